Source: an optimization exercise on an open RTL-to-GDS flow (aim: small area, a short achievable clock period and few clock cycles). Production flows keep margins and buffers that such runs may drop. At most, simulation tests tie the RTL to the original design; equivalence was not proved. The runs stand in the order in which they began. Some may have run side by side, so a run need not build on the results above it, and the first need not be the original design. Some runs may be left out. An edit can pass the tests and still lose a function that they never use. Function not checked in run 3: the RTL went through the layout flow alone. Power is estimated from default activity; no workload was simulated.

--- flow/design.v ---
`timescale 1ns / 1ps
`timescale 1ns / 1ps
 `timescale 1ns / 1ps
module ALU(
    input wire [31:0] Operand1,
    input wire [31:0] Operand2,
    input wire [3:0] AluContrl,
    output reg [31:0] AluOut
    );
    always@(*)
    begin
      case(AluContrl)
        4'd0 : AluOut = Operand1 << Operand2[4:0];
        4'd1 : AluOut = Operand1 >> Operand2[4:0];
        4'd2 : AluOut = $signed(Operand1) >>> Operand2[4:0];
        4'd3 : AluOut = Operand1 + Operand2;
        4'd4 : AluOut = Operand1 - Operand2;
        4'd5 : AluOut = Operand1 ^ Operand2;
        4'd6  : AluOut = Operand1 | Operand2;
        4'd7 : AluOut = Operand1 & Operand2;
        4'd8 : AluOut = $signed(Operand1) < $signed(Operand2) ? 32'b01 : 32'b0;
        4'd9: AluOut = $unsigned(Operand1) < $unsigned(Operand2) ? 32'b01 : 32'b0;
        4'd10 : AluOut = Operand2;
        default : AluOut = 32'b0; 
      endcase
    end
endmodule
`timescale 1ns / 1ps
 `timescale 1ns / 1ps
module BranchDecisionMaking(
    input wire [2:0] BranchTypeE,
    input wire signed [31:0] Operand1,Operand2,
    output reg BranchE
    );
    always@(*)
    begin
      case(BranchTypeE)
        3'd1 :   BranchE <= Operand1 == Operand2;
        3'd2 :   BranchE <= Operand1 != Operand2;
        3'd3 :   BranchE <= $signed(Operand1) < $signed(Operand2);
        3'd4:   BranchE <= $unsigned(Operand1) < $unsigned(Operand2);
        3'd5 :   BranchE <= $signed(Operand1) >= $signed(Operand2);
        3'd6:   BranchE <= $unsigned(Operand1) >= $unsigned(Operand2);
        default :   BranchE <= 1'b0;
      endcase
    end
endmodule
`timescale 1ns / 1ps
 `timescale 1ns / 1ps
module ControlUnit(
    input wire [6:0] Op,
    input wire [2:0] Fn3,
    input wire [6:0] Fn7,
    output wire JalD,
    output wire JalrD,
    output reg [2:0] RegWriteD,
    output wire MemToRegD,
    output reg [3:0] MemWriteD,
    output wire LoadNpcD,
    output reg [1:0] RegReadD,
    output reg [2:0] BranchTypeD,
    output reg [3:0] AluContrlD,
    output wire [1:0] AluSrc2D,
    output wire AluSrc1D,
    output reg [2:0] ImmType        
    );
    assign JalD     = (Op == 7'b1101111);    
    assign JalrD    = (Op == 7'b1100111);   
    assign MemToRegD= (Op == 7'b0000011);    
    assign LoadNpcD = JalD || JalrD;          
    assign AluSrc1D = (Op == 7'b0010111);    
    assign AluSrc2D = (Op == 7'b0010011) && ((Fn3 == 3'b001) || (Fn3 == 3'b101)) ? 2'b01 : ( (Op == 7'b0110011 || Op == 7'b1100011 ) ? 2'b00 : 2'b10 ) ;
    always@(*)
    begin
        case(Op)
            7'b0000011: 
            begin
                case(Fn3)
                    3'b000: 
                    begin
                        RegWriteD   <=  3'd1;
                        MemWriteD   <=  4'b0000;
                        RegReadD    <=  2'b10;
                        BranchTypeD <=  3'd0;
                        AluContrlD  <=  4'd3;
                        ImmType     <=  3'd1;
                    end
                    3'b001: 
                    begin
                        RegWriteD   <=  3'd2;
                        MemWriteD   <=  4'b0000;
                        RegReadD    <=  2'b10;
                        BranchTypeD <=  3'd0;
                        AluContrlD  <=  4'd3;
                        ImmType     <=  3'd1;
                    end
                    3'b010: 
                    begin
                        RegWriteD   <=  3'd3;
                        MemWriteD   <=  4'b0000;
                        RegReadD    <=  2'b10;
                        BranchTypeD <=  3'd0;
                        AluContrlD  <=  4'd3;
                        ImmType     <=  3'd1;
                    end
                    3'b100: 
                    begin
                        RegWriteD   <=  3'd4;
                        MemWriteD   <=  4'b0000;
                        RegReadD    <=  2'b10;
                        BranchTypeD <=  3'd0;
                        AluContrlD  <=  4'd3;
                        ImmType     <=  3'd1;
                    end
                    3'b101: 
                    begin
                        RegWriteD   <=  3'd5;
                        MemWriteD   <=  4'b0000;
                        RegReadD    <=  2'b10;
                        BranchTypeD <=  3'd0;
                        AluContrlD  <=  4'd3;
                        ImmType     <=  3'd1;
                    end
                    default:
                    begin
                        RegWriteD   <=  3'b0;
                        MemWriteD   <=  4'b0000;
                        RegReadD    <=  2'b00;
                        BranchTypeD <=  3'd0;
                        AluContrlD  <=  4'd3;
                        ImmType     <=  3'd0;
                    end
                endcase
            end
            7'b0100011: 
            begin
                case(Fn3)
                    3'b000: 
                    begin
                        RegWriteD   <=  3'b0;
                        MemWriteD   <=  4'b0001;
                        RegReadD    <=  2'b11;
                        BranchTypeD <=  3'd0;
                        AluContrlD  <=  4'd3;
                        ImmType     <=  3'd2;
                    end
                    3'b001: 
                    begin
                        RegWriteD   <=  3'b0;
                        MemWriteD   <=  4'b0011;
                        RegReadD    <=  2'b11;
                        BranchTypeD <=  3'd0;
                        AluContrlD  <=  4'd3;
                        ImmType     <=  3'd2;
                    end
                    3'b010: 
                    begin
                        RegWriteD   <=  3'b0;
                        MemWriteD   <=  4'b1111;
                        RegReadD    <=  2'b11;
                        BranchTypeD <=  3'd0;
                        AluContrlD  <=  4'd3;
                        ImmType     <=  3'd2;
                    end
                    default:
                    begin
                        RegWriteD   <=  3'b0;
                        MemWriteD   <=  4'b0000;
                        RegReadD    <=  2'b00;
                        BranchTypeD <=  3'd0;
                        AluContrlD  <=  4'd3;
                        ImmType     <=  3'd0;
                    end
                endcase
            end
            7'b0110011: 
            begin
                case(Fn3)
                    3'b000: 
                    begin
                        case(Fn7)
                            7'b0000000: 
                            begin
                                RegWriteD   <=  3'd3;
                                MemWriteD   <=  4'b0000;
                                RegReadD    <=  2'b11;
                                BranchTypeD <=  3'd0;
                                AluContrlD  <=  4'd3;
                                ImmType     <=  3'd0;
                            end
                            7'b0100000: 
                            begin
                                RegWriteD   <=  3'd3;
                                MemWriteD   <=  4'b0000;
                                RegReadD    <=  2'b11;
                                BranchTypeD <=  3'd0;
                                AluContrlD  <=  4'd4;
                                ImmType     <=  3'd0;
                            end
                            default:
                            begin
                                RegWriteD   <=  3'b0;
                                MemWriteD   <=  4'b0000;
                                RegReadD    <=  2'b00;
                                BranchTypeD <=  3'd0;
                                AluContrlD  <=  4'd3;
                                ImmType     <=  3'd0;
                            end
                        endcase
                    end
                    3'b100: 
                    begin
                        RegWriteD   <=  3'd3;
                        MemWriteD   <=  4'b0000;
                        RegReadD    <=  2'b11;
                        BranchTypeD <=  3'd0;
                        AluContrlD  <=  4'd5;
                        ImmType     <=  3'd0;
                    end
                    3'b110: 
                    begin
                        RegWriteD   <=  3'd3;
                        MemWriteD   <=  4'b0000;
                        RegReadD    <=  2'b11;
                        BranchTypeD <=  3'd0;
                        AluContrlD  <=  4'd6;
                        ImmType     <=  3'd0;
                    end
                    3'b111: 
                    begin
                        RegWriteD   <=  3'd3;
                        MemWriteD   <=  4'b0000;
                        RegReadD    <=  2'b11;
                        BranchTypeD <=  3'd0;
                        AluContrlD  <=  4'd7;
                        ImmType     <=  3'd0;
                    end
                    3'b001: 
                    begin
                        RegWriteD   <=  3'd3;
                        MemWriteD   <=  4'b0000;
                        RegReadD    <=  2'b11;
                        BranchTypeD <=  3'd0;
                        AluContrlD  <=  4'd0;
                        ImmType     <=  3'd0;
                    end
                    3'b101: 
                    begin
                        case(Fn7)
                            7'b0000000: 
                            begin
                                RegWriteD   <=  3'd3;
                                MemWriteD   <=  4'b0000;
                                RegReadD    <=  2'b11;
                                BranchTypeD <=  3'd0;
                                AluContrlD  <=  4'd1;
                                ImmType     <=  3'd0;
                            end
                            7'b0100000: 
                            begin
                                RegWriteD   <=  3'd3;
                                MemWriteD   <=  4'b0000;
                                RegReadD    <=  2'b11;
                                BranchTypeD <=  3'd0;
                                AluContrlD  <=  4'd2;
                                ImmType     <=  3'd0;
                            end
                            default:
                            begin
                                RegWriteD   <=  3'b0;
                                MemWriteD   <=  4'b0000;
                                RegReadD    <=  2'b00;
                                BranchTypeD <=  3'd0;
                                AluContrlD  <=  4'd3;
                                ImmType     <=  3'd0;
                            end
                        endcase
                    end
                    3'b010: 
                    begin
                        RegWriteD   <=  3'd3;
                        MemWriteD   <=  4'b0000;
                        RegReadD    <=  2'b11;
                        BranchTypeD <=  3'd0;
                        AluContrlD  <=  4'd8;
                        ImmType     <=  3'd0;
                    end
                    3'b011: 
                    begin
                        RegWriteD   <=  3'd3;
                        MemWriteD   <=  4'b0000;
                        RegReadD    <=  2'b11;
                        BranchTypeD <=  3'd0;
                        AluContrlD  <=  4'd9;
                        ImmType     <=  3'd0;
                    end
                    default:
                    begin
                        RegWriteD   <=  3'b0;
                        MemWriteD   <=  4'b0000;
                        RegReadD    <=  2'b00;
                        BranchTypeD <=  3'd0;
                        AluContrlD  <=  4'd3;
                        ImmType     <=  3'd0;
                    end
                endcase
            end
            7'b0010011: 
            begin
                case(Fn3)
                    3'b000: 
                    begin
                        RegWriteD   <=  3'd3;
                        MemWriteD   <=  4'b0000;
                        RegReadD    <=  2'b10;
                        BranchTypeD <=  3'd0;
                        AluContrlD  <=  4'd3;
                        ImmType     <=  3'd1;
                    end
                    3'b100: 
                    begin
                        RegWriteD   <=  3'd3;
                        MemWriteD   <=  4'b0000;
                        RegReadD    <=  2'b10;
                        BranchTypeD <=  3'd0;
                        AluContrlD  <=  4'd5;
                        ImmType     <=  3'd1;
                    end
                    3'b110: 
                    begin
                        RegWriteD   <=  3'd3;
                        MemWriteD   <=  4'b0000;
                        RegReadD    <=  2'b10;
                        BranchTypeD <=  3'd0;
                        AluContrlD  <=  4'd6;
                        ImmType     <=  3'd1;
                    end
                    3'b111: 
                    begin
                        RegWriteD   <=  3'd3;
                        MemWriteD   <=  4'b0000;
                        RegReadD    <=  2'b10;
                        BranchTypeD <=  3'd0;
                        AluContrlD  <=  4'd7;
                        ImmType     <=  3'd1;
                    end
                    3'b001: 
                    begin
                        RegWriteD   <=  3'd3;
                        MemWriteD   <=  4'b0000;
                        RegReadD    <=  2'b10;
                        BranchTypeD <=  3'd0;
                        AluContrlD  <=  4'd0;
                        ImmType     <=  3'd0;
                    end
                    3'b101: 
                    begin
                        case(Fn7)
                            7'b0000000: 
                            begin
                                RegWriteD   <=  3'd3;
                                MemWriteD   <=  4'b0000;
                                RegReadD    <=  2'b10;
                                BranchTypeD <=  3'd0;
                                AluContrlD  <=  4'd1;
                                ImmType     <=  3'd0;
                            end
                            7'b0100000: 
                            begin
                                RegWriteD   <=  3'd3;
                                MemWriteD   <=  4'b0000;
                                RegReadD    <=  2'b10;
                                BranchTypeD <=  3'd0;
                                AluContrlD  <=  4'd2;
                                ImmType     <=  3'd0;
                            end
                            default:
                            begin
                                RegWriteD   <=  3'b0;
                                MemWriteD   <=  4'b0000;
                                RegReadD    <=  2'b00;
                                BranchTypeD <=  3'd0;
                                AluContrlD  <=  4'd3;
                                ImmType     <=  3'd0;
                            end
                        endcase
                    end
                    3'b010: 
                    begin
                        RegWriteD   <=  3'd3;
                        MemWriteD   <=  4'b0000;
                        RegReadD    <=  2'b10;
                        BranchTypeD <=  3'd0;
                        AluContrlD  <=  4'd8;
                        ImmType     <=  3'd1;
                    end
                    3'b011: 
                    begin
                        RegWriteD   <=  3'd3;
                        MemWriteD   <=  4'b0000;
                        RegReadD    <=  2'b10;
                        BranchTypeD <=  3'd0;
                        AluContrlD  <=  4'd9;
                        ImmType     <=  3'd1;
                    end
                    default:
                    begin
                        RegWriteD   <=  3'b0;
                        MemWriteD   <=  4'b0000;
                        RegReadD    <=  2'b00;
                        BranchTypeD <=  3'd0;
                        AluContrlD  <=  4'd3;
                        ImmType     <=  3'd0;
                    end
                endcase
            end
            7'b0110111: 
            begin
                RegWriteD   <=  3'd3;
                MemWriteD   <=  4'b0000;
                RegReadD    <=  2'b00;
                BranchTypeD <=  3'd0;
                AluContrlD  <=  4'd10;
                ImmType     <=  3'd4;
            end
            7'b0010111: 
            begin
                RegWriteD   <=  3'd3;
                MemWriteD   <=  4'b0000;
                RegReadD    <=  2'b00;
                BranchTypeD <=  3'd0;
                AluContrlD  <=  4'd3;
                ImmType     <=  3'd4;
            end
            7'b1100011: 
            begin
                case(Fn3)
                    3'b000: 
                    begin
                        RegWriteD   <=  3'b0;
                        MemWriteD   <=  4'b0000;
                        RegReadD    <=  2'b11;
                        BranchTypeD <=  3'd1;
                        AluContrlD  <=  4'd3;
                        ImmType     <=  3'd3;
                    end
                    3'b001: 
                    begin
                        RegWriteD   <=  3'b0;
                        MemWriteD   <=  4'b0000;
                        RegReadD    <=  2'b11;
                        BranchTypeD <=  3'd2;
                        AluContrlD  <=  4'd3;
                        ImmType     <=  3'd3;
                    end
                    3'b100: 
                    begin
                        RegWriteD   <=  3'b0;
                        MemWriteD   <=  4'b0000;
                        RegReadD    <=  2'b11;
                        BranchTypeD <=  3'd3;
                        AluContrlD  <=  4'd3;
                        ImmType     <=  3'd3;
                    end
                    3'b101: 
                    begin
                        RegWriteD   <=  3'b0;
                        MemWriteD   <=  4'b0000;
                        RegReadD    <=  2'b11;
                        BranchTypeD <=  3'd5;
                        AluContrlD  <=  4'd3;
                        ImmType     <=  3'd3;
                    end
                    3'b110: 
                    begin
                        RegWriteD   <=  3'b0;
                        MemWriteD   <=  4'b0000;
                        RegReadD    <=  2'b11;
                        BranchTypeD <=  3'd4;
                        AluContrlD  <=  4'd3;
                        ImmType     <=  3'd3;
                    end
                    3'b111: 
                    begin
                        RegWriteD   <=  3'b0;
                        MemWriteD   <=  4'b0000;
                        RegReadD    <=  2'b11;
                        BranchTypeD <=  3'd6;
                        AluContrlD  <=  4'd3;
                        ImmType     <=  3'd3;
                    end
                    default:
                    begin
                        RegWriteD   <=  3'b0;
                        MemWriteD   <=  4'b0000;
                        RegReadD    <=  2'b00;
                        BranchTypeD <=  3'd0;
                        AluContrlD  <=  4'd3;
                        ImmType     <=  3'd0;
                    end
                endcase
            end
            7'b1101111: 
            begin
                RegWriteD   <=  3'd3;
                MemWriteD   <=  4'b0000;
                RegReadD    <=  2'b00;
                BranchTypeD <=  3'd0;
                AluContrlD  <=  4'd3;
                ImmType     <=  3'd5;
            end
            7'b1100111: 
            begin
                RegWriteD   <=  3'd3;
                MemWriteD   <=  4'b0000;
                RegReadD    <=  2'b10;
                BranchTypeD <=  3'd0;
                AluContrlD  <=  4'd3;
                ImmType     <=  3'd1;
            end
            default:
            begin
                RegWriteD   <=  3'b0;
                MemWriteD   <=  4'b0000;
                RegReadD    <=  2'b00;
                BranchTypeD <=  3'd0;
                AluContrlD  <=  4'd3;
                ImmType     <=  3'd0;
            end
        endcase
    end
endmodule
`timescale 1ns / 1ps
 `timescale 1ns / 1ps
module DataExt(
    input wire [31:0] IN,
    input wire [1:0] LoadedBytesSelect,
    input wire [2:0] RegWriteW,
    output reg [31:0] OUT
    );    
    always@(*)
    begin
        case(RegWriteW)
            3'd1 :
            begin
                case(LoadedBytesSelect)
                    2'b00:  OUT <= { {24{IN[7]}}, IN[7:0] };
                    2'b01:  OUT <= { {24{IN[15]}}, IN[15:8] };
                    2'b10:  OUT <= { {24{IN[23]}}, IN[23:16] };
                    2'b11:  OUT <= { {24{IN[31]}}, IN[31:24] };
                    default: OUT <= 32'b0;
                endcase
            end
            3'd2 :
            begin
                case(LoadedBytesSelect)
                    2'b00:  OUT <= { {16{IN[15]}}, IN[15:0] };
                    2'b01:  OUT <= { {16{IN[23]}}, IN[23:8] };
                    2'b10:  OUT <= { {16{IN[31]}}, IN[31:16] };
                    default: OUT <= 32'b0;
                endcase
            end
            3'd3 :
            begin
                OUT = IN;
            end
            3'd4:
            begin
                case(LoadedBytesSelect)
                    2'b00:  OUT <= { 24'b0, IN[7:0] };
                    2'b01:  OUT <= { 24'b0, IN[15:8] };
                    2'b10:  OUT <= { 24'b0, IN[23:16] };
                    2'b11:  OUT <= { 24'b0, IN[31:24] };
                    default: OUT <= 32'b0;
                endcase
            end
            3'd5:
            begin
                case(LoadedBytesSelect)
                    2'b00:  OUT <= { 16'b0, IN[15:0] };
                    2'b01:  OUT <= { 16'b0, IN[23:8] };
                    2'b10:  OUT <= { 16'b0, IN[31:16] };
                    default: OUT <= 32'b0;
                endcase
            end
        default:    OUT = 32'b0;
        endcase
    end
endmodule
`timescale 1ns / 1ps
module EXSegReg(
    input wire clk,
    input wire en,
    input wire clear,
    input wire [31:0] PCD,
    output reg [31:0] PCE, 
    input wire [31:0] JalNPC,
    output reg [31:0] BrNPC, 
    input wire [31:0] ImmD,
    output reg [31:0] ImmE,
    input wire [4:0] RdD,
    output reg [4:0] RdE,
    input wire [4:0] Rs1D,
    output reg [4:0] Rs1E,
    input wire [4:0] Rs2D,
    output reg [4:0] Rs2E,
    input wire [31:0] RegOut1D,
    output reg [31:0] RegOut1E,
    input wire [31:0] RegOut2D,
    output reg [31:0] RegOut2E,
    input wire JalrD,
    output reg JalrE,
    input wire [2:0] RegWriteD,
    output reg [2:0] RegWriteE,
    input wire MemToRegD,
    output reg MemToRegE,
    input wire [3:0] MemWriteD,
    output reg [3:0] MemWriteE,
    input wire LoadNpcD,
    output reg LoadNpcE,
    input wire [1:0] RegReadD,
    output reg [1:0] RegReadE, 
    input wire [2:0] BranchTypeD,
    output reg [2:0] BranchTypeE,
    input wire [3:0] AluContrlD,
    output reg [3:0] AluContrlE,
    input wire AluSrc1D,
    output reg AluSrc1E,
    input wire [1:0] AluSrc2D,
    output reg [1:0] AluSrc2E
    );
    always@(posedge clk) begin
        if(en)
            if(clear)
                begin
                PCE<=32'b0; 
                BrNPC<=32'b0; 
                ImmE<=32'b0;
                RdE<=32'b0;
                Rs1E<=5'b0;
                Rs2E<=5'b0;
                RegOut1E<=32'b0;
                RegOut2E<=32'b0;
                JalrE<=1'b0;
                RegWriteE<=1'b0;
                MemToRegE<=1'b0;
                MemWriteE<=1'b0;
                LoadNpcE<=1'b0;
                RegReadE<=2'b00;
                BranchTypeE<=3'b0;
                AluContrlE<=4'b0;
                AluSrc1E<=1'b0; 
                AluSrc2E<=2'b0;     
            end else begin
                PCE<=PCD; 
                BrNPC<=JalNPC; 
                ImmE<=ImmD;
                RdE<=RdD;
                Rs1E<=Rs1D;
                Rs2E<=Rs2D;
                RegOut1E<=RegOut1D;
                RegOut2E<=RegOut2D;
                JalrE<=JalrD;
                RegWriteE<=RegWriteD;
                MemToRegE<=MemToRegD;
                MemWriteE<=MemWriteD;
                LoadNpcE<=LoadNpcD;
                RegReadE<=RegReadD;
                BranchTypeE<=BranchTypeD;
                AluContrlE<=AluContrlD;
                AluSrc1E<=AluSrc1D;
                AluSrc2E<=AluSrc2D;         
            end
        end
endmodule
`timescale 1ns / 1ps
module HarzardUnit(
    input wire CpuRst, ICacheMiss, DCacheMiss, 
    input wire BranchE, JalrE, JalD, 
    input wire [4:0] Rs1D, Rs2D, Rs1E, Rs2E, RdE, RdM, RdW,
    input wire [1:0] RegReadE,
    input wire [2:0] MemToRegE, RegWriteM, RegWriteW,
    output reg StallF, FlushF, StallD, FlushD, StallE, FlushE, StallM, FlushM, StallW, FlushW,
    output reg [1:0] Forward1E, Forward2E
    );
    wire LoadUseE = (Rs1D == RdE || Rs2D == RdE) && MemToRegE[0] == 1'b1;
    always@(*)
    begin
        if(DCacheMiss)
        begin
            StallF <= 1'b1;
            StallD <= 1'b1;
            StallE <= 1'b1;
            StallM <= 1'b1;
            StallW <= 1'b1;
        end
        else if((Rs1D == RdE || Rs2D == RdE) && MemToRegE[0] == 1'b1)
        begin
            StallF <= 1'b1;
            StallD <= 1'b1;
            StallE <= 1'b0;
            StallM <= 1'b0;
            StallW <= 1'b0;
        end
        else
        begin
            StallF <= 1'b0;
            StallD <= 1'b0;
            StallE <= 1'b0;
            StallM <= 1'b0;
            StallW <= 1'b0;
        end
    end
    always@(*)
    begin
        if(CpuRst)
        begin
            FlushF <= 1'b1;
            FlushD <= 1'b1;
            FlushE <= 1'b1;
            FlushM <= 1'b1;
            FlushW <= 1'b1;
        end
        else if(BranchE || JalrE)
        begin
            FlushF <= 1'b0;
            FlushD <= 1'b1;
            FlushE <= 1'b1;
            FlushM <= 1'b0;
            FlushW <= 1'b0;
        end
        else if(JalD)
        begin
            FlushF <= 1'b0;
            FlushD <= 1'b1;
            FlushE <= LoadUseE;    
            FlushM <= 1'b0;
            FlushW <= 1'b0;
        end
        else
        begin
            FlushF <= 1'b0;
            FlushD <= 1'b0;
            FlushE <= LoadUseE;    
            FlushM <= 1'b0;
            FlushW <= 1'b0;
        end
    end
    always@(*)
    begin
        if(RegReadE[1] == 1'b1)
        begin
            if(RegWriteM != 3'b0 && RdM != 5'b0 && Rs1E == RdM)                      
                Forward1E <= 2'b10;
            else if(RegWriteW != 3'b0 && RdW != 5'b0 && Rs1E == RdW)  
                Forward1E <= 2'b01;
            else
                Forward1E <= 2'b00;
        end
        else    Forward1E <= 2'b00;
    end
    always@(*)
    begin
        if(RegReadE[0] == 1'b1)
        begin
            if(RegWriteM != 3'b0 && RdM != 5'b0 && Rs2E == RdM)                      
                Forward2E <= 2'b10;
            else if(RegWriteW != 3'b0 && RdW != 5'b0 && Rs2E == RdW)  
                Forward2E <= 2'b01;
            else
                Forward2E <= 2'b00;
        end
        else    Forward2E <= 2'b00;
    end
endmodule
`timescale 1ns / 1ps
module IDSegReg(
    input wire clk,
    input wire clear,
    input wire en,
    input wire [31:0] A,
    output wire [31:0] RD,
    output wire [31:0] IM_Addr,
    input wire [31:0] IM_RData,
    input wire [31:0] PCF,
    output reg [31:0] PCD
    );
    always@(posedge clk)
        if(en)
            PCD <= clear ? 0: PCF;
    assign IM_Addr = A;
    wire [31:0] RD_raw = IM_RData;
    reg stall_ff;
    reg clear_ff;
    reg [31:0] RD_old;
    always @ (posedge clk)
    begin
        stall_ff<=~en;
        clear_ff<=clear;
        RD_old<=RD_raw;
    end
    assign RD = stall_ff ? RD_old : (clear_ff ? 32'b0 : RD_raw );
endmodule
`timescale 1ns / 1ps
module IFSegReg(
    input wire clk,
    input wire en, clear,
    input wire [31:0] PC_In,
    output reg [31:0] PCF
    );
    always@(posedge clk)
        if(en) begin
            if(clear)
                PCF <= 0;
            else 
                PCF <= PC_In;
        end
endmodule
`timescale 1ns / 1ps
 `timescale 1ns / 1ps
module ImmOperandUnit(
    input wire [31:7] In,
    input wire [2:0] Type,
    output reg [31:0] Out
    );
    always@(*)
    begin
        case(Type)
            3'd1: Out <= { {21{In[31]}}, In[30:20] };
            3'd0: Out <= 32'b0;
            3'd2: Out <= { {21{In[31]}}, In[30:25], In[11:7] };
            3'd3: Out <= { {20{In[31]}}, In[7], In[30:25], In[11:8], 1'b0 };
            3'd4: Out <= { In[31:12], 12'b0 };
            3'd5: Out <= { {12{In[31]}}, In[19:12], In[20], In[30:21], 1'b0 };
            default:Out <= 32'hxxxxxxxx;
        endcase
    end
endmodule
`timescale 1ns / 1ps
module MEMSegReg(
    input wire clk,
    input wire en,
    input wire clear,
    input wire [31:0] AluOutE,
    output reg [31:0] AluOutM, 
    input wire [31:0] ForwardData2,
    output reg [31:0] StoreDataM, 
    input wire [4:0] RdE,
    output reg [4:0] RdM,
    input wire [31:0] PCE,
    output reg [31:0] PCM,
    input wire [2:0] RegWriteE,
    output reg [2:0] RegWriteM,
    input wire MemToRegE,
    output reg MemToRegM,
    input wire [3:0] MemWriteE,
    output reg [3:0] MemWriteM,
    input wire LoadNpcE,
    output reg LoadNpcM
    );
    always@(posedge clk)
        if(en) begin
            AluOutM    <= clear ?     0 : AluOutE;
            StoreDataM <= clear ?     0 : ForwardData2;
            RdM        <= clear ?  5'h0 : RdE;
            PCM        <= clear ?     0 : PCE;
            RegWriteM  <= clear ?  3'h0 : RegWriteE;
            MemToRegM  <= clear ?  1'b0 : MemToRegE;
            MemWriteM  <= clear ?  4'b0 : MemWriteE;
            LoadNpcM   <= clear ?     0 : LoadNpcE;
        end
endmodule
`timescale 1ns / 1ps
module NPC_Generator(
    input wire [31:0] PCF,JalrTarget, BranchTarget, JalTarget,
    input wire BranchE,JalD,JalrE,
    output reg [31:0] PC_In
    );
    always@(*)
    begin
        case({ BranchE, JalrE, JalD })
            3'b100  :   PC_In <= BranchTarget;
            3'b101  :   PC_In <= BranchTarget;   
            3'b010  :   PC_In <= JalrTarget;
            3'b011  :   PC_In <= JalrTarget;     
            3'b001  :   PC_In <= JalTarget;
            3'b000  :   PC_In <= PCF + 4;
            default :   PC_In <= PCF;
        endcase
    end
endmodule
`timescale 1ns / 1ps
module RegisterFile(
    input wire clk,
    input wire rst,
    input wire WE3,
    input wire [4:0] A1,
    input wire [4:0] A2,
    input wire [4:0] A3,
    input wire [31:0] WD3,
    output wire [31:0] RD1,
    output wire [31:0] RD2
    );
    reg [31:0] RegFile[31:1];
    integer i;
    always@(posedge clk)
    begin
        if(rst)                                 for(i=1;i<32;i=i+1) RegFile[i][31:0]<=32'b0;
        else if( (WE3==1'b1) && (A3!=5'b0) )    RegFile[A3]<=WD3;
    end
    wire Byp1 = (WE3==1'b1) && (A3==A1);
    wire Byp2 = (WE3==1'b1) && (A3==A2);
    assign RD1= (A1==5'b0)?32'b0:(Byp1?WD3:RegFile[A1]);
    assign RD2= (A2==5'b0)?32'b0:(Byp2?WD3:RegFile[A2]);
endmodule
`timescale 1ns / 1ps
module WBSegReg(
    input wire clk,
    input wire en,
    input wire clear,
    input wire [31:0] A,
    input wire [31:0] WD,
    input wire [3:0] WE,
    output wire [31:0] RD,
    output reg [1:0] LoadedBytesSelect,
    output wire [31:0] DM_Addr,
    output reg [3:0] DM_WE,
    output reg [31:0] DM_WData,
    input wire [31:0] DM_RData,
    input wire [31:0] ResultM,
    output reg [31:0] ResultW,
    input wire [4:0] RdM,
    output reg [4:0] RdW,
    input wire [2:0] RegWriteM,
    output reg [2:0] RegWriteW,
    input wire MemToRegM,
    output reg MemToRegW
    );
    always@(posedge clk)
        if(en) begin
            LoadedBytesSelect <= clear ? 2'b00 : A[1:0];
            RegWriteW         <= clear ?  3'b0 : RegWriteM;
            MemToRegW         <= clear ?  1'b0 : MemToRegM;
            ResultW           <= clear ?     0 : ResultM;
            RdW               <= clear ?  5'b0 : RdM;
        end
    always@(*)
    begin
        case(WE)
            4'b0001:    DM_WE = WE << A[1:0];
            4'b0011:    DM_WE = WE << A[1:0];
            4'b1111:    DM_WE = WE;
            default:    DM_WE = 4'b0000;
        endcase
        DM_WData = WD << (A[1:0] * 8);
    end
    assign DM_Addr = A;
    wire [31:0] RD_raw = DM_RData;
    reg stall_ff;
    reg clear_ff;
    reg [31:0] RD_old;
    always @ (posedge clk)
    begin
        stall_ff<=~en;
        clear_ff<=clear;
        RD_old<=RD_raw;
    end
    assign RD = stall_ff ? RD_old : (clear_ff ? 32'b0 : RD_raw );
endmodule
`timescale 1ns / 1ps
module RV32Core(
    input wire CPU_CLK,
    input wire CPU_RST,
    output wire [31:0] IM_Addr,
    input wire [31:0] IM_RData,
    output wire [31:0] DM_Addr,
    output wire [3:0] DM_WE,
    output wire [31:0] DM_WData,
    input wire [31:0] DM_RData
    );
    wire StallF, FlushF, StallD, FlushD, StallE, FlushE, StallM, FlushM, StallW, FlushW;
    wire [31:0] PC_In;
    wire [31:0] PCF;
    wire [31:0] Instr, PCD;
    wire JalD, JalrD, LoadNpcD, MemToRegD, AluSrc1D;
    wire [2:0] RegWriteD;
    wire [3:0] MemWriteD;
    wire [1:0] RegReadD;
    wire [2:0] BranchTypeD;
    wire [3:0] AluContrlD;
    wire [1:0] AluSrc2D;
    wire [2:0] RegWriteW;
    wire [4:0] RdW;
    wire [31:0] RegWriteData;
    wire [31:0] DM_RD_Ext;
    wire [2:0] ImmType;
    wire [31:0] ImmD;
    wire [31:0] JalNPC;
    wire [31:0] BrNPC; 
    wire [31:0] ImmE;
    wire [6:0] OpCodeD, Funct7D;
    wire [2:0] Funct3D;
    wire [4:0] Rs1D, Rs2D, RdD;
    wire [4:0] Rs1E, Rs2E, RdE;
    wire [31:0] RegOut1D;
    wire [31:0] RegOut1E;
    wire [31:0] RegOut2D;
    wire [31:0] RegOut2E;
    wire JalrE;
    wire [2:0] RegWriteE;
    wire MemToRegE;
    wire [3:0] MemWriteE;
    wire LoadNpcE;
    wire [1:0] RegReadE;
    wire [2:0] BranchTypeE;
    wire [3:0] AluContrlE;
    wire AluSrc1E;
    wire [1:0] AluSrc2E;
    wire [31:0] Operand1;
    wire [31:0] Operand2;
    wire BranchE;
    wire [31:0] AluOutE;
    wire [31:0] AluOutM; 
    wire [31:0] ForwardData1;
    wire [31:0] ForwardData2;
    wire [31:0] PCE;
    wire [31:0] StoreDataM; 
    wire [4:0] RdM;
    wire [31:0] PCM;
    wire [2:0] RegWriteM;
    wire MemToRegM;
    wire [3:0] MemWriteM;
    wire LoadNpcM;
    wire [31:0] DM_RD;
    wire [31:0] ResultM;
    wire [31:0] ResultW;
    wire MemToRegW;
    wire [1:0] Forward1E;
    wire [1:0] Forward2E;
    wire [1:0] LoadedBytesSelect;
    assign {Funct7D, Rs2D, Rs1D, Funct3D, RdD, OpCodeD} = Instr;
    assign JalNPC=ImmD+PCD;
    assign ForwardData1 = Forward1E[1]?(AluOutM):( Forward1E[0]?RegWriteData:RegOut1E );
    assign Operand1 = AluSrc1E?PCE:ForwardData1;
    assign ForwardData2 = Forward2E[1]?(AluOutM):( Forward2E[0]?RegWriteData:RegOut2E );
    assign Operand2 = AluSrc2E[1]?(ImmE):( AluSrc2E[0]?Rs2E:ForwardData2 );
    assign ResultM = LoadNpcM ? (PCM+4) : AluOutM;
    assign RegWriteData = ~MemToRegW?ResultW:DM_RD_Ext;
    NPC_Generator NPC_Generator1(
        .PCF(PCF),
        .JalrTarget(AluOutE), 
        .BranchTarget(BrNPC), 
        .JalTarget(JalNPC),
        .BranchE(BranchE),
        .JalD(JalD),
        .JalrE(JalrE),
        .PC_In(PC_In)
    );
    IFSegReg IFSegReg1(
        .clk(CPU_CLK),
        .en(~StallF),
        .clear(FlushF), 
        .PC_In(PC_In),
        .PCF(PCF)
    );
    IDSegReg IDSegReg1(
        .clk(CPU_CLK),
        .clear(FlushD),
        .en(~StallD),
        .A(PCF),
        .RD(Instr),
        .IM_Addr(IM_Addr),
        .IM_RData(IM_RData),
        .PCF(PCF),
        .PCD(PCD) 
    );
    ControlUnit ControlUnit1(
        .Op(OpCodeD),
        .Fn3(Funct3D),
        .Fn7(Funct7D),
        .JalD(JalD),
        .JalrD(JalrD),
        .RegWriteD(RegWriteD),
        .MemToRegD(MemToRegD),
        .MemWriteD(MemWriteD),
        .LoadNpcD(LoadNpcD),
        .RegReadD(RegReadD),
        .BranchTypeD(BranchTypeD),
        .AluContrlD(AluContrlD),
        .AluSrc1D(AluSrc1D),
        .AluSrc2D(AluSrc2D),
        .ImmType(ImmType)
    );
    ImmOperandUnit ImmOperandUnit1(
        .In(Instr[31:7]),
        .Type(ImmType),
        .Out(ImmD)
    );
    RegisterFile RegisterFile1(
        .clk(CPU_CLK),
        .rst(CPU_RST),
        .WE3(|RegWriteW),
        .A1(Rs1D),
        .A2(Rs2D),
        .A3(RdW),
        .WD3(RegWriteData),
        .RD1(RegOut1D),
        .RD2(RegOut2D)
    );
    EXSegReg EXSegReg1(
        .clk(CPU_CLK),
        .en(~StallE),
        .clear(FlushE),
        .PCD(PCD),
        .PCE(PCE), 
        .JalNPC(JalNPC),
        .BrNPC(BrNPC), 
        .ImmD(ImmD),
        .ImmE(ImmE),
        .RdD(RdD),
        .RdE(RdE),
        .Rs1D(Rs1D),
        .Rs1E(Rs1E),
        .Rs2D(Rs2D),
        .Rs2E(Rs2E),
        .RegOut1D(RegOut1D),
        .RegOut1E(RegOut1E),
        .RegOut2D(RegOut2D),
        .RegOut2E(RegOut2E),
        .JalrD(JalrD),
        .JalrE(JalrE),
        .RegWriteD(RegWriteD),
        .RegWriteE(RegWriteE),
        .MemToRegD(MemToRegD),
        .MemToRegE(MemToRegE),
        .MemWriteD(MemWriteD),
        .MemWriteE(MemWriteE),
        .LoadNpcD(LoadNpcD),
        .LoadNpcE(LoadNpcE),
        .RegReadD(RegReadD),
        .RegReadE(RegReadE),
        .BranchTypeD(BranchTypeD),
        .BranchTypeE(BranchTypeE),
        .AluContrlD(AluContrlD),
        .AluContrlE(AluContrlE),
        .AluSrc1D(AluSrc1D),
        .AluSrc1E(AluSrc1E),
        .AluSrc2D(AluSrc2D),
        .AluSrc2E(AluSrc2E)
    	); 
    ALU ALU1(
        .Operand1(Operand1),
        .Operand2(Operand2),
        .AluContrl(AluContrlE),
        .AluOut(AluOutE)
    	);
    BranchDecisionMaking BranchDecisionMaking1(
        .BranchTypeE(BranchTypeE),
        .Operand1(Operand1),
        .Operand2(Operand2),
        .BranchE(BranchE)
        );
    MEMSegReg MEMSegReg1(
        .clk(CPU_CLK),
        .en(~StallM),
        .clear(FlushM),
        .AluOutE(AluOutE),
        .AluOutM(AluOutM), 
        .ForwardData2(ForwardData2),
        .StoreDataM(StoreDataM), 
        .RdE(RdE),
        .RdM(RdM),
        .PCE(PCE),
        .PCM(PCM),
        .RegWriteE(RegWriteE),
        .RegWriteM(RegWriteM),
        .MemToRegE(MemToRegE),
        .MemToRegM(MemToRegM),
        .MemWriteE(MemWriteE),
        .MemWriteM(MemWriteM),
        .LoadNpcE(LoadNpcE),
        .LoadNpcM(LoadNpcM)
    );
    WBSegReg WBSegReg1(
        .clk(CPU_CLK),
        .en(~StallW),
        .clear(FlushW),
        .A(AluOutM),
        .WD(StoreDataM),
        .WE(MemWriteM),
        .RD(DM_RD),
        .LoadedBytesSelect(LoadedBytesSelect),
        .DM_Addr(DM_Addr),
        .DM_WE(DM_WE),
        .DM_WData(DM_WData),
        .DM_RData(DM_RData),
        .ResultM(ResultM),
        .ResultW(ResultW), 
        .RdM(RdM),
        .RdW(RdW),
        .RegWriteM(RegWriteM),
        .RegWriteW(RegWriteW),
        .MemToRegM(MemToRegM),
        .MemToRegW(MemToRegW)
    );
    DataExt DataExt1(
        .IN(DM_RD),
        .LoadedBytesSelect(LoadedBytesSelect),
        .RegWriteW(RegWriteW),
        .OUT(DM_RD_Ext)
    );
    HarzardUnit HarzardUnit1(
        .CpuRst(CPU_RST),
        .BranchE(BranchE),
        .JalrE(JalrE),
        .JalD(JalD),
        .Rs1D(Rs1D),
        .Rs2D(Rs2D),
        .Rs1E(Rs1E),
        .Rs2E(Rs2E),
        .RegReadE(RegReadE),
        .MemToRegE({2'b0, MemToRegE}),
        .RdE(RdE),
        .RdM(RdM),
        .RegWriteM(RegWriteM),
        .RdW(RdW),
        .RegWriteW(RegWriteW),
        .ICacheMiss(1'b0),
        .DCacheMiss(1'b0),
        .StallF(StallF),
        .FlushF(FlushF),
        .StallD(StallD),
        .FlushD(FlushD),
        .StallE(StallE),
        .FlushE(FlushE),
        .StallM(StallM),
        .FlushM(FlushM),
        .StallW(StallW),
        .FlushW(FlushW),
        .Forward1E(Forward1E),
        .Forward2E(Forward2E)
    	);    
endmodule
--- flow/run.sh ---
#!/bin/bash
# synth_recipe.tcl (not shown) runs the flow's synth.tcl, then flattens the netlist and writes it again
# the make line also repeats each setting of config.mk as NAME=value (left out here)
make -C /OpenROAD-flow-scripts/flow DESIGN_CONFIG=/design/flow/config.mk WORK_HOME=/design/flow/orfs CLKGATE_MAP_FILE= SYNTH_SCRIPT=/design/flow/synth_recipe.tcl finish
--- flow/config.mk ---
export PLATFORM = sky130hd
export DESIGN_NAME = RV32Core
export DESIGN_NICKNAME = RV32Core
export VERILOG_FILES = /design/flow/design.v
export SDC_FILE = /design/flow/constraint.sdc
export NUM_CORES = 4
export LEC_CHECK = 0
export CAP_MARGIN = 20
export CORE_MARGIN = 2
export CORE_UTILIZATION = 25
export PLACE_DENSITY = 0.5
export SLEW_MARGIN = 20
--- flow/constraint.sdc ---
create_clock -name core_clock -period 10.0 [get_ports {CPU_CLK}]
set_input_delay 2.0000 -clock core_clock [delete_from_list [all_inputs] [get_ports {CPU_CLK}]]
set_output_delay 2.0000 -clock core_clock [all_outputs]
set_load 0.01 [all_outputs]
==> results of run 1 <==
-- cells by family (layout without fill, tap and decap cells) --
logic type,Yosys count,count (layout),share of synthesized area [%]
simple gates,5656,5656,28.43
compound gates,1639,1639,14.35
flops,1471,1471,47.00
buf+inv,1097,960,5.017
xor+xnor,143,143,1.459
fa+ha+maj,136,136,2.009
mux,124,124,1.738
other cells,1,50,0.004369
-- per-stage QoR --
step	total power [mW]	cell area [µm²]	setup slack, ns	util (%)	hold WS, ns
2_1_floorplan	8.569	85950	1.678	-	0.4138
3_3_place_gp	9.981	92800	0.6750	27.10	0.4401
3_5_place_dp	9.958	92830	0.7179	27.11	0.4423
4_1_cts	16.36	98450	1.570	28.75	0.4419
5_1_grt	16.81	98520	0.9502	28.77	0.4447
6_report	16.44	98560	1.213	28.78	0.4321
-- flip-flops by register name (all words and copies together) (netlist names), 4 cells and up --
name	cells
EXSegReg1.RegOut1E	32
EXSegReg1.RdE	5
MEMSegReg1.PCM	32
EXSegReg1.RegOut2E	32
MEMSegReg1.RdM	5
IFSegReg1.PCF	32
IDSegReg1.PCD	32
MEMSegReg1.StoreDataM	32
EXSegReg1.ImmE	32
RegisterFile1.RegFile	1024
EXSegReg1.Rs1E	5
EXSegReg1.Rs2E	5
IDSegReg1.RD_old	32
EXSegReg1.AluContrlE	4
EXSegReg1.BrNPC	32
WBSegReg1.RdW	5
MEMSegReg1.AluOutM	32
EXSegReg1.PCE	32
WBSegReg1.ResultW	32
-- critical path: cells and delay by family --
| kind | cells | cell delay [ns] |
|---|---|---|
| AOI/OAI and AO/OA | 9 | 2.99 |
| adders and majority gates | 2 | 0.64 |
| buffers and inverters | 4 | 1.35 |
| muxes | 1 | 0.63 |
| and+or+nand+nor | 8 | 1.91 |
-- cell usage in the layout (no fill, tap or decap), types with 88 or more instances in the layout --
cell and instances:
clkdlybuf4s50_1 164, a21oi_1 276, a31oi_1 88, dfxtp_1 376, inv_1 153, nor2_1 1480
nor3_1 101, nand3_1 1101, buf_4 269, clkbuf_16 192, o21ai_0 158, and3_1 228
nand2_1 2324, a211oi_1 174, edfxtp_1 1088, nor2b_1 100, ha_1 133, a311oi_1 337
-- metal layers --
| layer | vias to the layer above | part of all wire (%) | track usage, % |
|---|---|---|---|
| li1 | 35790 | - | - |
| met1 | 40370 | 41 | 33.09 |
| met2 | 5388 | 41 | 34.99 |
| met3 | 1050 | 12 | 7.238 |
| met4 | 40 | 5.8 | 12.50 |
| met5 | - | 0.090 | 0.3284 |
-- power by group --
group | internal (mW) | switching [mW] | leakage, nW
clock | 3.64 | 2.83 | 2.77
combinational | 0.829 | 2.15 | 18.3
sequential | 6.77 | 0.217 | 14.5
-- final timing paths --
check | end | depth (start not counted) | slack (ns)
min reg2reg | MEMSegReg1.RegWriteM[2] | 1 | 0.43
max | EXSegReg1.MemWriteE[2] | 24 | 1.21
min | MEMSegReg1.RegWriteM[2] | 1 | 0.43
max reg2reg | IFSegReg1.PCF[31] | 24 | 1.68
-- area by class of cell --
cell class,count,area (µm²)
Antenna cell,18,45.04
Clock buffer,247,5121
Clock inverter,77,495.5
Fill cell,36230,243900
Inverter,176,660.6
Multi-Input combinational cell,7730,42020
Sequential cell,1471,40350
Tap cell,4557,5702
Timing Repair Buffer,460,4170
==> flow_summary_export.csv, run 1 <==
group,metric,value,unit
logic_synthesis,synth_area,0.08584,mm²
logic_synthesis,syn_inst,10270,
die,io_pins,166,
finish,drive_above_1_share,8.159,%
routing,via_per_inst,5.608,
routing,routed_wl,443900,µm
outcome,status,"timing/DRC/antenna clean",
routing,wl_per_cell,30.12,µm
logic_synthesis,synth_cell_types,114,
logic_synthesis,synth_warnings,13,
global_route,antenna_found_initial,46,
logic_synthesis,synth_seq_cells,1471,
cts,post_cts_buffers,0,
routing,drc,0,
run,maxCapViolations,0,
worst_setup_path,path_class,"input port to flop",
logic_synthesis,async_reset_ff_share,0,%
worst_setup_path,crit_path_max_incr_delay,0.63,ns
global_route,track_usage,24.45,%
routing,ant_nets,0,
sta,max_freq,113.8,MHz
cts,cts_made_buffers,184,
logic_synthesis,synth.most_common_cell,"nand2_1",
hold_path,hold_path.class,"flop to flop",
worst_setup_path,worstPathArrival,9.55,ns
logic_synthesis,synthFlopType,"edfxtp_1",
die,initial_core_util,25.07,%
worst_setup_path,cp.required,10.76,ns
die,die_w,590.0,µm
logic_synthesis,ys_top_cells_by_area,"edfxtp_1 38%, nand2_1 10%, dfxtp_1 8.9%",
die,rows,215,
power_and_ir_drop,leakagePower,35.54,nW
cts,cts_root_buffer,"clkbuf_16",
finish,synthToLayoutAreaGrowth,14.82,%
routing,dr.pass1.iters,7,
die,die_h,590.0,µm
logic_synthesis,synthTopCellsByCount,"2356 x nand2_1, 1487 x nor2_1, 1101 x nand3_1, 1088 x edfxtp_1, 750 x clkbuf_1",
hold_path,hp-start,"EXSegReg1.RegWriteE[2]",
logic_synthesis,synth_top_cell_by_area,"edfxtp_1",
cts,worstSkewPairLatency,0.93,ns
sta,relSlewSlack,8.857,%
sta,finalCritPeriodShare,87.87,%
global_route,grt-ovfl-total,0,
placement,port_buffers,165,
worst_setup_path,crit_path_frequent_cell,"nor2_1",
sta,skew,0.1279,ns
sta,rsz0062_at_grt,"no",
worst_setup_path,cp_max_fo,69,
sta,fin_setup_tns,0,ns
worst_setup_path,end_kind,"flop",
cts,clkTransAtPathRegs,0.06,ns
die,core-area,0.3424,mm²
cts,hold_buffers,0,
global_route,grt_start_max_net_pins,130,
routing,vias,82640,
placement,dp_hpwl,287500,µm
worst_setup_path,crit_chain,"clkdlybuf4s50_1, mux4_2, nand3_2, o21ai_0, a221oi_4, a211oi_1, a22oi_1, inv_1, ha_1, or3_1, nor2_1, a211o_1, o21ai_0, a31oi_1, o311a_1, nor2_1, a21oi_1, inv_1, ha_1, nor2b_4, buf_4, nand2_2, nor2_1, and3_1",
cts,post_cts_resized,0,
routing,drtIter0Drc,12000,
logic_synthesis,synth_edf_count,1088,
cts,clk_path_buf_depth,4,
global_route,grt_pass1_vias,75830,
sta,drv_slew,0,
die,dieArea,0.3480,mm²
finish,nets,10230,
worst_setup_path,crit_path_start_kind,"input port",
logic_synthesis,synth_seq_area_share,47.00,%
placement,place_congestion,1.036,
logic_synthesis,avgSynthCellArea,8.360,µm²
finish,stdcell_count,14740,
sta,fin_crit,8.787,ns
logic_synthesis,synth_top_area_share,38.06,%
cts,clkSinkCount,1471,
cts,h-tree-depth,4,
sta,tightestPinTransition,1.358,ns
worst_setup_path,cp-startpoint,"DM_RData[7]",
sta,setup_viol,0,
global_route,grt_pass1_wl,610700,µm
cts,cts_tree,"done",
power_and_ir_drop,power_density,166.8,mW/mm²
worst_setup_path,crit_slowest_cell,"mux4_2",
worst_setup_path,r2r-start,"MEMSegReg1.RdM[0]",
power_and_ir_drop,peakVddDrop,138.9,µV
placement,numPlacedInstances,14390,
sta,finalHoldViolations,0,
Testbench counts, summed over its fixed seeds: cycles 86,895.
==> run 2: changes to the inputs <==
==> flow/design.v (replaced) <==
`timescale 1ns / 1ps
module RegisterFile(
    input wire clk,
    input wire rst,
    input wire we,
    input wire [4:0] wa,
    input wire [31:0] wd,
    input wire [4:0] ra1,
    input wire [4:0] ra2,
    output wire [31:0] rd1,
    output wire [31:0] rd2
    );
    reg [31:0] rf [1:31];
    wire [31:0] wdm = rst ? 32'b0 : wd;
    genvar i;
    generate
        for (i = 1; i < 32; i = i + 1) begin : g_reg
            always @(posedge clk)
                if (rst || (we && wa == i)) rf[i] <= wdm;
        end
    endgenerate
    assign rd1 = (ra1 == 5'd0) ? 32'b0 : rf[ra1];
    assign rd2 = (ra2 == 5'd0) ? 32'b0 : rf[ra2];
endmodule
`timescale 1ns / 1ps
module RV32Core(
    input wire CPU_CLK,
    input wire CPU_RST,
    output wire [31:0] IM_Addr,
    input wire [31:0] IM_RData,
    output wire [31:0] DM_Addr,
    output wire [3:0] DM_WE,
    output wire [31:0] DM_WData,
    input wire [31:0] DM_RData
    );
    wire clk = CPU_CLK;
    wire rst = CPU_RST;
    reg  [31:2] pc_f;            
    reg  [31:2] pc_d;            
    reg         v_d;             
    reg  [31:0] rs1v_e, rs2v_e;  
    reg  [31:0] imm_e;
    reg  [31:2] pc_e;
    reg  [4:0]  rd_e;
    reg         we_e, ld_e, st_e, br_e, jalr_e;
    reg  [3:0]  fa_e, fb_e;      
    reg         apc_e, azero_e, bimm_e, sub_e, sra_e, addonly_e, link_e;
    reg  [2:0]  f3_e;
    reg  [31:0] res_m, wdat_m;
    reg  [3:0]  dmwe_m;
    reg  [4:0]  rd_m;
    reg         we_m, ld_m;
    reg  [2:0]  f3_m;
    reg  [31:0] res_w;
    reg  [4:0]  rd_w;
    reg         we_w, ld_w;
    reg  [2:0]  f3_w;
    reg  [31:0] res_x;
    assign IM_Addr  = {pc_f, 2'b00};
    assign DM_Addr  = res_m;
    assign DM_WE    = dmwe_m;
    assign DM_WData = wdat_m;
    wire [15:0] ld_half = res_w[1] ? DM_RData[31:16] : DM_RData[15:0];
    wire [7:0]  ld_byte = res_w[0] ? ld_half[15:8] : ld_half[7:0];
    wire        ld_sgn  = ~f3_w[2] & (f3_w[0] ? ld_half[15] : ld_byte[7]);
    wire [31:0] ld_val  = f3_w[1] ? DM_RData :
                          f3_w[0] ? {{16{ld_sgn}}, ld_half} :
                                    {{24{ld_sgn}}, ld_byte};
    wire [31:0] wb_val  = ld_w ? ld_val : res_w;
    wire [31:0] ins = IM_RData;
    wire [4:0]  op  = ins[6:2];
    wire [4:0]  rd  = ins[11:7];
    wire [4:0]  rs1 = ins[19:15];
    wire [4:0]  rs2 = ins[24:20];
    wire [2:0]  f3  = ins[14:12];
    wire is_jal    =  op[4] &  op[1];
    wire is_jalr   =  op[4] & ~op[1] &  op[0];
    wire is_br     =  op[4] & ~op[0];
    wire is_load   = ~op[4] & ~op[3] & ~op[2];
    wire is_store  = ~op[4] &  op[3] & ~op[2];
    wire is_opimm  = ~op[4] & ~op[3] &  op[2] & ~op[0];
    wire is_auipc  = ~op[4] & ~op[3] &  op[2] &  op[0];
    wire is_op     = ~op[4] &  op[3] &  op[2] & ~op[0];
    wire is_lui    = ~op[4] &  op[3] &  op[2] &  op[0];
    wire use1      = ~op[0] | is_jalr;
    wire use2      =  op[3] & ~op[0];
    wire wr        = ~is_br & ~is_store & (rd != 5'd0);
    wire [31:0] imm_i = {{21{ins[31]}}, ins[30:20]};
    wire [31:0] imm_s = {{21{ins[31]}}, ins[30:25], ins[11:7]};
    wire [31:0] imm_b = {{20{ins[31]}}, ins[7], ins[30:25], ins[11:8], 1'b0};
    wire [31:0] imm_u = {ins[31:12], 12'b0};
    wire [31:0] imm_d = is_store ? imm_s :
                        is_br    ? imm_b :
                        (is_lui | is_auipc) ? imm_u : imm_i;
    wire [31:2] jal_off = {{12{ins[31]}}, ins[19:12], ins[20], ins[30:22]};
    wire [31:2] jal_tgt = pc_d + jal_off;
    wire [31:0] rf1, rf2;
    RegisterFile RegisterFile1(
        .clk(clk), .rst(rst),
        .we(we_w), .wa(rd_w), .wd(wb_val),
        .ra1(rs1), .ra2(rs2),
        .rd1(rf1), .rd2(rf2)
    );
    wire a_m = we_e & (rd_e == rs1);
    wire a_w = we_m & (rd_m == rs1);
    wire a_x = we_w & (rd_w == rs1);
    wire b_m = we_e & (rd_e == rs2);
    wire b_w = we_m & (rd_m == rs2);
    wire b_x = we_w & (rd_w == rs2);
    wire lu  = (use1 & ((a_m & ld_e) | (~a_m & a_w & ld_m))) |
               (use2 & ((b_m & ld_e) | (~b_m & b_w & ld_m)));
    wire [31:0] fwd_a = ({32{fa_e[0]}} & rs1v_e) | ({32{fa_e[1]}} & res_m) |
                        ({32{fa_e[2]}} & res_w)  | ({32{fa_e[3]}} & res_x);
    wire [31:0] fwd_b = ({32{fb_e[0]}} & rs2v_e) | ({32{fb_e[1]}} & res_m) |
                        ({32{fb_e[2]}} & res_w)  | ({32{fb_e[3]}} & res_x);
    wire [31:0] alu_a = apc_e ? {pc_e, 2'b00} : (azero_e ? 32'b0 : fwd_a);
    wire [31:0] alu_b = bimm_e ? imm_e : fwd_b;
    wire [32:0] sum   = {1'b0, alu_a} + {1'b0, alu_b ^ {32{sub_e}}} + {32'b0, sub_e};
    wire        eq    = (fwd_a == fwd_b);
    wire        ltu   = ~sum[32];
    wire        lts   = (alu_a[31] ^ alu_b[31]) ? alu_a[31] : sum[31];
    wire        shl   = ~f3_e[2];
    reg  [31:0] sh_in_r, sh_out_r;
    integer k;
    always @(*) begin
        for (k = 0; k < 32; k = k + 1) sh_in_r[k] = shl ? alu_a[31-k] : alu_a[k];
    end
    wire [31:0] sh_r  = $signed({sra_e & alu_a[31], sh_in_r}) >>> alu_b[4:0];
    always @(*) begin
        for (k = 0; k < 32; k = k + 1) sh_out_r[k] = shl ? sh_r[31-k] : sh_r[k];
    end
    reg [31:0] alu_out;
    always @(*) begin
        if (addonly_e) alu_out = sum[31:0];
        else case (f3_e)
            3'b000: alu_out = sum[31:0];
            3'b001: alu_out = sh_out_r;
            3'b010: alu_out = {31'b0, lts};
            3'b011: alu_out = {31'b0, ltu};
            3'b100: alu_out = alu_a ^ alu_b;
            3'b101: alu_out = sh_out_r;
            3'b110: alu_out = alu_a | alu_b;
            default: alu_out = alu_a & alu_b;
        endcase
    end
    wire [31:0] res_e = link_e ? {pc_d, 2'b00} : alu_out;
    reg cond;
    always @(*) begin
        case (f3_e)
            3'b000: cond = eq;
            3'b001: cond = ~eq;
            3'b100: cond = lts;
            3'b101: cond = ~lts;
            3'b110: cond = ltu;
            default: cond = ~ltu;
        endcase
    end
    wire [31:2] br_tgt = pc_e + imm_e[31:2];
    wire        take_br = br_e & cond;
    wire        redir_e = take_br | jalr_e;
    wire [3:0]  st_we = f3_e[1] ? 4'b1111 :
                        f3_e[0] ? (sum[1] ? 4'b1100 : 4'b0011) :
                                  (4'b0001 << sum[1:0]);
    wire [31:0] st_dat = f3_e[1] ? fwd_b :
                         f3_e[0] ? {2{fwd_b[15:0]}} : {4{fwd_b[7:0]}};
    wire dv      = v_d & ~redir_e;           
    wire replay  = dv & lu;
    wire jal_go  = dv & ~lu & is_jal;
    wire issue   = dv & ~lu;
    always @(posedge clk) begin
        if (rst)          pc_f <= 30'b0;
        else if (redir_e) pc_f <= take_br ? br_tgt : sum[31:2];
        else if (replay)  pc_f <= pc_d;
        else if (jal_go)  pc_f <= jal_tgt;
        else              pc_f <= pc_f + 30'd1;
        pc_d <= pc_f;
        v_d  <= ~rst & ~redir_e & ~replay & ~jal_go;
        rs1v_e  <= rf1;
        rs2v_e  <= rf2;
        imm_e   <= imm_d;
        pc_e    <= pc_d;
        rd_e    <= rd;
        we_e    <= ~rst & issue & wr;
        ld_e    <= ~rst & issue & is_load;
        st_e    <= ~rst & issue & is_store;
        br_e    <= ~rst & issue & is_br;
        jalr_e  <= ~rst & issue & is_jalr;
        fa_e    <= {a_x & ~a_w & ~a_m, a_w & ~a_m, a_m, ~a_m & ~a_w & ~a_x};
        fb_e    <= {b_x & ~b_w & ~b_m, b_w & ~b_m, b_m, ~b_m & ~b_w & ~b_x};
        apc_e   <= is_auipc;
        azero_e <= is_lui;
        bimm_e  <= ~is_op & ~is_br;
        sub_e   <= is_br | ((is_op | is_opimm) & (f3 == 3'b010 || f3 == 3'b011)) |
                   (is_op & f3 == 3'b000 & ins[30]);
        sra_e   <= ins[30];
        addonly_e <= ~is_op & ~is_opimm;
        link_e  <= is_jal | is_jalr;
        f3_e    <= f3;
        res_m  <= res_e;
        wdat_m <= st_dat;
        dmwe_m <= (~rst & st_e) ? st_we : 4'b0000;
        rd_m   <= rd_e;
        we_m   <= ~rst & we_e;
        ld_m   <= ~rst & ld_e;
        f3_m   <= f3_e;
        res_w  <= res_m;
        rd_w   <= rd_m;
        we_w   <= ~rst & we_m;
        ld_w   <= ld_m;
        f3_w   <= f3_m;
        res_x  <= wb_val;
    end
endmodule
==> run 2 against run 1 <==
Against the previous run: sequential share of layout area grew 7.5 points; critical endpoint is now pc_f[7]; setup slack gained 2.3 ns; combinational power grew 35%.
==> flow_summary_export.csv, run 2 <==
group,metric,value,unit
routing,drc,0,
routing,routed_wl,350600,µm
logic_synthesis,synthFlopType,"edfxtp_1",
worst_setup_path,crit_chain,"buf_4, a22oi_1, nand3_1, o21ai_0, xnor2_1, ha_1, a21o_1, a21oi_1, o21bai_1, a21oi_1, o21bai_1, a21o_1, a221o_1, a22o_1, a211oi_2, nand3_2, nor2_2, o221ai_1, a221oi_1",
routing,wl_per_cell,37.98,µm
logic_synthesis,ys_top_cells_by_area,"edfxtp_1 46%, dfxtp_1 11%, a22oi_1 6.0%",
logic_synthesis,synth_warnings,35,
placement,port_buffers,161,
worst_setup_path,worstPathArrival,7.16,ns
global_route,grt_pass1_vias,54070,
sta,setup_ws,3.537,ns
routing,ant_nets,0,
worst_setup_path,crit_path_start_kind,"flop",
logic_synthesis,synth.most_common_cell,"edfxtp_1",
finish,fin_util,29.57,%
sta,fin_setup_tns,0,ns
sta,skew,0.04406,ns
routing,drtIter0Drc,11460,
die,io_pins,166,
worst_setup_path,cp.required,10.69,ns
routing,via_per_inst,6.305,
cts,h-tree-depth,4,
cts,clkSinkCount,1359,
placement,dp_worst_setup_slack,3.282,ns
sta,fin_crit,6.463,ns
finish,synthToLayoutAreaGrowth,17.72,%
sta,drv_slew,0,
finish,design_area,0.07674,mm²
power_and_ir_drop,leakagePower,27.10,nW
power_and_ir_drop,peakVddDrop,191.9,µV
logic_synthesis,avgSynthCellArea,11.66,µm²
placement,dp_hpwl,216800,µm
sta,finalHoldViolations,0,
cts,post_cts_resized,0,
global_route,grt_pass1_wl,466000,µm
sta,finalCritPeriodShare,64.63,%
finish,drive_above_1_share,10.94,%
cts,cts_root_buffer,"clkbuf_16",
die,initial_core_util,25.12,%
die,die_h,514.6,µm
die,rows,187,
logic_synthesis,synth_area,0.06519,mm²
global_route,antenna_found_initial,35,
finish,final.fill_count,26250,
logic_synthesis,synth_top_area_share,45.70,%
global_route,grt_start_max_net_pins,65,
die,dieArea,0.2648,mm²
sta,setup_viol,0,
logic_synthesis,synth_seq_cells,1359,
cts,clk_path_buf_depth,3,
placement,place_congestion,0.9769,
finish,largest_reg_flops,992,
outcome,status,"timing/DRC/antenna clean",
sta,fin_worst_hold_slack,0.3338,ns
run,maxCapViolations,0,
cts,worstSkewPairLatency,0.82,ns
logic_synthesis,synth_edf_count,992,
worst_setup_path,end_kind,"flop",
cts,cts_tree,"done",
finish,largest_register,"RegisterFile1.rf",
global_route,track_usage,25.35,%
die,core-area,0.2595,mm²
logic_synthesis,synth_seq_area_share,56.97,%
cts,hold_buffers,0,
routing,vias,58210,
worst_setup_path,crit_slowest_cell,"dfxtp_1",
die,die_w,514.6,µm
logic_synthesis,async_reset_ff_share,0,%
cts,cts_made_buffers,143,
cts,post_cts_buffers,0,
sta,rsz0062_at_grt,"no",
logic_synthesis,synth_top_cell_by_area,"edfxtp_1",
sta,relSlewSlack,15.41,%
finish,mostFrequentLayoutCell,"edfxtp_1",
finish,final_cell_mix,"992 x edfxtp_1, 521 x a22oi_1, 362 x dfxtp_1, 337 x a21oi_1, 324 x nand2_1",
global_route,grt-ovfl-total,0,
worst_setup_path,crit_path_max_incr_delay,0.96,ns
sta,max_freq,154.7,MHz
routing,dr.pass1.iters,13,
logic_synthesis,synthTopCellsByCount,"992 x edfxtp_1, 521 x a22oi_1, 367 x dfxtp_1, 337 x a21oi_1, 333 x nand2_1",
hold_path,hold_path.class,"flop to flop",
logic_synthesis,synth_cell_types,106,
worst_setup_path,cp_max_fo,30,
sta,tightestPinTransition,1.269,ns
power_and_ir_drop,power_density,231.4,mW/mm²
finish,nets,5916,
cts,clkTransAtPathRegs,0.06,ns
worst_setup_path,path_class,"flop to flop",
placement,dpl-instance-area,0.07187,mm²
logic_synthesis,syn_inst,5592,
[run 2: cell count changes in the layout (fill, tap and decap cells not counted), sizes merged, moves of 89 or more]
cell,delta
edfxtp,-96
and3,-203
nor2,-1204
a211oi,-146
buf,-89
a221oi,+220
nand3,-927
a311oi,-338
nand2,-2023
a22o,+226
nand4,+102
a22oi,+461
[run 2: layer usage]
metal	share of wire, %	routed length [µm]	global-route usage [%]
met5	0.073	256	0.1096
met4	7.4	25940	14.99
met3	14	50700	9.143
met2	42	147900	37.82
met1	36	125800	31.28
[run 2: per-stage QoR]
step           total power, mW  instances
2_1_floorplan            9.931       5593
3_3_place_gp             12.05       8961
3_5_place_dp             12.06       8961
4_1_cts                  17.55       9217
5_1_grt                  18.19       9221
6_report                 17.76       9232
[run 2: area by class of cell]
type / instances / area, µm² / share of cell area (%)
antenna: 14 / 35.03 / 0.04565
clock buffer: 174 / 3865 / 5.036
clock inverter: 82 / 950.9 / 1.239
inverter: 130 / 489.2 / 0.6375
multi-input combinational: 3706 / 26760 / 34.88
sequential: 1359 / 37140 / 48.40
tap: 3402 / 4257 / 5.547
timing repair buffer: 365 / 3237 / 4.218
[run 2: final timing paths]
path	start	to	slack, ns	depth (start not counted)
min	f3_m[1]	f3_w[1]	0.33	0
min reg2reg	f3_m[1]	f3_w[1]	0.33	0
max reg2reg	fb_e[2]	pc_f[7]	3.54	19
max	fb_e[2]	pc_f[7]	3.54	19
[run 2: cells by family (layout without fill, tap and decap cells)]
kind of cell	after synthesis	count (layout)	share of synthesized area [%]
AOI/OAI and AO/OA	1975	1975	22.30
xor gates and xnor gates	212	212	2.906
adders and majority gates	149	149	2.881
buffers and inverters	528	751	3.106
DFF	1359	1359	56.97
muxes	117	117	2.582
other	1	16	0.005753
and+or+nand+nor	1251	1251	9.252
[run 2: report_power, final]
group | internal [mW] | switching [mW] | total, mW | leakage (nW)
registers | 7.32 | 0.841 | 8.16 | 13.2
clock network | 3.15 | 2.44 | 5.59 | 2.34
logic | 1.23 | 2.78 | 4.01 | 11.5
[run 2: worst max-delay path, delay by kind of cell, from the launching register on]
family                   cells  cell delay, ns
buffers and inverters        1            0.41
AO/OA/AOI/OAI               13            2.83
XOR/XNOR                     1            0.23
adder cells (fa/ha/maj)      1            0.42
flip-flops                   1            0.96
AND/OR/NAND/NOR              3            1.45
Testbench counts for the RTL of run 2, summed over its fixed seeds: cycles 87,574.
==> run 3: changes to the inputs <==
--- a/flow/design.v
+++ b/flow/design.v
@@ -37,13 +37,15 @@
     wire rst = CPU_RST;
     reg  [31:2] pc_f;            
+    reg  [31:2] pc_i;            
+    reg         v_i;             
+    reg  [31:2] ir;              
     reg  [31:2] pc_d;            
     reg         v_d;             
     reg  [31:0] rs1v_e, rs2v_e;  
-    reg  [31:0] imm_e;
-    reg  [31:2] pc_e;
+    reg  [31:0] imm_e;           
     reg  [4:0]  rd_e;
     reg         we_e, ld_e, st_e, br_e, jalr_e;
     reg  [3:0]  fa_e, fb_e;      
-    reg         apc_e, azero_e, bimm_e, sub_e, sra_e, addonly_e, link_e;
+    reg         azero_e, bimm_e, sub_e, sra_e, addonly_e, link_e;
     reg  [2:0]  f3_e;
     reg  [31:0] res_m, wdat_m;
@@ -57,4 +59,6 @@
     reg  [2:0]  f3_w;
     reg  [31:0] res_x;
+    reg  [4:0]  rd_x;
+    reg         we_x;
     assign IM_Addr  = {pc_f, 2'b00};
     assign DM_Addr  = res_m;
@@ -68,5 +72,5 @@
                                     {{24{ld_sgn}}, ld_byte};
     wire [31:0] wb_val  = ld_w ? ld_val : res_w;
-    wire [31:0] ins = IM_RData;
+    wire [31:0] ins = {ir, 2'b11};
     wire [4:0]  op  = ins[6:2];
     wire [4:0]  rd  = ins[11:7];
@@ -88,18 +92,22 @@
     wire [31:0] imm_i = {{21{ins[31]}}, ins[30:20]};
     wire [31:0] imm_s = {{21{ins[31]}}, ins[30:25], ins[11:7]};
-    wire [31:0] imm_b = {{20{ins[31]}}, ins[7], ins[30:25], ins[11:8], 1'b0};
     wire [31:0] imm_u = {ins[31:12], 12'b0};
+    wire [31:2] off_j = {{12{ins[31]}}, ins[19:12], ins[20], ins[30:22]};
+    wire [31:2] off_b = {{20{ins[31]}}, ins[7], ins[30:25], ins[11:9]};
+    wire [31:2] off_u = {ins[31:12], 10'b0};
+    wire [31:2] off   = op[1] ? off_j : (op[4] ? off_b : off_u);
+    wire [31:2] tgt_d = pc_d + off;
     wire [31:0] imm_d = is_store ? imm_s :
-                        is_br    ? imm_b :
-                        (is_lui | is_auipc) ? imm_u : imm_i;
-    wire [31:2] jal_off = {{12{ins[31]}}, ins[19:12], ins[20], ins[30:22]};
-    wire [31:2] jal_tgt = pc_d + jal_off;
+                        (is_br | is_auipc) ? {tgt_d, 2'b00} :
+                        is_lui ? imm_u : imm_i;
     wire [31:0] rf1, rf2;
     RegisterFile RegisterFile1(
         .clk(clk), .rst(rst),
-        .we(we_w), .wa(rd_w), .wd(wb_val),
+        .we(we_x), .wa(rd_x), .wd(res_x),
         .ra1(rs1), .ra2(rs2),
         .rd1(rf1), .rd2(rf2)
     );
+    wire [31:0] rv1 = (we_x && rd_x == rs1) ? res_x : rf1;
+    wire [31:0] rv2 = (we_x && rd_x == rs2) ? res_x : rf2;
     wire a_m = we_e & (rd_e == rs1);
     wire a_w = we_m & (rd_m == rs1);
@@ -114,5 +122,5 @@
     wire [31:0] fwd_b = ({32{fb_e[0]}} & rs2v_e) | ({32{fb_e[1]}} & res_m) |
                         ({32{fb_e[2]}} & res_w)  | ({32{fb_e[3]}} & res_x);
-    wire [31:0] alu_a = apc_e ? {pc_e, 2'b00} : (azero_e ? 32'b0 : fwd_a);
+    wire [31:0] alu_a = azero_e ? 32'b0 : fwd_a;
     wire [31:0] alu_b = bimm_e ? imm_e : fwd_b;
     wire [32:0] sum   = {1'b0, alu_a} + {1'b0, alu_b ^ {32{sub_e}}} + {32'b0, sub_e};
@@ -156,5 +164,4 @@
         endcase
     end
-    wire [31:2] br_tgt = pc_e + imm_e[31:2];
     wire        take_br = br_e & cond;
     wire        redir_e = take_br | jalr_e;
@@ -168,16 +175,19 @@
     wire jal_go  = dv & ~lu & is_jal;
     wire issue   = dv & ~lu;
+    wire flush   = rst | redir_e | replay | jal_go;
     always @(posedge clk) begin
         if (rst)          pc_f <= 30'b0;
-        else if (redir_e) pc_f <= take_br ? br_tgt : sum[31:2];
+        else if (redir_e) pc_f <= take_br ? imm_e[31:2] : sum[31:2];
         else if (replay)  pc_f <= pc_d;
-        else if (jal_go)  pc_f <= jal_tgt;
+        else if (jal_go)  pc_f <= tgt_d;
         else              pc_f <= pc_f + 30'd1;
-        pc_d <= pc_f;
-        v_d  <= ~rst & ~redir_e & ~replay & ~jal_go;
-        rs1v_e  <= rf1;
-        rs2v_e  <= rf2;
+        pc_i <= pc_f;
+        v_i  <= ~flush;
+        ir   <= IM_RData[31:2];
+        pc_d <= pc_i;
+        v_d  <= ~flush & v_i;
+        rs1v_e  <= rv1;
+        rs2v_e  <= rv2;
         imm_e   <= imm_d;
-        pc_e    <= pc_d;
         rd_e    <= rd;
         we_e    <= ~rst & issue & wr;
@@ -188,6 +198,5 @@
         fa_e    <= {a_x & ~a_w & ~a_m, a_w & ~a_m, a_m, ~a_m & ~a_w & ~a_x};
         fb_e    <= {b_x & ~b_w & ~b_m, b_w & ~b_m, b_m, ~b_m & ~b_w & ~b_x};
-        apc_e   <= is_auipc;
-        azero_e <= is_lui;
+        azero_e <= is_lui | is_auipc;
         bimm_e  <= ~is_op & ~is_br;
         sub_e   <= is_br | ((is_op | is_opimm) & (f3 == 3'b010 || f3 == 3'b011)) |
@@ -210,4 +219,6 @@
         f3_w   <= f3_m;
         res_x  <= wb_val;
+        rd_x   <= rd_w;
+        we_x   <= ~rst & we_w;
     end
 endmodule
==> flow/flow/run.sh (new file) <==
#!/bin/bash
set -euo pipefail
bash standard.sh SETUP_SLACK_MARGIN=${MARGIN:-6.5} finish > standard_flow.log 2>&1
==> flow/standard.sh (new file) <==
#!/bin/bash
# synth_recipe.tcl (not shown) runs the flow's synth.tcl, then flattens the netlist and writes it again
# the make line also repeats each setting of config.mk as NAME=value (left out here)
make -C /OpenROAD-flow-scripts/flow DESIGN_CONFIG=/design/flow/config.mk WORK_HOME=/design/flow/orfs CLKGATE_MAP_FILE= SYNTH_SCRIPT=/design/flow/synth_recipe.tcl "${@:-finish}"
--- a/flow/config.mk
+++ b/flow/config.mk
@@ -10,3 +10,4 @@
 export CORE_UTILIZATION = 25
 export PLACE_DENSITY = 0.5
+export SETUP_SLACK_MARGIN = 5
 export SLEW_MARGIN = 20
removed: flow/run.sh
==> run 3 against run 2 <==
Against the previous run: synthesized area up 0.61%; setup slack better by 1.7 ns; hold slack worse by 0.0090 ns; combinational power up 18%; largest power group unchanged; synthesized cell count down 0.21%; sequential share of layout area down 3.0 points; flip-flop and latch count up 36; routed wire length up 1.6%.
==> flow_summary_export.csv, run 3 <==
group,metric,value,unit
die,rows,188,
die,dieArea,0.2665,mm²
routing,drc,0,
sta,fin_crit,4.771,ns
logic_synthesis,syn_inst,5580,
routing,wl_per_cell,36.88,µm
global_route,track_usage,25.68,%
power_and_ir_drop,leakagePower,29.78,nW
global_route,grt_pass1_vias,56800,
placement,dp_worst_setup_slack,2.631,ns
cts,worstSkewPairLatency,0.86,ns
logic_synthesis,ys_top_cells_by_area,"edfxtp_1 45%, dfxtp_1 12%, a22oi_1 7.2%",
routing,drtIter0Drc,10770,
logic_synthesis,synth_cell_types,93,
run,maxCapViolations,0,
placement,port_buffers,161,
finish,final_cell_mix,"992 x edfxtp_1, 584 x a22oi_1, 376 x buf_4, 325 x dfxtp_1, 301 x a21oi_1",
die,initial_core_util,25.07,%
worst_setup_path,r2r_setup_slack,5.23,ns
finish,nets,6197,
hold_path,hold_path.class,"flop to flop",
finish,largest_reg_flops,992,
routing,routed_wl,356100,µm
sta,relSlewSlack,27.54,%
routing,vias,60230,
placement,place_congestion,0.9591,
worst_setup_path,end_kind,"flop",
die,die_w,516.2,µm
die,die_h,516.2,µm
sta,drv_slew,0,
logic_synthesis,synth_seq_cells,1395,
routing,ant_nets,0,
logic_synthesis,synth_warnings,35,
sta,max_freq,209.6,MHz
placement,dp_hpwl,206300,µm
finish,stdcell_count,9657,
logic_synthesis,synth_top_family_by_area,"compound AO/OA/AOI/OAI gates",
finish,drive_above_1_share,23.99,%
logic_synthesis,async_reset_ff_share,0,%
logic_synthesis,synth_simple_gate_area_share,8.806,%
sta,setup_viol,0,
cts,clkSinkCount,1395,
worst_setup_path,r2r-start,"fb_e[3]",
logic_synthesis,synth_edf_count,992,
worst_setup_path,cp_max_fo,7,
logic_synthesis,synth_area,0.06559,mm²
die,io_pins,166,
worst_setup_path,cp.required,10.72,ns
cts,clk_path_buf_depth,3,
sta,setup_ws,5.229,ns
sta,skew,0.07467,ns
global_route,antenna_found_initial,25,
outcome,status,"timing/DRC/antenna clean",
routing,via_per_inst,6.237,
finish,mostFrequentLayoutCell,"edfxtp_1",
logic_synthesis,synthFlopType,"edfxtp_1",
die,core-area,0.2616,mm²
sta,fin_setup_tns,0,ns
power_and_ir_drop,finalPower,19.36,mW
logic_synthesis,synthTopCellsByCount,"992 x edfxtp_1, 628 x a22oi_1, 403 x dfxtp_1, 342 x a21oi_1, 331 x clkbuf_1",
cts,clkTransAtPathRegs,0.06,ns
global_route,grt_start_max_net_pins,65,
worst_setup_path,worstPathArrival,5.50,ns
worst_setup_path,rr_worst_depth,20,
global_route,grt_pass1_wl,477400,µm
worst_setup_path,path_class,"flop to flop",
logic_synthesis,synth.mux.area_fraction,2.379,%
logic_synthesis,synth_top_cell_by_area,"edfxtp_1",
finish,largest_register,"RegisterFile1.rf",
sta,tightestPinTransition,1.087,ns
logic_synthesis,synth_top_area_share,45.42,%
hold_path,hold_path_depth,0,
power_and_ir_drop,peakVddDrop,190.8,µV
logic_synthesis,synth_fa_ha_area_share,2.446,%
logic_synthesis,synth_seq_area_share,57.72,%
logic_synthesis,synth_compound_area_share,23.35,%
hold_path,hp-start,"pc_i[28]",
sta,finalCritPeriodShare,47.71,%
logic_synthesis,avgSynthCellArea,11.75,µm²
finish,synthToLayoutAreaGrowth,28.04,%
cts,cts_root_buffer,"clkbuf_16",
power_and_ir_drop,power_density,230.5,mW/mm²
logic_synthesis,synth.most_common_cell,"edfxtp_1",
global_route,grt-ovfl-total,0,
cts,h-tree-depth,4,
worst_setup_path,r2r_end,"pc_f[8]",
sta,rsz0062_at_grt,"yes",
cts,cts_tree,"done",
routing,dr.pass1.iters,10,
placement,numPlacedInstances,9052,
sta,finalHoldViolations,0,
logic_synthesis,synth-xor-area-share,2.057,%
cts,cts_made_buffers,160,
worst_setup_path,crit_path_start_kind,"flop",
hold_path,hold-path-endpoint,"pc_d[28]",
## run 3: how the worst max path moves through the flow
stage          endpoint  cells after the start  startpoint  slack [ns]
5_1_grt        pc_f[20]                     19     fb_e[1]        5.15
4_1_cts        pc_f[23]                     19      bimm_e        5.30
3_5_place_dp       we_e                     19      bimm_e        2.63
3_3_place_gp       we_e                     19      bimm_e        2.75
2_1_floorplan  pc_f[21]                     23     fb_e[3]        5.52
6_report        pc_f[8]                     20     fb_e[3]        5.23
## run 3: critical path, cell delays in order, from the launching register on
cell and delay, ns:
dfxtp_4 0.39, buf_12 0.16, a22o_4 0.24, o31a_1 0.32
buf_12 0.16, mux2_4 0.33, inv_2 0.07, fa_2 0.23
nor2b_4 0.05, o31a_1 0.34, o211ai_1 0.19, buf_4 0.18
a211oi_2 0.07, o32a_1 0.36, a22o_1 0.23, or3_4 0.48
o21ai_4 0.10, buf_12 0.16, nor2_4 0.07, buf_12 0.18
a2111oi_4 0.35
## run 3: routing by layer
| metal | routed length [µm] | vias up | global-route usage, % |
|---|---|---|---|
| met3 | 51860 | 1571 | 8.555 |
| met1 | 126500 | 29710 | 31.93 |
| met5 | 106 | - | 0 |
| met2 | 148100 | 5521 | 37.98 |
| li1 | - | 23420 | - |
| met4 | 29570 | 16 | 16.53 |
## run 3: repair_timing
action | CTS | global route
setup buffers | 219 | 66
resized for setup | 858 | 211
gates cloned | 18 | 1
hold buffers | 0 | 0
pin swaps | 129 | 116
setup endpoints to repair | 702 | 359
## run 3: layout make-up
class / instances / area [µm²]
Multi-Input combinational cell: 3650 / 28910
Clock buffer: 201 / 4294
Inverter: 113 / 501.7
Clock inverter: 92 / 1282
Fill cell: 26180 / 177600
Timing Repair Buffer: 680 / 6425
Antenna cell: 7 / 17.52
Timing Repair inverter: 4 / 41.29
Sequential cell: 1395 / 38110
Tap cell: 3515 / 4398
## run 3: cell families after synthesis
| logic type | after synthesis |
|---|---|
| adders and majority gates | 127 |
| and+or+nand+nor | 1169 |
| other | 1 |
| AOI/OAI and AO/OA | 2083 |
| DFF | 1395 |
| xor gates and xnor gates | 154 |
| muxes | 111 |
| buffers and inverters | 540 |
## run 3: stage by stage
step | util (%) | cell area, µm² | hold WS [ns]
CTS | 31.58 | 82600 | 0.3253
detailed placement | 27.73 | 72540 | 0.3121
finish | 32.11 | 83980 | 0.3248
floorplan | - | 66000 | 0.3096
global route | 32.10 | 83960 | 0.3279
global placement | 27.72 | 72510 | 0.3095
## run 3: where the power goes
part,switching (mW),internal [mW]
clock network,2.63,3.63
registers,0.877,7.48
logic,2.97,1.77
total,6.48,12.9
==> run 4: changes to the inputs <==
==> flow/design.v: back to that of run 2 <==
==> flow/run.sh (new file) <==
#!/bin/bash
# synth_recipe.tcl (not shown) runs the flow's synth.tcl, then flattens the netlist and writes it again
# the make line also repeats each setting of config.mk as NAME=value (left out here)
make -C /OpenROAD-flow-scripts/flow DESIGN_CONFIG=/design/flow/config.mk WORK_HOME=/design/flow/orfs CLKGATE_MAP_FILE= SYNTH_SCRIPT=/design/flow/synth_recipe.tcl finish
removed: flow/flow/run.sh
removed: flow/standard.sh
==> run 4 against run 3 <==
Against the previous run: sequential share of layout area increased by 2.3 points; combinational power decreased by 12%; flip-flop and latch count decreased by 36; register-to-register slack got worse by 0.14 ns; count of clock-buffer cells in the layout decreased by 12; critical endpoint is now rs1v_e[18]; largest power group unchanged.
==> flow_summary_export.csv, run 4 <==
group,metric,value,unit
outcome,status,"timing/DRC/antenna clean",
logic_synthesis,ys_top_cells_by_area,"edfxtp_1 46%, dfxtp_1 11%, a22oi_1 6.0%",
finish,nets,5969,
die,die_h,514.6,µm
placement,port_buffers,161,
finish,drive_above_1_share,13.61,%
sta,fin_worst_hold_slack,0.3164,ns
finish,final.fill_count,26120,
finish,mostFrequentLayoutCell,"edfxtp_1",
cts,worstSkewPairLatency,0.83,ns
routing,wl_per_cell,38.63,µm
placement,place_congestion,0.9706,
routing,dr.pass1.iters,10,
placement,dpl-instance-area,0.07200,mm²
power_and_ir_drop,power.switching,6.186,mW
power_and_ir_drop,sw_frac_of_total,34.49,%
worst_setup_path,crit_chain,"clkdlybuf4s50_1, buf_6, nand2b_1, nor2_4, buf_4, a22o_1, a221oi_1, nand4_1, nor3_1, a21oi_1",
sta,tightestPinTransition,1.240,ns
logic_synthesis,synth_seq_cells,1359,
worst_setup_path,crit_slowest_cell,"nor2_4",
logic_synthesis,synth_edf_count,992,
cts,hold_buffers,0,
finish,synthToLayoutAreaGrowth,19.59,%
power_and_ir_drop,power_density,230.1,mW/mm²
finish,largest_register,"RegisterFile1.rf",
logic_synthesis,synth.most_common_cell,"edfxtp_1",
finish,fin_util,30.04,%
cts,clkSinkCount,1359,
placement,dp_worst_setup_slack,3.279,ns
worst_setup_path,crit_path_max_incr_delay,0.83,ns
sta,setup_ws,4.790,ns
cts,clk_path_buf_depth,3,
power_and_ir_drop,p_seq_share,45.5,%
die,core-area,0.2595,mm²
logic_synthesis,synthTopCellsByCount,"992 x edfxtp_1, 521 x a22oi_1, 367 x dfxtp_1, 337 x a21oi_1, 333 x nand2_1",
die,die_w,514.6,µm
sta,finalCritPeriodShare,52.10,%
sta,rsz0062_at_grt,"yes",
global_route,track_usage,25.95,%
logic_synthesis,synthFlopType,"edfxtp_1",
cts,clkTransAtPathRegs,0.07,ns
sta,relSlewSlack,17.31,%
finish,design_area,0.07796,mm²
routing,vias,59110,
worst_setup_path,path_class,"input port to flop",
routing,drc,0,
routing,drtIter0Drc,11040,
global_route,grt_pass1_vias,54610,
global_route,grt-ovfl-total,0,
power_and_ir_drop,power.internal,11.75,mW
die,io_pins,166,
logic_synthesis,synth_simple_gate_area_share,9.252,%
logic_synthesis,async_reset_ff_share,0,%
worst_setup_path,worstPathArrival,5.83,ns
finish,largest_reg_flops,992,
global_route,grt_pass1_wl,475700,µm
finish,final_cell_mix,"992 x edfxtp_1, 503 x a22oi_1, 357 x dfxtp_1, 332 x a21oi_1, 317 x nand2_1",
sta,fin_setup_tns,0,ns
logic_synthesis,synth_cell_types,106,
cts,cts_root_buffer,"clkbuf_16",
routing,via_per_inst,6.356,
sta,skew,0.06003,ns
sta,drv_slew,0,
cts,h-tree-depth,4,
power_and_ir_drop,leakagePower,27.57,nW
sta,max_freq,191.9,MHz
die,rows,187,
worst_setup_path,cp.required,10.61,ns
cts,cts_tree,"done",
sta,finalHoldViolations,0,
global_route,grt_start_max_net_pins,65,
cts,cts_made_buffers,145,
logic_synthesis,synth.mux.area_fraction,2.582,%
power_and_ir_drop,comb_power_share,23.1,%
routing,ant_nets,0,
run,maxCapViolations,0,
die,dieArea,0.2648,mm²
logic_synthesis,synth_top_area_share,45.70,%
logic_synthesis,syn_inst,5592,
sta,fin_crit,5.210,ns
hold_path,hold_path.class,"flop to flop",
logic_synthesis,synth_top_family_by_area,"compound AO/OA/AOI/OAI gates",
global_route,antenna_found_initial,35,
logic_synthesis,synth_area,0.06519,mm²
placement,dp_hpwl,220000,µm
sta,setup_viol,0,
worst_setup_path,cp_max_fo,21,
logic_synthesis,avgSynthCellArea,11.66,µm²
logic_synthesis,synth-xor-area-share,2.906,%
die,initial_core_util,25.12,%
logic_synthesis,synth_seq_area_share,56.97,%
logic_synthesis,synth_warnings,35,
power_and_ir_drop,peakVddDrop,191.1,µV
worst_setup_path,crit_path_start_kind,"input port",
logic_synthesis,synth_fa_ha_area_share,2.881,%
worst_setup_path,end_kind,"flop",
logic_synthesis,synth_compound_area_share,22.30,%
power_and_ir_drop,power_frac_clock,31.4,%
routing,routed_wl,359300,µm
logic_synthesis,synth_top_cell_by_area,"edfxtp_1",
## run 4: metrics by stage
| step | total power [mW] | cells |
|---|---|---|
| floorplan | 9.931 | 5593 |
| global placement | 12.09 | 8972 |
| detailed placement | 12.10 | 8972 |
| CTS | 17.67 | 9259 |
| global route | 18.35 | 9283 |
| finish | 17.93 | 9299 |
## run 4: logic make-up after synthesis
family,Yosys count
simple gates,1251
mux,117
xor+xnor,212
fa+ha+maj,149
compound gates,1975
flops,1359
buf+inv,528
other cells,1
## run 4: path summary, 6_finish.rpt
kind	from	end	slack, ns	cells after the start
max	IM_RData[19]	rs1v_e[18]	4.79	10
min	f3_m[2]	f3_w[2]	0.32	0
max reg2reg	res_m[19]	pc_f[31]	5.09	16
min reg2reg	f3_m[2]	f3_w[2]	0.32	0
## run 4: cell type report
cell class | count | area [µm²] | share of cell area (%)
Clock inverter | 80 | 962.2 | 1.234
Multi-Input combinational cell | 3708 | 27240 | 34.94
Inverter | 130 | 508.0 | 0.6516
Clock buffer | 189 | 3934 | 5.046
Timing Repair Buffer | 413 | 3857 | 4.948
Sequential cell | 1359 | 37150 | 47.65
Tap cell | 3402 | 4257 | 5.460
Timing Repair inverter | 1 | 5.005 | 0.006420
Antenna cell | 17 | 42.54 | 0.05457
## run 4: per-layer routing
metal  up-vias  global-route usage, %  routed length [µm]
met1     29390                  32.32              130100
li1      22680                      -                   -
met4        17                  16.33               29250
met3      1498                  9.075               50950
met5         -                 0.2009                 167
met2      5519                  38.11              148800
## run 4: what timing repair did
item                       CTS  global route
pin swaps                   10            19
hold endpoints to repair     0             0
setup buffers               14            20
gates resized for setup    116           106
gates cloned                 4             2
setup endpoints to repair  320           422
## run 4: worst max-delay path: cells and delay by family
family                 cells  cell delay (ns)
AND/OR/NAND/NOR            4             1.54
AO/OA/AOI/OAI              3             0.86
buffers and inverters      3             1.37
## run 4: power by group through the flow
stage,registers [mW],clock network (mW),logic [mW]
global placement,8.21,0,3.88
finish,8.16,5.62,4.15
floorplan,7.85,0,2.08
CTS,8.11,5.62,3.94
detailed placement,8.21,0,3.89
global route,8.22,5.84,4.29
Testbench counts for the RTL of run 4, summed over its fixed seeds: cycles 87,574.
==> run 5: changes to the inputs <==
==> flow/design.v (replaced) <==
`timescale 1ns / 1ps
module AddKS #(parameter W = 32) (
    input wire [W-1:0] a,
    input wire [W-1:0] b,
    input wire cin,
    output wire [W-1:0] s
    );
    wire [W-1:0] p0 = a ^ b;
    wire [W-1:0] g0 = a & b;
    reg  [W-1:0] g, p;
    integer i, d;
    always @(*) begin
        g = g0;
        p = p0;
        g[0] = g0[0] | (p0[0] & cin);
        for (d = 1; d < W; d = d * 2)
            for (i = W - 1; i >= d; i = i - 1) begin
                g[i] = g[i] | (p[i] & g[i-d]);
                p[i] = p[i] & p[i-d];
            end
    end
    assign s = p0 ^ {g[W-2:0], cin};
endmodule
module LtTree (
    input wire [31:0] a,
    input wire [31:0] b,
    output wire lt
    );
    reg [31:0] l, e;
    integer i, d;
    always @(*) begin
        l = ~a & b;
        e = ~(a ^ b);
        for (d = 1; d < 32; d = d * 2)
            for (i = 0; i < 32; i = i + 2 * d) begin
                l[i] = l[i+d] | (e[i+d] & l[i]);
                e[i] = e[i+d] & e[i];
            end
    end
    assign lt = l[0];
endmodule
`timescale 1ns / 1ps
module RegisterFile(
    input wire clk,
    input wire rst,
    input wire we,
    input wire [4:0] wa,
    input wire [31:0] wd,
    input wire [4:0] ra1,
    input wire [4:0] ra2,
    output reg [31:0] rd1,
    output reg [31:0] rd2
    );
    reg [31:0] rf [1:31];
    wire [31:0] wdm = rst ? 32'b0 : wd;
    genvar i;
    generate
        for (i = 1; i < 32; i = i + 1) begin : g_reg
            always @(posedge clk)
                if (rst || (we && wa == i)) rf[i] <= wdm;
        end
    endgenerate
    integer k;
    always @(*) begin
        rd1 = 32'b0;
        rd2 = 32'b0;
        for (k = 1; k < 32; k = k + 1) begin
            rd1 = rd1 | ({32{ra1 == k}} & rf[k]);
            rd2 = rd2 | ({32{ra2 == k}} & rf[k]);
        end
    end
endmodule
`timescale 1ns / 1ps
module RV32Core(
    input wire CPU_CLK,
    input wire CPU_RST,
    output wire [31:0] IM_Addr,
    input wire [31:0] IM_RData,
    output wire [31:0] DM_Addr,
    output wire [3:0] DM_WE,
    output wire [31:0] DM_WData,
    input wire [31:0] DM_RData
    );
    wire clk = CPU_CLK;
    wire rst = CPU_RST;
    reg  [31:2] pc_f;            
    reg  [31:2] pc_d;            
    reg         v_d;             
    reg  [31:0] rs1v_e, rs2v_e;  
    reg  [31:0] imm_e;           
    reg  [4:0]  rd_e;
    reg  [31:2] pc_e;
    reg         we_e, ld_e, st_e, jalr_e, jal_e;
    reg         kill_e;          
    reg  [3:0]  fa_e;            
    reg  [3:0]  fb_e;            
    reg  [2:0]  fs_e;            
    reg  [5:0]  fh_e;            
    reg  [7:0]  rs_e;            
    reg  [3:0]  bc_e;            
    reg         sub_e, sgn_e, sra_e;
    reg  [2:0]  f3_e;
    reg  [31:0] res_m, wdat_m;
    reg  [3:0]  dmwe_m;
    reg  [4:0]  rd_m;
    reg         we_m, ld_m;
    reg  [2:0]  f3_m;
    reg  [31:0] res_w;
    reg  [4:0]  rd_w;
    reg         we_w, ld_w;
    reg  [2:0]  f3_w;
    assign IM_Addr  = {pc_f, 2'b00};
    assign DM_Addr  = res_m;
    assign DM_WE    = dmwe_m;
    assign DM_WData = wdat_m;
    wire [15:0] ld_half = res_w[1] ? DM_RData[31:16] : DM_RData[15:0];
    wire [7:0]  ld_byte = res_w[0] ? ld_half[15:8] : ld_half[7:0];
    wire        ld_sgn  = ~f3_w[2] & (f3_w[0] ? ld_half[15] : ld_byte[7]);
    wire [31:0] ld_val  = f3_w[1] ? DM_RData :
                          f3_w[0] ? {{16{ld_sgn}}, ld_half} :
                                    {{24{ld_sgn}}, ld_byte};
    wire [31:0] wb_val  = ld_w ? ld_val : res_w;
    wire [31:0] ins = IM_RData;
    wire [4:0]  op  = ins[6:2];
    wire [4:0]  rd  = ins[11:7];
    wire [4:0]  rs1 = ins[19:15];
    wire [4:0]  rs2 = ins[24:20];
    wire [2:0]  f3  = ins[14:12];
    wire is_jal    =  op[4] &  op[1];
    wire is_jalr   =  op[4] & ~op[1] &  op[0];
    wire is_br     =  op[4] & ~op[0];
    wire is_load   = ~op[4] & ~op[3] & ~op[2];
    wire is_store  = ~op[4] &  op[3] & ~op[2];
    wire is_opimm  = ~op[4] & ~op[3] &  op[2] & ~op[0];
    wire is_auipc  = ~op[4] & ~op[3] &  op[2] &  op[0];
    wire is_op     = ~op[4] &  op[3] &  op[2] & ~op[0];
    wire is_lui    = ~op[4] &  op[3] &  op[2] &  op[0];
    wire use1      = ~op[0] | is_jalr;
    wire use2      =  op[3] & ~op[0];
    wire wr        = ~is_br & ~is_store & (rd != 5'd0);
    wire [31:0] imm_i = {{21{ins[31]}}, ins[30:20]};
    wire [31:0] imm_s = {{21{ins[31]}}, ins[30:25], ins[11:7]};
    wire [31:0] imm_u = {ins[31:12], 12'b0};
    wire [31:0] imm_b = {{20{ins[31]}}, ins[7], ins[30:25], ins[11:8], 1'b0};
    wire [31:0] imm_j = {{12{ins[31]}}, ins[19:12], ins[20], ins[30:21], 1'b0};
    wire [31:0] imm_d = is_store ? imm_s :
                        is_br ? imm_b :
                        is_jal ? imm_j :
                        (is_lui | is_auipc) ? imm_u : imm_i;
    wire [31:0] rf1, rf2;
    RegisterFile RegisterFile1(
        .clk(clk), .rst(rst),
        .we(we_w), .wa(rd_w), .wd(wb_val),
        .ra1(rs1), .ra2(rs2),
        .rd1(rf1), .rd2(rf2)
    );
    wire [31:0] rv1 = (we_w && rd_w == rs1) ? wb_val : rf1;
    wire [31:0] rv2 = (we_w && rd_w == rs2) ? wb_val : rf2;
    wire a_m = we_e & (rd_e == rs1);
    wire a_w = we_m & (rd_m == rs1);
    wire b_m = we_e & (rd_e == rs2);
    wire b_w = we_m & (rd_m == rs2);
    wire [2:0] sel_a = {a_w & ~a_m, a_m, ~a_m & ~a_w};
    wire [2:0] sel_b = {b_w & ~b_m, b_m, ~b_m & ~b_w};
    wire alu_op = is_op | is_opimm;
    wire bimm   = ~is_op & ~is_br;
    wire lu  = (use1 & ((a_m & ld_e) | (~a_m & a_w & ld_m))) |
               (use2 & ((b_m & ld_e) | (~b_m & b_w & ld_m)));
    wire [31:0] alu_a = ({32{fa_e[0]}} & rs1v_e) | ({32{fa_e[1]}} & res_m) |
                        ({32{fa_e[2]}} & res_w)  | ({32{fa_e[3]}} & {pc_e, 2'b00});
    wire [31:0] alu_b = ({32{fb_e[0]}} & rs2v_e) | ({32{fb_e[1]}} & res_m) |
                        ({32{fb_e[2]}} & res_w)  | ({32{fb_e[3]}} & imm_e);
    wire [31:0] st_b  = ({32{fs_e[0]}} & rs2v_e) | ({32{fs_e[1]}} & res_m) |
                        ({32{fs_e[2]}} & res_w);
    function [31:0] rev32(input [31:0] x);
        integer j;
        for (j = 0; j < 32; j = j + 1) rev32[j] = x[31-j];
    endfunction
    wire [31:0] sh_in = ({32{fh_e[0]}} & rs1v_e) | ({32{fh_e[1]}} & res_m) |
                        ({32{fh_e[2]}} & res_w)  |
                        ({32{fh_e[3]}} & rev32(rs1v_e)) | ({32{fh_e[4]}} & rev32(res_m)) |
                        ({32{fh_e[5]}} & rev32(res_w));
    wire [31:0] sum;
    AddKS #(32) AddAlu(.a(alu_a), .b(alu_b ^ {32{sub_e}}), .cin(sub_e), .s(sum));
    wire [31:0] cmp_a = {alu_a[31] ^ sgn_e, alu_a[30:0]};
    wire [31:0] cmp_b = {alu_b[31] ^ sgn_e, alu_b[30:0]};
    wire        lt;
    LtTree Cmp(.a(cmp_a), .b(cmp_b), .lt(lt));
    wire        eq    = (alu_a == alu_b);
    wire [31:0] sh_r  = $signed({sra_e & sh_in[31], sh_in}) >>> alu_b[4:0];
    wire [31:0] res_e = ({32{rs_e[0]}} & sum) |
                        ({32{rs_e[1]}} & sh_r) |
                        ({32{rs_e[2]}} & rev32(sh_r)) |
                        {31'b0, rs_e[3] & lt} |
                        ({32{rs_e[4]}} & (alu_a ^ alu_b)) |
                        ({32{rs_e[5]}} & (alu_a | alu_b)) |
                        ({32{rs_e[6]}} & (alu_a & alu_b)) |
                        ({32{rs_e[7]}} & {pc_d, 2'b00});
    wire [3:0]  bcv     = bc_e & {4{~kill_e}};
    wire        jalv    = jal_e & ~kill_e;
    wire        jalrv   = jalr_e & ~kill_e;
    wire        take_br = (bcv[0] & eq) | (bcv[1] & ~eq) | (bcv[2] & lt) | (bcv[3] & ~lt);
    wire [31:2] tgt_e   = pc_e + imm_e[31:2];
    wire        redir_e = take_br | jalrv | jalv;
    wire [3:0]  st_we = f3_e[1] ? 4'b1111 :
                        f3_e[0] ? (sum[1] ? 4'b1100 : 4'b0011) :
                                  (4'b0001 << sum[1:0]);
    wire [31:0] st_dat = f3_e[1] ? st_b :
                         f3_e[0] ? {2{st_b[15:0]}} : {4{st_b[7:0]}};
    wire replay  = v_d & lu;
    wire issue   = v_d & ~lu;
    wire [31:2] pc_seq = rst    ? 30'b0 :
                         jalrv  ? sum[31:2] :
                         jalv   ? tgt_e :
                         replay ? pc_d : pc_f + 30'd1;
    always @(posedge clk) begin
        pc_f <= take_br ? tgt_e : pc_seq;
        pc_d <= pc_f;
        kill_e <= redir_e;
        v_d  <= ~rst & ~redir_e & ~replay;
        rs1v_e  <= rv1;
        rs2v_e  <= rv2;
        imm_e   <= imm_d;
        rd_e    <= rd;
        we_e    <= ~rst & issue & wr;
        ld_e    <= ~rst & issue & is_load;
        st_e    <= ~rst & issue & is_store;
        jalr_e  <= ~rst & issue & is_jalr;
        jal_e   <= ~rst & issue & is_jal;
        pc_e    <= pc_d;
        bc_e    <= (~rst & issue & is_br) ?
                   {f3[2] & f3[0], f3[2] & ~f3[0], ~f3[2] & f3[0], ~f3[2] & ~f3[0]} : 4'b0000;
        fa_e    <= is_lui ? 4'b0000 : is_auipc ? 4'b1000 : {1'b0, sel_a};
        fb_e    <= bimm ? 4'b1000 : {1'b0, sel_b};
        fs_e    <= sel_b;
        fh_e    <= (f3[2] ? {3'b000, sel_a} : {sel_a, 3'b000});
        rs_e    <= {is_jal | is_jalr,
                    alu_op & f3 == 3'b111,
                    alu_op & f3 == 3'b110,
                    alu_op & f3 == 3'b100,
                    alu_op & f3[2:1] == 2'b01,
                    alu_op & f3 == 3'b001,
                    alu_op & f3 == 3'b101,
                    ~alu_op & ~is_jal & ~is_jalr | alu_op & f3 == 3'b000};
        sub_e   <= is_op & ins[30];
        sgn_e   <= is_br ? ~f3[1] : ~f3[0];
        sra_e   <= ins[30];
        f3_e    <= f3;
        res_m  <= res_e;
        wdat_m <= st_dat;
        dmwe_m <= (~rst & st_e & ~kill_e) ? st_we : 4'b0000;
        rd_m   <= rd_e;
        we_m   <= ~rst & we_e & ~kill_e;
        ld_m   <= ~rst & ld_e & ~kill_e;
        f3_m   <= f3_e;
        res_w  <= res_m;
        rd_w   <= rd_m;
        we_w   <= ~rst & we_m;
        ld_w   <= ld_m;
        f3_w   <= f3_m;
    end
endmodule
==> flow/flow/run.sh (new file) <==
#!/bin/bash
# The standard layout (standard.sh: ORFS synthesis to final layout), with
# the port buffers that ORFS inserts made plain buffers (buf_4) instead of the
# delay cell buffer_ports picks by default. Every port still gets a buffer.
set -euo pipefail
bash standard.sh "BUFFER_PORTS_ARGS=-buffer_cell sky130_fd_sc_hd__buf_4" finish > standard_flow.log 2>&1
==> flow/standard.sh (new file) <==
#!/bin/bash
# synth_recipe.tcl (not shown) runs the flow's synth.tcl, then flattens the netlist and writes it again
# the make line also repeats each setting of config.mk as NAME=value (left out here)
make -C /OpenROAD-flow-scripts/flow DESIGN_CONFIG=/design/flow/config.mk WORK_HOME=/design/flow/orfs CLKGATE_MAP_FILE= SYNTH_SCRIPT=/design/flow/synth_recipe.tcl "${@:-finish}"
removed: flow/run.sh
==> run 5 against run 4 <==
Against the previous run: maximum frequency grew 2.1%; register-to-register slack lost 0.07 ns; count of clock-buffer cells in the layout shrank 14; synthesized area shrank 3.4%; sequential power grew 1%; synthesized cell count shrank 7.2%; die area shrank 3.4%.
==> flow_summary_export.csv, run 5 <==
group,metric,value,unit
outcome,status,"timing/DRC/antenna clean",
routing,wl_per_cell,39.56,µm
logic_synthesis,syn_inst,5190,
cts,cts_root_buffer,"clkbuf_16",
placement,port_buffers,161,
finish,drive_above_1_share,14.02,%
sta,setup_ws,4.896,ns
global_route,grtUsageMet1,31.99,%
global_route,track_usage,25.94,%
finish,nets,5552,
hold_path,hp-start,"f3_m[0]",
power_and_ir_drop,leakagePower,26.47,nW
die,die_h,505.8,µm
worst_setup_path,cp.required,10.61,ns
sta,fin_worst_hold_slack,0.3276,ns
logic_synthesis,synth_top_area_share,47.33,%
cts,clkTransAtPathRegs,0.06,ns
worst_setup_path,rr_worst_depth,14,
power_and_ir_drop,peakVddDrop,132.8,µV
placement,dp_hpwl,216800,µm
logic_synthesis,synth_area,0.06294,mm²
routing,drtIter0Drc,10910,
logic_synthesis,synth_seq_cells,1345,
worst_setup_path,cp_top_family,"simple AND/OR/NAND/NOR gates",
logic_synthesis,synthTopCellsByCount,"992 x edfxtp_1, 422 x a221oi_1, 418 x a22o_1, 353 x dfxtp_1, 337 x a22oi_1",
logic_synthesis,ys_top_cells_by_area,"edfxtp_1 47%, dfxtp_1 11%, a221oi_1 5.9%",
die,die_w,505.8,µm
global_route,grt_start_max_net_pins,49,
logic_synthesis,synth_cell_types,85,
cts,cts_tree,"done",
finish,design_area,0.07405,mm²
routing,dr.pass1.iters,10,
worst_setup_path,crit_slowest_cell,"nor3_1",
sta,finalHoldViolations,0,
die,initial_core_util,25.08,%
finish,final.fill_count,25450,
sta,finalCritPeriodShare,51.04,%
finish,largest_reg_flops,992,
sta,relSlewSlack,7.807,%
hold_path,hold-path-endpoint,"f3_w[0]",
global_route,grt_pass1_vias,51590,
worst_setup_path,cp_num_buf_inv,2,
logic_synthesis,synth.most_common_cell,"edfxtp_1",
cts,cts_made_buffers,139,
worst_setup_path,crit_chain,"buf_4, nand2b_1, nor2_4, buf_4, a22o_1, a221oi_1, nand4_1, nor3_1, a21oi_1",
sta,fin_setup_tns,0,ns
cts,worstSkewPairLatency,0.83,ns
global_route,grt-ovfl-total,0,
worst_setup_path,worstPathArrival,5.71,ns
logic_synthesis,synthFlopType,"edfxtp_1",
cts,clk_path_buf_depth,3,
finish,synthToLayoutAreaGrowth,17.65,%
global_route,grt.busiest_layer,"met2",
hold_path,hold_path.class,"flop to flop",
worst_setup_path,end_kind,"flop",
logic_synthesis,avgSynthCellArea,12.13,µm²
routing,via_per_inst,6.387,
worst_setup_path,r2r-start,"fb_e[0]",
sta,setup_viol,0,
routing,ant_nets,0,
logic_synthesis,synth_top_cell_by_area,"edfxtp_1",
global_route,grt_pass1_wl,458400,µm
global_route,globalRouteMet3Util,9.682,%
finish,stdcell_count,8802,
sta,fin_crit,5.104,ns
placement,numPlacedInstances,8531,
worst_setup_path,path_class,"input port to flop",
placement,dp_worst_setup_slack,4.370,ns
placement,place_congestion,0.9888,
finish,mostFrequentLayoutCell,"edfxtp_1",
die,dieArea,0.2558,mm²
sta,skew,0.04042,ns
power_and_ir_drop,power_density,230.6,mW/mm²
worst_setup_path,crit_path_start_kind,"input port",
sta,max_freq,195.9,MHz
sta,tightestPinTransition,1.372,ns
worst_setup_path,r2r_end,"pc_f[25]",
logic_synthesis,synth_seq_area_share,58.56,%
placement,dpl-instance-area,0.06921,mm²
finish,final_cell_mix,"992 x edfxtp_1, 422 x a221oi_1, 418 x a22o_1, 370 x buf_4, 345 x dfxtp_1",
routing,vias,56220,
worst_setup_path,crit_path_max_incr_delay,1.02,ns
worst_setup_path,crit_path_frequent_cell,"buf_4",
logic_synthesis,async_reset_ff_share,0,%
cts,clkSinkCount,1345,
logic_synthesis,synth_edf_count,992,
die,rows,184,
routing,drc,0,
die,io_pins,166,
sta,drv_slew,0,
die,core-area,0.2509,mm²
routing,routed_wl,348200,µm
hold_path,hold_path_depth,0,
worst_setup_path,r2r_setup_slack,5.02,ns
worst_setup_path,cp_max_fo,25,
sta,rsz0062_at_grt,"yes",
finish,largest_register,"RegisterFile1.rf",
global_route,antenna_found_initial,34,
run,maxCapViolations,0,
global_route,use_met2,37.92,%
logic_synthesis,synth_warnings,5,
cts,h-tree-depth,4,
## run 5: cell count changes in the layout (fill, tap and decap cells not counted), moves of 109 or more
cell / before / now
a21oi_1: 332 / 223
a22oi_1: 503 / 337
buf_4: 214 / 370
clkdlybuf4s50_1: 146 / 0
a221oi_1: 253 / 422
a22o_1: 253 / 418
## run 5: logic make-up after synthesis
| family | count (synthesis) | share of synthesized area (%) |
|---|---|---|
| buffers and inverters | 500 | 3.032 |
| XOR/XNOR | 146 | 2.032 |
| flip-flops | 1345 | 58.56 |
| AND/OR/NAND/NOR | 991 | 7.473 |
| other | 1 | 0.005958 |
| multiplexers | 112 | 1.889 |
| AO/OA/AOI/OAI | 1937 | 23.85 |
| adder cells (fa/ha/maj) | 158 | 3.165 |
## run 5: final cells by class
| class | count | area (µm²) | area share (%) |
|---|---|---|---|
| clock inverter | 80 | 887.1 | 1.198 |
| tap | 3348 | 4189 | 5.657 |
| timing repair buffer | 378 | 2854 | 3.854 |
| sequential | 1345 | 36870 | 49.79 |
| inverter | 118 | 446.7 | 0.6032 |
| antenna | 12 | 30.03 | 0.04055 |
| clock buffer | 175 | 3747 | 5.061 |
| multi-input combinational | 3346 | 25030 | 33.80 |
## run 5: worst max path at each step
stage	from	depth (start not counted)	to	slack, ns
global route	fb_e[2]	17	pc_f[31]	4.98
floorplan	rd_w[1]	3	RegisterFile1.rf[19][0]	5.34
CTS	fb_e[3]	17	pc_f[31]	5.01
finish	IM_RData[21]	9	rs2v_e[1]	4.90
detailed placement	fb_e[1]	16	pc_f[25]	4.37
global placement	fb_e[1]	16	pc_f[25]	4.32
## run 5: metal layers
metal / vias to the layer above / wire length (µm) / part of all wire [%]
li1: 21460 / - / -
met1: 27880 / 125500 / 36
met2: 5400 / 144700 / 42
met3: 1455 / 49710 / 14
met4: 22 / 28080 / 8.1
met5: - / 291 / 0.084
## run 5: repair_timing
action,in CTS,in global routing
hold buffers,0,0
endpoints found under the setup margin,51,22
cloned,0,0
hold endpoints to repair,0,0
resized for setup,12,11
pin swaps,0,1
buffers inserted,1,1
## run 5: through the flow
stage | power (mW) | util (%)
final | 17.07 | 29.51
after global routing | 17.44 | 29.50
after CTS | 16.84 | 29.45
after detailed placement | 11.52 | 27.58
after global placement | 11.52 | 27.57
after floorplan | 9.465 | -
## run 5: where the power goes
part	internal [mW]	switching [mW]	leakage, nW	total (mW)
logic	1.01	2.42	11.1	3.43
clock network	2.99	2.42	2.26	5.40
registers	7.19	1.05	13.1	8.25
total	11.2	5.88	26.5	17.1
Testbench counts for the RTL of run 5, summed over its fixed seeds: cycles 89,076.
==> run 6: changes to the inputs <==
--- a/flow/config.mk
+++ b/flow/config.mk
@@ -9,4 +9,7 @@
 export CORE_MARGIN = 2
 export CORE_UTILIZATION = 25
+export CTS_BUF_LIST = sky130_fd_sc_hd__clkbuf_8
+export CTS_CLUSTER_DIAMETER = 60
+export CTS_CLUSTER_SIZE = 12
 export PLACE_DENSITY = 0.5
 export SETUP_SLACK_MARGIN = 5
==> run 6 against run 5 <==
Against the previous run: routed wire length hardly changed; clock power is 36% lower; critical path depth is 5 higher; synthesized area stayed put; register-to-register slack better by 0.03 ns; largest cell class unchanged; largest power group unchanged; highest routed layer unchanged.
==> flow_summary_export.csv, run 6 <==
group,metric,value,unit
finish,fin_util,28.58,%
sta,setup_viol,0,
global_route,track_usage,25.94,%
die,io_pins,166,
outcome,status,"timing/DRC/antenna clean",
logic_synthesis,syn_inst,5190,
sta,rsz0062_at_grt,"yes",
logic_synthesis,synth_warnings,5,
die,core-area,0.2509,mm²
power_and_ir_drop,leakagePower,25.41,nW
logic_synthesis,synth_area,0.06294,mm²
die,die_h,505.8,µm
logic_synthesis,synth_seq_area_share,58.56,%
sta,fin_crit,4.948,ns
sta,tightestPinTransition,1.317,ns
sta,fin_setup_tns,0,ns
logic_synthesis,synthTopCellsByCount,"992 x edfxtp_1, 422 x a221oi_1, 418 x a22o_1, 353 x dfxtp_1, 337 x a22oi_1",
cts,cts_root_buffer,"clkbuf_8",
power_and_ir_drop,peakVddDrop,134.5,µV
die,dieArea,0.2558,mm²
routing,drc,0,
cts,h-tree-depth,4,
routing,via_per_inst,6.419,
placement,numPlacedInstances,8531,
placement,dp_hpwl,216800,µm
finish,drive_above_1_share,13.32,%
hold_path,hold_path.class,"flop to flop",
routing,wl_per_cell,39.87,µm
worst_setup_path,worstPathArrival,5.81,ns
finish,largest_register,"RegisterFile1.rf",
global_route,antenna_found_initial,38,
finish,stdcell_count,8738,
cts,cts_tree,"done",
die,initial_core_util,25.08,%
cts,cts_made_buffers,138,
global_route,grt_pass1_wl,458300,µm
logic_synthesis,ys_top_cells_by_area,"edfxtp_1 47%, dfxtp_1 11%, a221oi_1 5.9%",
finish,final_cell_mix,"992 x edfxtp_1, 422 x a221oi_1, 418 x a22o_1, 370 x buf_4, 346 x dfxtp_1",
logic_synthesis,synth_edf_count,992,
sta,finalCritPeriodShare,49.48,%
global_route,grt_pass1_vias,51780,
sta,relSlewSlack,11.50,%
worst_setup_path,cp_max_fo,32,
finish,final.fill_count,25630,
die,rows,184,
die,die_w,505.8,µm
routing,routed_wl,348400,µm
cts,clkTransAtPathRegs,0.09,ns
finish,synthToLayoutAreaGrowth,13.95,%
worst_setup_path,crit_path_start_kind,"flop",
logic_synthesis,synth_cell_types,85,
logic_synthesis,synth_seq_cells,1345,
cts,clkSinkCount,1345,
run,maxCapViolations,0,
sta,skew,0.07142,ns
finish,largest_reg_flops,992,
routing,drtIter0Drc,10960,
routing,ant_nets,0,
logic_synthesis,avgSynthCellArea,12.13,µm²
logic_synthesis,synth_top_cell_by_area,"edfxtp_1",
worst_setup_path,cp.required,10.86,ns
sta,max_freq,202.1,MHz
global_route,grt-ovfl-total,0,
placement,place_congestion,0.9888,
worst_setup_path,path_class,"flop to flop",
finish,nets,5550,
logic_synthesis,synthFlopType,"edfxtp_1",
cts,clk_path_buf_depth,3,
cts,hold_buffers,0,
finish,mostFrequentLayoutCell,"edfxtp_1",
placement,port_buffers,161,
sta,finalHoldViolations,0,
logic_synthesis,async_reset_ff_share,0,%
logic_synthesis,synth.most_common_cell,"edfxtp_1",
routing,vias,56090,
worst_setup_path,end_kind,"flop",
sta,fin_worst_hold_slack,0.3321,ns
global_route,grt_start_max_net_pins,49,
routing,dr.pass1.iters,13,
sta,drv_slew,0,
logic_synthesis,synth_top_area_share,47.33,%
power_and_ir_drop,power_density,210.7,mW/mm²
cts,worstSkewPairLatency,0.98,ns
-- run 6: cell counts after synthesis --
No cell type changed its count.
-- run 6: worst paths after layout --
| kind | startpoint | end | slack (ns) | depth (start not counted) |
|---|---|---|---|---|
| max | fb_e[0] | pc_f[25] | 5.05 | 14 |
| min | f3_m[0] | f3_w[0] | 0.33 | 0 |
| max reg2reg | fb_e[0] | pc_f[25] | 5.05 | 14 |
| min reg2reg | f3_m[0] | f3_w[0] | 0.33 | 0 |
-- run 6: through the flow --
step	instance area (µm²)	power [mW]	setup WS (ns)
detailed placement	69210	11.52	4.370
global route	71670	15.46	4.991
CTS	71560	14.88	5.024
finish	71720	15.11	5.052
global placement	69190	11.52	4.323
floorplan	62940	9.465	5.343
-- run 6: layout make-up --
cell class,instances,area (µm²),share of cell area [%]
Antenna cell,23,57.56,0.08026
Clock buffer,141,1941,2.706
Clock inverter,40,351.6,0.4903
Inverter,118,446.7,0.6229
Multi-Input combinational cell,3346,25020,34.88
Sequential cell,1345,36870,51.41
Tap cell,3348,4189,5.841
Timing Repair Buffer,377,2844,3.966
-- run 6: kinds of logic (layout without fill, tap and decap cells) --
logic type      Yosys count  after routing  synth area share (%)
simple gates            991            991                 7.473
fa+ha+maj               158            158                 3.165
compound gates         1937           1937                 23.85
xor+xnor                146            146                 2.032
flops                  1345           1345                 58.56
other cells               1             25              0.005958
buf+inv                 500            676                 3.032
mux                     112            112                 1.889
-- run 6: where the power goes --
group	leakage (nW)	internal [mW]	switching (mW)
registers	13.1	7.18	1.05
clock network	1.21	1.35	2.10
logic	11.1	1.01	2.42
-- run 6: routing by layer --
metal,wire (µm),GRT usage [%],vias up
li1,-,-,21370
met1,125200,32.09,27750
met2,143900,37.55,5510
met5,340,1.000,-
met4,28090,17.00,14
met3,50850,9.735,1449
-- run 6: worst max-delay path, stage by stage, from the launching register on --
cell and delay [ns]:
dfxtp_1 0.32, buf_6 0.20, a22oi_1 0.60, nand2_1 0.41, ha_1 0.43, nor2_1 0.07
and4_1 0.26, o21a_1 0.24, a2111o_1 0.48, o311ai_1 0.60, and2_1 0.24, a21o_1 0.52
a32o_1 0.26, a31oi_1 0.04, o2bb2ai_1 0.18
-- run 6: what timing repair did --
item	4_1_cts	5_1_grt
setup buffers	1	1
gates resized for setup	12	11
pin swaps	0	2
endpoints found under the setup margin	51	26
==> run 7: changes to the inputs <==
==> flow/flow/run.sh (replaced) <==
#!/bin/bash
set -euo pipefail
bash standard.sh "BUFFER_PORTS_ARGS=-buffer_cell sky130_fd_sc_hd__buf_4" SETUP_SLACK_MARGIN=5.6 finish > standard_flow.log 2>&1
==> run 7 against run 6 <==
Against the previous run: still clean on timing, DRC and antenna; first-iteration DRC count rose by 4.3%; hold slack barely moved; cell count rose by 0.21%; flip-flop and latch count did not move; clock skew fell by 0.0023 ns; global-route usage rose by 0.24 points; via count rose by 0.51%.
==> flow_summary_export.csv, run 7 <==
group,metric,value,unit
sta,relSlewSlack,12.27,%
placement,port_buffers,161,
hold_path,hp-start,"f3_m[0]",
global_route,track_usage,26.18,%
cts,clkSinkCount,1345,
sta,max_freq,218.9,MHz
placement,dpl-instance-area,0.06923,mm²
die,initial_core_util,25.08,%
worst_setup_path,end_kind,"flop",
finish,mostFrequentLayoutCell,"edfxtp_1",
logic_synthesis,synthTopCellsByCount,"992 x edfxtp_1, 422 x a221oi_1, 418 x a22o_1, 353 x dfxtp_1, 337 x a22oi_1",
worst_setup_path,cp_max_fo,21,
finish,synthToLayoutAreaGrowth,15.08,%
die,rows,184,
logic_synthesis,synth.most_common_cell,"edfxtp_1",
routing,vias,56370,
routing,via_per_inst,6.438,
logic_synthesis,synth_cell_types,85,
outcome,status,"timing/DRC/antenna clean",
sta,tightestPinTransition,1.302,ns
hold_path,hold_path_depth,0,
sta,setup_viol,0,
logic_synthesis,synth_seq_cells,1345,
logic_synthesis,async_reset_ff_share,0,%
cts,cts_root_buffer,"clkbuf_8",
logic_synthesis,synth_top_cell_by_area,"edfxtp_1",
finish,fin_util,28.86,%
worst_setup_path,r2r-start,"fa_e[2]",
global_route,use_met2,38.33,%
worst_setup_path,r2r_end,"pc_f[17]",
global_route,grt_start_max_net_pins,57,
logic_synthesis,synth_seq_area_share,58.56,%
sta,drv_slew,0,
global_route,grt_pass1_wl,463500,µm
logic_synthesis,avgSynthCellArea,12.13,µm²
die,die_h,505.8,µm
worst_setup_path,crit_path_start_kind,"input port",
run,maxCapViolations,0,
die,dieArea,0.2558,mm²
finish,largest_reg_flops,992,
cts,h-tree-depth,4,
sta,rsz0062_at_grt,"yes",
logic_synthesis,synth_area,0.06294,mm²
cts,cts_made_buffers,140,
cts,cts_tree,"done",
hold_path,hold-path-endpoint,"f3_w[0]",
sta,fin_crit,4.569,ns
die,die_w,505.8,µm
global_route,grtUsageMet1,32.21,%
global_route,globalRouteMet3Util,10.15,%
placement,place_congestion,1.019,
power_and_ir_drop,leakagePower,25.72,nW
logic_synthesis,synth_warnings,5,
logic_synthesis,ys_top_cells_by_area,"edfxtp_1 47%, dfxtp_1 11%, a221oi_1 5.9%",
global_route,antenna_found_initial,42,
worst_setup_path,path_class,"input port to flop",
power_and_ir_drop,power_density,213.0,mW/mm²
finish,nets,5570,
finish,largest_register,"RegisterFile1.rf",
finish,design_area,0.07243,mm²
logic_synthesis,syn_inst,5190,
cts,clk_path_buf_depth,3,
cts,clkTransAtPathRegs,0.08,ns
cts,worstSkewPairLatency,0.99,ns
finish,drive_above_1_share,14.82,%
worst_setup_path,rr_worst_depth,16,
routing,routed_wl,351200,µm
die,io_pins,166,
routing,drc,0,
finish,final_cell_mix,"992 x edfxtp_1, 422 x a221oi_1, 418 x a22o_1, 374 x buf_4, 336 x dfxtp_1",
logic_synthesis,synthFlopType,"edfxtp_1",
sta,fin_setup_tns,0,ns
routing,ant_nets,0,
global_route,grt-ovfl-total,0,
hold_path,hold_path.class,"flop to flop",
sta,finalCritPeriodShare,45.69,%
routing,drtIter0Drc,11430,
routing,dr.pass1.iters,10,
global_route,grt.busiest_layer,"met2",
worst_setup_path,cp.required,10.76,ns
power_and_ir_drop,peakVddDrop,121.5,µV
global_route,grt_pass1_vias,52060,
die,core-area,0.2509,mm²
placement,dp_hpwl,213800,µm
routing,wl_per_cell,40.11,µm
sta,finalHoldViolations,0,
logic_synthesis,synth_top_area_share,47.33,%
logic_synthesis,synth_edf_count,992,
sta,skew,0.06915,ns
worst_setup_path,r2r_setup_slack,5.64,ns
worst_setup_path,worstPathArrival,5.33,ns
==> run 7: cell counts after synthesis <==
Identical to the previous run, type by type.
==> run 7: critical path, stage by stage <==
cell and delay (ns):
buf_4 0.14, inv_1 0.10, nand2_1 0.60, nor2_4 0.06, buf_4 0.27, buf_4 0.38, a22o_1 0.31, a221oi_1 0.26
nand4_1 0.12, nor3_1 0.97, a21oi_1 0.07
==> run 7: where the power goes <==
part	internal, mW	leakage, nW	switching [mW]
Sequential	7.19	13.1	1.05
Clock	1.41	1.29	2.15
Combinational	1.09	11.3	2.55
==> run 7: through the flow <==
step | hold WS [ns] | setup WS, ns | instances | power [mW]
after floorplan | 0.3096 | 5.711 | 5191 | 9.465
after global placement | 0.3135 | 4.521 | 8526 | 11.60
after detailed placement | 0.3188 | 4.489 | 8528 | 11.59
after CTS | 0.3321 | 5.600 | 8728 | 15.10
after global routing | 0.3436 | 5.505 | 8747 | 15.76
final | 0.3326 | 5.431 | 8756 | 15.43
==> run 7: area by class of cell <==
type                    count  area, µm²
fillers                 25640     178500
repair buffers            394       3100
well taps                3348       4189
clock buffers             143       1968
repair inverters            1      5.005
flip-flops and latches   1345      36880
inverters                 118      455.4
clock inverters            50      449.2
multi-input cells        3346      25360
diodes                     11      27.53
==> run 7: worst max-delay path by stage <==
| stage | start | to | slack, ns | cells after the start |
|---|---|---|---|---|
| after floorplan | CPU_RST | RegisterFile1.rf[21][0] | 5.71 | 4 |
| after global placement | IM_RData[20] | rs2v_e[16] | 4.52 | 10 |
| after detailed placement | IM_RData[20] | rs2v_e[16] | 4.49 | 10 |
| after CTS | IM_RData[15] | rs1v_e[2] | 5.60 | 9 |
| after global routing | fa_e[2] | pc_f[17] | 5.51 | 15 |
| final | IM_RData[16] | rs1v_e[24] | 5.43 | 11 |
==> run 7: logic make-up after synthesis <==
logic type / share of synthesized area (%)
AO/OA/AOI/OAI: 23.85
flip-flops: 58.56
AND/OR/NAND/NOR: 7.473
buffers and inverters: 3.032
adder cells (fa/ha/maj): 3.165
XOR/XNOR: 2.032
multiplexers: 1.889
other: 0.005958
==> run 7: per-layer routing <==
metal | routed length [µm] | up-vias
met4 | 28550 | 26
met2 | 145300 | 5538
met5 | 347 | -
met1 | 125300 | 27850
met3 | 51640 | 1532
li1 | - | 21430
==> run 7: timing repair <==
action	4_1_cts	5_1_grt
pin swaps	5	14
endpoints found under the setup margin	59	39
resized for setup	63	52
hold buffers	0	0
buffers inserted	6	11
cloned	1	1
==> run 8: changes to the inputs <==
==> flow/flow/run.sh (replaced) <==
#!/bin/bash
# The standard layout (standard.sh: ORFS synthesis to final layout), with
# the port buffers that ORFS inserts made plain buffers (buf_4) instead of the
# delay cell buffer_ports picks by default. Every port still gets a buffer.
set -euo pipefail
bash standard.sh "BUFFER_PORTS_ARGS=-buffer_cell sky130_fd_sc_hd__buf_4" finish > standard_flow.log 2>&1
--- a/flow/config.mk
+++ b/flow/config.mk
@@ -8,9 +8,9 @@
 export CAP_MARGIN = 20
 export CORE_MARGIN = 2
-export CORE_UTILIZATION = 25
+export CORE_UTILIZATION = 45
 export CTS_BUF_LIST = sky130_fd_sc_hd__clkbuf_8
 export CTS_CLUSTER_DIAMETER = 60
 export CTS_CLUSTER_SIZE = 12
-export PLACE_DENSITY = 0.5
+export PLACE_DENSITY = 0.6
 export SETUP_SLACK_MARGIN = 5
 export SLEW_MARGIN = 20
==> run 8 against run 7 <==
Against the previous run: critical path depth grew 5; final area decreased by 3.4%; via count increased by 1.5%; synthesized area is the same; still clean; critical endpoint is now pc_f[31]; largest power group unchanged; count of clock-buffer cells in the layout grew 1.
==> flow_summary_export.csv, run 8 <==
group,metric,value,unit
global_route,antenna_found_initial,20,
worst_setup_path,path_class,"flop to flop",
placement,port_buffers,161,
logic_synthesis,synth_seq_cells,1345,
global_route,grt-ovfl-total,0,
power_and_ir_drop,finalPower,15.17,mW
logic_synthesis,synth_warnings,5,
logic_synthesis,synthFlopType,"edfxtp_1",
sta,max_freq,203.0,MHz
sta,setup_ws,5.073,ns
cts,cts_root_buffer,"clkbuf_8",
finish,nets,5517,
sta,tightestPinTransition,1.471,ns
logic_synthesis,ys_top_cells_by_area,"edfxtp_1 47%, dfxtp_1 11%, a221oi_1 5.9%",
finish,final.fill_count,12280,
finish,final_cell_mix,"992 x edfxtp_1, 422 x a221oi_1, 418 x a22o_1, 350 x dfxtp_1, 336 x a22oi_1",
die,die_w,378.0,µm
cts,hold_buffers,0,
routing,vias,57200,
worst_setup_path,end_kind,"flop",
logic_synthesis,synth_edf_count,992,
logic_synthesis,synth_top_cell_by_area,"edfxtp_1",
finish,largest_reg_flops,992,
sta,finalHoldViolations,0,
die,rows,137,
logic_synthesis,synth.mux.area_fraction,1.889,%
sta,setup_viol,0,
placement,place_congestion,1.040,
logic_synthesis,synth_compound_area_share,23.85,%
cts,h-tree-depth,4,
sta,rsz0062_at_grt,"no",
logic_synthesis,synth_simple_gate_area_share,7.473,%
cts,cts_made_buffers,141,
cts,cts_tree,"done",
logic_synthesis,synth_seq_area_share,58.56,%
power_and_ir_drop,power_density,216.9,mW/mm²
routing,drc,0,
finish,synthToLayoutAreaGrowth,11.11,%
cts,clkTransAtPathRegs,0.08,ns
routing,ant_nets,0,
routing,wl_per_cell,43.76,µm
die,core-area,0.1392,mm²
sta,fin_worst_hold_slack,0.3312,ns
routing,routed_wl,318800,µm
worst_setup_path,cp_max_fo,32,
worst_setup_path,cp.required,10.85,ns
die,die_h,378.0,µm
routing,dr.pass1.iters,13,
sta,fin_setup_tns,0,ns
global_route,grt_pass1_vias,52360,
logic_synthesis,synthTopCellsByCount,"992 x edfxtp_1, 422 x a221oi_1, 418 x a22o_1, 353 x dfxtp_1, 337 x a22oi_1",
finish,mostFrequentLayoutCell,"edfxtp_1",
logic_synthesis,async_reset_ff_share,0,%
global_route,grt_start_max_net_pins,57,
logic_synthesis,synth_area,0.06294,mm²
logic_synthesis,synth_cell_types,85,
sta,skew,0.09043,ns
die,dieArea,0.1429,mm²
sta,relSlewSlack,1.905,%
global_route,track_usage,43.31,%
finish,largest_register,"RegisterFile1.rf",
sta,drv_slew,0,
logic_synthesis,synth.most_common_cell,"edfxtp_1",
sta,fin_crit,4.927,ns
die,initial_core_util,45.22,%
logic_synthesis,synth_fa_ha_area_share,3.165,%
run,maxCapViolations,0,
logic_synthesis,synth_top_area_share,47.33,%
finish,drive_above_1_share,12.73,%
placement,dp_hpwl,188900,µm
logic_synthesis,synth_top_family_by_area,"compound AO/OA/AOI/OAI gates",
routing,via_per_inst,7.852,
power_and_ir_drop,peakVddDrop,116.4,µV
sta,finalCritPeriodShare,49.27,%
outcome,status,"timing/DRC/antenna clean",
global_route,grt_pass1_wl,426600,µm
hold_path,hold_path.class,"flop to flop",
worst_setup_path,worstPathArrival,5.77,ns
placement,dp_worst_setup_slack,4.562,ns
logic_synthesis,avgSynthCellArea,12.13,µm²
power_and_ir_drop,leakagePower,25.52,nW
cts,clkSinkCount,1345,
worst_setup_path,crit_path_start_kind,"flop",
cts,worstSkewPairLatency,1.00,ns
routing,drtIter0Drc,13110,
logic_synthesis,synth-xor-area-share,2.032,%
cts,clk_path_buf_depth,3,
logic_synthesis,syn_inst,5190,
die,io_pins,166,
-- run 8: power breakdown --
group	internal (mW)	switching, mW	total, mW	leakage [nW]
clock	1.46	2.15	3.61	1.52
sequential	7.18	1.11	8.30	13.1
combinational	0.997	2.26	3.26	10.9
total	9.64	5.53	15.2	25.5
-- run 8: logic make-up after synthesis --
family / count (synthesis)
multiplexers: 112
AND/OR/NAND/NOR: 991
flip-flops: 1345
XOR/XNOR: 146
buffers and inverters: 500
other: 1
adder cells (fa/ha/maj): 158
AO/OA/AOI/OAI: 1937
-- run 8: path summary, 6_finish.rpt --
| kind | from | endpoint | slack (ns) | cells after the start |
|---|---|---|---|---|
| setup / recovery | fb_e[1] | pc_f[31] | 5.07 | 16 |
| hold / removal | f3_e[2] | f3_m[2] | 0.33 | 0 |
| setup reg to reg | fb_e[1] | pc_f[31] | 5.07 | 16 |
| hold reg to reg | f3_e[2] | f3_m[2] | 0.33 | 0 |
-- run 8: worst max-delay path, cell delays in order (launching register included) --
cell	delay (ns)
dfxtp_1	0.32
buf_6	0.18
a22oi_1	0.51
nand2_1	0.20
clkinvlp_4	0.30
xnor2_1	0.11
ha_1	0.42
and4_1	0.22
a32oi_1	0.20
o311ai_1	0.25
or2_1	0.33
a21oi_1	0.40
a21oi_1	0.31
a41o_1	0.35
xnor2_2	0.34
o221ai_1	0.16
a2bb2oi_1	0.22
-- run 8: routing by layer --
metal	GRT usage, %	share of wire [%]
met1	54.46	34
met2	58.89	39
met3	21.39	19
met4	26.84	8.2
met5	1.098	0.096
-- run 8: final cells by class --
type / count / area, µm² / area share, %
repair buffers: 339 / 2585 / 3.696
diodes: 21 / 52.55 / 0.07514
multi-input cells: 3346 / 25000 / 35.75
clock inverters: 94 / 644.4 / 0.9214
inverters: 118 / 454.2 / 0.6495
clock buffers: 144 / 1982 / 2.834
well taps: 1876 / 2347 / 3.356
flip-flops and latches: 1345 / 36860 / 52.71
repair inverters: 2 / 10.01 / 0.01431
-- run 8: stage by stage --
stage	instances	cell area, µm²	utilization [%]
2_1_floorplan	5191	62940	-
3_3_place_gp	7018	67060	48.18
3_5_place_dp	7018	67060	48.18
4_1_cts	7259	69740	50.10
5_1_grt	7267	69890	50.21
6_report	7285	69930	50.24
-- run 8: repair_timing --
item | CTS | global route
setup buffers | 1 | 3
cloned | 2 | 0
resized for setup | 7 | 18
setup endpoints to repair | 23 | 28
pin swaps | 0 | 2
==> run 9: changes to the inputs <==
==> flow/flow/run.sh (replaced) <==
#!/bin/bash
set -euo pipefail
bash standard.sh "BUFFER_PORTS_ARGS=-buffer_cell sky130_fd_sc_hd__buf_4" SETUP_SLACK_MARGIN=6.3 finish > standard_flow.log 2>&1
--- a/flow/config.mk
+++ b/flow/config.mk
@@ -8,9 +8,9 @@
 export CAP_MARGIN = 20
 export CORE_MARGIN = 2
-export CORE_UTILIZATION = 45
+export CORE_UTILIZATION = 25
 export CTS_BUF_LIST = sky130_fd_sc_hd__clkbuf_8
 export CTS_CLUSTER_DIAMETER = 60
 export CTS_CLUSTER_SIZE = 12
-export PLACE_DENSITY = 0.6
+export PLACE_DENSITY = 0.5
 export SETUP_SLACK_MARGIN = 5
 export SLEW_MARGIN = 20
==> run 9 against run 8 <==
Against the previous run: still clean on timing, DRC and antenna; maximum frequency rose by 25%; register-to-register slack improved by 1.0 ns; cell count rose by 23%; critical path depth increased by 3; sequential share of layout area fell by 4.9 points; die area rose by 79%; first-iteration DRC count shrank 14%; utilization decreased by 19 points; non-clock buffer count rose by 266; count of clock-buffer cells in the layout unchanged; clock skew fell by 0.020 ns; highest routed layer unchanged.
==> flow_summary_export.csv, run 9 <==
group,metric,value,unit
logic_synthesis,synth_area,0.06294,mm²
cts,clk_path_buf_depth,3,
finish,final.fill_count,25220,
routing,via_per_inst,6.461,
sta,setup_ws,6.072,ns
logic_synthesis,avgSynthCellArea,12.13,µm²
worst_setup_path,path_class,"flop to flop",
logic_synthesis,synth_warnings,5,
logic_synthesis,async_reset_ff_share,0,%
die,initial_core_util,25.08,%
global_route,grt_pass1_wl,475100,µm
finish,mostFrequentLayoutCell,"edfxtp_1",
die,die_h,505.8,µm
outcome,status,"timing/DRC/antenna clean",
cts,worstSkewPairLatency,0.97,ns
power_and_ir_drop,peakVddDrop,113.1,µV
placement,dp_worst_setup_slack,4.467,ns
finish,multi_input_area,0.02752,mm²
finish,final_cell_mix,"992 x edfxtp_1, 483 x buf_4, 418 x a22o_1, 416 x a221oi_1, 300 x dfxtp_1",
global_route,grt_start_max_net_pins,57,
placement,dp_hpwl,214100,µm
finish,drive_above_1_share,24.13,%
logic_synthesis,synthTopCellsByCount,"992 x edfxtp_1, 422 x a221oi_1, 418 x a22o_1, 353 x dfxtp_1, 337 x a22oi_1",
worst_setup_path,cp_max_fo,6,
routing,wl_per_cell,40.39,µm
sta,tightestPinTransition,1.290,ns
placement,numPlacedInstances,8504,
logic_synthesis,syn_inst,5190,
finish,largest_reg_flops,992,
logic_synthesis,synthFlopType,"edfxtp_1",
worst_setup_path,crit_path_start_kind,"flop",
logic_synthesis,synth_seq_area_share,58.56,%
finish,stdcell_count,8972,
routing,vias,57970,
finish,regArea,0.03697,mm²
sta,fin_setup_tns,0,ns
die,die_w,505.8,µm
finish,synthToLayoutAreaGrowth,22.92,%
finish,nets,5782,
global_route,grt-ovfl-total,0,
placement,place_congestion,0.9911,
routing,dr.pass1.iters,13,
routing,routed_wl,362400,µm
sta,fin_crit,3.928,ns
worst_setup_path,cp.required,10.86,ns
worst_setup_path,end_kind,"flop",
finish,largest_register,"RegisterFile1.rf",
global_route,grt_pass1_vias,53900,
sta,relSlewSlack,13.99,%
routing,ant_nets,0,
die,core-area,0.2509,mm²
cts,clkSinkCount,1345,
hold_path,hold_path.class,"flop to flop",
die,rows,184,
cts,h-tree-depth,4,
power_and_ir_drop,leakagePower,27.42,nW
sta,max_freq,254.6,MHz
routing,drtIter0Drc,11280,
logic_synthesis,synth_top_area_share,47.33,%
logic_synthesis,ys_top_cells_by_area,"edfxtp_1 47%, dfxtp_1 11%, a221oi_1 5.9%",
global_route,antenna_found_initial,35,
sta,rsz0062_at_grt,"yes",
die,dieArea,0.2558,mm²
cts,cts_made_buffers,139,
sta,finalHoldViolations,0,
logic_synthesis,synth_edf_count,992,
logic_synthesis,synth_top_cell_by_area,"edfxtp_1",
sta,setup_viol,0,
cts,cts_tree,"done",
sta,finalCritPeriodShare,39.28,%
logic_synthesis,synth_cell_types,85,
logic_synthesis,synth_seq_cells,1345,
global_route,track_usage,26.90,%
sta,skew,0.07085,ns
sta,drv_slew,0,
power_and_ir_drop,finalPower,16.11,mW
routing,drc,0,
die,io_pins,166,
power_and_ir_drop,power_density,208.2,mW/mm²
cts,cts_root_buffer,"clkbuf_8",
worst_setup_path,worstPathArrival,4.79,ns
placement,port_buffers,161,
logic_synthesis,synth.most_common_cell,"edfxtp_1",
cts,clkTransAtPathRegs,0.08,ns
run,maxCapViolations,0,
==> run 9: cell counts after synthesis <==
Identical to the previous run, type by type.
==> run 9: final cells by class <==
type / count / area share (%)
sequential: 1345 / 47.79
multi-input combinational: 3349 / 35.57
timing repair buffer: 605 / 7.378
tap: 3348 / 5.415
clock buffer: 144 / 2.562
inverter: 118 / 0.6469
clock inverter: 50 / 0.5903
antenna: 13 / 0.04205
==> run 9: cell families after synthesis <==
kind of cell	Yosys count	share of synthesized area, %
other	1	0.005958
and+or+nand+nor	991	7.473
AOI/OAI and AO/OA	1937	23.85
xor gates and xnor gates	146	2.032
DFF	1345	58.56
muxes	112	1.889
buffers and inverters	500	3.032
adders and majority gates	158	3.165
==> run 9: timing repair <==
item	CTS	global route
buffers inserted	141	97
setup endpoints to repair	760	499
hold endpoints to repair	0	0
cloned	13	8
pin swaps	122	121
hold buffers	0	0
resized for setup	464	233
==> run 9: path summary, 6_finish.rpt <==
path,start,end,slack (ns),cells past startpoint
max reg2reg,fa_e[2],pc_f[26],6.07,19
min,f3_m[1],f3_w[1],0.33,0
max,fa_e[2],pc_f[26],6.07,19
min reg2reg,f3_m[1],f3_w[1],0.33,0
==> run 9: metal layers <==
metal / track usage [%] / wire (µm) / up-vias
li1: - / - / 21860
met1: 31.94 / 125100 / 28490
met2: 38.29 / 146500 / 5849
met3: 12.63 / 58270 / 1730
met4: 18.45 / 32060 / 31
met5: 0.3148 / 487 / -
==> run 9: stage by stage <==
stage | utilization (%) | instance area, µm² | hold WS, ns
finish | 30.83 | 77360 | 0.3285
global route | 30.82 | 77340 | 0.3368
CTS | 29.97 | 75210 | 0.3331
detailed placement | 27.58 | 69200 | 0.3198
global placement | 27.57 | 69190 | 0.3125
floorplan | - | 63320 | 0.3096
==> run 9: worst max-delay path, stage by stage (launching register included) <==
cell,delay (ns)
dfxtp_4,0.36
buf_12,0.14
buf_6,0.12
buf_6,0.12
a22oi_2,0.18
nand2_2,0.16
ha_4,0.33
nor4_4,0.03
buf_4,0.15
and4_4,0.20
o21a_1,0.14
a2111o_1,0.42
buf_4,0.16
o311ai_4,0.34
a31oi_4,0.18
buf_6,0.16
nor2_4,0.23
o221ai_2,0.16
a21o_1,0.22
o21ai_2,0.06
==> run 9: report_power, final <==
group | switching (mW) | leakage (nW) | internal (mW)
clock | 2.12 | 1.29 | 1.45
sequential | 1.10 | 13.1 | 7.21
combinational | 2.78 | 13.0 | 1.44
total | 6.01 | 27.4 | 10.1
==> run 10: changes to the inputs <==
==> flow/flow/run.sh (replaced) <==
#!/bin/bash
set -euo pipefail
bash standard.sh "BUFFER_PORTS_ARGS=-buffer_cell sky130_fd_sc_hd__buf_4" SETUP_SLACK_MARGIN=6 finish > standard_flow.log 2>&1
--- a/flow/config.mk
+++ b/flow/config.mk
@@ -8,9 +8,9 @@
 export CAP_MARGIN = 20
 export CORE_MARGIN = 2
-export CORE_UTILIZATION = 25
+export CORE_UTILIZATION = 45
 export CTS_BUF_LIST = sky130_fd_sc_hd__clkbuf_8
 export CTS_CLUSTER_DIAMETER = 60
 export CTS_CLUSTER_SIZE = 12
-export PLACE_DENSITY = 0.5
+export PLACE_DENSITY = 0.6
 export SETUP_SLACK_MARGIN = 5
 export SLEW_MARGIN = 20
==> run 10 against run 9 <==
Against the previous run: still clean on timing, DRC and antenna; clock power grew 3%; setup slack lost 0.41 ns; synthesized cell count is the same; final area shrank 6.5%; die area shrank 44%; sequential share of layout area grew 3.2 points; clock skew grew 0.0021 ns; synthesized area is the same; critical path type is now input port to flop; largest cell class unchanged; largest power group unchanged.
==> flow_summary_export.csv, run 10 <==
group,metric,value,unit
outcome,status,"timing/DRC/antenna clean",
sta,rsz0062_at_grt,"yes",
worst_setup_path,cp_num_buf_inv,2,
power_and_ir_drop,power_density,215.4,mW/mm²
finish,synthToLayoutAreaGrowth,14.92,%
hold_path,hold_path.class,"flop to flop",
cts,clk_path_buf_depth,3,
worst_setup_path,crit_slowest_cell,"nor2_4",
sta,finalHoldViolations,0,
logic_synthesis,async_reset_ff_share,0,%
worst_setup_path,path_class,"input port to flop",
sta,skew,0.07296,ns
logic_synthesis,avgSynthCellArea,12.13,µm²
finish,nets,5609,
worst_setup_path,crit_path_frequent_cell,"buf_4",
worst_setup_path,cp_top_family,"simple AND/OR/NAND/NOR gates",
sta,fin_setup_tns,0,ns
die,rows,137,
finish,final_cell_mix,"992 x edfxtp_1, 421 x a221oi_1, 418 x a22o_1, 379 x buf_4, 327 x dfxtp_1",
finish,largest_reg_flops,992,
sta,drv_slew,0,
global_route,grt_pass1_vias,53040,
placement,dp_hpwl,197500,µm
logic_synthesis,synth_top_area_share,47.33,%
routing,drtIter0Drc,12640,
logic_synthesis,synth_area,0.06294,mm²
routing,vias,58120,
worst_setup_path,crit_chain,"buf_4, nand2b_2, nor2_4, buf_4, a22o_1, a221oi_1, nand4_1, nor3_1, a21oi_1",
die,dieArea,0.1429,mm²
logic_synthesis,synth_warnings,5,
power_and_ir_drop,peakVddDrop,149.7,µV
sta,relSlewSlack,9.410,%
power_and_ir_drop,power.switching,5.714,mW
placement,dpl-instance-area,0.06717,mm²
finish,mostFrequentLayoutCell,"edfxtp_1",
logic_synthesis,synth_seq_area_share,58.56,%
finish,drive_above_1_share,17.51,%
die,io_pins,166,
power_and_ir_drop,comb_power_share,22.7,%
sta,max_freq,230.5,MHz
die,die_w,378.0,µm
global_route,grt_pass1_wl,437500,µm
sta,tightestPinTransition,1.321,ns
routing,wl_per_cell,44.57,µm
worst_setup_path,cp.required,10.80,ns
sta,finalCritPeriodShare,43.39,%
placement,place_congestion,0.9988,
finish,design_area,0.07233,mm²
logic_synthesis,synth_cell_types,85,
global_route,track_usage,44.60,%
logic_synthesis,synthFlopType,"edfxtp_1",
cts,worstSkewPairLatency,0.98,ns
worst_setup_path,crit_path_start_kind,"input port",
cts,clkSinkCount,1345,
power_and_ir_drop,power.internal,9.864,mW
global_route,antenna_found_initial,15,
die,core-area,0.1392,mm²
cts,h-tree-depth,4,
sta,setup_viol,0,
placement,port_buffers,161,
finish,final.fill_count,12120,
finish,largest_register,"RegisterFile1.rf",
die,initial_core_util,45.22,%
routing,dr.pass1.iters,14,
power_and_ir_drop,sw_frac_of_total,36.68,%
logic_synthesis,synthTopCellsByCount,"992 x edfxtp_1, 422 x a221oi_1, 418 x a22o_1, 353 x dfxtp_1, 337 x a22oi_1",
routing,drc,0,
cts,cts_made_buffers,140,
logic_synthesis,synth_seq_cells,1345,
finish,fin_util,51.97,%
global_route,grt-ovfl-total,0,
routing,ant_nets,0,
routing,via_per_inst,7.866,
logic_synthesis,synth.most_common_cell,"edfxtp_1",
logic_synthesis,ys_top_cells_by_area,"edfxtp_1 47%, dfxtp_1 11%, a221oi_1 5.9%",
cts,cts_root_buffer,"clkbuf_8",
global_route,grt_start_max_net_pins,53,
cts,hold_buffers,0,
power_and_ir_drop,p_seq_share,53.6,%
run,maxCapViolations,0,
worst_setup_path,worstPathArrival,5.14,ns
power_and_ir_drop,power_frac_clock,23.6,%
logic_synthesis,synth_edf_count,992,
sta,fin_crit,4.339,ns
die,die_h,378.0,µm
power_and_ir_drop,leakagePower,26.42,nW
worst_setup_path,end_kind,"flop",
worst_setup_path,cp_max_fo,24,
logic_synthesis,synth_top_cell_by_area,"edfxtp_1",
routing,routed_wl,329300,µm
worst_setup_path,crit_path_max_incr_delay,0.74,ns
cts,cts_tree,"done",
sta,fin_worst_hold_slack,0.3315,ns
cts,clkTransAtPathRegs,0.10,ns
logic_synthesis,syn_inst,5190,
## run 10: metrics by stage
| step | power (mW) | setup slack (ns) | instances |
|---|---|---|---|
| 2_1_floorplan | 9.473 | 5.711 | 5191 |
| 3_3_place_gp | 11.37 | 4.229 | 7019 |
| 3_5_place_dp | 11.39 | 4.282 | 7020 |
| 4_1_cts | 15.09 | 5.939 | 7343 |
| 5_1_grt | 15.84 | 5.845 | 7373 |
| 6_report | 15.58 | 5.661 | 7389 |
## run 10: path summary, 6_finish.rpt
kind                startpoint         end  slack, ns  depth (start not counted)
hold / removal         f3_m[2]     f3_w[2]       0.33                          0
hold reg to reg        f3_m[2]     f3_w[2]       0.33                          0
setup / recovery  IM_RData[21]  rs2v_e[20]       5.66                          9
setup reg to reg       fa_e[0]   res_m[25]       5.89                         15
## run 10: cell type report
type | count | area [µm²] | share of cell area [%]
clock buffers | 146 | 2009 | 2.778
diodes | 18 | 45.04 | 0.06227
inverters | 118 | 466.7 | 0.6452
well taps | 1876 | 2347 | 3.245
flip-flops and latches | 1345 | 36900 | 51.02
clock inverters | 106 | 703.2 | 0.9722
repair inverters | 1 | 5.005 | 0.006919
multi-input cells | 3348 | 26130 | 36.12
repair buffers | 431 | 3726 | 5.151
## run 10: power groups by stage
stage,logic (mW),registers (mW),clock network [mW]
2_1_floorplan,1.69,7.78,0
4_1_cts,3.24,8.22,3.64
6_report,3.54,8.35,3.68
5_1_grt,3.64,8.34,3.86
3_3_place_gp,3.06,8.32,0
3_5_place_dp,3.07,8.32,0
## run 10: what timing repair did
| item | 4_1_cts | 5_1_grt |
|---|---|---|
| endpoints found under the hold margin | 0 | 0 |
| pin swaps | 48 | 33 |
| resized for setup | 180 | 113 |
| gates cloned | 11 | 2 |
| buffers inserted | 60 | 25 |
| endpoints found under the setup margin | 278 | 338 |
## run 10: worst register-to-register path: stages (launching register included)
cell,delay (ns)
dfxtp_4,0.39
bufbuf_16,0.31
a22oi_1,0.40
nand2_1,0.19
ha_2,0.36
and4_1,0.19
a32oi_1,0.22
o311ai_2,0.19
o21ai_1,0.19
or4b_4,0.53
a31oi_4,0.32
buf_6,0.15
o31ai_4,0.06
xnor2_2,0.28
nand2_1,0.10
o211ai_1,0.14
## run 10: per-layer routing
layer | GRT usage [%] | wire (µm) | vias to the layer above
met2 | 60.33 | 126800 | 6682
met4 | 27.99 | 28740 | 20
li1 | - | - | 21580
met1 | 56.50 | 112100 | 28020
met3 | 21.62 | 61100 | 1820
met5 | 1.098 | 523 | -
## run 10: cell families after synthesis
| kind of cell | share of synthesized area (%) |
|---|---|
| AO/OA/AOI/OAI | 23.85 |
| XOR/XNOR | 2.032 |
| adder cells (fa/ha/maj) | 3.165 |
| buffers and inverters | 3.032 |
| flip-flops | 58.56 |
| multiplexers | 1.889 |
| other | 0.005958 |
| AND/OR/NAND/NOR | 7.473 |
==> run 11: changes to the inputs <==
==> flow/flow/run.sh (replaced) <==
#!/bin/bash
set -euo pipefail
bash standard.sh "BUFFER_PORTS_ARGS=-buffer_cell sky130_fd_sc_hd__buf_4" SETUP_SLACK_MARGIN=6.5 finish > standard_flow.log 2>&1
==> run 11 against run 10 <==
Against the previous run: maximum frequency rose by 4.0%; still clean on timing, DRC and antenna; routed wire length rose by 3.3%; synthesized cell count did not move; cell count rose by 1.6%; flip-flop and latch count did not move; clock power fell by 4%; sequential share of layout area fell by 1.8 points; die area did not move; utilization rose by 2.2 points; register-to-register slack got worse by 0.06 ns; sequential power barely moved.
==> flow_summary_export.csv, run 11 <==
group,metric,value,unit
outcome,status,"timing/DRC/antenna clean",
logic_synthesis,synth_top_cell_by_area,"edfxtp_1",
die,die_w,378.0,µm
global_route,grt_start_max_net_pins,49,
logic_synthesis,ys_top_cells_by_area,"edfxtp_1 47%, dfxtp_1 11%, a221oi_1 5.9%",
routing,dr.pass1.iters,13,
routing,drtIter0Drc,12190,
finish,largest_register,"RegisterFile1.rf",
finish,nets,5743,
finish,final.fill_count,11800,
finish,mostFrequentLayoutCell,"edfxtp_1",
worst_setup_path,crit_slowest_cell,"a222oi_1",
global_route,antenna_found_initial,17,
worst_setup_path,crit_path_max_incr_delay,0.60,ns
routing,ant_nets,0,
logic_synthesis,synth_seq_cells,1345,
die,die_h,378.0,µm
power_and_ir_drop,peakVddDrop,143.7,µV
sta,finalCritPeriodShare,41.71,%
routing,drc,0,
worst_setup_path,cp_num_buf_inv,10,
logic_synthesis,synth_seq_area_share,58.56,%
logic_synthesis,synth_cell_types,85,
routing,via_per_inst,7.840,
die,rows,137,
cts,clkTransAtPathRegs,0.08,ns
cts,worstSkewPairLatency,0.99,ns
logic_synthesis,synthTopCellsByCount,"992 x edfxtp_1, 422 x a221oi_1, 418 x a22o_1, 353 x dfxtp_1, 337 x a22oi_1",
worst_setup_path,cp.required,10.86,ns
logic_synthesis,synth_area,0.06294,mm²
sta,drv_slew,0,
hold_path,hold_path.class,"flop to flop",
worst_setup_path,crit_path_start_kind,"flop",
sta,skew,0.06495,ns
worst_setup_path,cp_top_family,"compound AO/OA/AOI/OAI gates",
global_route,grt-ovfl-total,0,
global_route,grt_pass1_vias,53860,
cts,cts_tree,"done",
die,initial_core_util,45.22,%
cts,cts_made_buffers,139,
routing,wl_per_cell,45.29,µm
global_route,grt_pass1_wl,450500,µm
run,maxCapViolations,0,
worst_setup_path,end_kind,"flop",
worst_setup_path,path_class,"flop to flop",
cts,h-tree-depth,4,
logic_synthesis,async_reset_ff_share,0,%
power_and_ir_drop,finalPower,16.18,mW
worst_setup_path,cp_max_fo,5,
sta,fin_setup_tns,0,ns
sta,rsz0062_at_grt,"yes",
worst_setup_path,crit_path_frequent_cell,"buf_6",
logic_synthesis,avgSynthCellArea,12.13,µm²
worst_setup_path,crit_chain,"buf_12, a222oi_1, inv_1, buf_6, buf_6, ha_4, nor2b_1, o21a_1, o31ai_4, a21oi_2, a2111o_1, buf_6, a31oi_4, buf_6, buf_6, buf_6, buf_8, buf_8, o2bb2ai_1",
logic_synthesis,synth.most_common_cell,"edfxtp_1",
placement,port_buffers,161,
placement,dp_hpwl,193700,µm
logic_synthesis,synth_top_area_share,47.33,%
placement,place_congestion,1.042,
die,dieArea,0.1429,mm²
power_and_ir_drop,leakagePower,27.54,nW
routing,routed_wl,340100,µm
sta,setup_viol,0,
cts,clkSinkCount,1345,
sta,tightestPinTransition,1.296,ns
sta,fin_crit,4.171,ns
logic_synthesis,synth_edf_count,992,
sta,finalHoldViolations,0,
logic_synthesis,synthFlopType,"edfxtp_1",
finish,synthToLayoutAreaGrowth,19.86,%
sta,max_freq,239.8,MHz
logic_synthesis,synth_warnings,5,
logic_synthesis,syn_inst,5190,
power_and_ir_drop,power_density,214.5,mW/mm²
cts,clk_path_buf_depth,3,
finish,final_cell_mix,"992 x edfxtp_1, 418 x a22o_1, 406 x a221oi_1, 367 x buf_4, 288 x a22oi_1",
die,io_pins,166,
cts,hold_buffers,0,
finish,largest_reg_flops,992,
die,core-area,0.1392,mm²
worst_setup_path,worstPathArrival,5.03,ns
cts,cts_root_buffer,"clkbuf_8",
routing,vias,58880,
finish,drive_above_1_share,23.39,%
global_route,track_usage,46.26,%
sta,relSlewSlack,13.62,%
[run 11: changes by cell type in the layout (fill, tap and decap cells not counted), moves of 16 or more]
cell / change
o21ai_0: -33
buf_6: +97
dfxtp_4: +49
a21oi_1: -24
dfxtp_1: -53
nor2_4: +25
o21ai_2: +17
buf_12: +16
buf_8: +17
a21oi_2: +21
a22oi_2: +16
a22oi_1: -16
[run 11: repair_timing]
action	4_1_cts	5_1_grt
gates resized for setup	574	154
pin swaps	131	68
setup endpoints to repair	765	794
setup buffers	196	40
endpoints found under the hold margin	0	0
gates cloned	22	2
[run 11: worst paths after layout]
kind | from | endpoint | slack, ns | cells after the start
setup / recovery | fa_e[2] | pc_f[25] | 5.83 | 19
hold / removal | f3_e[2] | f3_m[2] | 0.33 | 0
setup reg to reg | fa_e[2] | pc_f[25] | 5.83 | 19
hold reg to reg | f3_e[2] | f3_m[2] | 0.33 | 0
[run 11: area by class of cell]
class,instances,area (µm²),share of cell area [%]
flip-flops and latches,1345,37090,49.17
multi-input cells,3355,27440,36.38
repair buffers,560,5483,7.268
well taps,1876,2347,3.112
clock buffers,144,1982,2.627
clock inverters,95,580.6,0.7696
inverters,118,464.2,0.6154
diodes,17,42.54,0.05639
[run 11: cell families (layout without fill, tap and decap cells)]
family / Yosys count / after routing / synth area share [%]
adder cells (fa/ha/maj): 158 / 158 / 3.165
multiplexers: 112 / 112 / 1.889
other: 1 / 19 / 0.005958
flip-flops: 1345 / 1345 / 58.56
AO/OA/AOI/OAI: 1937 / 1939 / 23.85
buffers and inverters: 500 / 917 / 3.032
XOR/XNOR: 146 / 146 / 2.032
AND/OR/NAND/NOR: 991 / 998 / 7.473
[run 11: per-stage QoR]
| stage | hold WS [ns] | std cells | utilization, % | instance area, µm² | setup WS [ns] |
|---|---|---|---|---|---|
| after floorplan | 0.3096 | 5191 | - | 64350 | 5.658 |
| after global placement | 0.3144 | 6986 | 48.42 | 67400 | 4.707 |
| after detailed placement | 0.3132 | 6991 | 48.44 | 67430 | 4.719 |
| after CTS | 0.3312 | 7448 | 53.41 | 74340 | 5.934 |
| after global routing | 0.3399 | 7499 | 54.18 | 75410 | 5.813 |
| final | 0.3312 | 7510 | 54.20 | 75430 | 5.829 |
[run 11: layer usage]
layer  share of wire (%)  track usage [%]  routed length, µm  vias up
li1                    -                -                  -    21880
met1                  34            57.30             114100    28530
met2                  38            62.16             130900     6512
met3                  18            23.16              62250     1928
met4                 9.6            32.02              32590       29
met5                0.10            1.304                354        -
[run 11: where the power goes]
| group | switching, mW | internal, mW | leakage, nW |
|---|---|---|---|
| registers | 1.14 | 7.22 | 13.1 |
| logic | 2.73 | 1.53 | 12.8 |
| clock network | 2.13 | 1.43 | 1.54 |

-- what the ideal ports hide --
The flow's constraints put no driver on any port. The routed layouts listed below were extracted and timed again, unchanged, in two steps.
Step 1 (the two cells are an assumption about what drives the block):
set clk [get_ports {CPU_CLK}]
set_driving_cell -lib_cell sky130_fd_sc_hd__clkbuf_16 $clk
set_driving_cell -lib_cell sky130_fd_sc_hd__buf_2 [delete_from_list [all_inputs] $clk]
Step 2, shift: input delay + t, output delay - t, t = (earliest + latest rising clock arrival at the registers) / 2. This alone moves slack from input paths to output paths.
a / b / c = ideal ports / drivers / drivers and shift; a / b = the first two.
| run | t, ns | slack for setup (ns) | slew at the worst register clock pin (ns) | worst slew at a driven data input, ns |
|---|---|---|---|---|
| run 1 | 0.963 | 1.213 / 1.292 / 0.329 | 0.07 / 0.07 | 0.16 |
| run 2 | 0.883 | 3.537 / 3.537 / 3.115 | 0.07 / 0.07 | 0.18 |
| run 3 | 0.918 | 5.229 / 5.229 / 5.229 | 0.07 / 0.07 | 0.07 |
| run 4 | 0.898 | 4.790 / 4.853 / 3.955 | 0.07 / 0.07 | 0.17 |
| run 5 | 0.903 | 4.896 / 4.853 / 3.951 | 0.08 / 0.08 | 0.17 |
| run 6 | 1.030 | 5.052 / 5.052 / 4.033 | 0.10 / 0.10 | 0.18 |
| run 7 | 1.044 | 5.431 / 5.402 / 4.358 | 0.10 / 0.10 | 0.19 |
| run 8 | 1.039 | 5.073 / 5.073 / 4.117 | 0.09 / 0.09 | 0.09 |
| run 9 | 1.024 | 6.072 / 6.072 / 5.115 | 0.10 / 0.10 | 0.18 |
| run 10 | 1.022 | 5.661 / 5.714 / 4.691 | 0.10 / 0.10 | 0.12 |
| run 11 | 1.034 | 5.829 / 5.829 / 5.190 | 0.10 / 0.10 | 0.06 |
After both steps every run listed still meets setup and hold. The setup slack of run 7, which loses most, moves by -0.029 ns with the drivers and by -1.073 ns with both steps.
